Source: an optimization exercise on an open RTL-to-GDS flow (aim: small area, a short achievable clock period and few clock cycles per item). Production flows keep margins and buffers that such runs may drop.
RTL that was checked went through simulation tests only; none was proved equivalent to the original.
The runs stand in the order in which they began. Some may have run side by side, so a run need not build on the results above it, and the first need not be the original design.
Not every run is shown, and edits may drop behaviour that the tests do not exercise.
Only the layout flow was run in runs 1 to 3, 6 and 7; the RTL was not checked for function there.
Power figures rest on the tool's default switching activity, not on a simulated workload.

==> flow/config.mk <==
export PLATFORM = sky130hd
export DESIGN_NAME = krnl_ro_rtl
export DESIGN_NICKNAME = krnl_ro_rtl
export VERILOG_FILES = /design/flow/design.v
export SDC_FILE = /design/flow/constraint.sdc
export NUM_CORES = 4
export LEC_CHECK = 0
export CAP_MARGIN = 20
export CORE_MARGIN = 2
export CORE_UTILIZATION = 40
export SLEW_MARGIN = 20
==> flow/constraint.sdc <==
create_clock -name core_clock -period 20.0 [get_ports {ap_clk}]
set_input_delay 4.0000 -clock core_clock [delete_from_list [all_inputs] [get_ports {ap_clk}]]
set_output_delay 4.0000 -clock core_clock [all_outputs]
set_load 0.01 [all_outputs]
==> flow/run.sh <==
#!/bin/bash
# synth_recipe.tcl (not shown) runs the flow's synth.tcl, then flattens the netlist and writes it again
# the make line also repeats each setting of config.mk as NAME=value (left out here)
make -C /OpenROAD-flow-scripts/flow DESIGN_CONFIG=/design/flow/config.mk WORK_HOME=/design/flow/orfs CLKGATE_MAP_FILE= SYNTH_SCRIPT=/design/flow/synth_recipe.tcl finish
==> flow/design.v <==
`default_nettype none
`timescale 1ps/1ps
module krnl_ro_rtl_counter  #(
  parameter integer C_WIDTH  = 4,
  parameter [C_WIDTH-1:0] C_INIT = {C_WIDTH{1'b0}}
)
( 
  input  wire               clk,
  input  wire               clken,
  input  wire               rst,
  input  wire               load,
  input  wire               incr,
  input  wire               decr,
  input  wire [C_WIDTH-1:0] load_value,
  output wire [C_WIDTH-1:0] count,
  output wire               is_zero
);
  localparam [C_WIDTH-1:0] LP_ZERO = {C_WIDTH{1'b0}};
  localparam [C_WIDTH-1:0] LP_ONE = {{C_WIDTH-1{1'b0}},1'b1};
  localparam [C_WIDTH-1:0] LP_MAX = {C_WIDTH{1'b1}};
  reg [C_WIDTH-1:0] count_r;
  reg   is_zero_r;
  assign count = count_r;
  always @(posedge clk) begin 
    if (rst) begin 
      count_r <= C_INIT;
    end
    else if (clken) begin 
      if (load) begin
        count_r <= load_value; 
      end
      else if (incr & ~decr) begin
        count_r <= count_r + 1'b1;
      end
      else if (~incr & decr) begin 
        count_r <= count_r - 1'b1;
      end
      else 
        count_r <= count_r;
    end
  end
  assign is_zero = is_zero_r;
  always @(posedge clk) begin 
    if (rst) begin 
      is_zero_r <= (C_INIT == LP_ZERO);
    end
    else if (clken) begin 
      if (load) begin 
        is_zero_r <= (load_value == LP_ZERO);
      end
      else begin
        is_zero_r <= incr ^ decr ? (decr && (count_r == LP_ONE)) || (incr && (count_r == LP_MAX)) : is_zero_r;
      end
    end
    else begin
      is_zero_r <= is_zero_r;
    end
  end
endmodule
`default_nettype wire
`default_nettype none
module krnl_ro_rtl_fifo #(
  parameter integer DEPTH            = 32,
  parameter integer WIDTH            = 32,
  parameter integer PROG_FULL_THRESH = 16
)
(
  input  wire             clk,
  input  wire             rst,
  input  wire             wr_en,
  input  wire [WIDTH-1:0] din,
  output wire             full,
  output wire             prog_full,
  input  wire             rd_en,
  output wire [WIDTH-1:0] dout,
  output wire             empty
);
localparam integer LP_AW = $clog2(DEPTH);
logic [WIDTH-1:0] mem [0:DEPTH-1];
logic [LP_AW-1:0] wptr;
logic [LP_AW-1:0] rptr;
logic [LP_AW:0]   count;
wire do_wr = wr_en & ~full;
wire do_rd = rd_en & ~empty;
assign full      = (count == DEPTH[LP_AW:0]);
assign empty     = (count == '0);
assign prog_full = (count >= PROG_FULL_THRESH[LP_AW:0]);
assign dout      = mem[rptr];
always @(posedge clk) begin
  if (rst) begin
    wptr  <= '0;
    rptr  <= '0;
    count <= '0;
  end
  else begin
    if (do_wr) wptr <= (wptr == DEPTH[LP_AW-1:0] - 1'b1) ? '0 : wptr + 1'b1;
    if (do_rd) rptr <= (rptr == DEPTH[LP_AW-1:0] - 1'b1) ? '0 : rptr + 1'b1;
    count <= count + {{LP_AW{1'b0}}, do_wr} - {{LP_AW{1'b0}}, do_rd};
  end
end
always @(posedge clk) begin
  if (do_wr) mem[wptr] <= din;
end
endmodule
`default_nettype wire
`default_nettype none
module krnl_ro_rtl_multiply #(
  parameter integer C_DATA_WIDTH   = 32,  
  parameter integer C_NUM_CHANNELS_MULT = 3    
)
(
  input wire                                         aclk,
  input wire                                         areset,
  input wire  [C_NUM_CHANNELS_MULT-1:0]                   s_tvalid,
  input wire  [C_NUM_CHANNELS_MULT-1:0][C_DATA_WIDTH-1:0] s_tdata,
  output wire [C_NUM_CHANNELS_MULT-1:0]                   s_tready,
  output wire                                        m_tvalid,
  output wire [C_DATA_WIDTH-1:0]                     m_tdata,
  input  wire                                        m_tready
);
logic [C_DATA_WIDTH-1:0] acc;
always_comb begin 
  acc = s_tdata[0]; 
  for (int i = 1; i < C_NUM_CHANNELS_MULT; i++) begin 
    acc = acc * s_tdata[i]; 
  end
end
assign m_tvalid = &s_tvalid;
assign m_tdata = acc;
assign s_tready = m_tready & m_tvalid ? {C_NUM_CHANNELS_MULT{1'b1}} : {C_NUM_CHANNELS_MULT{1'b0}};
endmodule
`default_nettype wire
`default_nettype none
module krnl_ro_rtl_axi_read_master #( 
  parameter integer C_ID_WIDTH         = 2,    
  parameter integer C_ADDR_WIDTH       = 64,
  parameter integer C_DATA_WIDTH       = 32,
  parameter integer C_NUM_CHANNELS     = 4,    
  parameter integer C_LENGTH_WIDTH     = 32,  
  parameter integer C_BURST_LEN        = 256,  
  parameter integer C_LOG_BURST_LEN    = 8,
  parameter integer C_MAX_OUTSTANDING  = 3 
)
(
  input  wire                                          aclk,
  input  wire                                          areset,
  input  wire                                          ctrl_start, 
  output wire                                          ctrl_done, 
  input  wire [C_NUM_CHANNELS-1:0][C_ADDR_WIDTH-1:0]   ctrl_offset,
  input  wire                     [C_LENGTH_WIDTH-1:0] ctrl_length,
  input  wire [C_NUM_CHANNELS-1:0]                     ctrl_prog_full,
  output wire                                          arvalid,
  input  wire                                          arready,
  output wire [C_ADDR_WIDTH-1:0]                       araddr,
  output wire [C_ID_WIDTH-1:0]                         arid,
  output wire [7:0]                                    arlen,
  output wire [2:0]                                    arsize,
  input  wire                                          rvalid,
  output wire                                          rready,
  input  wire [C_DATA_WIDTH - 1:0]                     rdata,
  input  wire                                          rlast,
  input  wire [C_ID_WIDTH - 1:0]                       rid,
  input  wire [1:0]                                    rresp,
  output wire [C_NUM_CHANNELS-1:0]                     m_tvalid,
  input  wire [C_NUM_CHANNELS-1:0]                     m_tready,
  output wire [C_NUM_CHANNELS-1:0][C_DATA_WIDTH-1:0]   m_tdata
);
localparam integer LP_MAX_OUTSTANDING_CNTR_WIDTH = $clog2(C_MAX_OUTSTANDING+1); 
localparam integer LP_TRANSACTION_CNTR_WIDTH = C_LENGTH_WIDTH-C_LOG_BURST_LEN;
logic [C_NUM_CHANNELS-1:0]            done;
logic [LP_TRANSACTION_CNTR_WIDTH-1:0] num_full_bursts;
logic                                 num_partial_bursts;
logic                                 start;
logic [LP_TRANSACTION_CNTR_WIDTH-1:0] num_transactions;
logic                                 has_partial_burst;
logic [C_LOG_BURST_LEN-1:0]           final_burst_len;
logic                                 single_transaction;
logic                                 ar_idle;
logic                                 ar_done;
logic                                                         fifo_stall;
logic                                                         arxfer;
logic                                                         arvalid_r; 
logic [C_NUM_CHANNELS-1:0][C_ADDR_WIDTH-1:0]                  addr;
logic [C_ID_WIDTH-1:0]                                        id;
logic [LP_TRANSACTION_CNTR_WIDTH-1:0]                         ar_transactions_to_go;
logic                                                         ar_final_transaction;
logic [C_NUM_CHANNELS-1:0]                                    incr_ar_to_r_cnt;
logic [C_NUM_CHANNELS-1:0]                                    decr_ar_to_r_cnt;
logic [C_NUM_CHANNELS-1:0]                                    stall_ar;
logic [C_NUM_CHANNELS-1:0][LP_MAX_OUTSTANDING_CNTR_WIDTH-1:0] outstanding_vacancy_count;
logic [C_NUM_CHANNELS-1:0]                                tvalid;
logic [C_NUM_CHANNELS-1:0][C_DATA_WIDTH-1:0]              tdata;
logic                                                     rxfer;
logic [C_NUM_CHANNELS-1:0]                                decr_r_transaction_cntr;
logic [C_NUM_CHANNELS-1:0][LP_TRANSACTION_CNTR_WIDTH-1:0] r_transactions_to_go;
logic [C_NUM_CHANNELS-1:0]                                r_final_transaction;
always @(posedge aclk) begin
  for (int i = 0; i < C_NUM_CHANNELS; i++) begin 
    done[i] <= rxfer & rlast & (rid == i) & r_final_transaction[i] ? 1'b1 : 
          ctrl_done ? 1'b0 : done[i]; 
  end
end
assign ctrl_done = &done;
assign num_full_bursts = ctrl_length[C_LOG_BURST_LEN+:C_LENGTH_WIDTH-C_LOG_BURST_LEN];
assign num_partial_bursts = ctrl_length[0+:C_LOG_BURST_LEN] ? 1'b1 : 1'b0; 
always @(posedge aclk) begin 
  start <= ctrl_start;
  num_transactions <= (num_partial_bursts == 1'b0) ? num_full_bursts - 1'b1 : num_full_bursts;
  has_partial_burst <= num_partial_bursts;
  final_burst_len <=  ctrl_length[0+:C_LOG_BURST_LEN] - 1'b1;
end
assign single_transaction = (num_transactions == {LP_TRANSACTION_CNTR_WIDTH{1'b0}}) ? 1'b1 : 1'b0;
assign arvalid = arvalid_r;
assign araddr = addr[id];
assign arlen  = ar_final_transaction || (start & single_transaction) ? final_burst_len : C_BURST_LEN - 1;
assign arsize = $clog2((C_DATA_WIDTH/8));
assign arid   = id;
assign arxfer = arvalid & arready;
assign fifo_stall = ctrl_prog_full[id];
always @(posedge aclk) begin 
  if (areset) begin 
    arvalid_r <= 1'b0;
  end
  else begin
    arvalid_r <= ~ar_idle & ~stall_ar[id] & ~arvalid_r & ~fifo_stall ? 1'b1 : 
                 arready ? 1'b0 : arvalid_r;
  end
end
always @(posedge aclk) begin 
  if (areset) begin 
    ar_idle <= 1'b1; 
  end
  else begin 
    ar_idle <= start   ? 1'b0 :
               ar_done ? 1'b1 : 
                         ar_idle;
  end
end
always @(posedge aclk) begin 
  if (start) begin 
    id <= C_NUM_CHANNELS[C_ID_WIDTH-1:0] - 1'b1;
  end
  else begin
    id <= ~arxfer      ? id :
          (id == '0)   ? C_NUM_CHANNELS[C_ID_WIDTH-1:0] - 1'b1 :
                         id - 1'b1; 
  end
end
always @(posedge aclk) begin 
  for (int i = 0; i < C_NUM_CHANNELS; i++) begin
    addr[i] <= ctrl_start          ? ctrl_offset[i] :
               arxfer && (id == i) ? addr[i] + C_BURST_LEN*C_DATA_WIDTH/8 : 
                                     addr[i];
  end
end
krnl_ro_rtl_counter #(
  .C_WIDTH ( LP_TRANSACTION_CNTR_WIDTH         ) ,
  .C_INIT  ( {LP_TRANSACTION_CNTR_WIDTH{1'b0}} ) 
)
inst_ar_transaction_cntr ( 
  .clk        ( aclk                   ) ,
  .clken      ( 1'b1                   ) ,
  .rst        ( areset                 ) ,
  .load       ( start                  ) ,
  .incr       ( 1'b0                   ) ,
  .decr       ( arxfer && id == '0     ) ,
  .load_value ( num_transactions       ) ,
  .count      ( ar_transactions_to_go  ) ,
  .is_zero    ( ar_final_transaction   ) 
);
assign ar_done = ar_final_transaction && arxfer && id == 1'b0;
always_comb begin 
  for (int i = 0; i < C_NUM_CHANNELS; i++) begin 
    incr_ar_to_r_cnt[i] = rxfer & rlast & (rid == i);
    decr_ar_to_r_cnt[i] = arxfer & (arid == i);
  end
end
krnl_ro_rtl_counter #(
  .C_WIDTH ( LP_MAX_OUTSTANDING_CNTR_WIDTH                       ) ,
  .C_INIT  ( C_MAX_OUTSTANDING[0+:LP_MAX_OUTSTANDING_CNTR_WIDTH] ) 
)
inst_ar_to_r_transaction_cntr[C_NUM_CHANNELS-1:0] ( 
  .clk        ( aclk                           ) ,
  .clken      ( 1'b1                           ) ,
  .rst        ( areset                         ) ,
  .load       ( 1'b0                           ) ,
  .incr       ( incr_ar_to_r_cnt               ) ,
  .decr       ( decr_ar_to_r_cnt               ) ,
  .load_value ( {LP_MAX_OUTSTANDING_CNTR_WIDTH{1'b0}} ) ,
  .count      ( outstanding_vacancy_count      ) ,
  .is_zero    ( stall_ar                       ) 
);
assign m_tvalid = tvalid;
assign m_tdata = tdata;
always_comb begin 
  for (int i = 0; i < C_NUM_CHANNELS; i++) begin
    tvalid[i] = rvalid && (rid == i); 
    tdata[i] = rdata;
  end
end
assign rready = 1'b1;
assign rxfer = rready & rvalid;
always_comb begin 
  for (int i = 0; i < C_NUM_CHANNELS; i++) begin 
    decr_r_transaction_cntr[i] = rxfer & rlast & (rid == i);
  end
end
krnl_ro_rtl_counter #(
  .C_WIDTH ( LP_TRANSACTION_CNTR_WIDTH         ) ,
  .C_INIT  ( {LP_TRANSACTION_CNTR_WIDTH{1'b0}} ) 
)
inst_r_transaction_cntr[C_NUM_CHANNELS-1:0] ( 
  .clk        ( aclk                          ) ,
  .clken      ( 1'b1                          ) ,
  .rst        ( areset                        ) ,
  .load       ( start                         ) ,
  .incr       ( 1'b0                          ) ,
  .decr       ( decr_r_transaction_cntr       ) ,
  .load_value ( num_transactions              ) ,
  .count      ( r_transactions_to_go          ) ,
  .is_zero    ( r_final_transaction           ) 
);
endmodule
`default_nettype wire
`default_nettype none
module krnl_ro_rtl_axi_write_master #(
  parameter integer C_ADDR_WIDTH       = 64,
  parameter integer C_DATA_WIDTH       = 32,
  parameter integer C_MAX_LENGTH_WIDTH = 32,
  parameter integer C_BURST_LEN        = 256,
  parameter integer C_LOG_BURST_LEN    = 8
)
(
  input wire                          ctrl_start,
  input wire [C_ADDR_WIDTH-1:0]       ctrl_offset,
  input wire [C_MAX_LENGTH_WIDTH-1:0] ctrl_length,
  output wire                         ctrl_done,
  input wire                          s_tvalid,
  input wire  [C_DATA_WIDTH-1:0]      s_tdata,
  output wire                         s_tready,
  input wire                          aclk,
  input wire                          areset,
  output wire [C_ADDR_WIDTH-1:0]      awaddr,
  output wire [7:0]                   awlen,
  output wire [2:0]                   awsize,
  output wire                         awvalid,
  input wire                          awready,
  output wire [C_DATA_WIDTH-1:0]      wdata,
  output wire [C_DATA_WIDTH/8-1:0]    wstrb,
  output wire                         wlast,
  output wire                         wvalid,
  input wire                          wready,
  input wire [1:0]                    bresp,
  input wire                          bvalid,
  output wire                         bready
);
localparam integer LP_LOG_MAX_W_TO_AW = 8;  
localparam integer LP_TRANSACTION_CNTR_WIDTH = C_MAX_LENGTH_WIDTH-C_LOG_BURST_LEN;
logic [LP_TRANSACTION_CNTR_WIDTH-1:0] num_full_bursts;
logic                                 num_partial_bursts;
logic                                 start;
logic [LP_TRANSACTION_CNTR_WIDTH-1:0] num_transactions;
logic                                 has_partial_burst;
logic [C_LOG_BURST_LEN-1:0]           final_burst_len;
logic                                 single_transaction;
logic                                 wxfer;        
logic                                 wfirst;
logic                                 load_burst_cntr;
logic [C_LOG_BURST_LEN-1:0]           wxfers_to_go;   
logic [LP_TRANSACTION_CNTR_WIDTH-1:0] w_transactions_to_go;
logic                                 w_final_transaction;
logic                                 w_almost_final_transaction;
logic                                 awxfer;
logic                                 awvalid_r; 
logic [C_ADDR_WIDTH-1:0]              addr;
logic                                 wfirst_d1; 
logic                                 wfirst_pulse;
logic [LP_LOG_MAX_W_TO_AW-1:0]        dbg_w_to_aw_outstanding;
logic                                 idle_aw;
logic [LP_TRANSACTION_CNTR_WIDTH-1:0] aw_transactions_to_go;
logic                                 aw_final_transaction;
wire                                  bxfer;
logic [LP_TRANSACTION_CNTR_WIDTH-1:0] b_transactions_to_go;
logic                                 b_final_transaction;
assign num_full_bursts = ctrl_length[C_LOG_BURST_LEN+:C_MAX_LENGTH_WIDTH-C_LOG_BURST_LEN];
assign num_partial_bursts = ctrl_length[0+:C_LOG_BURST_LEN] ? 1'b1 : 1'b0; 
always @(posedge aclk) begin 
  start <= ctrl_start;
  num_transactions <= (num_partial_bursts == 1'b0) ? num_full_bursts - 1'b1 : num_full_bursts;
  has_partial_burst <= num_partial_bursts;
  final_burst_len <=  ctrl_length[0+:C_LOG_BURST_LEN] - 1'b1;
end
assign ctrl_done = bxfer & b_final_transaction;
assign single_transaction = (num_transactions == {LP_TRANSACTION_CNTR_WIDTH{1'b0}}) ? 1'b1 : 1'b0;
assign wvalid        = s_tvalid;
assign wdata         = s_tdata;
assign wstrb         = {(C_DATA_WIDTH/8){1'b1}};
assign s_tready = wready;
assign wxfer = wvalid & wready; 
always @(posedge aclk) begin 
  if (areset) begin 
    wfirst <= 1'b1;
  end
  else begin
    wfirst <= wxfer ? wlast : wfirst;
  end
end
assign load_burst_cntr = (wxfer & wlast & w_almost_final_transaction & ~w_final_transaction) || (start & single_transaction);
krnl_ro_rtl_counter #(
  .C_WIDTH ( C_LOG_BURST_LEN         ) ,
  .C_INIT  ( {C_LOG_BURST_LEN{1'b1}} ) 
)
inst_burst_cntr ( 
  .clk        ( aclk            ) ,
  .clken      ( 1'b1            ) ,
  .rst        ( areset          ) ,
  .load       ( load_burst_cntr ) ,
  .incr       ( 1'b0            ) ,
  .decr       ( wxfer           ) ,
  .load_value ( final_burst_len ) ,
  .count      ( wxfers_to_go    ) ,
  .is_zero    ( wlast           ) 
);
krnl_ro_rtl_counter #(
  .C_WIDTH ( LP_TRANSACTION_CNTR_WIDTH         ) ,
  .C_INIT  ( {LP_TRANSACTION_CNTR_WIDTH{1'b0}} ) 
)
inst_w_transaction_cntr ( 
  .clk        ( aclk                 ) ,
  .clken      ( 1'b1                 ) ,
  .rst        ( areset               ) ,
  .load       ( start                ) ,
  .incr       ( 1'b0                 ) ,
  .decr       ( wxfer & wlast        ) ,
  .load_value ( num_transactions     ) ,
  .count      ( w_transactions_to_go ) ,
  .is_zero    ( w_final_transaction  ) 
);
always @(posedge aclk) begin
  w_almost_final_transaction <= (w_transactions_to_go == 1) ? 1'b1 : 1'b0;
end
assign awvalid = awvalid_r;
assign awxfer = awvalid & awready;
always @(posedge aclk) begin 
  if (areset) begin 
    awvalid_r <= 1'b0;
  end
  else begin
    awvalid_r <= ~idle_aw & ~awvalid_r ? 1'b1 : 
                 awready               ? 1'b0 : 
                                         awvalid_r;
  end
end
assign awaddr = addr;
always @(posedge aclk) begin 
  addr <= ctrl_start ? ctrl_offset :
          awxfer     ? addr + C_BURST_LEN*C_DATA_WIDTH/8 : 
                       addr;
end
assign awlen   = aw_final_transaction || (start & single_transaction) ? final_burst_len : C_BURST_LEN - 1;
assign awsize  = $clog2((C_DATA_WIDTH/8));
krnl_ro_rtl_counter #(
  .C_WIDTH (LP_LOG_MAX_W_TO_AW),
  .C_INIT ({LP_LOG_MAX_W_TO_AW{1'b0}})
)
inst_w_to_aw_cntr ( 
  .clk        ( aclk                    ) ,
  .clken      ( 1'b1                    ) ,
  .rst        ( areset                  ) ,
  .load       ( 1'b0                    ) ,
  .incr       ( wfirst_pulse            ) ,
  .decr       ( awxfer                  ) ,
  .load_value (                         ) ,
  .count      ( dbg_w_to_aw_outstanding ) ,
  .is_zero    ( idle_aw                 ) 
);
always @(posedge aclk) begin 
  wfirst_d1 <= wvalid & wfirst; 
end
always @(posedge aclk) begin 
  wfirst_pulse <= wvalid & wfirst & ~wfirst_d1;
end
krnl_ro_rtl_counter #(
  .C_WIDTH ( LP_TRANSACTION_CNTR_WIDTH         ) ,
  .C_INIT  ( {LP_TRANSACTION_CNTR_WIDTH{1'b0}} ) 
)
inst_aw_transaction_cntr ( 
  .clk        ( aclk                   ) ,
  .clken      ( 1'b1                   ) ,
  .rst        ( areset                 ) ,
  .load       ( start                  ) ,
  .incr       ( 1'b0                   ) ,
  .decr       ( awxfer                 ) ,
  .load_value ( num_transactions       ) ,
  .count      ( aw_transactions_to_go  ) ,
  .is_zero    ( aw_final_transaction   ) 
);
assign bready = 1'b1;
assign bxfer = bready & bvalid;
krnl_ro_rtl_counter #(
  .C_WIDTH ( LP_TRANSACTION_CNTR_WIDTH         ) ,
  .C_INIT  ( {LP_TRANSACTION_CNTR_WIDTH{1'b0}} ) 
)
inst_b_transaction_cntr ( 
  .clk        ( aclk                 ) ,
  .clken      ( 1'b1                 ) ,
  .rst        ( areset               ) ,
  .load       ( start                ) ,
  .incr       ( 1'b0                 ) ,
  .decr       ( bxfer                ) ,
  .load_value ( num_transactions     ) ,
  .count      ( b_transactions_to_go ) ,
  .is_zero    ( b_final_transaction  ) 
);
endmodule
`default_nettype wire
`timescale 1ns/1ps
module krnl_ro_rtl_control_s_axi
#(parameter
    C_S_AXI_ADDR_WIDTH = 7,
    C_S_AXI_DATA_WIDTH = 32
)(
    input  wire                          ACLK,
    input  wire                          ARESET,
    input  wire                          ACLK_EN,
    input  wire [C_S_AXI_ADDR_WIDTH-1:0] AWADDR,
    input  wire                          AWVALID,
    output wire                          AWREADY,
    input  wire [C_S_AXI_DATA_WIDTH-1:0] WDATA,
    input  wire [C_S_AXI_DATA_WIDTH/8-1:0] WSTRB,
    input  wire                          WVALID,
    output wire                          WREADY,
    output wire [1:0]                    BRESP,
    output wire                          BVALID,
    input  wire                          BREADY,
    input  wire [C_S_AXI_ADDR_WIDTH-1:0] ARADDR,
    input  wire                          ARVALID,
    output wire                          ARREADY,
    output wire [C_S_AXI_DATA_WIDTH-1:0] RDATA,
    output wire [1:0]                    RRESP,
    output wire                          RVALID,
    input  wire                          RREADY,
    output wire                          interrupt,
    output wire                          ap_start,
    input  wire                          ap_done,
    input  wire                          ap_ready,
    input  wire                          ap_idle,
    output wire [63:0]                   a,
    output wire [63:0]                   b,
    output wire [63:0]                   c,
    output wire [63:0]                   d,
    output wire [31:0]                   length_r,
    output wire [63:0]                   ro_in,
    output wire [63:0]                   ro_out
);
localparam
    ADDR_AP_CTRL         = 7'h00,
    ADDR_GIE             = 7'h04,
    ADDR_IER             = 7'h08,
    ADDR_ISR             = 7'h0c,
    ADDR_A_DATA_0        = 7'h10,
    ADDR_A_DATA_1        = 7'h14,
    ADDR_A_CTRL          = 7'h18,
    ADDR_B_DATA_0        = 7'h1c,
    ADDR_B_DATA_1        = 7'h20,
    ADDR_B_CTRL          = 7'h24,
    ADDR_D_DATA_0        = 7'h28,
    ADDR_D_DATA_1        = 7'h2c,
    ADDR_D_CTRL          = 7'h30,
    ADDR_C_DATA_0        = 7'h34,
    ADDR_C_DATA_1        = 7'h38,
    ADDR_C_CTRL          = 7'h3c,
    ADDR_LENGTH_R_DATA_0 = 7'h40,
    ADDR_LENGTH_R_CTRL   = 7'h44,
    ADDR_RO_IN_DATA_0    = 7'h48,
    ADDR_RO_IN_DATA_1    = 7'h4c,
    ADDR_RO_IN_DATA_CTRL = 7'h50,
    ADDR_RO_OUT_DATA_0   = 7'h54,
    ADDR_RO_OUT_DATA_1   = 7'h58,
    ADDR_RO_OUT_DATA_CTRL= 7'h5c,
    WRIDLE               = 2'd0,
    WRDATA               = 2'd1,
    WRRESP               = 2'd2,
    RDIDLE               = 2'd0,
    RDDATA               = 2'd1,
    ADDR_BITS         = 7;
    reg  [1:0]                    wstate;
    reg  [1:0]                    wnext;
    reg  [ADDR_BITS-1:0]          waddr;
    wire [31:0]                   wmask;
    wire                          aw_hs;
    wire                          w_hs;
    reg  [1:0]                    rstate;
    reg  [1:0]                    rnext;
    reg  [31:0]                   rdata;
    wire                          ar_hs;
    wire [ADDR_BITS-1:0]          raddr;
    wire                          int_ap_idle;
    wire                          int_ap_ready;
    reg                           int_ap_done;
    reg                           int_ap_start;
    reg                           int_auto_restart;
    reg                           int_gie;
    reg  [1:0]                    int_ier;
    reg  [1:0]                    int_isr;
    reg  [63:0]                   int_a;
    reg  [63:0]                   int_b;
    reg  [63:0]                   int_c;
    reg  [63:0]                   int_d;
    reg  [31:0]                   int_length_r;
    reg  [63:0]                   int_ro_in;
    reg  [63:0]                   int_ro_out;
assign AWREADY = (~ARESET) & (wstate == WRIDLE);
assign WREADY  = (wstate == WRDATA);
assign BRESP   = 2'b00;   
assign BVALID  = (wstate == WRRESP);
assign wmask   = { {8{WSTRB[3]}}, {8{WSTRB[2]}}, {8{WSTRB[1]}}, {8{WSTRB[0]}} };
assign aw_hs   = AWVALID & AWREADY;
assign w_hs    = WVALID & WREADY;
always @(posedge ACLK) begin
    if (ARESET)
        wstate <= WRIDLE;
    else if (ACLK_EN)
        wstate <= wnext;
end
always @(*) begin
    case (wstate)
        WRIDLE:
            if (AWVALID)
                wnext = WRDATA;
            else
                wnext = WRIDLE;
        WRDATA:
            if (WVALID)
                wnext = WRRESP;
            else
                wnext = WRDATA;
        WRRESP:
            if (BREADY)
                wnext = WRIDLE;
            else
                wnext = WRRESP;
        default:
            wnext = WRIDLE;
    endcase
end
always @(posedge ACLK) begin
    if (ACLK_EN) begin
        if (aw_hs)
            waddr <= AWADDR[ADDR_BITS-1:0];
    end
end
assign ARREADY = (~ARESET) && (rstate == RDIDLE);
assign RDATA   = rdata;
assign RRESP   = 2'b00;   
assign RVALID  = (rstate == RDDATA);
assign ar_hs   = ARVALID & ARREADY;
assign raddr   = ARADDR[ADDR_BITS-1:0];
always @(posedge ACLK) begin
    if (ARESET)
        rstate <= RDIDLE;
    else if (ACLK_EN)
        rstate <= rnext;
end
always @(*) begin
    case (rstate)
        RDIDLE:
            if (ARVALID)
                rnext = RDDATA;
            else
                rnext = RDIDLE;
        RDDATA:
            if (RREADY & RVALID)
                rnext = RDIDLE;
            else
                rnext = RDDATA;
        default:
            rnext = RDIDLE;
    endcase
end
always @(posedge ACLK) begin
    if (ACLK_EN) begin
        if (ar_hs) begin
            rdata <= 1'b0;
            case (raddr)
                ADDR_AP_CTRL: begin
                    rdata[0] <= int_ap_start;
                    rdata[1] <= int_ap_done;
                    rdata[2] <= int_ap_idle;
                    rdata[3] <= int_ap_ready;
                    rdata[7] <= int_auto_restart;
                end
                ADDR_GIE: begin
                    rdata <= int_gie;
                end
                ADDR_IER: begin
                    rdata <= int_ier;
                end
                ADDR_ISR: begin
                    rdata <= int_isr;
                end
                ADDR_A_DATA_0: begin
                    rdata <= int_a[31:0];
                end
                ADDR_A_DATA_1: begin
                    rdata <= int_a[63:32];
                end
                ADDR_B_DATA_0: begin
                    rdata <= int_b[31:0];
                end
                ADDR_B_DATA_1: begin
                    rdata <= int_b[63:32];
                end
                ADDR_C_DATA_0: begin
                    rdata <= int_c[31:0];
                end
                ADDR_C_DATA_1: begin
                    rdata <= int_c[63:32];
                end
                ADDR_D_DATA_0: begin
                    rdata <= int_d[31:0];
                end
                ADDR_D_DATA_1: begin
                    rdata <= int_d[63:32];
                end
                ADDR_LENGTH_R_DATA_0: begin
                    rdata <= int_length_r[31:0];
                end
                ADDR_RO_IN_DATA_0: begin
                    rdata <= int_ro_in[31:0];
                end
                ADDR_RO_IN_DATA_1: begin
                    rdata <= int_ro_in[63:32];
                end
                ADDR_RO_OUT_DATA_0: begin
                    rdata <= int_ro_out[31:0];
                end
                ADDR_RO_OUT_DATA_1: begin
                rdata <= int_ro_out[63:32];
                end
            endcase
        end
    end
end
assign interrupt    = int_gie & (|int_isr);
assign ap_start     = int_ap_start;
assign int_ap_idle  = ap_idle;
assign int_ap_ready = ap_ready;
assign a            = int_a;
assign b            = int_b;
assign c            = int_c;
assign d            = int_d;
assign length_r     = int_length_r;
assign ro_in        = int_ro_in;
assign ro_out       = int_ro_out;
always @(posedge ACLK) begin
    if (ARESET)
        int_ap_start <= 1'b0;
    else if (ACLK_EN) begin
        if (w_hs && waddr == ADDR_AP_CTRL && WSTRB[0] && WDATA[0])
            int_ap_start <= 1'b1;
        else if (int_ap_ready)
            int_ap_start <= int_auto_restart;  
    end
end
always @(posedge ACLK) begin
    if (ARESET)
        int_ap_done <= 1'b0;
    else if (ACLK_EN) begin
        if (ap_done)
            int_ap_done <= 1'b1;
        else if (ar_hs && raddr == ADDR_AP_CTRL)
            int_ap_done <= 1'b0;  
    end
end
always @(posedge ACLK) begin
    if (ARESET)
        int_auto_restart <= 1'b0;
    else if (ACLK_EN) begin
        if (w_hs && waddr == ADDR_AP_CTRL && WSTRB[0])
            int_auto_restart <=  WDATA[7];
    end
end
always @(posedge ACLK) begin
    if (ARESET)
        int_gie <= 1'b0;
    else if (ACLK_EN) begin
        if (w_hs && waddr == ADDR_GIE && WSTRB[0])
            int_gie <= WDATA[0];
    end
end
always @(posedge ACLK) begin
    if (ARESET)
        int_ier <= 1'b0;
    else if (ACLK_EN) begin
        if (w_hs && waddr == ADDR_IER && WSTRB[0])
            int_ier <= WDATA[1:0];
    end
end
always @(posedge ACLK) begin
    if (ARESET)
        int_isr[0] <= 1'b0;
    else if (ACLK_EN) begin
        if (int_ier[0] & ap_done)
            int_isr[0] <= 1'b1;
        else if (w_hs && waddr == ADDR_ISR && WSTRB[0])
            int_isr[0] <= int_isr[0] ^ WDATA[0];  
    end
end
always @(posedge ACLK) begin
    if (ARESET)
        int_isr[1] <= 1'b0;
    else if (ACLK_EN) begin
        if (int_ier[1] & ap_ready)
            int_isr[1] <= 1'b1;
        else if (w_hs && waddr == ADDR_ISR && WSTRB[0])
            int_isr[1] <= int_isr[1] ^ WDATA[1];  
    end
end
always @(posedge ACLK) begin
    if (ARESET)
        int_a[31:0] <= 0;
    else if (ACLK_EN) begin
        if (w_hs && waddr == ADDR_A_DATA_0)
            int_a[31:0] <= (WDATA[31:0] & wmask) | (int_a[31:0] & ~wmask);
    end
end
always @(posedge ACLK) begin
    if (ARESET)
        int_a[63:32] <= 0;
    else if (ACLK_EN) begin
        if (w_hs && waddr == ADDR_A_DATA_1)
            int_a[63:32] <= (WDATA[31:0] & wmask) | (int_a[63:32] & ~wmask);
    end
end
always @(posedge ACLK) begin
    if (ARESET)
        int_b[31:0] <= 0;
    else if (ACLK_EN) begin
        if (w_hs && waddr == ADDR_B_DATA_0)
            int_b[31:0] <= (WDATA[31:0] & wmask) | (int_b[31:0] & ~wmask);
    end
end
always @(posedge ACLK) begin
    if (ARESET)
        int_b[63:32] <= 0;
    else if (ACLK_EN) begin
        if (w_hs && waddr == ADDR_B_DATA_1)
            int_b[63:32] <= (WDATA[31:0] & wmask) | (int_b[63:32] & ~wmask);
    end
end
always @(posedge ACLK) begin
    if (ARESET)
        int_c[31:0] <= 0;
    else if (ACLK_EN) begin
        if (w_hs && waddr == ADDR_C_DATA_0)
            int_c[31:0] <= (WDATA[31:0] & wmask) | (int_c[31:0] & ~wmask);
    end
end
always @(posedge ACLK) begin
    if (ARESET)
        int_c[63:32] <= 0;
    else if (ACLK_EN) begin
        if (w_hs && waddr == ADDR_C_DATA_1)
            int_c[63:32] <= (WDATA[31:0] & wmask) | (int_c[63:32] & ~wmask);
    end
end
always @(posedge ACLK) begin
    if (ARESET)
        int_d[31:0] <= 0;
    else if (ACLK_EN) begin
        if (w_hs && waddr == ADDR_D_DATA_0)
            int_d[31:0] <= (WDATA[31:0] & wmask) | (int_d[31:0] & ~wmask);
    end
end
always @(posedge ACLK) begin
    if (ARESET)
        int_d[63:32] <= 0;
    else if (ACLK_EN) begin
        if (w_hs && waddr == ADDR_D_DATA_1)
            int_d[63:32] <= (WDATA[31:0] & wmask) | (int_d[63:32] & ~wmask);
    end
end
always @(posedge ACLK) begin
    if (ARESET)
        int_length_r[31:0] <= 0;
    else if (ACLK_EN) begin
        if (w_hs && waddr == ADDR_LENGTH_R_DATA_0)
            int_length_r[31:0] <= (WDATA[31:0] & wmask) | (int_length_r[31:0] & ~wmask);
    end
end
always @(posedge ACLK) begin
    if (ARESET)
        int_ro_in[31:0] <= 0;
    else if (ACLK_EN) begin
        if (w_hs && waddr == ADDR_RO_IN_DATA_0)
            int_ro_in[31:0] <= (WDATA[31:0] & wmask) | (int_ro_in[31:0] & ~wmask);
    end
end
always @(posedge ACLK) begin
    if (ARESET)
        int_ro_in[63:32] <= 0;
    else if (ACLK_EN) begin
        if (w_hs && waddr == ADDR_RO_IN_DATA_1)
            int_ro_in[63:32] <= (WDATA[31:0] & wmask) | (int_ro_in[63:32] & ~wmask);
    end
end
always @(posedge ACLK) begin
    if (ARESET)
        int_ro_out[31:0] <= 0;
    else if (ACLK_EN) begin
        if (w_hs && waddr == ADDR_RO_OUT_DATA_0)
            int_ro_out[31:0] <= (WDATA[31:0] & wmask) | (int_ro_out[31:0] & ~wmask);
    end
end
always @(posedge ACLK) begin
    if (ARESET)
        int_ro_out[63:32] <= 0;
    else if (ACLK_EN) begin
        if (w_hs && waddr == ADDR_RO_OUT_DATA_1)
            int_ro_out[63:32] <= (WDATA[31:0] & wmask) | (int_ro_out[63:32] & ~wmask);
    end
end
endmodule
`default_nettype none
`timescale 1 ns / 1 ps 
module krnl_ro_rtl_int #( 
  parameter integer  C_S_AXI_CONTROL_DATA_WIDTH = 32,
  parameter integer  C_S_AXI_CONTROL_ADDR_WIDTH = 7,
  parameter integer  C_M_AXI_GMEM_ID_WIDTH = 1,
  parameter integer  C_M_AXI_GMEM_ADDR_WIDTH = 64,
  parameter integer  C_M_AXI_GMEM_DATA_WIDTH = 32
)
(
  input  wire  ap_clk,
  input  wire  ap_rst_n,
  output wire                                 m_axi_gmem_AWVALID,
  input  wire                                 m_axi_gmem_AWREADY,
  output wire [C_M_AXI_GMEM_ADDR_WIDTH-1:0]   m_axi_gmem_AWADDR,
  output wire [C_M_AXI_GMEM_ID_WIDTH - 1:0]   m_axi_gmem_AWID,
  output wire [7:0]                           m_axi_gmem_AWLEN,
  output wire [2:0]                           m_axi_gmem_AWSIZE,
  output wire [1:0]                           m_axi_gmem_AWBURST,
  output wire [1:0]                           m_axi_gmem_AWLOCK,
  output wire [3:0]                           m_axi_gmem_AWCACHE,
  output wire [2:0]                           m_axi_gmem_AWPROT,
  output wire [3:0]                           m_axi_gmem_AWQOS,
  output wire [3:0]                           m_axi_gmem_AWREGION,
  output wire                                 m_axi_gmem_WVALID,
  input  wire                                 m_axi_gmem_WREADY,
  output wire [C_M_AXI_GMEM_DATA_WIDTH-1:0]   m_axi_gmem_WDATA,
  output wire [C_M_AXI_GMEM_DATA_WIDTH/8-1:0] m_axi_gmem_WSTRB,
  output wire                                 m_axi_gmem_WLAST,
  output wire                                 m_axi_gmem_ARVALID,
  input  wire                                 m_axi_gmem_ARREADY,
  output wire [C_M_AXI_GMEM_ADDR_WIDTH-1:0]   m_axi_gmem_ARADDR,
  output wire [C_M_AXI_GMEM_ID_WIDTH-1:0]     m_axi_gmem_ARID,
  output wire [7:0]                           m_axi_gmem_ARLEN,
  output wire [2:0]                           m_axi_gmem_ARSIZE,
  output wire [1:0]                           m_axi_gmem_ARBURST,
  output wire [1:0]                           m_axi_gmem_ARLOCK,
  output wire [3:0]                           m_axi_gmem_ARCACHE,
  output wire [2:0]                           m_axi_gmem_ARPROT,
  output wire [3:0]                           m_axi_gmem_ARQOS,
  output wire [3:0]                           m_axi_gmem_ARREGION,
  input  wire                                 m_axi_gmem_RVALID,
  output wire                                 m_axi_gmem_RREADY,
  input  wire [C_M_AXI_GMEM_DATA_WIDTH - 1:0] m_axi_gmem_RDATA,
  input  wire                                 m_axi_gmem_RLAST,
  input  wire [C_M_AXI_GMEM_ID_WIDTH - 1:0]   m_axi_gmem_RID,
  input  wire [1:0]                           m_axi_gmem_RRESP,
  input  wire                                 m_axi_gmem_BVALID,
  output wire                                 m_axi_gmem_BREADY,
  input  wire [1:0]                           m_axi_gmem_BRESP,
  input  wire [C_M_AXI_GMEM_ID_WIDTH - 1:0]   m_axi_gmem_BID,
  input  wire                                    s_axi_control_AWVALID,
  output wire                                    s_axi_control_AWREADY,
  input  wire [C_S_AXI_CONTROL_ADDR_WIDTH-1:0]   s_axi_control_AWADDR,
  input  wire                                    s_axi_control_WVALID,
  output wire                                    s_axi_control_WREADY,
  input  wire [C_S_AXI_CONTROL_DATA_WIDTH-1:0]   s_axi_control_WDATA,
  input  wire [C_S_AXI_CONTROL_DATA_WIDTH/8-1:0] s_axi_control_WSTRB,
  input  wire                                    s_axi_control_ARVALID,
  output wire                                    s_axi_control_ARREADY,
  input  wire [C_S_AXI_CONTROL_ADDR_WIDTH-1:0]   s_axi_control_ARADDR,
  output wire                                    s_axi_control_RVALID,
  input  wire                                    s_axi_control_RREADY,
  output wire [C_S_AXI_CONTROL_DATA_WIDTH-1:0]   s_axi_control_RDATA,
  output wire [1:0]                              s_axi_control_RRESP,
  output wire                                    s_axi_control_BVALID,
  input  wire                                    s_axi_control_BREADY,
  output wire [1:0]                              s_axi_control_BRESP,
  output wire                                    interrupt 
);
localparam integer LP_NUM_READ_CHANNELS  = 3;
localparam integer LP_NUM_READ_CHANNELS_MULT  = 3;
localparam integer LP_LENGTH_WIDTH       = 32;
localparam integer LP_DW_BYTES           = C_M_AXI_GMEM_DATA_WIDTH/8;
localparam integer LP_AXI_BURST_LEN      = 8;
localparam integer LP_LOG_BURST_LEN      = $clog2(LP_AXI_BURST_LEN);
localparam integer LP_RD_MAX_OUTSTANDING = 3;
localparam integer LP_RD_FIFO_DEPTH      = LP_AXI_BURST_LEN*(LP_RD_MAX_OUTSTANDING + 1);
localparam integer LP_WR_FIFO_DEPTH      = LP_AXI_BURST_LEN;
logic areset;  
logic ap_start;
logic ap_start_pulse;
logic ap_start_r;
logic ap_ready;
logic ap_done;
logic ap_idle;
logic [C_M_AXI_GMEM_ADDR_WIDTH-1:0] a;
logic [C_M_AXI_GMEM_ADDR_WIDTH-1:0] b;
logic [C_M_AXI_GMEM_ADDR_WIDTH-1:0] c;
logic [C_M_AXI_GMEM_ADDR_WIDTH-1:0] d;
logic [C_M_AXI_GMEM_ADDR_WIDTH-1:0] ro_in;
logic [C_M_AXI_GMEM_ADDR_WIDTH-1:0] ro_out;
logic [LP_LENGTH_WIDTH-1:0]         length_r;
logic read_done;
logic [LP_NUM_READ_CHANNELS-1:0] rd_tvalid;
logic [LP_NUM_READ_CHANNELS-1:0] rd_tready_n; 
logic [LP_NUM_READ_CHANNELS-1:0] [C_M_AXI_GMEM_DATA_WIDTH-1:0] rd_tdata;
logic [LP_NUM_READ_CHANNELS-1:0] ctrl_rd_fifo_prog_full;
logic [LP_NUM_READ_CHANNELS-1:0] rd_fifo_tvalid_n;
logic [LP_NUM_READ_CHANNELS-1:0] rd_fifo_tready; 
logic [LP_NUM_READ_CHANNELS-1:0] [C_M_AXI_GMEM_DATA_WIDTH-1:0] rd_fifo_tdata;
logic                               adder_tvalid;
logic                               adder_tready_n; 
logic [C_M_AXI_GMEM_DATA_WIDTH-1:0] adder_tdata;
logic                               wr_fifo_tvalid_n;
logic                               wr_fifo_tready; 
logic [C_M_AXI_GMEM_DATA_WIDTH-1:0] wr_fifo_tdata;
assign m_axi_gmem_AWID     = {C_M_AXI_GMEM_ID_WIDTH{1'b0}};
assign m_axi_gmem_AWBURST  = 2'b01;
assign m_axi_gmem_AWLOCK   = 2'b00;
assign m_axi_gmem_AWCACHE  = 4'b0011;
assign m_axi_gmem_AWPROT   = 3'b000;
assign m_axi_gmem_AWQOS    = 4'b0000;
assign m_axi_gmem_AWREGION = 4'b0000;
assign m_axi_gmem_ARBURST  = 2'b01;
assign m_axi_gmem_ARLOCK   = 2'b00;
assign m_axi_gmem_ARCACHE  = 4'b0011;
assign m_axi_gmem_ARPROT   = 3'b000;
assign m_axi_gmem_ARQOS    = 4'b0000;
assign m_axi_gmem_ARREGION = 4'b0000;
always @(posedge ap_clk) begin 
  areset <= ~ap_rst_n; 
end
always @(posedge ap_clk) begin 
  begin 
    ap_start_r <= ap_start;
  end
end
assign ap_start_pulse = ap_start & ~ap_start_r;
always @(posedge ap_clk) begin 
  if (areset) begin 
    ap_idle <= 1'b1;
  end
  else begin 
    ap_idle <= ap_done        ? 1'b1 : 
               ap_start_pulse ? 1'b0 : 
                                ap_idle;
  end
end
assign ap_ready = ap_done;
krnl_ro_rtl_control_s_axi #(
  .C_S_AXI_ADDR_WIDTH( C_S_AXI_CONTROL_ADDR_WIDTH ),
  .C_S_AXI_DATA_WIDTH( C_S_AXI_CONTROL_DATA_WIDTH )
) 
inst_krnl_ro_control_s_axi (
  .AWVALID   ( s_axi_control_AWVALID         ) ,
  .AWREADY   ( s_axi_control_AWREADY         ) ,
  .AWADDR    ( s_axi_control_AWADDR          ) ,
  .WVALID    ( s_axi_control_WVALID          ) ,
  .WREADY    ( s_axi_control_WREADY          ) ,
  .WDATA     ( s_axi_control_WDATA           ) ,
  .WSTRB     ( s_axi_control_WSTRB           ) ,
  .ARVALID   ( s_axi_control_ARVALID         ) ,
  .ARREADY   ( s_axi_control_ARREADY         ) ,
  .ARADDR    ( s_axi_control_ARADDR          ) ,
  .RVALID    ( s_axi_control_RVALID          ) ,
  .RREADY    ( s_axi_control_RREADY          ) ,
  .RDATA     ( s_axi_control_RDATA           ) ,
  .RRESP     ( s_axi_control_RRESP           ) ,
  .BVALID    ( s_axi_control_BVALID          ) ,
  .BREADY    ( s_axi_control_BREADY          ) ,
  .BRESP     ( s_axi_control_BRESP           ) ,
  .ACLK      ( ap_clk                        ) ,
  .ARESET    ( areset                        ) ,
  .ACLK_EN   ( 1'b1                          ) ,
  .ap_start  ( ap_start                      ) ,
  .interrupt ( interrupt                     ) ,
  .ap_ready  ( ap_ready                      ) ,
  .ap_done   ( ap_done                       ) ,  
  .ap_idle   ( ap_idle                       ) ,
  .a         ( a[0+:C_M_AXI_GMEM_ADDR_WIDTH] ) ,
  .b         ( b[0+:C_M_AXI_GMEM_ADDR_WIDTH] ) ,
  .c         ( c[0+:C_M_AXI_GMEM_ADDR_WIDTH] ) ,
  .d         ( d[0+:C_M_AXI_GMEM_ADDR_WIDTH] ) ,
  .ro_in     ( ro_in[0+:C_M_AXI_GMEM_ADDR_WIDTH] ) ,
  .ro_out    ( ro_out[0+:C_M_AXI_GMEM_ADDR_WIDTH] ) ,
  .length_r  ( length_r[0+:LP_LENGTH_WIDTH]  ) 
);
krnl_ro_rtl_axi_read_master #( 
  .C_ADDR_WIDTH       ( C_M_AXI_GMEM_ADDR_WIDTH ) ,
  .C_DATA_WIDTH       ( C_M_AXI_GMEM_DATA_WIDTH ) ,
  .C_ID_WIDTH         ( C_M_AXI_GMEM_ID_WIDTH   ) ,
  .C_NUM_CHANNELS     ( LP_NUM_READ_CHANNELS    ) ,
  .C_LENGTH_WIDTH     ( LP_LENGTH_WIDTH         ) ,
  .C_BURST_LEN        ( LP_AXI_BURST_LEN        ) ,
  .C_LOG_BURST_LEN    ( LP_LOG_BURST_LEN        ) ,
  .C_MAX_OUTSTANDING  ( LP_RD_MAX_OUTSTANDING   )
)
inst_axi_read_master ( 
  .aclk           ( ap_clk                 ) ,
  .areset         ( areset                 ) ,
  .ctrl_start     ( ap_start_pulse         ) ,
  .ctrl_done      ( read_done              ) ,
  .ctrl_offset    ( {b,a,ro_in}            ) ,
  .ctrl_length    ( length_r               ) ,
  .ctrl_prog_full ( ctrl_rd_fifo_prog_full ) ,
  .arvalid        ( m_axi_gmem_ARVALID     ) ,
  .arready        ( m_axi_gmem_ARREADY     ) ,
  .araddr         ( m_axi_gmem_ARADDR      ) ,
  .arid           ( m_axi_gmem_ARID        ) ,
  .arlen          ( m_axi_gmem_ARLEN       ) ,
  .arsize         ( m_axi_gmem_ARSIZE      ) ,
  .rvalid         ( m_axi_gmem_RVALID      ) ,
  .rready         ( m_axi_gmem_RREADY      ) ,
  .rdata          ( m_axi_gmem_RDATA       ) ,
  .rlast          ( m_axi_gmem_RLAST       ) ,
  .rid            ( m_axi_gmem_RID         ) ,
  .rresp          ( m_axi_gmem_RRESP       ) ,
  .m_tvalid       ( rd_tvalid              ) ,
  .m_tready       ( ~rd_tready_n           ) ,
  .m_tdata        ( rd_tdata               ) 
);
krnl_ro_rtl_fifo #(
  .DEPTH            ( LP_RD_FIFO_DEPTH        ) ,
  .WIDTH            ( C_M_AXI_GMEM_DATA_WIDTH ) ,
  .PROG_FULL_THRESH ( LP_AXI_BURST_LEN-2      )
) inst_rd_fifo[LP_NUM_READ_CHANNELS-1:0] (
  .clk       ( ap_clk                 ) ,
  .rst       ( areset                 ) ,
  .wr_en     ( rd_tvalid              ) ,
  .din       ( rd_tdata               ) ,
  .full      ( rd_tready_n            ) ,
  .prog_full ( ctrl_rd_fifo_prog_full ) ,
  .rd_en     ( rd_fifo_tready         ) ,
  .dout      ( rd_fifo_tdata          ) ,
  .empty     ( rd_fifo_tvalid_n       )
);
krnl_ro_rtl_multiply #( 
  .C_DATA_WIDTH   ( C_M_AXI_GMEM_DATA_WIDTH ) ,
  .C_NUM_CHANNELS_MULT ( LP_NUM_READ_CHANNELS_MULT ) 
)
inst_adder ( 
  .aclk     ( ap_clk                 ) ,
  .areset   ( areset                 ) ,
  .s_tvalid ( ~rd_fifo_tvalid_n[2:0] ) ,
  .s_tready ( rd_fifo_tready[2:0]    ) ,
  .s_tdata  ( rd_fifo_tdata[2:0]     ) ,
  .m_tvalid ( adder_tvalid         ) ,
  .m_tready ( ~adder_tready_n      ) ,
  .m_tdata  ( adder_tdata          ) 
);
krnl_ro_rtl_fifo #(
  .DEPTH            ( LP_WR_FIFO_DEPTH        ) ,
  .WIDTH            ( C_M_AXI_GMEM_DATA_WIDTH ) ,
  .PROG_FULL_THRESH ( LP_WR_FIFO_DEPTH        )
) inst_wr_fifo (
  .clk       ( ap_clk           ) ,
  .rst       ( areset           ) ,
  .wr_en     ( adder_tvalid     ) ,
  .din       ( adder_tdata      ) ,
  .full      ( adder_tready_n   ) ,
  .prog_full (                  ) ,
  .rd_en     ( wr_fifo_tready   ) ,
  .dout      ( wr_fifo_tdata    ) ,
  .empty     ( wr_fifo_tvalid_n )
);
krnl_ro_rtl_axi_write_master #( 
  .C_ADDR_WIDTH       ( C_M_AXI_GMEM_ADDR_WIDTH ) ,
  .C_DATA_WIDTH       ( C_M_AXI_GMEM_DATA_WIDTH ) ,
  .C_MAX_LENGTH_WIDTH ( LP_LENGTH_WIDTH     ) ,
  .C_BURST_LEN        ( LP_AXI_BURST_LEN        ) ,
  .C_LOG_BURST_LEN    ( LP_LOG_BURST_LEN        ) 
)
inst_axi_write_master ( 
  .aclk        ( ap_clk             ) ,
  .areset      ( areset             ) ,
  .ctrl_start  ( ap_start_pulse     ) ,
  .ctrl_offset ( c                  ) ,
  .ctrl_length ( length_r           ) ,
  .ctrl_done   ( ap_done            ) ,
  .awvalid     ( m_axi_gmem_AWVALID ) ,
  .awready     ( m_axi_gmem_AWREADY ) ,
  .awaddr      ( m_axi_gmem_AWADDR  ) ,
  .awlen       ( m_axi_gmem_AWLEN   ) ,
  .awsize      ( m_axi_gmem_AWSIZE  ) ,
  .s_tvalid    ( ~wr_fifo_tvalid_n  ) ,
  .s_tready    ( wr_fifo_tready     ) ,
  .s_tdata     ( wr_fifo_tdata      ) ,
  .wvalid      ( m_axi_gmem_WVALID  ) ,
  .wready      ( m_axi_gmem_WREADY  ) ,
  .wdata       ( m_axi_gmem_WDATA   ) ,
  .wstrb       ( m_axi_gmem_WSTRB   ) ,
  .wlast       ( m_axi_gmem_WLAST   ) ,
  .bvalid      ( m_axi_gmem_BVALID  ) ,
  .bready      ( m_axi_gmem_BREADY  ) ,
  .bresp       ( m_axi_gmem_BRESP   ) 
);
endmodule
`default_nettype wire
`default_nettype none
`timescale 1 ns / 1 ps 
module krnl_ro_rtl #( 
  parameter integer  C_S_AXI_CONTROL_DATA_WIDTH = 32,
  parameter integer  C_S_AXI_CONTROL_ADDR_WIDTH = 7,
  parameter integer  C_M_AXI_GMEM_ID_WIDTH = 2,
  parameter integer  C_M_AXI_GMEM_ADDR_WIDTH = 64,
  parameter integer  C_M_AXI_GMEM_DATA_WIDTH = 32
)
(
  input  wire  ap_clk,
  input  wire  ap_rst_n,
  output wire                                 m_axi_gmem_AWVALID,
  input  wire                                 m_axi_gmem_AWREADY,
  output wire [C_M_AXI_GMEM_ADDR_WIDTH-1:0]   m_axi_gmem_AWADDR,
  output wire [C_M_AXI_GMEM_ID_WIDTH - 1:0]   m_axi_gmem_AWID,
  output wire [7:0]                           m_axi_gmem_AWLEN,
  output wire [2:0]                           m_axi_gmem_AWSIZE,
  output wire [1:0]                           m_axi_gmem_AWBURST,
  output wire [1:0]                           m_axi_gmem_AWLOCK,
  output wire [3:0]                           m_axi_gmem_AWCACHE,
  output wire [2:0]                           m_axi_gmem_AWPROT,
  output wire [3:0]                           m_axi_gmem_AWQOS,
  output wire [3:0]                           m_axi_gmem_AWREGION,
  output wire                                 m_axi_gmem_WVALID,
  input  wire                                 m_axi_gmem_WREADY,
  output wire [C_M_AXI_GMEM_DATA_WIDTH-1:0]   m_axi_gmem_WDATA,
  output wire [C_M_AXI_GMEM_DATA_WIDTH/8-1:0] m_axi_gmem_WSTRB,
  output wire                                 m_axi_gmem_WLAST,
  output wire                                 m_axi_gmem_ARVALID,
  input  wire                                 m_axi_gmem_ARREADY,
  output wire [C_M_AXI_GMEM_ADDR_WIDTH-1:0]   m_axi_gmem_ARADDR,
  output wire [C_M_AXI_GMEM_ID_WIDTH-1:0]     m_axi_gmem_ARID,
  output wire [7:0]                           m_axi_gmem_ARLEN,
  output wire [2:0]                           m_axi_gmem_ARSIZE,
  output wire [1:0]                           m_axi_gmem_ARBURST,
  output wire [1:0]                           m_axi_gmem_ARLOCK,
  output wire [3:0]                           m_axi_gmem_ARCACHE,
  output wire [2:0]                           m_axi_gmem_ARPROT,
  output wire [3:0]                           m_axi_gmem_ARQOS,
  output wire [3:0]                           m_axi_gmem_ARREGION,
  input  wire                                 m_axi_gmem_RVALID,
  output wire                                 m_axi_gmem_RREADY,
  input  wire [C_M_AXI_GMEM_DATA_WIDTH - 1:0] m_axi_gmem_RDATA,
  input  wire                                 m_axi_gmem_RLAST,
  input  wire [C_M_AXI_GMEM_ID_WIDTH - 1:0]   m_axi_gmem_RID,
  input  wire [1:0]                           m_axi_gmem_RRESP,
  input  wire                                 m_axi_gmem_BVALID,
  output wire                                 m_axi_gmem_BREADY,
  input  wire [1:0]                           m_axi_gmem_BRESP,
  input  wire [C_M_AXI_GMEM_ID_WIDTH - 1:0]   m_axi_gmem_BID,
  input  wire                                    s_axi_control_AWVALID,
  output wire                                    s_axi_control_AWREADY,
  input  wire [C_S_AXI_CONTROL_ADDR_WIDTH-1:0]   s_axi_control_AWADDR,
  input  wire                                    s_axi_control_WVALID,
  output wire                                    s_axi_control_WREADY,
  input  wire [C_S_AXI_CONTROL_DATA_WIDTH-1:0]   s_axi_control_WDATA,
  input  wire [C_S_AXI_CONTROL_DATA_WIDTH/8-1:0] s_axi_control_WSTRB,
  input  wire                                    s_axi_control_ARVALID,
  output wire                                    s_axi_control_ARREADY,
  input  wire [C_S_AXI_CONTROL_ADDR_WIDTH-1:0]   s_axi_control_ARADDR,
  output wire                                    s_axi_control_RVALID,
  input  wire                                    s_axi_control_RREADY,
  output wire [C_S_AXI_CONTROL_DATA_WIDTH-1:0]   s_axi_control_RDATA,
  output wire [1:0]                              s_axi_control_RRESP,
  output wire                                    s_axi_control_BVALID,
  input  wire                                    s_axi_control_BREADY,
  output wire [1:0]                              s_axi_control_BRESP,
  output wire                                    interrupt 
);
krnl_ro_rtl_int #(
  .C_S_AXI_CONTROL_DATA_WIDTH  ( C_S_AXI_CONTROL_DATA_WIDTH ),
  .C_S_AXI_CONTROL_ADDR_WIDTH  ( C_S_AXI_CONTROL_ADDR_WIDTH ),
  .C_M_AXI_GMEM_ID_WIDTH       ( C_M_AXI_GMEM_ID_WIDTH ),
  .C_M_AXI_GMEM_ADDR_WIDTH     ( C_M_AXI_GMEM_ADDR_WIDTH ),
  .C_M_AXI_GMEM_DATA_WIDTH     ( C_M_AXI_GMEM_DATA_WIDTH )
)
inst_krnl_ro_rtl_int (
  .ap_clk                 ( ap_clk ),
  .ap_rst_n               ( ap_rst_n ),
  .m_axi_gmem_AWVALID     ( m_axi_gmem_AWVALID ),
  .m_axi_gmem_AWREADY     ( m_axi_gmem_AWREADY ),
  .m_axi_gmem_AWADDR      ( m_axi_gmem_AWADDR ),
  .m_axi_gmem_AWID        ( m_axi_gmem_AWID ),
  .m_axi_gmem_AWLEN       ( m_axi_gmem_AWLEN ),
  .m_axi_gmem_AWSIZE      ( m_axi_gmem_AWSIZE ),
  .m_axi_gmem_AWBURST     ( m_axi_gmem_AWBURST ),
  .m_axi_gmem_AWLOCK      ( m_axi_gmem_AWLOCK ),
  .m_axi_gmem_AWCACHE     ( m_axi_gmem_AWCACHE ),
  .m_axi_gmem_AWPROT      ( m_axi_gmem_AWPROT ),
  .m_axi_gmem_AWQOS       ( m_axi_gmem_AWQOS ),
  .m_axi_gmem_AWREGION    ( m_axi_gmem_AWREGION ),
  .m_axi_gmem_WVALID      ( m_axi_gmem_WVALID ),
  .m_axi_gmem_WREADY      ( m_axi_gmem_WREADY ),
  .m_axi_gmem_WDATA       ( m_axi_gmem_WDATA ),
  .m_axi_gmem_WSTRB       ( m_axi_gmem_WSTRB ),
  .m_axi_gmem_WLAST       ( m_axi_gmem_WLAST ),
  .m_axi_gmem_ARVALID     ( m_axi_gmem_ARVALID ),
  .m_axi_gmem_ARREADY     ( m_axi_gmem_ARREADY ),
  .m_axi_gmem_ARADDR      ( m_axi_gmem_ARADDR ),
  .m_axi_gmem_ARID        ( m_axi_gmem_ARID ),
  .m_axi_gmem_ARLEN       ( m_axi_gmem_ARLEN ),
  .m_axi_gmem_ARSIZE      ( m_axi_gmem_ARSIZE ),
  .m_axi_gmem_ARBURST     ( m_axi_gmem_ARBURST ),
  .m_axi_gmem_ARLOCK      ( m_axi_gmem_ARLOCK ),
  .m_axi_gmem_ARCACHE     ( m_axi_gmem_ARCACHE ),
  .m_axi_gmem_ARPROT      ( m_axi_gmem_ARPROT ),
  .m_axi_gmem_ARQOS       ( m_axi_gmem_ARQOS ),
  .m_axi_gmem_ARREGION    ( m_axi_gmem_ARREGION ),
  .m_axi_gmem_RVALID      ( m_axi_gmem_RVALID ),
  .m_axi_gmem_RREADY      ( m_axi_gmem_RREADY ),
  .m_axi_gmem_RDATA       ( m_axi_gmem_RDATA ),
  .m_axi_gmem_RLAST       ( m_axi_gmem_RLAST ),
  .m_axi_gmem_RID         ( m_axi_gmem_RID ),
  .m_axi_gmem_RRESP       ( m_axi_gmem_RRESP ),
  .m_axi_gmem_BVALID      ( m_axi_gmem_BVALID ),
  .m_axi_gmem_BREADY      ( m_axi_gmem_BREADY ),
  .m_axi_gmem_BRESP       ( m_axi_gmem_BRESP ),
  .m_axi_gmem_BID         ( m_axi_gmem_BID ),
  .s_axi_control_AWVALID  ( s_axi_control_AWVALID ),
  .s_axi_control_AWREADY  ( s_axi_control_AWREADY ),
  .s_axi_control_AWADDR   ( s_axi_control_AWADDR ),
  .s_axi_control_WVALID   ( s_axi_control_WVALID ),
  .s_axi_control_WREADY   ( s_axi_control_WREADY ),
  .s_axi_control_WDATA    ( s_axi_control_WDATA ),
  .s_axi_control_WSTRB    ( s_axi_control_WSTRB ),
  .s_axi_control_ARVALID  ( s_axi_control_ARVALID ),
  .s_axi_control_ARREADY  ( s_axi_control_ARREADY ),
  .s_axi_control_ARADDR   ( s_axi_control_ARADDR ),
  .s_axi_control_RVALID   ( s_axi_control_RVALID ),
  .s_axi_control_RREADY   ( s_axi_control_RREADY ),
  .s_axi_control_RDATA    ( s_axi_control_RDATA ),
  .s_axi_control_RRESP    ( s_axi_control_RRESP ),
  .s_axi_control_BVALID   ( s_axi_control_BVALID ),
  .s_axi_control_BREADY   ( s_axi_control_BREADY ),
  .s_axi_control_BRESP    ( s_axi_control_BRESP ),
  .interrupt              ( interrupt )
);
endmodule
`default_nettype wire
==> results.yml, run 1 <==
worst_hold_path:
  hold_path_class: "reg -> reg"
  hold_depth: 1
  holdCritStartpoint: "inst_krnl_ro_rtl_int.inst_axi_write_master.wfirst_d1"
synth:
  yosysWarningCount: 11
  synthMuxAreaShare_pct: 12.10
  synth_compound_area_share_pct: 3.901
  synth.yosys.seq_area_share_pct: 60.01
  synth-edff-count: 3623
  netlist_area_um2: 204300
  ys_types: 83
  syn_area_per_cell_um2: 14.66
  synthSimpleGateAreaFrac_pct: 7.995
  synthAdderAreaFrac_pct: 10.12
  synthXorXnorAreaFrac_pct: 2.461
  syn-instance-count: 13933
  async_flop_share_pct: 0
  synth_top_family_by_area: "multiplexers"
  ys_ff_latch: 4313
  synthFlopType: "edfxtp_1"
worst_setup_path:
  r2r_slack_ns: 0.96
  critical-path-max-stage-delay_ns: 0.71
  r2r_end: "inst_krnl_ro_rtl_int.inst_wr_fifo.mem[0][31]"
  start_kind: "flop"
  slowest_stage: "dfxtp_4"
  crit_path_end_kind: "flop"
  required_ns: 20.70
  path_class: "reg -> reg"
  cp.arrival_ns: 19.74
  cp_max_fo: 34
  rr_worst_depth: 58
  path_common_cell: "fa_1"
finish:
  layout.nets: 15548
  drive_gt1_share_pct: 15.70
  area_growth_pct: 12.97
  num-fill-cells: 44549
sta:
  layout_min_cycle_time_ns: 19.04
  max_freq_mhz: 52.53
  fin_crit_sh_pct: 95.18
  finalHoldViolCount: 0
  slew_violations: 0
  rsz0062_at_grt: "no"
  max-slew-margin-rel_pct: 17.69
  tns_ns: 0
  final-setup-viol-count: 0
  worst_slew_pin_slew_ns: 1.222
  fin_skew_ns: 0.1169
clocking:
  clk_latency_ns: 1.04
  postCtsHoldBufs: 0
  clockBufferDepth: 4
  post_cts_buffers: 0
  clkSlewWorstSetupHoldPaths_ns: 0.06
  root_buffer: "clkbuf_16"
  cts-htree-levels: 5
  cts.sinks: 4313
  cts.repair.resized: 0
  cts_tree: "built"
  cts_buffers: 438
die:
  die_y_um: 718.7
  die_w_um: 718.7
  design.die.area_um2: 516500
  fp-row-count: 262
  core_um2: 508800
  pin_count: 379
  floorplan.initialDensity_pct: 40.16
detailed_routing:
  drc: 0
  viasPerCell: 5.623
  avgRoutedWirePerCell_um: 26.80
  drtPass1Iterations: 6
  dr_total_vias: 120397
  detail-route-antenna-nets: 0
  wirelength_um: 573700
  drtIter0Drc: 13818
grt:
  grt_pass1_vias: 119491
  grt_pass1_wl_um: 832300
  grt_overflow_total: 0
  antenna_found_initial: 46
  grt_max_degree: 169
  gr-usage-all-layers_pct: 21.76
run:
  maxCapViolCount: 0
placement:
  globalplace.congestion: 0.8609
  port_buffers: 306
  hpwl_um: 359200
outcome:
  status: "no timing/DRC/antenna violations"
metrics by stage:
step	setup WS, ns	hold WS, ns	area (um^2)	utilization, %	instances
after global placement	1.090	0.3744	216300	42.51	20575
after CTS	0.9826	0.3847	230700	45.34	21390
after floorplan	1.810	0.3639	204500	-	13997
after global routing	0.08458	0.3964	230800	45.36	21400
final	0.9634	0.3809	230800	45.36	21410
after detailed placement	0.9769	0.3758	216300	42.51	20575
metal layers:
layer | share of wire (%) | up-vias | GRT usage (%)
met5 | 0.013 | - | 0
met2 | 46 | 4886 | 34.58
met3 | 7.7 | 853 | 3.192
met4 | 3.6 | 12 | 6.796
met1 | 42 | 63080 | 31.03
li1 | - | 51566 | -
worst max-delay path by stage:
stage / startpoint / endpoint / slack (ns)
global route: flop / inst_krnl_ro_rtl_int.inst_wr_fifo.mem[0][31] / 0.08
floorplan: flop / inst_krnl_ro_rtl_int.inst_wr_fifo.mem[0][31] / 1.81
CTS: flop / inst_krnl_ro_rtl_int.inst_wr_fifo.mem[0][31] / 0.98
detailed placement: flop / inst_krnl_ro_rtl_int.inst_wr_fifo.mem[4][31] / 0.98
global placement: flop / inst_krnl_ro_rtl_int.inst_wr_fifo.mem[4][31] / 1.09
finish: flop / inst_krnl_ro_rtl_int.inst_wr_fifo.mem[0][31] / 0.96
cell usage after synthesis (all sizes together), types with 87 or more instances:
| library cell | count | share of area [%] |
|---|---|---|
| edfxtp | 3623 | 53 |
| nand2 | 1634 | 3.0 |
| mux4 | 975 | 11 |
| inv | 904 | 1.7 |
| fa | 820 | 8.0 |
| a21oi | 695 | 1.7 |
| dfxtp | 690 | 6.8 |
| clkbuf | 574 | 1.1 |
| nor2 | 545 | 1.0 |
| nand3 | 535 | 1.3 |
| ha | 340 | 2.1 |
| xnor2 | 337 | 1.4 |
| o21ai | 312 | 0.76 |
| buf | 232 | 0.69 |
| xor2 | 219 | 0.94 |
| and2 | 213 | 0.65 |
| mux2i | 171 | 0.84 |
| a22oi | 113 | 0.42 |
| nand2b | 112 | 0.34 |
| mux2 | 92 | 0.51 |
| nor3 | 87 | 0.21 |
worst max-delay path: cells and delay by family (launching register included):
family | cells | cell delay [ns]
flip-flops | 1 | 0.71
AO/OA/AOI/OAI | 6 | 1.37
multiplexers | 3 | 1.48
AND/OR/NAND/NOR | 7 | 1.53
adder cells (fa/ha/maj) | 17 | 7.68
XOR/XNOR | 17 | 4.74
buffers and inverters | 8 | 1.21
layout by cell type, fill, tap and decap left out, types with 113 or more instances in the layout:
cell             instances
edfxtp_1              3623
nand2_1               1627
mux4_2                 971
inv_1                  900
fa_1                   820
a21oi_1                695
dfxtp_1                669
nand3_1                535
clkbuf_16              442
nor2_1                 420
buf_4                  365
ha_1                   340
xnor2_1                329
o21ai_0                311
clkdlybuf4s50_1        270
xor2_1                 219
and2_1                 212
mux2i_1                167
nor2_4                 115
a22oi_1                113
cell type report:
| type | instances | area (um^2) | area share [%] |
|---|---|---|---|
| sequential | 4313 | 122700 | 53.15 |
| multi-input combinational | 7971 | 76010 | 32.93 |
| clock buffer | 541 | 11590 | 5.023 |
| tap | 6732 | 8423 | 3.650 |
| timing repair buffer | 654 | 5821 | 2.522 |
| inverter | 907 | 3415 | 1.479 |
| clock inverter | 274 | 2821 | 1.223 |
| antenna | 18 | 45.04 | 0.01952 |
cells by family after synthesis:
group	count (synthesis)
DFF	4313
and+or+nand+nor	3567
buffers and inverters	1713
AOI/OAI and AO/OA	1377
muxes	1238
adders and majority gates	1160
xor gates and xnor gates	563
other	2
Power of run 1 is not shown: default switching activity piles up to over one toggle a cycle in this logic, so the estimate is an artifact.
## Run 2: large edit since run 1, in outline
flow/design.v: 1353 -> 2786 lines; modules unchanged: 5
  krnl_ro_rtl_multiply: edited, 25 -> 1609 lines, shown in part
  krnl_ro_rtl_control_s_axi: edited, 407 -> 225 lines
  krnl_ro_rtl_int: edited, 286 -> 316 lines
  code outside the modules changed too, not shown
==> module krnl_ro_rtl_multiply, changes in run 2, first 74 of 1633 lines <==
@@ -1,25 +1,1609 @@
-module krnl_ro_rtl_multiply #(
-  parameter integer C_DATA_WIDTH   = 32,  
-  parameter integer C_NUM_CHANNELS_MULT = 3    
-)
-(
-  input wire                                         aclk,
-  input wire                                         areset,
-  input wire  [C_NUM_CHANNELS_MULT-1:0]                   s_tvalid,
-  input wire  [C_NUM_CHANNELS_MULT-1:0][C_DATA_WIDTH-1:0] s_tdata,
-  output wire [C_NUM_CHANNELS_MULT-1:0]                   s_tready,
-  output wire                                        m_tvalid,
-  output wire [C_DATA_WIDTH-1:0]                     m_tdata,
-  input  wire                                        m_tready
+module krnl_ro_rtl_multiply (
+  input  wire [31:0] a,
+  input  wire [31:0] b,
+  output wire [31:0] p
 );
-logic [C_DATA_WIDTH-1:0] acc;
-always_comb begin 
-  acc = s_tdata[0]; 
-  for (int i = 1; i < C_NUM_CHANNELS_MULT; i++) begin 
-    acc = acc * s_tdata[i]; 
-  end
-end
-assign m_tvalid = &s_tvalid;
-assign m_tdata = acc;
-assign s_tready = m_tready & m_tvalid ? {C_NUM_CHANNELS_MULT{1'b1}} : {C_NUM_CHANNELS_MULT{1'b0}};
+  wire neg0;
+  wire one0;
+  wire two0;
+  wire pp0_0;
+  wire pp0_1;
+  wire pp0_2;
+  wire pp0_3;
+  wire pp0_4;
+  wire pp0_5;
+  wire pp0_6;
+  wire pp0_7;
+  wire pp0_8;
+  wire pp0_9;
+  wire pp0_10;
+  wire pp0_11;
+  wire pp0_12;
+  wire pp0_13;
+  wire pp0_14;
+  wire pp0_15;
+  wire pp0_16;
+  wire pp0_17;
+  wire pp0_18;
+  wire pp0_19;
+  wire pp0_20;
+  wire pp0_21;
+  wire pp0_22;
+  wire pp0_23;
+  wire pp0_24;
+  wire pp0_25;
+  wire pp0_26;
+  wire pp0_27;
+  wire pp0_28;
+  wire pp0_29;
+  wire pp0_30;
+  wire pp0_31;
+  wire neg1;
+  wire one1;
+  wire two1;
+  wire pp1_0;
+  wire pp1_1;
+  wire pp1_2;
+  wire pp1_3;
+  wire pp1_4;
+  wire pp1_5;
+  wire pp1_6;
==> module krnl_ro_rtl_control_s_axi as of run 2 <==
module krnl_ro_rtl_control_s_axi #(
  parameter integer C_S_AXI_ADDR_WIDTH = 7,
  parameter integer C_S_AXI_DATA_WIDTH = 32
)(
  input  wire                            ACLK,
  input  wire                            ARESET,       
  input  wire                            ARESET_NEXT,  
  input  wire [C_S_AXI_ADDR_WIDTH-1:0]   AWADDR,
  input  wire                            AWVALID,
  output wire                            AWREADY,
  input  wire [C_S_AXI_DATA_WIDTH-1:0]   WDATA,
  input  wire [C_S_AXI_DATA_WIDTH/8-1:0] WSTRB,
  input  wire                            WVALID,
  output wire                            WREADY,
  output wire [1:0]                      BRESP,
  output wire                            BVALID,
  input  wire                            BREADY,
  input  wire [C_S_AXI_ADDR_WIDTH-1:0]   ARADDR,
  input  wire                            ARVALID,
  output wire                            ARREADY,
  output wire [C_S_AXI_DATA_WIDTH-1:0]   RDATA,
  output wire [1:0]                      RRESP,
  output wire                            RVALID,
  input  wire                            RREADY,
  output wire                            interrupt,
  output wire                            ap_start_pulse,  
  input  wire                            ap_done,         
  output wire [63:0]                     a,
  output wire [63:0]                     b,
  output wire [63:0]                     c,
  output wire [31:0]                     length_r,
  output wire [63:0]                     ro_in
);
localparam [6:0]
  ADDR_AP_CTRL       = 7'h00,
  ADDR_GIE           = 7'h04,
  ADDR_IER           = 7'h08,
  ADDR_ISR           = 7'h0c,
  ADDR_A_DATA_0      = 7'h10,
  ADDR_A_DATA_1      = 7'h14,
  ADDR_B_DATA_0      = 7'h1c,
  ADDR_B_DATA_1      = 7'h20,
  ADDR_D_DATA_0      = 7'h28,
  ADDR_D_DATA_1      = 7'h2c,
  ADDR_C_DATA_0      = 7'h34,
  ADDR_C_DATA_1      = 7'h38,
  ADDR_LENGTH_R      = 7'h40,
  ADDR_RO_IN_DATA_0  = 7'h48,
  ADDR_RO_IN_DATA_1  = 7'h4c,
  ADDR_RO_OUT_DATA_0 = 7'h54,
  ADDR_RO_OUT_DATA_1 = 7'h58;
reg        w_idle;       
reg        awready_r;    
reg        wready_r;     
reg        bvalid_r;     
reg  [6:0] waddr;
wire aw_hs = AWVALID & awready_r;
wire w_hs  = WVALID & wready_r;
wire w_idle_next = ARESET | (w_idle & ~AWVALID) | (bvalid_r & BREADY);
always @(posedge ACLK) begin
  if (ARESET) begin
    w_idle   <= 1'b1;
    wready_r <= 1'b0;
    bvalid_r <= 1'b0;
  end
  else begin
    w_idle   <= w_idle_next;
    wready_r <= aw_hs | (wready_r & ~WVALID);
    bvalid_r <= w_hs | (bvalid_r & ~BREADY);
  end
  awready_r <= ~ARESET_NEXT & w_idle_next;
  if (aw_hs) waddr <= AWADDR;
end
assign AWREADY = awready_r;
assign WREADY  = wready_r;
assign BVALID  = bvalid_r;
assign BRESP   = 2'b00;
reg         int_ap_start;
reg         int_ap_done;
reg         int_ap_idle;
reg         int_auto_restart;
reg         int_gie;
reg  [1:0]  int_ier;
reg  [1:0]  int_isr;
reg         int_irq;
reg         start_pulse;
reg  [63:0] int_a, int_b, int_c, int_d, int_ro_in, int_ro_out;
reg  [31:0] int_length_r;
wire wr_ctrl = w_hs && waddr == ADDR_AP_CTRL && WSTRB[0];
wire wr_gie  = w_hs && waddr == ADDR_GIE     && WSTRB[0];
wire wr_ier  = w_hs && waddr == ADDR_IER     && WSTRB[0];
wire wr_isr  = w_hs && waddr == ADDR_ISR     && WSTRB[0];
wire set_start = wr_ctrl && WDATA[0] && !int_ap_start;
reg        r_idle;     
reg        arready_r;  
reg        r_sel;      
reg        rvalid_r;
reg  [6:0] raddr;
reg  [31:0] rdata_r;
wire rd_ctrl = r_sel && raddr == ADDR_AP_CTRL;
wire       gie_next = wr_gie ? WDATA[0] : int_gie;
wire [1:0] isr_next;
assign isr_next[0] = (int_ier[0] & ap_done) ? 1'b1 :
                     wr_isr ? int_isr[0] ^ WDATA[0] : int_isr[0];
assign isr_next[1] = (int_ier[1] & ap_done) ? 1'b1 :
                     wr_isr ? int_isr[1] ^ WDATA[1] : int_isr[1];
always @(posedge ACLK) begin
  if (ARESET) begin
    int_ap_start     <= 1'b0;
    int_ap_done      <= 1'b0;
    int_ap_idle      <= 1'b1;
    int_auto_restart <= 1'b0;
    int_gie          <= 1'b0;
    int_ier          <= 2'b0;
    int_isr          <= 2'b0;
    int_irq          <= 1'b0;
    start_pulse      <= 1'b0;
  end
  else begin
    if (wr_ctrl && WDATA[0])
      int_ap_start <= 1'b1;
    else if (ap_done)
      int_ap_start <= int_auto_restart;
    if (ap_done)
      int_ap_done <= 1'b1;
    else if (rd_ctrl)
      int_ap_done <= 1'b0;
    if (ap_done)
      int_ap_idle <= 1'b1;
    else if (set_start)
      int_ap_idle <= 1'b0;
    if (wr_ctrl)
      int_auto_restart <= WDATA[7];
    int_gie     <= gie_next;
    if (wr_ier)
      int_ier <= WDATA[1:0];
    int_isr     <= isr_next;
    int_irq     <= gie_next & (|isr_next);
    start_pulse <= set_start;
  end
end
function automatic [31:0] wmerge(input [31:0] old, input [31:0] d, input [3:0] s);
  wmerge = { s[3] ? d[31:24] : old[31:24], s[2] ? d[23:16] : old[23:16],
             s[1] ? d[15:8]  : old[15:8],  s[0] ? d[7:0]   : old[7:0] };
endfunction
always @(posedge ACLK) begin
  if (ARESET) begin
    int_a        <= 64'b0;
    int_b        <= 64'b0;
    int_c        <= 64'b0;
    int_d        <= 64'b0;
    int_ro_in    <= 64'b0;
    int_ro_out   <= 64'b0;
    int_length_r <= 32'b0;
  end
  else if (w_hs) begin
    case (waddr)
      ADDR_A_DATA_0:      int_a[31:0]       <= wmerge(int_a[31:0],       WDATA, WSTRB);
      ADDR_A_DATA_1:      int_a[63:32]      <= wmerge(int_a[63:32],      WDATA, WSTRB);
      ADDR_B_DATA_0:      int_b[31:0]       <= wmerge(int_b[31:0],       WDATA, WSTRB);
      ADDR_B_DATA_1:      int_b[63:32]      <= wmerge(int_b[63:32],      WDATA, WSTRB);
      ADDR_C_DATA_0:      int_c[31:0]       <= wmerge(int_c[31:0],       WDATA, WSTRB);
      ADDR_C_DATA_1:      int_c[63:32]      <= wmerge(int_c[63:32],      WDATA, WSTRB);
      ADDR_D_DATA_0:      int_d[31:0]       <= wmerge(int_d[31:0],       WDATA, WSTRB);
      ADDR_D_DATA_1:      int_d[63:32]      <= wmerge(int_d[63:32],      WDATA, WSTRB);
      ADDR_LENGTH_R:      int_length_r      <= wmerge(int_length_r,      WDATA, WSTRB);
      ADDR_RO_IN_DATA_0:  int_ro_in[31:0]   <= wmerge(int_ro_in[31:0],   WDATA, WSTRB);
      ADDR_RO_IN_DATA_1:  int_ro_in[63:32]  <= wmerge(int_ro_in[63:32],  WDATA, WSTRB);
      ADDR_RO_OUT_DATA_0: int_ro_out[31:0]  <= wmerge(int_ro_out[31:0],  WDATA, WSTRB);
      ADDR_RO_OUT_DATA_1: int_ro_out[63:32] <= wmerge(int_ro_out[63:32], WDATA, WSTRB);
      default: ;
    endcase
  end
end
assign interrupt      = int_irq;
assign ap_start_pulse = start_pulse;
assign a              = int_a;
assign b              = int_b;
assign c              = int_c;
assign length_r       = int_length_r;
assign ro_in          = int_ro_in;
wire ar_hs = ARVALID & arready_r;
wire r_idle_next = ARESET | (r_idle & ~ARVALID) | (rvalid_r & RREADY);
always @(posedge ACLK) begin
  if (ARESET) begin
    r_idle   <= 1'b1;
    r_sel    <= 1'b0;
    rvalid_r <= 1'b0;
  end
  else begin
    r_idle   <= r_idle_next;
    r_sel    <= ar_hs;
    rvalid_r <= r_sel | (rvalid_r & ~RREADY);
  end
  arready_r <= ~ARESET_NEXT & r_idle_next;
  if (ar_hs) raddr <= ARADDR;
  if (r_sel) begin
    case (raddr)
      ADDR_AP_CTRL:       rdata_r <= {24'b0, int_auto_restart, 3'b0, ap_done,
                                      int_ap_idle, int_ap_done, int_ap_start};
      ADDR_GIE:           rdata_r <= {31'b0, int_gie};
      ADDR_IER:           rdata_r <= {30'b0, int_ier};
      ADDR_ISR:           rdata_r <= {30'b0, int_isr};
      ADDR_A_DATA_0:      rdata_r <= int_a[31:0];
      ADDR_A_DATA_1:      rdata_r <= int_a[63:32];
      ADDR_B_DATA_0:      rdata_r <= int_b[31:0];
      ADDR_B_DATA_1:      rdata_r <= int_b[63:32];
      ADDR_C_DATA_0:      rdata_r <= int_c[31:0];
      ADDR_C_DATA_1:      rdata_r <= int_c[63:32];
      ADDR_D_DATA_0:      rdata_r <= int_d[31:0];
      ADDR_D_DATA_1:      rdata_r <= int_d[63:32];
      ADDR_LENGTH_R:      rdata_r <= int_length_r;
      ADDR_RO_IN_DATA_0:  rdata_r <= int_ro_in[31:0];
      ADDR_RO_IN_DATA_1:  rdata_r <= int_ro_in[63:32];
      ADDR_RO_OUT_DATA_0: rdata_r <= int_ro_out[31:0];
      ADDR_RO_OUT_DATA_1: rdata_r <= int_ro_out[63:32];
      default:            rdata_r <= 32'b0;
    endcase
  end
end
assign ARREADY = arready_r;
assign RVALID  = rvalid_r;
assign RDATA   = rdata_r;
assign RRESP   = 2'b00;
endmodule
==> module krnl_ro_rtl_int as of run 2 <==
module krnl_ro_rtl_int #( 
  parameter integer  C_S_AXI_CONTROL_DATA_WIDTH = 32,
  parameter integer  C_S_AXI_CONTROL_ADDR_WIDTH = 7,
  parameter integer  C_M_AXI_GMEM_ID_WIDTH = 1,
  parameter integer  C_M_AXI_GMEM_ADDR_WIDTH = 64,
  parameter integer  C_M_AXI_GMEM_DATA_WIDTH = 32
)
(
  input  wire  ap_clk,
  input  wire  ap_rst_n,
  output wire                                 m_axi_gmem_AWVALID,
  input  wire                                 m_axi_gmem_AWREADY,
  output wire [C_M_AXI_GMEM_ADDR_WIDTH-1:0]   m_axi_gmem_AWADDR,
  output wire [C_M_AXI_GMEM_ID_WIDTH - 1:0]   m_axi_gmem_AWID,
  output wire [7:0]                           m_axi_gmem_AWLEN,
  output wire [2:0]                           m_axi_gmem_AWSIZE,
  output wire [1:0]                           m_axi_gmem_AWBURST,
  output wire [1:0]                           m_axi_gmem_AWLOCK,
  output wire [3:0]                           m_axi_gmem_AWCACHE,
  output wire [2:0]                           m_axi_gmem_AWPROT,
  output wire [3:0]                           m_axi_gmem_AWQOS,
  output wire [3:0]                           m_axi_gmem_AWREGION,
  output wire                                 m_axi_gmem_WVALID,
  input  wire                                 m_axi_gmem_WREADY,
  output wire [C_M_AXI_GMEM_DATA_WIDTH-1:0]   m_axi_gmem_WDATA,
  output wire [C_M_AXI_GMEM_DATA_WIDTH/8-1:0] m_axi_gmem_WSTRB,
  output wire                                 m_axi_gmem_WLAST,
  output wire                                 m_axi_gmem_ARVALID,
  input  wire                                 m_axi_gmem_ARREADY,
  output wire [C_M_AXI_GMEM_ADDR_WIDTH-1:0]   m_axi_gmem_ARADDR,
  output wire [C_M_AXI_GMEM_ID_WIDTH-1:0]     m_axi_gmem_ARID,
  output wire [7:0]                           m_axi_gmem_ARLEN,
  output wire [2:0]                           m_axi_gmem_ARSIZE,
  output wire [1:0]                           m_axi_gmem_ARBURST,
  output wire [1:0]                           m_axi_gmem_ARLOCK,
  output wire [3:0]                           m_axi_gmem_ARCACHE,
  output wire [2:0]                           m_axi_gmem_ARPROT,
  output wire [3:0]                           m_axi_gmem_ARQOS,
  output wire [3:0]                           m_axi_gmem_ARREGION,
  input  wire                                 m_axi_gmem_RVALID,
  output wire                                 m_axi_gmem_RREADY,
  input  wire [C_M_AXI_GMEM_DATA_WIDTH - 1:0] m_axi_gmem_RDATA,
  input  wire                                 m_axi_gmem_RLAST,
  input  wire [C_M_AXI_GMEM_ID_WIDTH - 1:0]   m_axi_gmem_RID,
  input  wire [1:0]                           m_axi_gmem_RRESP,
  input  wire                                 m_axi_gmem_BVALID,
  output wire                                 m_axi_gmem_BREADY,
  input  wire [1:0]                           m_axi_gmem_BRESP,
  input  wire [C_M_AXI_GMEM_ID_WIDTH - 1:0]   m_axi_gmem_BID,
  input  wire                                    s_axi_control_AWVALID,
  output wire                                    s_axi_control_AWREADY,
  input  wire [C_S_AXI_CONTROL_ADDR_WIDTH-1:0]   s_axi_control_AWADDR,
  input  wire                                    s_axi_control_WVALID,
  output wire                                    s_axi_control_WREADY,
  input  wire [C_S_AXI_CONTROL_DATA_WIDTH-1:0]   s_axi_control_WDATA,
  input  wire [C_S_AXI_CONTROL_DATA_WIDTH/8-1:0] s_axi_control_WSTRB,
  input  wire                                    s_axi_control_ARVALID,
  output wire                                    s_axi_control_ARREADY,
  input  wire [C_S_AXI_CONTROL_ADDR_WIDTH-1:0]   s_axi_control_ARADDR,
  output wire                                    s_axi_control_RVALID,
  input  wire                                    s_axi_control_RREADY,
  output wire [C_S_AXI_CONTROL_DATA_WIDTH-1:0]   s_axi_control_RDATA,
  output wire [1:0]                              s_axi_control_RRESP,
  output wire                                    s_axi_control_BVALID,
  input  wire                                    s_axi_control_BREADY,
  output wire [1:0]                              s_axi_control_BRESP,
  output wire                                    interrupt 
);
localparam integer LP_RD_BURST_LEN = 2;    
localparam integer LP_LOG_RD_BURST = 1;
localparam integer LP_WQ_DEPTH     = 2;    
localparam integer LP_LEN_W        = 13;   
logic        areset;
logic        start;
logic        done;
logic [63:0] a, b, c, ro_in;
logic [31:0] length_r;
wire  [LP_LEN_W-1:0] len = length_r[LP_LEN_W-1:0];
always @(posedge ap_clk) begin
  areset <= ~ap_rst_n;
end
krnl_ro_rtl_control_s_axi #(
  .C_S_AXI_ADDR_WIDTH ( C_S_AXI_CONTROL_ADDR_WIDTH ),
  .C_S_AXI_DATA_WIDTH ( C_S_AXI_CONTROL_DATA_WIDTH )
)
inst_krnl_ro_control_s_axi (
  .ACLK           ( ap_clk                ),
  .ARESET         ( areset                ),
  .ARESET_NEXT    ( ~ap_rst_n             ),
  .AWADDR         ( s_axi_control_AWADDR  ),
  .AWVALID        ( s_axi_control_AWVALID ),
  .AWREADY        ( s_axi_control_AWREADY ),
  .WDATA          ( s_axi_control_WDATA   ),
  .WSTRB          ( s_axi_control_WSTRB   ),
  .WVALID         ( s_axi_control_WVALID  ),
  .WREADY         ( s_axi_control_WREADY  ),
  .BRESP          ( s_axi_control_BRESP   ),
  .BVALID         ( s_axi_control_BVALID  ),
  .BREADY         ( s_axi_control_BREADY  ),
  .ARADDR         ( s_axi_control_ARADDR  ),
  .ARVALID        ( s_axi_control_ARVALID ),
  .ARREADY        ( s_axi_control_ARREADY ),
  .RDATA          ( s_axi_control_RDATA   ),
  .RRESP          ( s_axi_control_RRESP   ),
  .RVALID         ( s_axi_control_RVALID  ),
  .RREADY         ( s_axi_control_RREADY  ),
  .interrupt      ( interrupt             ),
  .ap_start_pulse ( start                 ),
  .ap_done        ( done                  ),
  .a              ( a                     ),
  .b              ( b                     ),
  .c              ( c                     ),
  .length_r       ( length_r              ),
  .ro_in          ( ro_in                 )
);
assign m_axi_gmem_AWID     = {C_M_AXI_GMEM_ID_WIDTH{1'b0}};
assign m_axi_gmem_AWSIZE   = 3'd2;
assign m_axi_gmem_AWBURST  = 2'b01;
assign m_axi_gmem_AWLOCK   = 2'b00;
assign m_axi_gmem_AWCACHE  = 4'b0011;
assign m_axi_gmem_AWPROT   = 3'b000;
assign m_axi_gmem_AWQOS    = 4'b0000;
assign m_axi_gmem_AWREGION = 4'b0000;
assign m_axi_gmem_ARSIZE   = 3'd2;
assign m_axi_gmem_ARBURST  = 2'b01;
assign m_axi_gmem_ARLOCK   = 2'b00;
assign m_axi_gmem_ARCACHE  = 4'b0011;
assign m_axi_gmem_ARPROT   = 3'b000;
assign m_axi_gmem_ARQOS    = 4'b0000;
assign m_axi_gmem_ARREGION = 4'b0000;
assign m_axi_gmem_WSTRB    = {C_M_AXI_GMEM_DATA_WIDTH/8{1'b1}};
assign m_axi_gmem_BREADY   = 1'b1;
logic                       arvalid_r;
logic [63:0]                araddr_r;
logic [LP_LOG_RD_BURST-1:0] arlen_r;
logic [1:0]                 arid_r;
logic                       ar_more;   
logic [1:0]                 ar_sel;    
logic [LP_LEN_W-2:0]        ar_off;    
logic [LP_LEN_W-1:0]        ar_rem;    
wire                  ar_hs   = arvalid_r & m_axi_gmem_ARREADY;
wire                  ar_load = start | (ar_hs & ar_more);
wire [LP_LEN_W-1:0]   ar_rem_c = start ? len : ar_rem;
wire                  ar_last_chunk = (ar_rem_c <= LP_RD_BURST_LEN);
wire [63:0]           ar_base = (ar_sel == 2'd0) ? ro_in : (ar_sel == 2'd1) ? a : b;
always @(posedge ap_clk) begin
  if (areset) begin
    arvalid_r <= 1'b0;
    ar_more   <= 1'b0;
    ar_sel    <= 2'd0;
    ar_off    <= '0;
  end
  else begin
    if (ar_load)
      arvalid_r <= 1'b1;
    else if (ar_hs)
      arvalid_r <= 1'b0;
    if (ar_load) begin
      ar_more <= ~(ar_sel == 2'd2 && ar_last_chunk);
      ar_rem  <= ar_rem_c;
      if (ar_sel == 2'd2) begin
        ar_sel <= 2'd0;
        ar_off <= ar_last_chunk ? '0 : ar_off + LP_RD_BURST_LEN;
        ar_rem <= ar_rem_c - LP_RD_BURST_LEN;
      end
      else begin
        ar_sel <= ar_sel + 1'b1;
      end
    end
  end
  if (ar_load) begin
    araddr_r <= ar_base + {ar_off, 2'b00};
    arlen_r  <= ar_last_chunk ? ar_rem_c[LP_LOG_RD_BURST-1:0] - 1'b1 : {LP_LOG_RD_BURST{1'b1}};
    arid_r   <= ar_sel;
  end
end
assign m_axi_gmem_ARVALID = arvalid_r;
assign m_axi_gmem_ARADDR  = {araddr_r[63:2], 2'b00};
assign m_axi_gmem_ARLEN   = {{(8-LP_LOG_RD_BURST){1'b0}}, arlen_r};
assign m_axi_gmem_ARID    = arid_r;
logic                       rready_r;
logic                       r_v;
logic [31:0]                r_d;
logic [1:0]                 r_id;
logic                       r_last;
logic [LP_LOG_RD_BURST-1:0] r_k;       
logic [31:0]                slot [LP_RD_BURST_LEN];
logic [31:0]                prod;
always @(posedge ap_clk) begin
  r_d    <= m_axi_gmem_RDATA;
  r_id   <= m_axi_gmem_RID;
  r_last <= m_axi_gmem_RLAST;
  if (areset)
    r_v <= 1'b0;
  else
    r_v <= m_axi_gmem_RVALID & rready_r;
  if (areset | start)
    r_k <= '0;
  else if (r_v)
    r_k <= r_last ? '0 : r_k + 1'b1;
end
wire        r_is_x = (r_id == 2'd0);
wire        r_is_z = (r_id == 2'd2);
wire [31:0] mul_a  = r_is_x ? 32'd1 : slot[r_k];
krnl_ro_rtl_multiply inst_mul (
  .a ( mul_a ),
  .b ( r_d   ),
  .p ( prod  )
);
always @(posedge ap_clk) begin
  for (int i = 0; i < LP_RD_BURST_LEN; i++) begin
    if (r_v && !r_is_z && r_k == i) slot[i] <= prod;
  end
end
logic                awvalid_r;
logic                aw_adv;
logic                aw_more;
logic [63:10]        aw_hi;
logic [7:0]          awlen_r;
logic [LP_LEN_W-1:0] aw_rem;      
wire                aw_hs    = awvalid_r & m_axi_gmem_AWREADY;
wire [LP_LEN_W-1:0] aw_rem_n = start ? len : aw_rem - 13'd256;
always @(posedge ap_clk) begin
  if (areset) begin
    awvalid_r <= 1'b0;
    aw_adv    <= 1'b0;
  end
  else begin
    if (start | aw_adv)
      awvalid_r <= 1'b1;
    else if (aw_hs)
      awvalid_r <= 1'b0;
    aw_adv <= aw_hs & aw_more;
  end
  if (start | aw_adv) begin
    aw_rem  <= aw_rem_n;
    aw_more <= (aw_rem_n > 13'd256);
    awlen_r <= (aw_rem_n > 13'd256) ? 8'hFF : aw_rem_n[7:0] - 1'b1;
  end
  if (start)
    aw_hi <= c[63:10];
  else if (aw_adv)
    aw_hi <= aw_hi + 1'b1;
end
assign m_axi_gmem_AWVALID = awvalid_r;
assign m_axi_gmem_AWADDR  = {aw_hi, c[9:0]};
assign m_axi_gmem_AWLEN   = awlen_r;
wire                res_v = r_v & r_is_z;
logic [LP_LEN_W-1:0] w_rem;
logic [7:0]          w_cnt;
wire                 res_l = (w_rem == 1) | (w_cnt == 8'hFF);
always @(posedge ap_clk) begin
  if (start) begin
    w_rem <= len;
    w_cnt <= '0;
  end
  else if (res_v) begin
    w_rem <= w_rem - 1'b1;
    w_cnt <= w_cnt + 1'b1;
  end
end
localparam integer LP_WQ_AW = (LP_WQ_DEPTH > 1) ? $clog2(LP_WQ_DEPTH) : 1;
logic                  wvalid_r;
logic [31:0]           wdata_r;
logic                  wlast_r;
logic [32:0]           wq [LP_WQ_DEPTH];
logic [LP_WQ_AW-1:0]   wq_wp, wq_rp;
logic [LP_WQ_AW:0]     wq_n;
wire w_take    = ~wvalid_r | m_axi_gmem_WREADY;
wire wq_empty  = (wq_n == 0);
wire wq_pop    = w_take & ~wq_empty;
wire res_to_w  = w_take & wq_empty & res_v;
wire wq_push   = res_v & ~res_to_w;
wire [LP_WQ_AW:0] wq_n_next = wq_n + wq_push - wq_pop;
wire wvalid_next = w_take ? (~wq_empty | res_v) : 1'b1;
always @(posedge ap_clk) begin
  if (areset) begin
    wvalid_r <= 1'b0;
    wq_n     <= '0;
    wq_wp    <= '0;
    wq_rp    <= '0;
    rready_r <= 1'b0;
  end
  else begin
    wvalid_r <= wvalid_next;
    wq_n     <= wq_n_next;
    if (wq_push) wq_wp <= (wq_wp == LP_WQ_DEPTH-1) ? '0 : wq_wp + 1'b1;
    if (wq_pop)  wq_rp <= (wq_rp == LP_WQ_DEPTH-1) ? '0 : wq_rp + 1'b1;
    rready_r <= ({1'b0, wq_n_next} + wvalid_next + (m_axi_gmem_RVALID & rready_r)) <= LP_WQ_DEPTH;
  end
  if (res_v) wq[wq_wp] <= {res_l, prod};
  if (wq_pop)
    {wlast_r, wdata_r} <= wq[wq_rp];
  else if (res_to_w)
    {wlast_r, wdata_r} <= {res_l, prod};
end
assign m_axi_gmem_RREADY = rready_r;
assign m_axi_gmem_WVALID = wvalid_r;
assign m_axi_gmem_WDATA  = wdata_r;
assign m_axi_gmem_WLAST  = wlast_r;
logic       busy;
logic [4:0] b_left;
assign done = busy & m_axi_gmem_BVALID & (b_left == 5'd1);
always @(posedge ap_clk) begin
  if (areset)
    busy <= 1'b0;
  else if (start)
    busy <= 1'b1;
  else if (done)
    busy <= 1'b0;
  if (start)
    b_left <= (len + 13'd255) >> 8;
  else if (m_axi_gmem_BVALID)
    b_left <= b_left - 1'b1;
end
endmodule
==> results.yml, run 2 <==
synth:
  synthSimpleGateAreaFrac_pct: 16.86
  ys_types: 91
  synthAdderAreaFrac_pct: 10.97
  synth_commonest_cells: "843 x nand2_1, 616 x a21oi_1, 593 x nor2_1"
  synth_compound_area_share_pct: 18.02
  yosys.area.top_type: "edfxtp_1"
  async_flop_share_pct: 0
  synthTopCellsByArea: "edfxtp_1 20%, dfxtp_1 18%, fa_1 6.7%"
  synth.yosys.seq_area_share_pct: 37.84
  syn_area_per_cell_um2: 8.602
  syn-instance-count: 6627
  synth_top_family_by_area: "compound AO/OA/AOI/OAI gates"
  synthMuxAreaShare_pct: 5.467
  synthXorXnorAreaFrac_pct: 4.168
  synth_top_area_share_pct: 20.07
  ys_ff_latch: 887
  netlist_area_um2: 57010
  synth-edff-count: 381
  synthFlopType: "dfxtp_1"
  yosysWarningCount: 3
  synth_most_common_cell: "nand2_1"
finish:
  layout_common_cells: "843 x nand2_1, 616 x a21oi_1, 555 x nor2_1"
  area_growth_pct: 12.69
  largest-register: "inst_krnl_ro_rtl_int.wq"
  regArea_um2: 21620
  num-fill-cells: 13750
  stdcell_area_um2: 64240
  drive_gt1_share_pct: 6.856
  largest_reg_flops: 66
  multiInputGateArea_um2: 32000
  layout.nets: 6933
  final_common_cell: "nand2_1"
clocking:
  root_buffer: "clkbuf_16"
  clk_latency_ns: 0.78
  clockBufferDepth: 3
  clkSlewWorstSetupHoldPaths_ns: 0.06
  cts_tree: "built"
  cts.repair.resized: 0
  postCtsHoldBufs: 0
  cts.sinks: 887
  cts_buffers: 98
  post_cts_buffers: 0
  cts-htree-levels: 3
sta:
  hold_ws_ns: 0.4558
  layout_min_cycle_time_ns: 8.757
  tns_ns: 0
  slew_violations: 0
  max-slew-margin-rel_pct: 20.69
  fin_crit_sh_pct: 43.78
  final-setup-viol-count: 0
  rsz0062_at_grt: "no"
  max_freq_mhz: 114.2
  finalHoldViolCount: 0
  fin_skew_ns: 0.08006
  worst_slew_pin_slew_ns: 1.190
grt:
  grt_pass1_wl_um: 304700
  antenna_found_initial: 11
  gr-usage-all-layers_pct: 27.46
  grt_pass1_vias: 47006
  grt_overflow_total: 0
  grt_max_degree: 96
worst_setup_path:
  cp.arrival_ns: 9.19
  critical-path-max-stage-delay_ns: 0.81
  critical_path_buf_inv_count: 3
  crit_chain: "buf_4, mux2_2, and2_1, o22ai_1, nor2_1, nor2_1, a221oi_1, fa_1, fa_1, fa_1, inv_1, fa_1, inv_1, fa_1, ha_1, and3_1, nand2_1, or3_1, o21ai_0, a31oi_1, o211a_1, a211oi_1"
  required_ns: 20.43
  start_kind: "flop"
  cp_max_fo: 21
  crit_path_end_kind: "flop"
  path_class: "reg -> reg"
  path_common_cell: "fa_1"
  slowest_stage: "o21ai_0"
  critPathTopFamily: "adder cells"
placement:
  dpl-instance-area_um2: 60950
  port_buffers: 308
  hpwl_um: 141000
  globalplace.congestion: 0.9602
outcome:
  status: "no timing/DRC/antenna violations"
worst_hold_path:
  hold_path_class: "reg -> reg"
detailed_routing:
  avgRoutedWirePerCell_um: 24.33
  viasPerCell: 5.957
  drc: 0
  drtIter0Drc: 6723
  wirelength_um: 207600
  drtPass1Iterations: 8
  detail-route-antenna-nets: 0
  dr_total_vias: 50815
die:
  pin_count: 379
  floorplan.initialDensity_pct: 40.26
  fp-row-count: 138
  die_y_um: 381.5
  core_um2: 141600
  die_w_um: 381.5
  design.die.area_um2: 145600
run:
  maxCapViolCount: 0
## run 2: cell count changes in the layout (fill, tap and decap cells not counted), sizes merged, moves of 256 or more
cell,before,now
edfxtp,3623,381
inv,920,251
mux4,975,0
clkbuf,541,139
fa,820,190
buf,384,128
nand2,1634,843
## run 2: per-layer routing
layer  up-vias  global-route usage [%]  wire (um)
met5         -                 0.09921         70
met4        10                   15.09      12590
met3       509                   5.695      19150
met2      2562                   45.01      97740
met1     24443                   33.70      78040
li1      23291                       -          -
## run 2: layout make-up
class / instances / area share [%]
diodes: 4 / 0.01558
clock buffers: 139 / 4.228
clock inverters: 44 / 0.8239
inverters: 250 / 1.461
multi-input cells: 4881 / 49.81
flip-flops and latches: 887 / 33.66
well taps: 1890 / 3.681
repair buffers: 436 / 6.322
## run 2: worst paths after layout
path | start | to | slack [ns] | cells past startpoint
setup / recovery | inst_krnl_ro_rtl_int.r_k | inst_krnl_ro_rtl_int.wdata_r[30] | 11.24 | 22
hold / removal | flop | flop | 0.46 | 2
setup reg to reg | inst_krnl_ro_rtl_int.r_k | inst_krnl_ro_rtl_int.wdata_r[30] | 11.24 | 22
hold reg to reg | flop | flop | 0.46 | 2
## run 2: tightest hold or removal path: stages (launching register included)
cell and delay (ns):
dfxtp_1 0.31, nand2_1 0.05, a21oi_1 0.05
## run 2: cell families (layout without fill, tap and decap cells)
kind of cell	after synthesis	in the layout
AND/OR/NAND/NOR	2185	2185
XOR/XNOR	265	265
adder cells (fa/ha/maj)	413	413
buffers and inverters	922	869
AO/OA/AOI/OAI	1650	1650
flip-flops	887	887
other	2	69
multiplexers	303	303
## run 2: through the flow
stage          cells  utilization [%]  setup WS (ns)
2_1_floorplan   6690                -          12.50
3_3_place_gp    8342            43.04          11.37
3_5_place_dp    8342            43.05          11.35
4_1_cts         8525            45.34          11.33
5_1_grt         8527            45.37          10.81
6_report        8531            45.37          11.24
Power of run 2 is left out for the same reason.
==> run 3, diff against run 2 <==
--- a/flow/config.mk
+++ b/flow/config.mk
@@ -6,4 +6,5 @@
 export NUM_CORES = 4
 export LEC_CHECK = 0
+export ABC_AREA = 1
 export CAP_MARGIN = 20
 export CORE_MARGIN = 2
==> results.yml, run 3 <==
worst_setup_path:
  r2r_start: "inst_krnl_ro_rtl_int.r_d[1]"
  r2r_end: "inst_krnl_ro_rtl_int.wdata_r[28]"
  slowest_stage: "clkinv_1"
  crit_path_end_kind: "flop"
  critical_path_buf_inv_count: 5
  cp.arrival_ns: 9.23
  required_ns: 20.55
  critPathTopFamily: "adder cells"
  path_class: "reg -> reg"
  start_kind: "flop"
  critical-path-max-stage-delay_ns: 0.82
  rr_worst_depth: 25
  cp_max_fo: 34
  r2r_slack_ns: 11.32
  path_common_cell: "fa_1"
synth:
  synth_top_area_share_pct: 22.01
  ys_ff_latch: 887
  syn-instance-count: 6256
  yosysWarningCount: 3
  synthFlopType: "dfxtp_1"
  synth.yosys.seq_area_share_pct: 41.50
  yosys.area.top_type: "edfxtp_1"
  netlist_area_um2: 51980
  ys_types: 68
  synth_commonest_cells: "913 x nand2_1, 839 x inv_1, 506 x dfxtp_1"
  async_flop_share_pct: 0
  synth_most_common_cell: "nand2_1"
  synth-edff-count: 381
  syn_area_per_cell_um2: 8.309
  synthTopCellsByArea: "edfxtp_1 22%, dfxtp_1 19%, fa_1 7.3%"
detailed_routing:
  drc: 0
  drtIter0Drc: 4992
  wirelength_um: 189200
  drtPass1Iterations: 6
  avgRoutedWirePerCell_um: 22.99
  dr_total_vias: 45468
  viasPerCell: 5.527
  detail-route-antenna-nets: 0
grt:
  grt_max_degree: 147
  gr-usage-all-layers_pct: 27.91
  antenna_found_initial: 13
  grt_overflow_total: 0
  grt_pass1_wl_um: 277800
  grt_pass1_vias: 42774
finish:
  final_core_util_pct: 46.12
  area_growth_pct: 14.74
  stdcell_count: 8226
  largest_reg_flops: 66
  final_common_cell: "nand2_1"
  drive_gt1_share_pct: 5.215
  layout.nets: 6775
  largest-register: "inst_krnl_ro_rtl_int.wq"
  layout_common_cells: "909 x nand2_1, 836 x inv_1, 502 x dfxtp_1"
clocking:
  cts_buffers: 100
  post_cts_buffers: 0
  clk_latency_ns: 0.74
  cts-htree-levels: 3
  clockBufferDepth: 3
  root_buffer: "clkbuf_16"
  cts.repair.resized: 0
  cts.sinks: 887
  postCtsHoldBufs: 0
  clkSlewWorstSetupHoldPaths_ns: 0.06
  cts_tree: "built"
sta:
  finalHoldViolCount: 0
  worst_slew_pin_slew_ns: 1.218
  setup_ws_ns: 11.32
  tns_ns: 0
  fin_crit_sh_pct: 43.38
  layout_min_cycle_time_ns: 8.677
  final-setup-viol-count: 0
  max_freq_mhz: 115.3
  max-slew-margin-rel_pct: 18.52
  rsz0062_at_grt: "no"
  slew_violations: 0
  fin_skew_ns: 0.08790
run:
  maxCapViolCount: 0
placement:
  post-place-ws_ns: 11.48
  globalplace.congestion: 0.9510
  placedCellCount: 8034
  hpwl_um: 135600
  port_buffers: 308
die:
  die_y_um: 364.5
  core_um2: 129300
  fp-row-count: 132
  die_w_um: 364.5
  pin_count: 379
  floorplan.initialDensity_pct: 40.20
  design.die.area_um2: 132900
worst_hold_path:
  hold_path_class: "reg -> reg"
  hold_depth: 2
outcome:
  status: "no timing/DRC/antenna violations"
run 3: cell count changes in the layout (fill, tap and decap cells not counted), moves of 66 or more:
cell / change
nand3_1: -213
inv_1: +590
xnor2_1: -114
mux2i_1: -246
o22ai_1: +223
a222oi_1: -89
o21ai_0: +157
nor2_1: -82
nand2_1: +66
a21oi_1: -122
xor2_1: +270
a22oi_1: -89
maj3_1: -137
run 3: layer usage:
layer | global-route usage [%] | vias up | wire length [um]
li1 | - | 21089 | -
met1 | 34.53 | 21681 | 71710
met2 | 45.90 | 2204 | 88710
met3 | 5.125 | 480 | 16340
met4 | 15.58 | 14 | 12300
met5 | 0 | - | 92
run 3: layout make-up:
cell class / count / area, um^2
diodes: 3 / 7.507
clock buffers: 134 / 2835
clock inverters: 53 / 550.5
fillers: 12619 / 69680
inverters: 887 / 3338
multi-input cells: 4139 / 25490
flip-flops and latches: 887 / 21580
well taps: 1742 / 2180
repair buffers: 381 / 3659
run 3: logic make-up (layout without fill, tap and decap cells):
group,Yosys count,count (layout),synth area share [%]
other,2,68,0.01445
buffers and inverters,1293,1455,10.05
muxes,2,2,0.03851
AOI/OAI and AO/OA,1558,1558,17.14
and+or+nand+nor,1821,1821,14.84
xor gates and xnor gates,417,417,7.026
DFF,887,887,41.50
adders and majority gates,276,276,9.387
run 3: stage by stage:
stage / hold slack, ns / instance area [um^2]
3_3_place_gp: 0.4334 / 56200
3_5_place_dp: 0.4389 / 56210
4_1_cts: 0.4485 / 59600
6_report: 0.4490 / 59640
2_1_floorplan: 0.4241 / 52220
5_1_grt: 0.4653 / 59640
run 3: worst register-to-register path, cell delays in order, from the launching register on:
cell      delay [ns]
dfxtp_2         0.31
buf_4           0.48
clkinv_1        0.58
nor2_1          0.32
clkinv_1        0.82
o22ai_1         0.52
xor2_1          0.24
fa_1            0.47
fa_1            0.52
fa_1            0.54
inv_1           0.07
fa_1            0.55
inv_1           0.07
fa_1            0.54
ha_1            0.40
nand2_1         0.09
nor4_1          0.45
nand3_1         0.13
nand3_1         0.29
nand3_1         0.11
nand2_1         0.11
nand2_1         0.06
nand2_1         0.06
xor2_1          0.55
nor2_1          0.08
a31oi_1         0.15
run 3: worst max-delay path by stage:
stage	from	endpoint	slack, ns	cells past startpoint
after floorplan	m_axi_gmem_ARREADY	inst_krnl_ro_rtl_int.ar_off[11]	12.88	12
final	inst_krnl_ro_rtl_int.r_d[1]	inst_krnl_ro_rtl_int.wdata_r[28]	11.32	25
after global placement	inst_krnl_ro_rtl_int.r_d[1]	inst_krnl_ro_rtl_int.wq[0][31]	11.44	24
after global routing	inst_krnl_ro_rtl_int.r_d[1]	inst_krnl_ro_rtl_int.wdata_r[28]	10.85	25
after CTS	inst_krnl_ro_rtl_int.r_d[1]	inst_krnl_ro_rtl_int.wdata_r[28]	11.43	25
after detailed placement	inst_krnl_ro_rtl_int.r_d[1]	inst_krnl_ro_rtl_int.wdata_r[28]	11.48	25
Power of run 3 is left out for the same reason.
==> run 4, diff against run 3 <==
--- a/flow/design.v
+++ b/flow/design.v
@@ -107,5 +107,7 @@
 module krnl_ro_rtl_multiply (
   input  wire [31:0] a,
-  input  wire [31:0] b,
+  input  wire [15:0] bneg,   
+  input  wire [15:0] bone,   
+  input  wire [15:0] btwo,   
   output wire [31:0] p
 );
@@ -910,7 +912,7 @@
   wire s239;
   wire c239;
-  assign neg0 = b[1];
-  assign one0 = b[0] ^ 1'b0;
-  assign two0 = (b[1] & ~b[0] & ~1'b0) | (~b[1] & b[0] & 1'b0);
+  assign neg0 = bneg[0];
+  assign one0 = bone[0];
+  assign two0 = btwo[0];
   assign pp0_0 = (one0 & a[0]) ^ neg0;
   assign pp0_1 = ((one0 & a[1]) | (two0 & a[0])) ^ neg0;
@@ -945,7 +947,7 @@
   assign pp0_30 = ((one0 & a[30]) | (two0 & a[29])) ^ neg0;
   assign pp0_31 = ((one0 & a[31]) | (two0 & a[30])) ^ neg0;
-  assign neg1 = b[3];
-  assign one1 = b[2] ^ b[1];
-  assign two1 = (b[3] & ~b[2] & ~b[1]) | (~b[3] & b[2] & b[1]);
+  assign neg1 = bneg[1];
+  assign one1 = bone[1];
+  assign two1 = btwo[1];
   assign pp1_0 = (one1 & a[0]) ^ neg1;
   assign pp1_1 = ((one1 & a[1]) | (two1 & a[0])) ^ neg1;
@@ -978,7 +980,7 @@
   assign pp1_28 = ((one1 & a[28]) | (two1 & a[27])) ^ neg1;
   assign pp1_29 = ((one1 & a[29]) | (two1 & a[28])) ^ neg1;
-  assign neg2 = b[5];
-  assign one2 = b[4] ^ b[3];
-  assign two2 = (b[5] & ~b[4] & ~b[3]) | (~b[5] & b[4] & b[3]);
+  assign neg2 = bneg[2];
+  assign one2 = bone[2];
+  assign two2 = btwo[2];
   assign pp2_0 = (one2 & a[0]) ^ neg2;
   assign pp2_1 = ((one2 & a[1]) | (two2 & a[0])) ^ neg2;
@@ -1009,7 +1011,7 @@
   assign pp2_26 = ((one2 & a[26]) | (two2 & a[25])) ^ neg2;
   assign pp2_27 = ((one2 & a[27]) | (two2 & a[26])) ^ neg2;
-  assign neg3 = b[7];
-  assign one3 = b[6] ^ b[5];
-  assign two3 = (b[7] & ~b[6] & ~b[5]) | (~b[7] & b[6] & b[5]);
+  assign neg3 = bneg[3];
+  assign one3 = bone[3];
+  assign two3 = btwo[3];
   assign pp3_0 = (one3 & a[0]) ^ neg3;
   assign pp3_1 = ((one3 & a[1]) | (two3 & a[0])) ^ neg3;
@@ -1038,7 +1040,7 @@
   assign pp3_24 = ((one3 & a[24]) | (two3 & a[23])) ^ neg3;
   assign pp3_25 = ((one3 & a[25]) | (two3 & a[24])) ^ neg3;
-  assign neg4 = b[9];
-  assign one4 = b[8] ^ b[7];
-  assign two4 = (b[9] & ~b[8] & ~b[7]) | (~b[9] & b[8] & b[7]);
+  assign neg4 = bneg[4];
+  assign one4 = bone[4];
+  assign two4 = btwo[4];
   assign pp4_0 = (one4 & a[0]) ^ neg4;
   assign pp4_1 = ((one4 & a[1]) | (two4 & a[0])) ^ neg4;
@@ -1065,7 +1067,7 @@
   assign pp4_22 = ((one4 & a[22]) | (two4 & a[21])) ^ neg4;
   assign pp4_23 = ((one4 & a[23]) | (two4 & a[22])) ^ neg4;
-  assign neg5 = b[11];
-  assign one5 = b[10] ^ b[9];
-  assign two5 = (b[11] & ~b[10] & ~b[9]) | (~b[11] & b[10] & b[9]);
+  assign neg5 = bneg[5];
+  assign one5 = bone[5];
+  assign two5 = btwo[5];
   assign pp5_0 = (one5 & a[0]) ^ neg5;
   assign pp5_1 = ((one5 & a[1]) | (two5 & a[0])) ^ neg5;
@@ -1090,7 +1092,7 @@
   assign pp5_20 = ((one5 & a[20]) | (two5 & a[19])) ^ neg5;
   assign pp5_21 = ((one5 & a[21]) | (two5 & a[20])) ^ neg5;
-  assign neg6 = b[13];
-  assign one6 = b[12] ^ b[11];
-  assign two6 = (b[13] & ~b[12] & ~b[11]) | (~b[13] & b[12] & b[11]);
+  assign neg6 = bneg[6];
+  assign one6 = bone[6];
+  assign two6 = btwo[6];
   assign pp6_0 = (one6 & a[0]) ^ neg6;
   assign pp6_1 = ((one6 & a[1]) | (two6 & a[0])) ^ neg6;
@@ -1113,7 +1115,7 @@
   assign pp6_18 = ((one6 & a[18]) | (two6 & a[17])) ^ neg6;
   assign pp6_19 = ((one6 & a[19]) | (two6 & a[18])) ^ neg6;
-  assign neg7 = b[15];
-  assign one7 = b[14] ^ b[13];
-  assign two7 = (b[15] & ~b[14] & ~b[13]) | (~b[15] & b[14] & b[13]);
+  assign neg7 = bneg[7];
+  assign one7 = bone[7];
+  assign two7 = btwo[7];
   assign pp7_0 = (one7 & a[0]) ^ neg7;
   assign pp7_1 = ((one7 & a[1]) | (two7 & a[0])) ^ neg7;
@@ -1134,7 +1136,7 @@
   assign pp7_16 = ((one7 & a[16]) | (two7 & a[15])) ^ neg7;
   assign pp7_17 = ((one7 & a[17]) | (two7 & a[16])) ^ neg7;
-  assign neg8 = b[17];
-  assign one8 = b[16] ^ b[15];
-  assign two8 = (b[17] & ~b[16] & ~b[15]) | (~b[17] & b[16] & b[15]);
+  assign neg8 = bneg[8];
+  assign one8 = bone[8];
+  assign two8 = btwo[8];
   assign pp8_0 = (one8 & a[0]) ^ neg8;
   assign pp8_1 = ((one8 & a[1]) | (two8 & a[0])) ^ neg8;
@@ -1153,7 +1155,7 @@
   assign pp8_14 = ((one8 & a[14]) | (two8 & a[13])) ^ neg8;
   assign pp8_15 = ((one8 & a[15]) | (two8 & a[14])) ^ neg8;
-  assign neg9 = b[19];
-  assign one9 = b[18] ^ b[17];
-  assign two9 = (b[19] & ~b[18] & ~b[17]) | (~b[19] & b[18] & b[17]);
+  assign neg9 = bneg[9];
+  assign one9 = bone[9];
+  assign two9 = btwo[9];
   assign pp9_0 = (one9 & a[0]) ^ neg9;
   assign pp9_1 = ((one9 & a[1]) | (two9 & a[0])) ^ neg9;
@@ -1170,7 +1172,7 @@
   assign pp9_12 = ((one9 & a[12]) | (two9 & a[11])) ^ neg9;
   assign pp9_13 = ((one9 & a[13]) | (two9 & a[12])) ^ neg9;
-  assign neg10 = b[21];
-  assign one10 = b[20] ^ b[19];
-  assign two10 = (b[21] & ~b[20] & ~b[19]) | (~b[21] & b[20] & b[19]);
+  assign neg10 = bneg[10];
+  assign one10 = bone[10];
+  assign two10 = btwo[10];
   assign pp10_0 = (one10 & a[0]) ^ neg10;
   assign pp10_1 = ((one10 & a[1]) | (two10 & a[0])) ^ neg10;
@@ -1185,7 +1187,7 @@
   assign pp10_10 = ((one10 & a[10]) | (two10 & a[9])) ^ neg10;
   assign pp10_11 = ((one10 & a[11]) | (two10 & a[10])) ^ neg10;
-  assign neg11 = b[23];
-  assign one11 = b[22] ^ b[21];
-  assign two11 = (b[23] & ~b[22] & ~b[21]) | (~b[23] & b[22] & b[21]);
+  assign neg11 = bneg[11];
+  assign one11 = bone[11];
+  assign two11 = btwo[11];
   assign pp11_0 = (one11 & a[0]) ^ neg11;
   assign pp11_1 = ((one11 & a[1]) | (two11 & a[0])) ^ neg11;
@@ -1198,7 +1200,7 @@
   assign pp11_8 = ((one11 & a[8]) | (two11 & a[7])) ^ neg11;
   assign pp11_9 = ((one11 & a[9]) | (two11 & a[8])) ^ neg11;
-  assign neg12 = b[25];
-  assign one12 = b[24] ^ b[23];
-  assign two12 = (b[25] & ~b[24] & ~b[23]) | (~b[25] & b[24] & b[23]);
+  assign neg12 = bneg[12];
+  assign one12 = bone[12];
+  assign two12 = btwo[12];
   assign pp12_0 = (one12 & a[0]) ^ neg12;
   assign pp12_1 = ((one12 & a[1]) | (two12 & a[0])) ^ neg12;
@@ -1209,7 +1211,7 @@
   assign pp12_6 = ((one12 & a[6]) | (two12 & a[5])) ^ neg12;
   assign pp12_7 = ((one12 & a[7]) | (two12 & a[6])) ^ neg12;
-  assign neg13 = b[27];
-  assign one13 = b[26] ^ b[25];
-  assign two13 = (b[27] & ~b[26] & ~b[25]) | (~b[27] & b[26] & b[25]);
+  assign neg13 = bneg[13];
+  assign one13 = bone[13];
+  assign two13 = btwo[13];
   assign pp13_0 = (one13 & a[0]) ^ neg13;
   assign pp13_1 = ((one13 & a[1]) | (two13 & a[0])) ^ neg13;
@@ -1218,14 +1220,14 @@
   assign pp13_4 = ((one13 & a[4]) | (two13 & a[3])) ^ neg13;
   assign pp13_5 = ((one13 & a[5]) | (two13 & a[4])) ^ neg13;
-  assign neg14 = b[29];
-  assign one14 = b[28] ^ b[27];
-  assign two14 = (b[29] & ~b[28] & ~b[27]) | (~b[29] & b[28] & b[27]);
+  assign neg14 = bneg[14];
+  assign one14 = bone[14];
+  assign two14 = btwo[14];
   assign pp14_0 = (one14 & a[0]) ^ neg14;
   assign pp14_1 = ((one14 & a[1]) | (two14 & a[0])) ^ neg14;
   assign pp14_2 = ((one14 & a[2]) | (two14 & a[1])) ^ neg14;
   assign pp14_3 = ((one14 & a[3]) | (two14 & a[2])) ^ neg14;
-  assign neg15 = b[31];
-  assign one15 = b[30] ^ b[29];
-  assign two15 = (b[31] & ~b[30] & ~b[29]) | (~b[31] & b[30] & b[29]);
+  assign neg15 = bneg[15];
+  assign one15 = bone[15];
+  assign two15 = btwo[15];
   assign pp15_0 = (one15 & a[0]) ^ neg15;
   assign pp15_1 = ((one15 & a[1]) | (two15 & a[0])) ^ neg15;
@@ -2460,120 +2462,133 @@
 assign m_axi_gmem_WSTRB    = {C_M_AXI_GMEM_DATA_WIDTH/8{1'b1}};
 assign m_axi_gmem_BREADY   = 1'b1;
-logic                       arvalid_r;
-logic [63:0]                araddr_r;
-logic [LP_LOG_RD_BURST-1:0] arlen_r;
-logic [1:0]                 arid_r;
-logic                       ar_more;   
-logic [1:0]                 ar_sel;    
-logic [LP_LEN_W-2:0]        ar_off;    
-logic [LP_LEN_W-1:0]        ar_rem;    
-wire                  ar_hs   = arvalid_r & m_axi_gmem_ARREADY;
-wire                  ar_load = start | (ar_hs & ar_more);
-wire [LP_LEN_W-1:0]   ar_rem_c = start ? len : ar_rem;
-wire                  ar_last_chunk = (ar_rem_c <= LP_RD_BURST_LEN);
-wire [63:0]           ar_base = (ar_sel == 2'd0) ? ro_in : (ar_sel == 2'd1) ? a : b;
+logic                arvalid_r;
+logic                awvalid_r;
+logic [63:2]         axaddr_r;
+logic [7:0]          axlen_r;
+logic [1:0]          axid_r;
+logic                ax_more;   
+logic [1:0]          ax_sel;    
+logic [LP_LEN_W-2:0] ax_off;    
+logic [LP_LEN_W-1:0] ax_rem;    
+wire                ax_hs    = (arvalid_r & m_axi_gmem_ARREADY) | (awvalid_r & m_axi_gmem_AWREADY);
+wire                ax_load  = start | (ax_hs & ax_more);
+wire [LP_LEN_W-1:0] ax_rem_c = start ? len : ax_rem;
+wire                ax_wr    = (ax_sel == 2'd3);
+wire                rd_last  = (ax_rem_c <= LP_RD_BURST_LEN);
+wire                wr_last  = (ax_rem_c <= 13'd256);
+logic [63:0]        ax_base;
+always_comb begin
+  case (ax_sel)
+    2'd0:    ax_base = ro_in;
+    2'd1:    ax_base = a;
+    2'd2:    ax_base = b;
+    default: ax_base = c;
+  endcase
+end
 always @(posedge ap_clk) begin
   if (areset) begin
     arvalid_r <= 1'b0;
-    ar_more   <= 1'b0;
-    ar_sel    <= 2'd0;
-    ar_off    <= '0;
+    awvalid_r <= 1'b0;
+    ax_more   <= 1'b0;
+    ax_sel    <= 2'd0;
+    ax_off    <= '0;
   end
   else begin
-    if (ar_load)
-      arvalid_r <= 1'b1;
-    else if (ar_hs)
+    if (ax_load) begin
+      arvalid_r <= ~ax_wr;
+      awvalid_r <= ax_wr;
+    end
+    else if (ax_hs) begin
       arvalid_r <= 1'b0;
-    if (ar_load) begin
-      ar_more <= ~(ar_sel == 2'd2 && ar_last_chunk);
-      ar_rem  <= ar_rem_c;
-      if (ar_sel == 2'd2) begin
-        ar_sel <= 2'd0;
-        ar_off <= ar_last_chunk ? '0 : ar_off + LP_RD_BURST_LEN;
-        ar_rem <= ar_rem_c - LP_RD_BURST_LEN;
+      awvalid_r <= 1'b0;
+    end
+    if (ax_load) begin
+      ax_more <= ~(ax_wr & wr_last);
+      ax_rem  <= ax_rem_c;
+      if (ax_wr) begin
+        ax_sel <= wr_last ? 2'd0 : 2'd3;
+        ax_off <= wr_last ? '0 : ax_off + 12'd256;
+        ax_rem <= ax_rem_c - 13'd256;
+      end
+      else if (ax_sel == 2'd2) begin
+        ax_sel <= rd_last ? 2'd3 : 2'd0;
+        ax_off <= rd_last ? '0 : ax_off + LP_RD_BURST_LEN;
+        ax_rem <= rd_last ? len : ax_rem_c - LP_RD_BURST_LEN;
       end
       else begin
-        ar_sel <= ar_sel + 1'b1;
+        ax_sel <= ax_sel + 1'b1;
       end
     end
   end
-  if (ar_load) begin
-    araddr_r <= ar_base + {ar_off, 2'b00};
-    arlen_r  <= ar_last_chunk ? ar_rem_c[LP_LOG_RD_BURST-1:0] - 1'b1 : {LP_LOG_RD_BURST{1'b1}};
-    arid_r   <= ar_sel;
+  if (ax_load) begin
+    axaddr_r <= ax_base[63:2] + {50'b0, ax_off};
+    axlen_r  <= ax_wr ? (wr_last ? ax_rem_c[7:0] - 1'b1 : 8'hFF)
+                      : (rd_last ? {7'b0, ax_rem_c[LP_LOG_RD_BURST-1:0] - 1'b1} : LP_RD_BURST_LEN - 1);
+    axid_r   <= ax_sel;
   end
 end
 assign m_axi_gmem_ARVALID = arvalid_r;
-assign m_axi_gmem_ARADDR  = {araddr_r[63:2], 2'b00};
-assign m_axi_gmem_ARLEN   = {{(8-LP_LOG_RD_BURST){1'b0}}, arlen_r};
-assign m_axi_gmem_ARID    = arid_r;
-logic                       rready_r;
-logic                       r_v;
-logic [31:0]                r_d;
-logic [1:0]                 r_id;
-logic                       r_last;
-logic [LP_LOG_RD_BURST-1:0] r_k;       
-logic [31:0]                slot [LP_RD_BURST_LEN];
-logic [31:0]                prod;
-always @(posedge ap_clk) begin
-  r_d    <= m_axi_gmem_RDATA;
-  r_id   <= m_axi_gmem_RID;
-  r_last <= m_axi_gmem_RLAST;
-  if (areset)
-    r_v <= 1'b0;
-  else
-    r_v <= m_axi_gmem_RVALID & rready_r;
-  if (areset | start)
-    r_k <= '0;
-  else if (r_v)
-    r_k <= r_last ? '0 : r_k + 1'b1;
-end
-wire        r_is_x = (r_id == 2'd0);
-wire        r_is_z = (r_id == 2'd2);
-wire [31:0] mul_a  = r_is_x ? 32'd1 : slot[r_k];
-krnl_ro_rtl_multiply inst_mul (
-  .a ( mul_a ),
-  .b ( r_d   ),
-  .p ( prod  )
-);
+assign m_axi_gmem_ARADDR  = {axaddr_r, 2'b00};
+assign m_axi_gmem_ARLEN   = axlen_r;
+assign m_axi_gmem_ARID    = axid_r;
+assign m_axi_gmem_AWVALID = awvalid_r;
+assign m_axi_gmem_AWADDR  = {axaddr_r, 2'b00};
+assign m_axi_gmem_AWLEN   = axlen_r;
+logic        rready_r;
+logic        r_x, r_y, r_z;    
+logic [15:0] r_neg, r_one, r_two;
+logic [31:0] slot0, slot1;
+logic [1:0]  q_n;
+logic [31:0] prod;
+logic [31:0] r_raw;
+wire  [32:0] rdx = {m_axi_gmem_RDATA, 1'b0};
+wire         r_in = m_axi_gmem_RVALID & rready_r;
 always @(posedge ap_clk) begin
-  for (int i = 0; i < LP_RD_BURST_LEN; i++) begin
-    if (r_v && !r_is_z && r_k == i) slot[i] <= prod;
+  for (int j = 0; j < 16; j++) begin
+    r_neg[j] <= rdx[2*j+2];
+    r_one[j] <= rdx[2*j+1] ^ rdx[2*j];
+    r_two[j] <= (rdx[2*j+2] & ~rdx[2*j+1] & ~rdx[2*j]) | (~rdx[2*j+2] & rdx[2*j+1] & rdx[2*j]);
   end
-end
-logic                awvalid_r;
-logic                aw_adv;
-logic                aw_more;
-logic [63:10]        aw_hi;
-logic [7:0]          awlen_r;
-logic [LP_LEN_W-1:0] aw_rem;      
-wire                aw_hs    = awvalid_r & m_axi_gmem_AWREADY;
-wire [LP_LEN_W-1:0] aw_rem_n = start ? len : aw_rem - 13'd256;
-always @(posedge ap_clk) begin
   if (areset) begin
-    awvalid_r <= 1'b0;
-    aw_adv    <= 1'b0;
+    r_x <= 1'b0;
+    r_y <= 1'b0;
+    r_z <= 1'b0;
   end
   else begin
-    if (start | aw_adv)
-      awvalid_r <= 1'b1;
-    else if (aw_hs)
-      awvalid_r <= 1'b0;
-    aw_adv <= aw_hs & aw_more;
+    r_x <= r_in & (m_axi_gmem_RID == 2'd0);
+    r_y <= r_in & (m_axi_gmem_RID == 2'd1);
+    r_z <= r_in & (m_axi_gmem_RID == 2'd2);
   end
-  if (start | aw_adv) begin
-    aw_rem  <= aw_rem_n;
-    aw_more <= (aw_rem_n > 13'd256);
-    awlen_r <= (aw_rem_n > 13'd256) ? 8'hFF : aw_rem_n[7:0] - 1'b1;
-  end
-  if (start)
-    aw_hi <= c[63:10];
-  else if (aw_adv)
-    aw_hi <= aw_hi + 1'b1;
 end
-assign m_axi_gmem_AWVALID = awvalid_r;
-assign m_axi_gmem_AWADDR  = {aw_hi, c[9:0]};
-assign m_axi_gmem_AWLEN   = awlen_r;
-wire                res_v = r_v & r_is_z;
+always_comb begin
+  for (int j = 0; j < 16; j++) begin
+    r_raw[2*j+1] = r_neg[j];
+    r_raw[2*j]   = r_one[j] ^ ((j > 0) ? r_neg[(j > 0) ? j-1 : 0] : 1'b0);
+  end
+end
+krnl_ro_rtl_multiply inst_mul (
+  .a    ( slot0 ),
+  .bneg ( r_neg ),
+  .bone ( r_one ),
+  .btwo ( r_two ),
+  .p    ( prod  )
+);
+always @(posedge ap_clk) begin
+  if (areset | start)
+    q_n <= 2'd0;
+  else
+    q_n <= q_n + r_x - r_z;
+  if (r_x && q_n == 2'd0)
+    slot0 <= r_raw;
+  else if (r_y && q_n == 2'd1)
+    slot0 <= prod;
+  else if ((r_y || r_z) && q_n == 2'd2)
+    slot0 <= slot1;
+  if (r_x && q_n == 2'd1)
+    slot1 <= r_raw;
+  else if (r_y && q_n == 2'd2)
+    slot1 <= prod;
+end
+wire                 res_v = r_z;
 logic [LP_LEN_W-1:0] w_rem;
 logic [7:0]          w_cnt;
@@ -2603,4 +2618,5 @@
 wire [LP_WQ_AW:0] wq_n_next = wq_n + wq_push - wq_pop;
 wire wvalid_next = w_take ? (~wq_empty | res_v) : 1'b1;
+wire in_z        = m_axi_gmem_RVALID & rready_r & (m_axi_gmem_RID == 2'd2);
 always @(posedge ap_clk) begin
   if (areset) begin
@@ -2616,5 +2632,5 @@
     if (wq_push) wq_wp <= (wq_wp == LP_WQ_DEPTH-1) ? '0 : wq_wp + 1'b1;
     if (wq_pop)  wq_rp <= (wq_rp == LP_WQ_DEPTH-1) ? '0 : wq_rp + 1'b1;
-    rready_r <= ({1'b0, wq_n_next} + wvalid_next + (m_axi_gmem_RVALID & rready_r)) <= LP_WQ_DEPTH;
+    rready_r <= ({1'b0, wq_n_next} + wvalid_next + in_z) <= LP_WQ_DEPTH;
   end
   if (res_v) wq[wq_wp] <= {res_l, prod};
==> flow/flow/run.sh (new file) <==
#!/bin/bash
# The standard layout, with repair_timing asked to leave setup slack
# SETUP_SLACK_MARGIN ns at the design's clock period, so that the layout
# is timed for a shorter period than the one it is checked at. The SDC and
# every other step are the standard flow's own.
set -euo pipefail
bash standard.sh SETUP_SLACK_MARGIN=14 finish > flow_make.log 2>&1
==> flow/standard.sh (new file) <==
#!/bin/bash
# synth_recipe.tcl (not shown) runs the flow's synth.tcl, then flattens the netlist and writes it again
# the make line also repeats each setting of config.mk as NAME=value (left out here)
make -C /OpenROAD-flow-scripts/flow DESIGN_CONFIG=/design/flow/config.mk WORK_HOME=/design/flow/orfs CLKGATE_MAP_FILE= SYNTH_SCRIPT=/design/flow/synth_recipe.tcl "${@:-finish}"
--- a/flow/config.mk
+++ b/flow/config.mk
@@ -7,6 +7,6 @@
 export LEC_CHECK = 0
 export ABC_AREA = 1
-export CAP_MARGIN = 20
+export CAP_MARGIN = 30
 export CORE_MARGIN = 2
-export CORE_UTILIZATION = 40
+export CORE_UTILIZATION = 60
 export SLEW_MARGIN = 20
removed: flow/run.sh
==> results.yml, run 4 <==
outcome:
  status: "no timing/DRC/antenna violations"
die:
  fp-row-count: 106
  design.die.area_um2: 86210
  die_w_um: 293.6
  floorplan.initialDensity_pct: 60.42
  core_um2: 83290
  pin_count: 379
  die_y_um: 293.6
finish:
  layout_common_cells: "852 x nand2_1, 789 x inv_1, 548 x o21ai_0"
  multiInputGateArea_um2: 26620
  layout.nets: 6830
  num-fill-cells: 6471
  stdcell_area_um2: 59820
  drive_gt1_share_pct: 11.43
  final_common_cell: "nand2_1"
  largest-register: "inst_krnl_ro_rtl_int.wq"
  area_growth_pct: 18.87
  regArea_um2: 19850
  largest_reg_flops: 66
detailed_routing:
  viasPerCell: 6.134
  detail-route-antenna-nets: 0
  dr_total_vias: 46654
  wirelength_um: 180700
  drc: 0
  avgRoutedWirePerCell_um: 23.76
  drtIter0Drc: 5884
  drtPass1Iterations: 7
run:
  maxCapViolCount: 0
synth:
  syn-instance-count: 6227
  synth_top_family_by_area: "compound AO/OA/AOI/OAI gates"
  synth-edff-count: 312
  synthFlopType: "dfxtp_1"
  synthAdderAreaFrac_pct: 9.746
  synthTopCellsByArea: "dfxtp_1 21%, edfxtp_1 19%, fa_1 7.6%"
  synthMuxAreaShare_pct: 0.4376
  synth_commonest_cells: "870 x nand2_1, 846 x inv_1, 568 x o21ai_0"
  synth_top_area_share_pct: 20.72
  synthXorXnorAreaFrac_pct: 6.805
  yosysWarningCount: 2
  synth.yosys.seq_area_share_pct: 39.34
  netlist_area_um2: 50330
  synth_compound_area_share_pct: 18.18
  ys_ff_latch: 833
  synthSimpleGateAreaFrac_pct: 14.30
  syn_area_per_cell_um2: 8.082
  ys_types: 58
  async_flop_share_pct: 0
  synth_most_common_cell: "nand2_1"
  yosys.area.top_type: "dfxtp_1"
sta:
  fin_crit_sh_pct: 30.75
  final-setup-viol-count: 0
  max-slew-margin-rel_pct: 20.17
  tns_ns: 0
  max_freq_mhz: 162.6
  fin_skew_ns: 0.06224
  layout_min_cycle_time_ns: 6.150
  worst_slew_pin_slew_ns: 1.191
  finalHoldViolCount: 0
  hold_ws_ns: 0.4493
  slew_violations: 0
  rsz0062_at_grt: "yes"
worst_setup_path:
  rr_worst_depth: 22
  cp_max_fo: 7
  path_class: "reg -> reg"
  start_kind: "flop"
  cp.arrival_ns: 6.53
  required_ns: 20.38
  r2r_slack_ns: 13.85
  r2r_start: "inst_krnl_ro_rtl_int.r_one[0]"
  crit_path_end_kind: "flop"
  r2r_end: "inst_krnl_ro_rtl_int.wdata_r[29]"
clocking:
  cts-htree-levels: 3
  clkSlewWorstSetupHoldPaths_ns: 0.06
  clk_latency_ns: 0.70
  clockBufferDepth: 3
  root_buffer: "clkbuf_16"
  cts_tree: "built"
  cts.sinks: 833
  cts_buffers: 89
placement:
  port_buffers: 312
  globalplace.congestion: 1.024
  hpwl_um: 122200
  dpl-instance-area_um2: 53510
grt:
  grt_pass1_vias: 43512
  grt_max_degree: 140
  gr-usage-all-layers_pct: 40.08
  grt_pass1_wl_um: 263300
  antenna_found_initial: 2
  grt_overflow_total: 0
worst_hold_path:
  hold_path_class: "reg -> reg"
  hold_depth: 2
[run 4: changes by cell type after synthesis, sizes merged, moves of 9 or more]
| cell | delta |
|---|---|
| o21ai | +145 |
| a21oi | -84 |
| edfxtp | -69 |
| buf | +58 |
| o211ai | +45 |
| nand2 | -39 |
| nor3 | -38 |
| o22ai | -26 |
| mux2 | +16 |
| dfxtp | +15 |
| xor2 | -14 |
| xnor2 | -12 |
| a211oi | -9 |
[run 4: per-stage QoR]
stage | setup slack (ns) | utilization (%) | cells
floorplan | 13.83 | - | 6285
global placement | 13.03 | 64.16 | 7284
detailed placement | 13.00 | 64.24 | 7290
CTS | 13.95 | 69.69 | 7537
global route | 13.67 | 71.82 | 7604
finish | 13.85 | 71.82 | 7606
[run 4: cell type report]
cell class,count,share of cell area (%)
clock buffers,120,4.231
clock inverters,46,0.9893
diodes,2,0.008366
repair inverters,6,0.07111
well taps,1080,2.259
multi-input cells,4098,44.50
flip-flops and latches,833,33.18
inverters,891,5.890
repair buffers,530,8.864
[run 4: worst max path at each step]
stage	start	slack (ns)	end
after floorplan	m_axi_gmem_ARREADY	13.83	inst_krnl_ro_rtl_int.ax_rem[0]
after global placement	inst_krnl_ro_rtl_int.r_one[2]	13.03	inst_krnl_ro_rtl_int.wdata_r[29]
after detailed placement	inst_krnl_ro_rtl_int.r_one[2]	13.00	inst_krnl_ro_rtl_int.wdata_r[29]
after CTS	s_axi_control_WVALID	13.95	flop
after global routing	inst_krnl_ro_rtl_int.r_one[0]	13.67	inst_krnl_ro_rtl_int.wdata_r[29]
final	inst_krnl_ro_rtl_int.r_one[0]	13.85	inst_krnl_ro_rtl_int.wdata_r[29]
[run 4: kinds of logic after synthesis]
group                    Yosys count
multiplexers                      20
buffers and inverters           1354
flip-flops                       833
AND/OR/NAND/NOR                 1734
AO/OA/AOI/OAI                   1615
XOR/XNOR                         391
other                              2
adder cells (fa/ha/maj)          278
[run 4: metal layers]
metal | vias to the layer above | GRT usage (%) | part of all wire, %
met1 | 21819 | 49.36 | 36
met3 | 798 | 7.923 | 11
li1 | 20992 | - | -
met2 | 3041 | 64.34 | 45
met4 | 4 | 26.16 | 7.9
met5 | - | 0 | 0.014
[run 4: worst max-delay path, stage by stage (launching register included)]
cell and delay [ns]:
dfxtp_4 0.38, clkinvlp_4 0.14, buf_12 0.17, clkbuf_16 0.17, o22ai_1 0.22, xor2_1 0.22
ha_1 0.28, fa_1 0.54, fa_1 0.52, fa_1 0.55, inv_1 0.07, fa_1 0.54
inv_1 0.06, fa_2 0.50, ha_4 0.40, nand2_4 0.11, nor3_4 0.25, nor3b_2 0.18
o21ai_1 0.14, nand2_1 0.11, nand2_2 0.11, nand3_2 0.08, o21ai_0 0.10
[run 4: what timing repair did]
item                                   CTS  global route
pin swaps                               29            82
resized for setup                      165           265
hold buffers                             0             0
setup endpoints to repair              118           311
buffers inserted                        73            59
cloned                                   8             3
endpoints found under the hold margin    0             0
Testbench counts for the RTL of run 4, summed over its fixed seeds: cycles 18,687, items 5,627.
Power of run 4 is left out for the same reason.
==> run 5, diff against run 4 <==
--- a/flow/config.mk
+++ b/flow/config.mk
@@ -9,4 +9,4 @@
 export CAP_MARGIN = 30
 export CORE_MARGIN = 2
-export CORE_UTILIZATION = 60
+export CORE_UTILIZATION = 40
 export SLEW_MARGIN = 20
==> results.yml, run 5 <==
outcome:
  status: "no timing/DRC/antenna violations"
finish:
  largest_reg_flops: 66
  drive_gt1_share_pct: 10.90
  layout_common_cells: "854 x nand2_1, 803 x inv_1, 553 x o21ai_0"
  stdcell_count: 8210
  largest-register: "inst_krnl_ro_rtl_int.wq"
  layout.nets: 6861
  area_growth_pct: 19.91
  final_common_cell: "nand2_1"
die:
  design.die.area_um2: 128700
  core_um2: 125200
  die_y_um: 358.7
  die_w_um: 358.7
  fp-row-count: 130
  floorplan.initialDensity_pct: 40.18
  pin_count: 379
sta:
  worst_slew_pin_slew_ns: 1.246
  fin_skew_ns: 0.03897
  final-setup-viol-count: 0
  layout_min_cycle_time_ns: 6.097
  rsz0062_at_grt: "yes"
  max_freq_mhz: 164.0
  fin_crit_sh_pct: 30.49
  slew_violations: 0
  finalHoldViolCount: 0
  tns_ns: 0
  max-slew-margin-rel_pct: 16.65
detailed_routing:
  wirelength_um: 187600
  dr_total_vias: 45759
  detail-route-antenna-nets: 0
  drc: 0
  drtIter0Drc: 5253
  viasPerCell: 5.574
  avgRoutedWirePerCell_um: 22.85
  drtPass1Iterations: 6
clocking:
  cts_buffers: 95
  root_buffer: "clkbuf_16"
  clk_latency_ns: 0.73
  clkSlewWorstSetupHoldPaths_ns: 0.07
  cts_tree: "built"
  cts-htree-levels: 3
  clockBufferDepth: 3
  cts.sinks: 833
  postCtsHoldBufs: 0
grt:
  grt_overflow_total: 0
  grt_util_met2_pct: 45.32
  grt_pass1_wl_um: 273300
  grt_max_degree: 117
  grt_pass1_vias: 42739
  grtUsageMet3_pct: 5.447
  antenna_found_initial: 4
  gr-usage-all-layers_pct: 28.29
  grt_use_met1_pct: 36.57
  grt-busiest-layer: "met2"
synth:
  ys_ff_latch: 833
  yosysWarningCount: 2
  async_flop_share_pct: 0
  syn-instance-count: 6227
  synth.yosys.seq_area_share_pct: 39.34
  synth_most_common_cell: "nand2_1"
  synth_commonest_cells: "870 x nand2_1, 846 x inv_1, 568 x o21ai_0"
  syn_area_per_cell_um2: 8.082
  synthFlopType: "dfxtp_1"
  synthTopCellsByArea: "dfxtp_1 21%, edfxtp_1 19%, fa_1 7.6%"
  ys_types: 58
  synth-edff-count: 312
  yosys.area.top_type: "dfxtp_1"
  synth_top_area_share_pct: 20.72
  netlist_area_um2: 50330
worst_setup_path:
  path_common_cell: "fa_1"
  required_ns: 20.44
  cp_max_fo: 5
  crit_path_start: "inst_krnl_ro_rtl_int.slot0[18]"
  critical-path-max-stage-delay_ns: 0.61
  cp.arrival_ns: 6.54
  crit_path_end_kind: "flop"
  start_kind: "flop"
  crit_chain: "clkinvlp_4, buf_4, o22ai_2, xor2_2, fa_1, fa_1, fa_1, fa_1, inv_1, fa_1, inv_1, fa_2, ha_4, a21oi_4, o21ai_0, a221oi_2, nand3_2, nand3_1, o21ai_0"
  r2r_start: "inst_krnl_ro_rtl_int.slot0[18]"
  path_class: "reg -> reg"
  slowest_stage: "fa_2"
placement:
  port_buffers: 312
  hpwl_um: 131500
  globalplace.congestion: 0.9423
  placedCellCount: 7865
worst_hold_path:
  hold_path_class: "reg -> reg"
run:
  maxCapViolCount: 0
run 5: kinds of logic (layout without fill, tap and decap cells):
group	after synthesis	in the layout	share of synthesized area (%)
XOR/XNOR	391	391	6.805
AO/OA/AOI/OAI	1615	1615	18.18
AND/OR/NAND/NOR	1734	1734	14.30
flip-flops	833	833	39.34
adder cells (fa/ha/maj)	278	278	9.746
buffers and inverters	1354	1626	11.17
multiplexers	20	20	0.4376
other	2	63	0.01492
run 5: per-layer routing:
| metal | vias up | wire length [um] | part of all wire, % |
|---|---|---|---|
| met5 | - | 21 | 0.011 |
| met4 | 4 | 10490 | 5.6 |
| met3 | 518 | 16600 | 8.8 |
| met2 | 2404 | 85940 | 46 |
| met1 | 21746 | 74580 | 40 |
| li1 | 21087 | - | - |
run 5: timing repair:
action,CTS,global route
endpoints found under the setup margin,284,260
gates cloned,10,1
pin swaps,48,46
setup buffers,83,68
gates resized for setup,188,153
run 5: worst paths after layout:
path,end,slack [ns],depth (start not counted)
setup / recovery,inst_krnl_ro_rtl_int.wdata_r[29],13.90,19
hold / removal,flop,0.44,2
setup reg to reg,inst_krnl_ro_rtl_int.wdata_r[29],13.90,19
hold reg to reg,flop,0.44,2
run 5: final cells by class:
cell class                 count  area [um^2]
clock inverter                29        331.6
inverter                     891         3518
sequential                   833        19850
clock buffer                 145         2771
multi-input combinational   4098        26250
fill                       12089        64900
timing repair inverter         7        52.55
tap                         1650         2064
antenna                        3        7.507
timing repair buffer         554         5503
run 5: critical path: cells and delay by family (launching register included):
kind | cells | cell delay [ns]
buffers and inverters | 4 | 0.47
adder cells (fa/ha/maj) | 7 | 3.54
flip-flops | 1 | 0.44
XOR/XNOR | 1 | 0.10
AND/OR/NAND/NOR | 2 | 0.35
AO/OA/AOI/OAI | 5 | 0.91
run 5: metrics by stage:
stage                     utilization [%]  setup slack (ns)  hold slack [ns]  cell area (um^2)
final                               48.18             13.90           0.4425             60350
after global routing                48.18             13.74           0.4599             60340
after CTS                           47.12             13.88           0.4461             59010
after detailed placement            43.40             12.70           0.4369             54360
after global placement              43.24             12.67           0.4326             54160
after floorplan                         -             13.83           0.4237             50640
Power of run 5 is left out for the same reason.
==> run 6, diff against run 5 <==
--- a/flow/design.v
+++ b/flow/design.v
@@ -110,5 +110,6 @@
   input  wire [15:0] bone,   
   input  wire [15:0] btwo,   
-  output wire [31:0] p
+  output wire [31:0] s,    
+  output wire [31:0] c
 );
   wire neg0;
@@ -1712,7 +1713,6 @@
   assign s239 = s209 ^ c179 ^ c208;
   assign c239 = (s209 & c179) | (s209 & c208) | (c179 & c208);
-  wire [31:0] r0 = {s239, s238, s237, s236, s235, s234, s233, s232, s231, s230, s229, s228, s227, s226, s225, s224, s223, s222, s221, s220, s219, s218, s217, s216, s215, s214, s213, s212, s211, s210, pp0_1, pp0_0};
-  wire [31:0] r1 = {c238, c237, c236, c235, c234, c233, c232, c231, c230, c229, c228, c227, c226, c225, c224, c223, c222, c221, c220, c219, c218, c217, c216, c215, c214, c213, c212, c211, c210, neg1, 1'b0, neg0};
-  assign p = r0 + r1;
+  assign s = {s239, s238, s237, s236, s235, s234, s233, s232, s231, s230, s229, s228, s227, s226, s225, s224, s223, s222, s221, s220, s219, s218, s217, s216, s215, s214, s213, s212, s211, s210, pp0_1, pp0_0};
+  assign c = {c238, c237, c236, c235, c234, c233, c232, c231, c230, c229, c228, c227, c226, c225, c224, c223, c222, c221, c220, c219, c218, c217, c216, c215, c214, c213, c212, c211, c210, neg1, 1'b0, neg0};
 endmodule
 `default_nettype wire
@@ -2247,4 +2247,15 @@
              s[1] ? d[15:8]  : old[15:8],  s[0] ? d[7:0]   : old[7:0] };
 endfunction
+reg        wr_arg;
+reg [31:0] wr_data;
+reg [3:0]  wr_strb;
+always @(posedge ACLK) begin
+  wr_data <= WDATA;
+  wr_strb <= WSTRB;
+  if (ARESET)
+    wr_arg <= 1'b0;
+  else
+    wr_arg <= w_hs;
+end
 always @(posedge ACLK) begin
   if (ARESET) begin
@@ -2257,19 +2268,19 @@
     int_length_r <= 32'b0;
   end
-  else if (w_hs) begin
+  else if (wr_arg) begin
     case (waddr)
-      ADDR_A_DATA_0:      int_a[31:0]       <= wmerge(int_a[31:0],       WDATA, WSTRB);
-      ADDR_A_DATA_1:      int_a[63:32]      <= wmerge(int_a[63:32],      WDATA, WSTRB);
-      ADDR_B_DATA_0:      int_b[31:0]       <= wmerge(int_b[31:0],       WDATA, WSTRB);
-      ADDR_B_DATA_1:      int_b[63:32]      <= wmerge(int_b[63:32],      WDATA, WSTRB);
-      ADDR_C_DATA_0:      int_c[31:0]       <= wmerge(int_c[31:0],       WDATA, WSTRB);
-      ADDR_C_DATA_1:      int_c[63:32]      <= wmerge(int_c[63:32],      WDATA, WSTRB);
-      ADDR_D_DATA_0:      int_d[31:0]       <= wmerge(int_d[31:0],       WDATA, WSTRB);
-      ADDR_D_DATA_1:      int_d[63:32]      <= wmerge(int_d[63:32],      WDATA, WSTRB);
-      ADDR_LENGTH_R:      int_length_r      <= wmerge(int_length_r,      WDATA, WSTRB);
-      ADDR_RO_IN_DATA_0:  int_ro_in[31:0]   <= wmerge(int_ro_in[31:0],   WDATA, WSTRB);
-      ADDR_RO_IN_DATA_1:  int_ro_in[63:32]  <= wmerge(int_ro_in[63:32],  WDATA, WSTRB);
-      ADDR_RO_OUT_DATA_0: int_ro_out[31:0]  <= wmerge(int_ro_out[31:0],  WDATA, WSTRB);
-      ADDR_RO_OUT_DATA_1: int_ro_out[63:32] <= wmerge(int_ro_out[63:32], WDATA, WSTRB);
+      ADDR_A_DATA_0:      int_a[31:0]       <= wmerge(int_a[31:0],       wr_data, wr_strb);
+      ADDR_A_DATA_1:      int_a[63:32]      <= wmerge(int_a[63:32],      wr_data, wr_strb);
+      ADDR_B_DATA_0:      int_b[31:0]       <= wmerge(int_b[31:0],       wr_data, wr_strb);
+      ADDR_B_DATA_1:      int_b[63:32]      <= wmerge(int_b[63:32],      wr_data, wr_strb);
+      ADDR_C_DATA_0:      int_c[31:0]       <= wmerge(int_c[31:0],       wr_data, wr_strb);
+      ADDR_C_DATA_1:      int_c[63:32]      <= wmerge(int_c[63:32],      wr_data, wr_strb);
+      ADDR_D_DATA_0:      int_d[31:0]       <= wmerge(int_d[31:0],       wr_data, wr_strb);
+      ADDR_D_DATA_1:      int_d[63:32]      <= wmerge(int_d[63:32],      wr_data, wr_strb);
+      ADDR_LENGTH_R:      int_length_r      <= wmerge(int_length_r,      wr_data, wr_strb);
+      ADDR_RO_IN_DATA_0:  int_ro_in[31:0]   <= wmerge(int_ro_in[31:0],   wr_data, wr_strb);
+      ADDR_RO_IN_DATA_1:  int_ro_in[63:32]  <= wmerge(int_ro_in[63:32],  wr_data, wr_strb);
+      ADDR_RO_OUT_DATA_0: int_ro_out[31:0]  <= wmerge(int_ro_out[31:0],  wr_data, wr_strb);
+      ADDR_RO_OUT_DATA_1: int_ro_out[63:32] <= wmerge(int_ro_out[63:32], wr_data, wr_strb);
       default: ;
     endcase
@@ -2538,9 +2549,12 @@
 logic        r_x, r_y, r_z;    
 logic [15:0] r_neg, r_one, r_two;
+logic        m_y, m_z;         
+logic [31:0] m_s, m_c;
+logic        last_x;           
 logic [31:0] slot0, slot1;
 logic [1:0]  q_n;
-logic [31:0] prod;
 logic [31:0] r_raw;
-wire  [32:0] rdx = {m_axi_gmem_RDATA, 1'b0};
+logic [31:0] mul_s, mul_c;
+wire  [32:0] rdx  = {m_axi_gmem_RDATA, 1'b0};
 wire         r_in = m_axi_gmem_RVALID & rready_r;
 always @(posedge ap_clk) begin
@@ -2551,7 +2565,10 @@
   end
   if (areset) begin
-    r_x <= 1'b0;
-    r_y <= 1'b0;
-    r_z <= 1'b0;
+    r_x    <= 1'b0;
+    r_y    <= 1'b0;
+    r_z    <= 1'b0;
+    m_y    <= 1'b0;
+    m_z    <= 1'b0;
+    last_x <= 1'b0;
   end
   else begin
@@ -2559,5 +2576,10 @@
     r_y <= r_in & (m_axi_gmem_RID == 2'd1);
     r_z <= r_in & (m_axi_gmem_RID == 2'd2);
+    m_y <= r_y;
+    m_z <= r_z;
+    if (r_in) last_x <= (m_axi_gmem_RID == 2'd0);
   end
+  m_s <= mul_s;
+  m_c <= mul_c;
 end
 always_comb begin
@@ -2572,23 +2594,27 @@
   .bone ( r_one ),
   .btwo ( r_two ),
-  .p    ( prod  )
+  .s    ( mul_s ),
+  .c    ( mul_c )
 );
+wire [31:0] prod = m_s + m_c;
+wire       q_pop  = r_y | r_z;
+wire [1:0] q_left = q_n - q_pop;
 always @(posedge ap_clk) begin
   if (areset | start)
     q_n <= 2'd0;
   else
-    q_n <= q_n + r_x - r_z;
-  if (r_x && q_n == 2'd0)
+    q_n <= q_left + (r_x | m_y);
+  if (r_x && q_left == 2'd0)
     slot0 <= r_raw;
-  else if (r_y && q_n == 2'd1)
+  else if (m_y && q_left == 2'd0)
     slot0 <= prod;
-  else if ((r_y || r_z) && q_n == 2'd2)
+  else if (q_pop)
     slot0 <= slot1;
-  if (r_x && q_n == 2'd1)
+  if (r_x && q_left == 2'd1)
     slot1 <= r_raw;
-  else if (r_y && q_n == 2'd2)
+  else if (m_y && q_left == 2'd1)
     slot1 <= prod;
 end
-wire                 res_v = r_z;
+wire                 res_v = m_z;
 logic [LP_LEN_W-1:0] w_rem;
 logic [7:0]          w_cnt;
@@ -2618,5 +2644,13 @@
 wire [LP_WQ_AW:0] wq_n_next = wq_n + wq_push - wq_pop;
 wire wvalid_next = w_take ? (~wq_empty | res_v) : 1'b1;
-wire in_z        = m_axi_gmem_RVALID & rready_r & (m_axi_gmem_RID == 2'd2);
+wire in_z        = r_in & (m_axi_gmem_RID == 2'd2);
+wire in_y_single = r_in & (m_axi_gmem_RID == 2'd1) & m_axi_gmem_RLAST & last_x;
+wire [2:0] held   = wvalid_r + wq_n;
+wire [2:0] held_k = held + m_z + r_z;
+wire       w_pop  = wvalid_r & m_axi_gmem_WREADY;
+wire       rready_next = !in_y_single &&
+                         ((held_k <= LP_WQ_DEPTH - 1) ||
+                          (held_k == LP_WQ_DEPTH     && (!in_z || w_pop)) ||
+                          (held_k == LP_WQ_DEPTH + 1 && !in_z && w_pop));
 always @(posedge ap_clk) begin
   if (areset) begin
@@ -2632,5 +2666,5 @@
     if (wq_push) wq_wp <= (wq_wp == LP_WQ_DEPTH-1) ? '0 : wq_wp + 1'b1;
     if (wq_pop)  wq_rp <= (wq_rp == LP_WQ_DEPTH-1) ? '0 : wq_rp + 1'b1;
-    rready_r <= ({1'b0, wq_n_next} + wvalid_next + in_z) <= LP_WQ_DEPTH;
+    rready_r <= rready_next;
   end
   if (res_v) wq[wq_wp] <= {res_l, prod};
==> flow/flow/run.sh (replaced) <==
#!/bin/bash
# The standard layout with two changes to how it is made:
# - repair_timing is asked to leave SETUP_SLACK_MARGIN ns of setup slack at
#   the design's clock period, so the layout is timed for a shorter period
#   than the one it is checked at (the SDC is the standard flow's own, unchanged);
# - every input and output port still gets a buffer, but a plain buf cell
#   that the resizer may size up, not the delay buffer buffer_ports picks.
set -euo pipefail
bash standard.sh SETUP_SLACK_MARGIN=15.5 \
  "BUFFER_PORTS_ARGS=-buffer_cell sky130_fd_sc_hd__buf_1" finish > flow_make.log 2>&1
==> results.yml, run 6 <==
detailed_routing:
  avgRoutedWirePerCell_um: 21.91
  drc: 0
  wirelength_um: 191800
  drtIter0Drc: 5426
  viasPerCell: 5.441
  detail-route-antenna-nets: 0
  drtPass1Iterations: 9
  dr_total_vias: 47637
synth:
  synthTopCellsByArea: "dfxtp_1 23%, edfxtp_1 17%, nand2_1 7.1%"
  yosysWarningCount: 2
  synthSimpleGateAreaFrac_pct: 16.41
  synth_most_common_cell: "nand2_1"
  async_flop_share_pct: 0
  netlist_area_um2: 53680
  yosys.area.top_type: "dfxtp_1"
  syn_area_per_cell_um2: 8.024
  synth_compound_area_share_pct: 16.21
  synth_top_area_share_pct: 23.27
  ys_types: 57
  syn-instance-count: 6690
  synth-edff-count: 312
  synth.yosys.seq_area_share_pct: 40.73
  synthXorXnorAreaFrac_pct: 5.809
  synth_top_family_by_area: "simple AND/OR/NAND/NOR gates"
  synthFlopType: "dfxtp_1"
  synthAdderAreaFrac_pct: 9.184
  ys_ff_latch: 936
  synth_commonest_cells: "1,016 x nand2_1, 907 x inv_1, 680 x o21ai_0"
  synthMuxAreaShare_pct: 0.5501
sta:
  fin_skew_ns: 0.08212
  fin_crit_sh_pct: 27.27
  finalHoldViolCount: 0
  max_freq_mhz: 183.3
  slew_violations: 0
  rsz0062_at_grt: "yes"
  final-setup-viol-count: 0
  max-slew-margin-rel_pct: 31.69
  worst_slew_pin_slew_ns: 1.022
  layout_min_cycle_time_ns: 5.455
  tns_ns: 0
outcome:
  status: "no timing/DRC/antenna violations"
pwr:
  total_power_uw: 7601
  leakagePower_uw: 0.02505
  power_density_nw_per_um2: 123.1
  vdd_drop_max_v: 0.0001139
clocking:
  cts.sinks: 936
  root_buffer: "clkbuf_16"
  clockBufferDepth: 3
  postCtsHoldBufs: 0
  cts-htree-levels: 3
  clk_latency_ns: 0.77
  clkSlewWorstSetupHoldPaths_ns: 0.06
  cts_tree: "built"
  cts_buffers: 102
grt:
  grt_pass1_wl_um: 279500
  grtUsageMet3_pct: 4.784
  antenna_found_initial: 8
  grt_max_degree: 193
  grt_use_met1_pct: 37.35
  grt_pass1_vias: 44627
  grt_util_met2_pct: 41.81
  gr-usage-all-layers_pct: 27.02
  grt-busiest-layer: "met2"
  grt_overflow_total: 0
finish:
  largest_reg_flops: 66
  drive_gt1_share_pct: 12.32
  layout_common_cells: "1,005 x nand2_1, 865 x inv_1, 655 x o21ai_0"
  final_common_cell: "nand2_1"
  largest-register: "inst_krnl_ro_rtl_int.wq"
  stdcell_area_um2: 61750
  layout.nets: 7275
  area_growth_pct: 15.03
worst_setup_path:
  crit_chain: "buf_1"
  rr_worst_depth: 21
  crit_path_end_kind: "output port"
  slowest_stage: "edfxtp_1"
  critical-path-max-stage-delay_ns: 0.53
  critPathTopFamily: "flip-flops"
  critical_path_buf_inv_count: 1
  required_ns: 16.00
  start_kind: "flop"
  r2r_start: "inst_krnl_ro_rtl_int.slot0[21]"
  r2r_slack_ns: 15.48
  r2r_end: "inst_krnl_ro_rtl_int.m_s[31]"
  path_class: "reg -> out"
  cp_max_fo: 1
  cp.arrival_ns: 1.45
placement:
  hpwl_um: 133100
  dpl-instance-area_um2: 55670
  port_buffers: 313
  globalplace.congestion: 0.9466
die:
  floorplan.initialDensity_pct: 40.27
  fp-row-count: 134
  die_w_um: 370.3
  pin_count: 379
  design.die.area_um2: 137100
  core_um2: 133300
  die_y_um: 370.3
worst_hold_path:
  hold_path_class: "reg -> reg"
  hold_depth: 2
run:
  maxCapViolCount: 0
## run 6: cell count changes in the layout (fill, tap and decap cells not counted), moves of 101 or more
cell | previous run | this run
clkdlybuf4s50_1 | 312 | 0
clkbuf_2 | 1 | 189
nand2_1 | 854 | 1005
nand3_1 | 170 | 290
o21ai_0 | 553 | 655
buf_1 | 0 | 101
## run 6: power breakdown
group          switching [uW]  internal (uW)
Clock                     856           1170
Combinational            2100           1120
Sequential               79.0           2270
## run 6: kinds of logic (layout without fill, tap and decap cells)
kind of cell / after synthesis / after routing
simple gates: 2082 / 2083
compound gates: 1589 / 1589
buf+inv: 1418 / 1652
flops: 936 / 936
xor+xnor: 356 / 356
fa+ha+maj: 280 / 280
mux: 27 / 27
other cells: 2 / 64
## run 6: area by class of cell
type	instances	area, um^2
Tap cell	1768	2212
Clock buffer	129	2776
Timing Repair Buffer	500	3613
Antenna cell	5	12.51
Fill cell	13026	71540
Clock inverter	65	815.8
Multi-Input combinational cell	4394	26580
Timing Repair inverter	11	55.05
Sequential cell	936	21940
Inverter	947	3735
## run 6: stage by stage
stage	hold WS, ns	setup slack, ns	util (%)	instances
2_1_floorplan	0.3290	14.06	-	6747
3_3_place_gp	0.4335	14.30	41.71	8421
3_5_place_dp	0.4372	14.23	41.76	8424
4_1_cts	0.4470	14.52	45.56	8704
5_1_grt	0.4669	14.50	46.32	8752
6_report	0.4443	14.55	46.32	8755
## run 6: what timing repair did
action                     4_1_cts  5_1_grt
setup buffers                   62       39
pin swaps                       23       34
gates resized for setup        187      289
setup endpoints to repair      407      352
hold endpoints to repair         0        0
cloned                          24        3
## run 6: worst max-delay path by stage
| stage | cells after the start | slack (ns) | endpoint |
|---|---|---|---|
| finish | 1 | 14.55 | s_axi_control_RDATA[3] |
| CTS | 1 | 14.52 | s_axi_control_RDATA[3] |
| global route | 1 | 14.50 | s_axi_control_RDATA[3] |
| floorplan | 3 | 14.06 | inst_krnl_ro_rtl_int.axaddr_r[10] |
| global placement | 7 | 14.30 | flop |
| detailed placement | 7 | 14.23 | flop |
## run 6: metal layers
layer  wire (um)  part of all wire, %  vias up
met3       18430                  9.6      440
met5          25                0.013        -
met1       80120                   42    22565
met2       84910                   44     2386
li1            -                    -    22242
met4        8334                  4.3        4
==> run 7, diff against run 6 <==
--- a/flow/design.v
+++ b/flow/design.v
@@ -2481,8 +2481,7 @@
 logic [1:0]          ax_sel;    
 logic [LP_LEN_W-2:0] ax_off;    
-logic [LP_LEN_W-1:0] ax_rem;    
 wire                ax_hs    = (arvalid_r & m_axi_gmem_ARREADY) | (awvalid_r & m_axi_gmem_AWREADY);
 wire                ax_load  = start | (ax_hs & ax_more);
-wire [LP_LEN_W-1:0] ax_rem_c = start ? len : ax_rem;
+wire [LP_LEN_W-1:0] ax_rem_c = len - {1'b0, ax_off};    
 wire                ax_wr    = (ax_sel == 2'd3);
 wire                rd_last  = (ax_rem_c <= LP_RD_BURST_LEN);
@@ -2516,14 +2515,11 @@
     if (ax_load) begin
       ax_more <= ~(ax_wr & wr_last);
-      ax_rem  <= ax_rem_c;
       if (ax_wr) begin
         ax_sel <= wr_last ? 2'd0 : 2'd3;
         ax_off <= wr_last ? '0 : ax_off + 12'd256;
-        ax_rem <= ax_rem_c - 13'd256;
       end
       else if (ax_sel == 2'd2) begin
         ax_sel <= rd_last ? 2'd3 : 2'd0;
         ax_off <= rd_last ? '0 : ax_off + LP_RD_BURST_LEN;
-        ax_rem <= rd_last ? len : ax_rem_c - LP_RD_BURST_LEN;
       end
       else begin
@@ -2548,5 +2544,5 @@
 logic        rready_r;
 logic        r_x, r_y, r_z;    
-logic [15:0] r_neg, r_one, r_two;
+logic [31:0] r_d;
 logic        m_y, m_z;         
 logic [31:0] m_s, m_c;
@@ -2554,14 +2550,9 @@
 logic [31:0] slot0, slot1;
 logic [1:0]  q_n;
-logic [31:0] r_raw;
+logic [15:0] b_neg, b_one, b_two;
 logic [31:0] mul_s, mul_c;
-wire  [32:0] rdx  = {m_axi_gmem_RDATA, 1'b0};
 wire         r_in = m_axi_gmem_RVALID & rready_r;
 always @(posedge ap_clk) begin
-  for (int j = 0; j < 16; j++) begin
-    r_neg[j] <= rdx[2*j+2];
-    r_one[j] <= rdx[2*j+1] ^ rdx[2*j];
-    r_two[j] <= (rdx[2*j+2] & ~rdx[2*j+1] & ~rdx[2*j]) | (~rdx[2*j+2] & rdx[2*j+1] & rdx[2*j]);
-  end
+  r_d <= m_axi_gmem_RDATA;
   if (areset) begin
     r_x    <= 1'b0;
@@ -2583,15 +2574,17 @@
   m_c <= mul_c;
 end
+wire [32:0] rdx = {r_d, 1'b0};
 always_comb begin
   for (int j = 0; j < 16; j++) begin
-    r_raw[2*j+1] = r_neg[j];
-    r_raw[2*j]   = r_one[j] ^ ((j > 0) ? r_neg[(j > 0) ? j-1 : 0] : 1'b0);
+    b_neg[j] = rdx[2*j+2];
+    b_one[j] = rdx[2*j+1] ^ rdx[2*j];
+    b_two[j] = (rdx[2*j+2] & ~rdx[2*j+1] & ~rdx[2*j]) | (~rdx[2*j+2] & rdx[2*j+1] & rdx[2*j]);
   end
 end
 krnl_ro_rtl_multiply inst_mul (
   .a    ( slot0 ),
-  .bneg ( r_neg ),
-  .bone ( r_one ),
-  .btwo ( r_two ),
+  .bneg ( b_neg ),
+  .bone ( b_one ),
+  .btwo ( b_two ),
   .s    ( mul_s ),
   .c    ( mul_c )
@@ -2606,5 +2599,5 @@
     q_n <= q_left + (r_x | m_y);
   if (r_x && q_left == 2'd0)
-    slot0 <= r_raw;
+    slot0 <= r_d;
   else if (m_y && q_left == 2'd0)
     slot0 <= prod;
@@ -2612,5 +2605,5 @@
     slot0 <= slot1;
   if (r_x && q_left == 2'd1)
-    slot1 <= r_raw;
+    slot1 <= r_d;
   else if (m_y && q_left == 2'd1)
     slot1 <= prod;
--- a/flow/config.mk
+++ b/flow/config.mk
@@ -11,2 +11,3 @@
 export CORE_UTILIZATION = 40
 export SLEW_MARGIN = 20
+export TNS_END_PERCENT = 0
==> results.yml, run 7 <==
clocking:
  cts-htree-levels: 3
  cts_buffers: 101
  cts_tree: "built"
  clkSlewWorstSetupHoldPaths_ns: 0.06
  clockBufferDepth: 3
  cts.sinks: 907
  clk_latency_ns: 0.76
  root_buffer: "clkbuf_16"
synth:
  synthFlopType: "dfxtp_1"
  synth_top_area_share_pct: 23.41
  synth.yosys.seq_area_share_pct: 40.67
  synth_commonest_cells: "871 x inv_1, 837 x nand2_1, 620 x o21ai_0"
  synth-edff-count: 299
  synth_most_common_cell: "inv_1"
  synthTopCellsByArea: "dfxtp_1 23%, edfxtp_1 17%, fa_1 7.4%"
  syn-instance-count: 6339
  syn_area_per_cell_um2: 8.204
  async_flop_share_pct: 0
  netlist_area_um2: 52000
  yosysWarningCount: 2
  ys_ff_latch: 907
  yosys.area.top_type: "dfxtp_1"
  ys_types: 70
sta:
  tns_ns: 0
  layout_min_cycle_time_ns: 5.446
  hold_ws_ns: 0.4473
  worst_slew_pin_slew_ns: 1.077
  fin_skew_ns: 0.07803
  slew_violations: 0
  finalHoldViolCount: 0
  final-setup-viol-count: 0
  rsz0062_at_grt: "yes"
  max_freq_mhz: 183.6
  fin_crit_sh_pct: 27.23
  max-slew-margin-rel_pct: 27.46
grt:
  grt_max_degree: 170
  gr-usage-all-layers_pct: 27.17
  grt_overflow_total: 0
  grt_pass1_vias: 42490
  grt_pass1_wl_um: 270400
  antenna_found_initial: 13
detailed_routing:
  drtIter0Drc: 4865
  drc: 0
  detail-route-antenna-nets: 0
  avgRoutedWirePerCell_um: 22.45
  wirelength_um: 186900
  dr_total_vias: 45848
  drtPass1Iterations: 6
  viasPerCell: 5.505
pwr:
  leakagePower_uw: 0.02328
  power_density_nw_per_um2: 122.3
  vdd_drop_max_v: 0.0001005
die:
  die_y_um: 364.6
  die_w_um: 364.6
  core_um2: 129300
  design.die.area_um2: 132900
  floorplan.initialDensity_pct: 40.21
  fp-row-count: 132
  pin_count: 379
worst_setup_path:
  critPathTopFamily: "flip-flops"
  r2r_start: "inst_krnl_ro_rtl_int.r_d[7]"
  crit_path_end_kind: "output port"
  crit_chain: "clkbuf_2"
  slowest_stage: "edfxtp_1"
  path_class: "reg -> out"
  cp_max_fo: 1
  critical-path-max-stage-delay_ns: 0.52
  r2r_slack_ns: 14.65
  start_kind: "flop"
  r2r_end: "inst_krnl_ro_rtl_int.m_s[31]"
  critical_path_buf_inv_count: 1
  cp.arrival_ns: 1.45
  rr_worst_depth: 26
  required_ns: 16.00
finish:
  layout.nets: 6889
  area_growth_pct: 13.47
  layout_common_cells: "859 x inv_1, 821 x nand2_1, 614 x o21ai_0"
  stdcell_count: 8329
  final_common_cell: "inv_1"
  num-fill-cells: 12655
  largest-register: "inst_krnl_ro_rtl_int.wq"
  largest_reg_flops: 66
  drive_gt1_share_pct: 7.564
worst_hold_path:
  hold_path_class: "reg -> reg"
  hold_depth: 2
placement:
  port_buffers: 313
  globalplace.congestion: 0.9542
  hpwl_um: 131300
  placedCellCount: 8074
outcome:
  status: "no timing/DRC/antenna violations"
run:
  maxCapViolCount: 0
-- run 7: cell types whose count changed after synthesis, moves of 36 or more --
| cell | change |
|---|---|
| nor2_1 | -91 |
| nand2_1 | -179 |
| inv_1 | -36 |
| o21ai_0 | -60 |
| a221oi_1 | +40 |
| nand3_1 | -79 |
| a21oi_1 | +45 |
-- run 7: metal layers --
metal	part of all wire (%)	vias to the layer above	GRT usage [%]	wire [um]
met1	41	21866	37.05	77470
met2	44	2305	41.31	81670
met4	4.3	12	10.72	8115
met3	10	431	6.690	19610
li1	-	21234	-	-
met5	0.039	-	0	73
-- run 7: repair_timing --
action                     in CTS  in global routing
hold buffers                    0                  0
setup buffers                   9                 39
setup endpoints to repair     411                424
cloned                          7                  5
resized for setup              82                 68
pin swaps                       5                 20
-- run 7: report_power, final --
part / internal [uW] / switching [uW] / leakage, uW
Combinational: 1000 / 1910 / 0.0138
Clock: 1160 / 844 / 0.00176
Sequential: 2210 / 87.9 / 0.00770
Total: 4370 / 2840 / 0.0233
-- run 7: cell families (layout without fill, tap and decap cells) --
group                      count (synthesis)  in the layout  share of synthesized area, %
xor gates and xnor gates                 371            371                         6.263
muxes                                      7              7                        0.1347
other                                      2             64                       0.01444
and+or+nand+nor                         1721           1721                         13.96
AOI/OAI and AO/OA                       1662           1662                         18.13
adders and majority gates                288            288                         9.701
buffers and inverters                   1381           1567                         11.12
DFF                                      907            907                         40.67
-- run 7: area by class of cell --
type	instances	area (um^2)	area share (%)
timing repair buffer	459	2826	4.790
multi-input combinational	4110	25650	43.46
inverter	916	3536	5.992
clock inverter	57	718.2	1.217
antenna	3	7.507	0.01272
sequential	907	21190	35.91
timing repair inverter	3	15.01	0.02544
clock buffer	132	2892	4.900
tap	1742	2180	3.694
-- run 7: worst max-delay path by stage --
stage | to | slack (ns) | cells past startpoint
after floorplan | inst_krnl_ro_rtl_int.ax_sel[1] | 13.95 | 7
after global placement | inst_krnl_ro_rtl_int.m_s[31] | 13.44 | 25
after detailed placement | inst_krnl_ro_rtl_int.m_s[31] | 13.39 | 26
after CTS | s_axi_control_RDATA[4] | 14.48 | 1
after global routing | inst_krnl_ro_rtl_int.m_s[31] | 14.46 | 26
final | s_axi_control_RDATA[4] | 14.55 | 1
-- run 7: stage by stage --
| stage | power (uW) | cell area (um^2) | setup WS [ns] | util, % |
|---|---|---|---|---|
| 6_report | 7215 | 59010 | 14.55 | 45.63 |
| 5_1_grt | 7678 | 59000 | 14.46 | 45.63 |
| 4_1_cts | 7232 | 58270 | 14.48 | 45.06 |
| 3_5_place_dp | 5192 | 54150 | 13.39 | 41.87 |
| 3_3_place_gp | 5123 | 53900 | 13.44 | 41.68 |
| 2_1_floorplan | 4162 | 52260 | 13.95 | - |
==> run 8, diff against run 7 <==
--- a/flow/design.v
+++ b/flow/design.v
@@ -2544,5 +2544,5 @@
 logic        rready_r;
 logic        r_x, r_y, r_z;    
-logic [31:0] r_d;
+logic [15:0] r_neg, r_one, r_two;
 logic        m_y, m_z;         
 logic [31:0] m_s, m_c;
@@ -2550,9 +2550,14 @@
 logic [31:0] slot0, slot1;
 logic [1:0]  q_n;
-logic [15:0] b_neg, b_one, b_two;
+logic [31:0] r_raw;
 logic [31:0] mul_s, mul_c;
+wire  [32:0] rdx  = {m_axi_gmem_RDATA, 1'b0};
 wire         r_in = m_axi_gmem_RVALID & rready_r;
 always @(posedge ap_clk) begin
-  r_d <= m_axi_gmem_RDATA;
+  for (int j = 0; j < 16; j++) begin
+    r_neg[j] <= rdx[2*j+2];
+    r_one[j] <= rdx[2*j+1] ^ rdx[2*j];
+    r_two[j] <= (rdx[2*j+2] & ~rdx[2*j+1] & ~rdx[2*j]) | (~rdx[2*j+2] & rdx[2*j+1] & rdx[2*j]);
+  end
   if (areset) begin
     r_x    <= 1'b0;
@@ -2574,17 +2579,15 @@
   m_c <= mul_c;
 end
-wire [32:0] rdx = {r_d, 1'b0};
 always_comb begin
   for (int j = 0; j < 16; j++) begin
-    b_neg[j] = rdx[2*j+2];
-    b_one[j] = rdx[2*j+1] ^ rdx[2*j];
-    b_two[j] = (rdx[2*j+2] & ~rdx[2*j+1] & ~rdx[2*j]) | (~rdx[2*j+2] & rdx[2*j+1] & rdx[2*j]);
+    r_raw[2*j+1] = r_neg[j];
+    r_raw[2*j]   = r_one[j] ^ ((j > 0) ? r_neg[(j > 0) ? j-1 : 0] : 1'b0);
   end
 end
 krnl_ro_rtl_multiply inst_mul (
   .a    ( slot0 ),
-  .bneg ( b_neg ),
-  .bone ( b_one ),
-  .btwo ( b_two ),
+  .bneg ( r_neg ),
+  .bone ( r_one ),
+  .btwo ( r_two ),
   .s    ( mul_s ),
   .c    ( mul_c )
@@ -2599,5 +2602,5 @@
     q_n <= q_left + (r_x | m_y);
   if (r_x && q_left == 2'd0)
-    slot0 <= r_d;
+    slot0 <= r_raw;
   else if (m_y && q_left == 2'd0)
     slot0 <= prod;
@@ -2605,5 +2608,5 @@
     slot0 <= slot1;
   if (r_x && q_left == 2'd1)
-    slot1 <= r_d;
+    slot1 <= r_raw;
   else if (m_y && q_left == 2'd1)
     slot1 <= prod;
@@ -2671,18 +2674,18 @@
 assign m_axi_gmem_WDATA  = wdata_r;
 assign m_axi_gmem_WLAST  = wlast_r;
-logic       busy;
-logic [4:0] b_left;
-assign done = busy & m_axi_gmem_BVALID & (b_left == 5'd1);
+logic       b_last;    
+logic [4:0] b_left;    
+assign done = b_last & m_axi_gmem_BVALID;
 always @(posedge ap_clk) begin
-  if (areset)
-    busy <= 1'b0;
-  else if (start)
-    busy <= 1'b1;
-  else if (done)
-    busy <= 1'b0;
   if (start)
     b_left <= (len + 13'd255) >> 8;
   else if (m_axi_gmem_BVALID)
     b_left <= b_left - 1'b1;
+  if (areset)
+    b_last <= 1'b0;
+  else if (start)
+    b_last <= (len <= 13'd256);
+  else if (m_axi_gmem_BVALID)
+    b_last <= b_last ? 1'b0 : (b_left == 5'd2);
 end
 endmodule
==> results.yml, run 8 <==
detailed_routing:
  drc: 0
  drtIter0Drc: 5381
  drtPass1Iterations: 8
  viasPerCell: 5.540
  dr_total_vias: 46086
  avgRoutedWirePerCell_um: 22.53
  detail-route-antenna-nets: 0
  wirelength_um: 187400
finish:
  num-fill-cells: 12755
  largest-register: "inst_krnl_ro_rtl_int.wq"
  layout.nets: 6872
  final_common_cell: "inv_1"
  largest_reg_flops: 66
  layout_common_cells: "896 x inv_1, 738 x nand2_1, 625 x o21ai_0"
  area_growth_pct: 11.57
  stdcell_area_um2: 58370
  drive_gt1_share_pct: 6.772
grt:
  grt_max_degree: 204
  grt_pass1_vias: 42410
  grt_pass1_wl_um: 273300
  grt_overflow_total: 0
  antenna_found_initial: 15
  gr-usage-all-layers_pct: 27.31
sta:
  max_freq_mhz: 184.5
  tns_ns: 0
  fin_skew_ns: 0.03841
  setup_ws_ns: 14.58
  slew_violations: 0
  final-setup-viol-count: 0
  finalHoldViolCount: 0
  fin_crit_sh_pct: 27.10
  worst_slew_pin_slew_ns: 1.069
  max-slew-margin-rel_pct: 27.99
  rsz0062_at_grt: "yes"
  layout_min_cycle_time_ns: 5.419
placement:
  globalplace.congestion: 0.9171
  hpwl_um: 129800
  port_buffers: 313
  dpl-instance-area_um2: 54320
  post-place-ws_ns: 13.86
synth:
  ys_types: 62
  yosysWarningCount: 2
  synthTopCellsByArea: "dfxtp_1 24%, edfxtp_1 17%, fa_1 7.3%"
  synth.yosys.seq_area_share_pct: 41.04
  synth_commonest_cells: "915 x inv_1, 744 x nand2_1, 625 x o21ai_0"
  ys_ff_latch: 923
  synthFlopType: "dfxtp_1"
  syn_area_per_cell_um2: 8.244
  async_flop_share_pct: 0
  synth_top_area_share_pct: 23.88
  synth_most_common_cell: "inv_1"
  synth-edff-count: 299
  syn-instance-count: 6346
  yosys.area.top_type: "dfxtp_1"
  netlist_area_um2: 52320
clocking:
  cts.sinks: 923
  cts-htree-levels: 3
  root_buffer: "clkbuf_16"
  clkSlewWorstSetupHoldPaths_ns: 0.07
  cts_tree: "built"
  cts_buffers: 104
  clockBufferDepth: 3
  postCtsHoldBufs: 0
  clk_latency_ns: 0.75
die:
  fp-row-count: 132
  die_y_um: 365.7
  pin_count: 379
  design.die.area_um2: 133700
  die_w_um: 365.7
  floorplan.initialDensity_pct: 40.35
  core_um2: 129600
worst_setup_path:
  critical-path-max-stage-delay_ns: 0.49
  slowest_stage: "edfxtp_1"
  crit_chain: "clkbuf_2"
  required_ns: 16.00
  critPathTopFamily: "flip-flops"
  cp_max_fo: 2
  critical_path_buf_inv_count: 1
  path_class: "reg -> out"
  cp.arrival_ns: 1.42
  crit_path_end_kind: "output port"
  start_kind: "flop"
pwr:
  leakagePower_uw: 0.02306
  total_power_uw: 7288
  power_density_nw_per_um2: 124.9
  vdd_drop_max_v: 0.0001297
run:
  maxCapViolCount: 0
worst_hold_path:
  hold_path_class: "reg -> reg"
outcome:
  status: "no timing/DRC/antenna violations"
run 8: cell types whose count changed after synthesis, sizes merged, moves of 20 or more:
| cell | before | now |
|---|---|---|
| nor2 | 509 | 537 |
| nand3 | 221 | 178 |
| xor2 | 325 | 356 |
| o21ai | 661 | 685 |
| inv | 893 | 932 |
| nand2 | 843 | 754 |
| mux2 | 0 | 20 |
run 8: kinds of logic after synthesis:
| group | after synthesis | share of synthesized area [%] |
|---|---|---|
| buf+inv | 1420 | 11.30 |
| flops | 923 | 41.04 |
| mux | 23 | 0.4879 |
| xor+xnor | 386 | 6.462 |
| other cells | 2 | 0.01435 |
| compound gates | 1699 | 18.25 |
| fa+ha+maj | 287 | 9.605 |
| simple gates | 1606 | 12.84 |
run 8: worst paths after layout:
path	start	to	slack [ns]	depth (start not counted)
worst max-delay path	inst_krnl_ro_rtl_int.axaddr_r[44]	m_axi_gmem_AWADDR[44]	14.58	1
worst max register to register	inst_krnl_ro_rtl_int.r_one[8]	inst_krnl_ro_rtl_int.m_s[31]	14.74	23
worst min-delay path	flop	flop	0.45	2
worst min register to register	flop	flop	0.45	2
run 8: area by class of cell:
| type | count | area, um^2 | area share (%) |
|---|---|---|---|
| clock inverter | 52 | 559.3 | 0.9582 |
| inverter | 955 | 3687 | 6.317 |
| antenna | 6 | 15.01 | 0.02572 |
| clock buffer | 143 | 2944 | 5.044 |
| multi-input combinational | 4061 | 25240 | 43.24 |
| sequential | 923 | 21490 | 36.82 |
| timing repair inverter | 5 | 25.02 | 0.04287 |
| timing repair buffer | 432 | 2223 | 3.809 |
| tap | 1742 | 2180 | 3.734 |
run 8: metal layers:
layer | share of wire (%) | global-route usage (%)
met5 | 0.047 | 0
met4 | 3.5 | 9.796
met3 | 11 | 5.905
met2 | 43 | 41.25
met1 | 42 | 38.36
run 8: report_power, final:
group	internal (uW)	switching (uW)	total, uW
logic	1030	1970	2990
clock network	1130	838	1970
registers	2250	84.7	2330
run 8: worst reg2reg max path, cell delays in order (launching register included):
cell and delay [ns]:
dfxtp_2 0.48, clkinvlp_4 0.28, o22ai_1 0.28, xor2_1 0.21, fa_1 0.51, fa_1 0.51
fa_1 0.57, inv_1 0.06, fa_1 0.53, inv_1 0.06, fa_1 0.44, xor2_1 0.17
or2_2 0.32, nand2_1 0.06, nand2_1 0.06, nand2_1 0.06, nand2_1 0.05, nand2_1 0.12
inv_1 0.05, nand2_1 0.06, nand2_1 0.05, nand3b_1 0.15, nand2_1 0.06, inv_1 0.04
run 8: per-stage QoR:
stage | hold WS, ns | std cells | utilization (%)
2_1_floorplan | 0.3290 | 6404 | -
6_report | 0.4460 | 8319 | 45.02
4_1_cts | 0.4464 | 8277 | 44.70
5_1_grt | 0.4543 | 8314 | 45.01
3_3_place_gp | 0.4326 | 8065 | 41.80
3_5_place_dp | 0.4367 | 8070 | 41.90
run 8: what timing repair did:
| item | 4_1_cts | 5_1_grt |
|---|---|---|
| gates resized for setup | 14 | 39 |
| endpoints found under the setup margin | 413 | 451 |
| pin swaps | 0 | 1 |
| buffers inserted | 9 | 29 |
| gates cloned | 3 | 2 |
Testbench counts for the RTL of run 8, summed over its fixed seeds: cycles 18,719, items 5,627.
==> run 9, diff against run 8 <==
--- a/flow/design.v
+++ b/flow/design.v
@@ -2481,6 +2481,8 @@
 logic [1:0]          ax_sel;    
 logic [LP_LEN_W-2:0] ax_off;    
+logic               ar_go;      
+logic               aw_go;      
 wire                ax_hs    = (arvalid_r & m_axi_gmem_ARREADY) | (awvalid_r & m_axi_gmem_AWREADY);
-wire                ax_load  = start | (ax_hs & ax_more);
+wire                ax_load  = start | (ar_go & m_axi_gmem_ARREADY) | (aw_go & m_axi_gmem_AWREADY);
 wire [LP_LEN_W-1:0] ax_rem_c = len - {1'b0, ax_off};    
 wire                ax_wr    = (ax_sel == 2'd3);
@@ -2496,8 +2498,13 @@
   endcase
 end
+wire arvalid_n = ax_load ? ~ax_wr : (arvalid_r & ~ax_hs);
+wire awvalid_n = ax_load ?  ax_wr : (awvalid_r & ~ax_hs);
+wire ax_more_n = ax_load ? ~(ax_wr & wr_last) : ax_more;
 always @(posedge ap_clk) begin
   if (areset) begin
     arvalid_r <= 1'b0;
     awvalid_r <= 1'b0;
+    ar_go     <= 1'b0;
+    aw_go     <= 1'b0;
     ax_more   <= 1'b0;
     ax_sel    <= 2'd0;
@@ -2505,14 +2512,10 @@
   end
   else begin
+    arvalid_r <= arvalid_n;
+    awvalid_r <= awvalid_n;
+    ar_go     <= arvalid_n & ax_more_n;
+    aw_go     <= awvalid_n & ax_more_n;
+    ax_more   <= ax_more_n;
     if (ax_load) begin
-      arvalid_r <= ~ax_wr;
-      awvalid_r <= ax_wr;
-    end
-    else if (ax_hs) begin
-      arvalid_r <= 1'b0;
-      awvalid_r <= 1'b0;
-    end
-    if (ax_load) begin
-      ax_more <= ~(ax_wr & wr_last);
       if (ax_wr) begin
         ax_sel <= wr_last ? 2'd0 : 2'd3;
@@ -2638,5 +2641,6 @@
 wire res_to_w  = w_take & wq_empty & res_v;
 wire wq_push   = res_v & ~res_to_w;
-wire [LP_WQ_AW:0] wq_n_next = wq_n + wq_push - wq_pop;
+wire [LP_WQ_AW:0] wq_n_next = (wq_push == wq_pop) ? wq_n :
+                              wq_push ? wq_n + 1'b1 : wq_n - 1'b1;
 wire wvalid_next = w_take ? (~wq_empty | res_v) : 1'b1;
 wire in_z        = r_in & (m_axi_gmem_RID == 2'd2);
==> flow/flow/run.sh (replaced) <==
#!/bin/bash
# The standard layout with three changes to how it is made:
# - repair_timing is asked to leave SETUP_SLACK_MARGIN ns of setup slack at
#   the design's clock period, so the layout is timed for a shorter period
#   than the one it is checked at (the SDC is the standard flow's own, unchanged);
# - every input and output port still gets a buffer, but a plain buf cell
#   that the resizer may size up, not the delay buffer buffer_ports picks;
# - clock tree synthesis clusters up to 25 sinks within 60 um per buffer
#   and adds no dummy loads, so the tree has fewer buffers.
set -euo pipefail
bash standard.sh SETUP_SLACK_MARGIN=15.5 \
  "BUFFER_PORTS_ARGS=-buffer_cell sky130_fd_sc_hd__buf_1" \
  "CTS_ARGS=-sink_clustering_enable -repair_clock_nets -dont_use_dummy_load -sink_clustering_size 25 -sink_clustering_max_diameter 60" \
  finish > flow_make.log 2>&1
==> results.yml, run 9 <==
synth:
  synth_commonest_cells: "902 x inv_1, 805 x nand2_1, 626 x dfxtp_1"
  synth_top_area_share_pct: 23.99
  synth_most_common_cell: "inv_1"
  synthFlopType: "dfxtp_1"
  syn_area_per_cell_um2: 8.228
  syn-instance-count: 6348
  ys_ff_latch: 925
  yosysWarningCount: 2
  ys_types: 60
  yosys.area.top_type: "dfxtp_1"
  synth-edff-count: 299
  async_flop_share_pct: 0
  synthTopCellsByArea: "dfxtp_1 24%, edfxtp_1 17%, fa_1 7.3%"
  synth.yosys.seq_area_share_pct: 41.18
  netlist_area_um2: 52230
detailed_routing:
  avgRoutedWirePerCell_um: 22.43
  wl_met1_um: 78130
  dr_total_vias: 45493
  drtPass1Iterations: 6
  top_layer: "met5"
  detail-route-antenna-nets: 0
  wl_met3_um: 19140
  wl_met2_um: 77440
  viasPerCell: 5.550
  drc: 0
  drtIter0Drc: 4990
  wirelength_um: 183900
sta:
  tns_ns: 0
  fin_skew_ns: 0.1140
  finalHoldViolCount: 0
  fin_crit_sh_pct: 27.18
  worst_slew_pin_slew_ns: 1.052
  slew_violations: 0
  rsz0062_at_grt: "yes"
  layout_min_cycle_time_ns: 5.437
  final-setup-viol-count: 0
  max_freq_mhz: 183.9
  max-slew-margin-rel_pct: 29.13
worst_setup_path:
  crit_chain: "clkbuf_2"
  critPathTopFamily: "flip-flops"
  critical_path_buf_inv_count: 1
  path_class: "reg -> out"
  crit_path_end_kind: "output port"
  start_kind: "flop"
  slowest_stage: "edfxtp_1"
  critical-path-max-stage-delay_ns: 0.53
  cp_max_fo: 2
  cp.arrival_ns: 1.44
  required_ns: 16.00
pwr:
  vdd_drop_max_v: 0.00008847
  power_density_nw_per_um2: 111.6
  leakagePower_uw: 0.02259
  total_power_uw: 6357
clocking:
  cts-htree-levels: 3
  cts.sinks: 925
  clk_latency_ns: 0.75
  cts_tree: "built"
  root_buffer: "clkbuf_16"
  clockBufferDepth: 3
  postCtsHoldBufs: 0
  cts_buffers: 97
  clkSlewWorstSetupHoldPaths_ns: 0.07
finish:
  final_common_cell: "inv_1"
  layout_common_cells: "895 x inv_1, 800 x nand2_1, 625 x o21ai_0"
  largest-register: "inst_krnl_ro_rtl_int.wq"
  layout.nets: 6842
  area_growth_pct: 9.023
  largest_reg_flops: 66
  drive_gt1_share_pct: 5.053
die:
  floorplan.initialDensity_pct: 40.34
  fp-row-count: 132
  die_w_um: 365.4
  die_y_um: 365.4
  design.die.area_um2: 133500
  pin_count: 379
  core_um2: 129500
placement:
  globalplace.congestion: 0.9282
  hpwl_um: 130400
  port_buffers: 313
grt:
  gr-usage-all-layers_pct: 26.99
  grt_max_degree: 159
  grt_pass1_vias: 42198
  grt_pass1_wl_um: 270000
  grt_overflow_total: 0
  antenna_found_initial: 6
worst_hold_path:
  hold_path_class: "reg -> reg"
run:
  maxCapViolCount: 0
outcome:
  status: "no timing/DRC/antenna violations"
==> run 9: kinds of logic (layout without fill, tap and decap cells) <==
| kind of cell | Yosys count | in the layout | synth area share, % |
|---|---|---|---|
| xor+xnor | 385 | 385 | 6.456 |
| compound gates | 1629 | 1629 | 17.54 |
| buf+inv | 1411 | 1457 | 11.21 |
| other cells | 2 | 63 | 0.01438 |
| flops | 925 | 925 | 41.18 |
| simple gates | 1686 | 1686 | 13.50 |
| mux | 25 | 25 | 0.5270 |
| fa+ha+maj | 285 | 285 | 9.572 |
==> run 9: path summary, 6_finish.rpt <==
kind	startpoint	to	slack, ns	cells after the start
max reg2reg	inst_krnl_ro_rtl_int.ax_sel[0]	inst_krnl_ro_rtl_int.axaddr_r[39]	14.67	19
min	flop	flop	0.41	2
max	inst_krnl_ro_rtl_int.axaddr_r[56]	m_axi_gmem_ARADDR[56]	14.56	1
min reg2reg	flop	flop	0.41	2
==> run 9: area by class of cell <==
cell class,count,area (um^2)
Fill cell,12937,72540
Timing Repair inverter,1,5.005
Multi-Input combinational cell,4070,25210
Sequential cell,925,21520
Clock buffer,97,2427
Antenna cell,3,7.507
Tap cell,1742,2180
Timing Repair Buffer,414,2003
Inverter,945,3601
==> run 9: where the power goes <==
group          leakage [uW]  switching [uW]  internal (uW)  total (uW)
registers           0.00786            67.1           2220        2280
clock network       0.00120             716            843        1560
logic                0.0135            1660            860        2520
==> run 9: tightest hold or removal path, cell delays in order, from the launching register on <==
cell and delay [ns]:
dfxtp_1 0.31, nand2_1 0.08, nor2_1 0.04
==> run 9: what timing repair did <==
item	in CTS	in global routing
resized for setup	3	14
endpoints found under the hold margin	0	0
buffers inserted	4	14
endpoints found under the setup margin	407	448
gates cloned	0	1
==> run 9: stage by stage <==
stage	instances	worst slack, ns	util [%]	hold slack (ns)	instance area, um^2
after floorplan	6406	14.49	-	0.3290	52520
after global placement	8068	14.12	41.85	0.4331	54190
after detailed placement	8076	14.07	41.94	0.4379	54310
after CTS	8177	14.55	43.85	0.3999	56770
after global routing	8194	14.54	43.97	0.4461	56940
final	8197	14.56	43.98	0.4054	56950
==> run 9: metal layers <==
layer	vias up	GRT usage [%]
met4	4	11.92
li1	20997	-
met2	2358	39.87
met1	21686	37.50
met3	448	6.293
met5	-	0
Testbench counts for the RTL of run 9, summed over its fixed seeds: cycles 18,719, items 5,627.
==> run 10, diff against run 9 <==
--- a/flow/flow/run.sh
+++ b/flow/flow/run.sh
@@ -6,9 +6,9 @@
 # - every input and output port still gets a buffer, but a plain buf cell
 #   that the resizer may size up, not the delay buffer buffer_ports picks;
-# - clock tree synthesis clusters up to 25 sinks within 60 um per buffer
+# - clock tree synthesis clusters up to 30 sinks within 40 um per buffer
 #   and adds no dummy loads, so the tree has fewer buffers.
 set -euo pipefail
 bash standard.sh SETUP_SLACK_MARGIN=15.5 \
   "BUFFER_PORTS_ARGS=-buffer_cell sky130_fd_sc_hd__buf_1" \
-  "CTS_ARGS=-sink_clustering_enable -repair_clock_nets -dont_use_dummy_load -sink_clustering_size 25 -sink_clustering_max_diameter 60" \
+  "CTS_ARGS=-sink_clustering_enable -repair_clock_nets -dont_use_dummy_load -sink_clustering_size 30 -sink_clustering_max_diameter 40" \
   finish > flow_make.log 2>&1
==> results.yml, run 10 <==
synth:
  synth-edff-count: 299
  synthFlopType: "dfxtp_1"
  synthTopCellsByArea: "dfxtp_1 24%, edfxtp_1 17%, fa_1 7.3%"
  async_flop_share_pct: 0
  netlist_area_um2: 52230
  synth.yosys.seq_area_share_pct: 41.18
  syn_area_per_cell_um2: 8.228
  synth_top_area_share_pct: 23.99
  yosys.area.top_type: "dfxtp_1"
  ys_types: 60
  synth_most_common_cell: "inv_1"
  ys_ff_latch: 925
  syn-instance-count: 6348
  yosysWarningCount: 2
  synth_commonest_cells: "902 x inv_1, 805 x nand2_1, 626 x dfxtp_1"
pwr:
  power_density_nw_per_um2: 118.6
  total_power_uw: 6907
  vdd_drop_max_v: 0.00007549
  leakagePower_uw: 0.02324
worst_hold_path:
  holdCritStartpoint: "inst_krnl_ro_rtl_int.r_y"
  hold_path_class: "reg -> reg"
sta:
  rsz0062_at_grt: "yes"
  tns_ns: 0
  final-setup-viol-count: 0
  fin_crit_sh_pct: 27.29
  finalHoldViolCount: 0
  worst_slew_pin_slew_ns: 1.125
  layout_min_cycle_time_ns: 5.458
  max_freq_mhz: 183.2
  slew_violations: 0
  setup_ws_ns: 14.54
  fin_skew_ns: 0.1150
  max-slew-margin-rel_pct: 24.24
detailed_routing:
  drtIter0Drc: 4783
  avgRoutedWirePerCell_um: 22.43
  viasPerCell: 5.531
  drtPass1Iterations: 7
  dr_total_vias: 45603
  drc: 0
  detail-route-antenna-nets: 0
  wirelength_um: 184900
clocking:
  clkSlewWorstSetupHoldPaths_ns: 0.05
  clockBufferDepth: 3
  cts_buffers: 150
  cts.sinks: 925
  root_buffer: "clkbuf_16"
  cts-htree-levels: 4
  cts_tree: "built"
  clk_latency_ns: 0.80
worst_setup_path:
  r2r_start: "inst_krnl_ro_rtl_int.r_one[7]"
  critical-path-max-stage-delay_ns: 0.52
  cp_max_fo: 2
  required_ns: 16.00
  start_kind: "flop"
  cp.arrival_ns: 1.46
  path_class: "reg -> out"
  crit_path_start: "inst_krnl_ro_rtl_int.axaddr_r[56]"
  crit_path_end_kind: "output port"
  crit_chain: "buf_1"
  critical_path_buf_inv_count: 1
  critPathTopFamily: "flip-flops"
  slowest_stage: "edfxtp_1"
grt:
  antenna_found_initial: 7
  gr-usage-all-layers_pct: 27.19
  grt_max_degree: 159
  grt_pass1_vias: 42710
  grt_pass1_wl_um: 271500
  grt_overflow_total: 0
finish:
  stdcell_area_um2: 58250
  largest_reg_flops: 66
  layout_common_cells: "897 x inv_1, 800 x nand2_1, 625 x o21ai_0"
  area_growth_pct: 11.52
  drive_gt1_share_pct: 5.723
  largest-register: "inst_krnl_ro_rtl_int.wq"
  final_common_cell: "inv_1"
  layout.nets: 6890
die:
  floorplan.initialDensity_pct: 40.34
  core_um2: 129500
  pin_count: 379
  die_y_um: 365.4
  die_w_um: 365.4
  design.die.area_um2: 133500
  fp-row-count: 132
placement:
  post-place-ws_ns: 14.07
  dpl-instance-area_um2: 54310
  hpwl_um: 130400
  globalplace.congestion: 0.9282
  port_buffers: 313
run:
  maxCapViolCount: 0
outcome:
  status: "no timing/DRC/antenna violations"
## run 10: timing repair
action,4_1_cts,5_1_grt
gates resized for setup,2,17
endpoints found under the setup margin,402,437
hold buffers,0,0
buffers inserted,2,11
## run 10: final timing paths
check | depth (start not counted) | end | slack (ns)
max | 1 | m_axi_gmem_ARADDR[56] | 14.54
min | 2 | inst_krnl_ro_rtl_int.m_y | 0.44
max reg2reg | 19 | inst_krnl_ro_rtl_int.m_s[31] | 14.72
min reg2reg | 2 | inst_krnl_ro_rtl_int.m_y | 0.44
## run 10: metal layers
metal	global-route usage, %	wire length (um)
met1	37.36	78130
met5	0	25
met3	6.615	19860
met4	12.95	8780
met2	40.04	78110
## run 10: logic make-up after synthesis
| family | after synthesis | share of synthesized area, % |
|---|---|---|
| and+or+nand+nor | 1686 | 13.50 |
| other | 2 | 0.01438 |
| DFF | 925 | 41.18 |
| muxes | 25 | 0.5270 |
| xor gates and xnor gates | 385 | 6.456 |
| adders and majority gates | 285 | 9.572 |
| buffers and inverters | 1411 | 11.21 |
| AOI/OAI and AO/OA | 1629 | 17.54 |
## run 10: stage by stage
step	std cells	hold WS, ns	utilization [%]
2_1_floorplan	6406	0.3290	-
3_3_place_gp	8068	0.4331	41.85
3_5_place_dp	8076	0.4379	41.94
4_1_cts	8228	0.4442	44.86
5_1_grt	8242	0.4613	44.98
6_report	8245	0.4408	44.99
## run 10: layout make-up
type	count	area, um^2
fillers	12829	71230
repair buffers	410	1998
clock buffers	150	3754
diodes	3	7.507
inverters	945	3591
multi-input cells	4070	25210
well taps	1742	2180
flip-flops and latches	925	21520
## run 10: power breakdown
group          internal [uW]  switching [uW]  leakage (uW)  total [uW]
combinational            861            1660        0.0135        2520
clock                   1290             807       0.00185        2100
sequential              2220            66.9       0.00786        2290
==> run 11, diff against run 10 <==
--- a/flow/flow/run.sh
+++ b/flow/flow/run.sh
@@ -6,9 +6,9 @@
 # - every input and output port still gets a buffer, but a plain buf cell
 #   that the resizer may size up, not the delay buffer buffer_ports picks;
-# - clock tree synthesis clusters up to 30 sinks within 40 um per buffer
+# - clock tree synthesis clusters up to 25 sinks within 60 um per buffer
 #   and adds no dummy loads, so the tree has fewer buffers.
 set -euo pipefail
 bash standard.sh SETUP_SLACK_MARGIN=15.5 \
   "BUFFER_PORTS_ARGS=-buffer_cell sky130_fd_sc_hd__buf_1" \
-  "CTS_ARGS=-sink_clustering_enable -repair_clock_nets -dont_use_dummy_load -sink_clustering_size 30 -sink_clustering_max_diameter 40" \
+  "CTS_ARGS=-sink_clustering_enable -repair_clock_nets -dont_use_dummy_load -sink_clustering_size 25 -sink_clustering_max_diameter 60" \
   finish > flow_make.log 2>&1
--- a/flow/config.mk
+++ b/flow/config.mk
@@ -6,5 +6,4 @@
 export NUM_CORES = 4
 export LEC_CHECK = 0
-export ABC_AREA = 1
 export CAP_MARGIN = 30
 export CORE_MARGIN = 2
==> results.yml, run 11 <==
synth:
  synth_top_area_share_pct: 24.42
  yosysWarningCount: 2
  synthTopCellsByArea: "dfxtp_1 24%, edfxtp_1 17%, fa_1 7.5%"
  async_flop_share_pct: 0
  synth_commonest_cells: "626 x dfxtp_1, 549 x nand2_1, 409 x a21oi_1"
  ys_types: 83
  synthFlopType: "dfxtp_1"
  synth.yosys.seq_area_share_pct: 41.91
  ys_ff_latch: 925
  netlist_area_um2: 51320
  syn_area_per_cell_um2: 9.709
  yosys.area.top_type: "dfxtp_1"
  synth-edff-count: 299
  syn-instance-count: 5286
  synth_most_common_cell: "dfxtp_1"
clocking:
  cts-htree-levels: 3
  cts.sinks: 925
  postCtsHoldBufs: 0
  clockBufferDepth: 3
  cts_tree: "built"
  cts_buffers: 89
  clk_latency_ns: 0.74
  root_buffer: "clkbuf_16"
  clkSlewWorstSetupHoldPaths_ns: 0.07
die:
  floorplan.initialDensity_pct: 40.25
  fp-row-count: 131
  die_y_um: 362.2
  design.die.area_um2: 131200
  core_um2: 127500
  pin_count: 379
  die_w_um: 362.2
pwr:
  leakagePower_uw: 0.01980
  power_density_nw_per_um2: 114.6
  vdd_drop_max_v: 0.0001364
detailed_routing:
  wirelength_um: 176700
  drc: 0
  viasPerCell: 5.938
  drtPass1Iterations: 8
  dr_total_vias: 41634
  detail-route-antenna-nets: 0
  drtIter0Drc: 4886
  avgRoutedWirePerCell_um: 25.20
outcome:
  status: "no timing/DRC/antenna violations"
worst_setup_path:
  crit_path_end_kind: "output port"
  cp_max_fo: 2
  cp.arrival_ns: 1.45
  start_kind: "flop"
  required_ns: 16.00
  path_class: "reg -> out"
finish:
  layout_common_cells: "616 x dfxtp_1, 548 x nand2_1, 408 x a21oi_1"
  area_growth_pct: 8.828
  final_common_cell: "dfxtp_1"
  largest_reg_flops: 66
  num-fill-cells: 12179
  drive_gt1_share_pct: 6.640
  layout.nets: 5736
  largest-register: "inst_krnl_ro_rtl_int.wq"
sta:
  fin_skew_ns: 0.09462
  setup_ws_ns: 14.55
  worst_slew_pin_slew_ns: 0.9828
  tns_ns: 0
  finalHoldViolCount: 0
  fin_crit_sh_pct: 27.27
  rsz0062_at_grt: "yes"
  slew_violations: 0
  final-setup-viol-count: 0
  max_freq_mhz: 183.4
  max-slew-margin-rel_pct: 33.97
  layout_min_cycle_time_ns: 5.453
placement:
  port_buffers: 313
  globalplace.congestion: 0.8951
  hpwl_um: 113700
  post-place-ws_ns: 13.93
grt:
  gr-usage-all-layers_pct: 26.15
  antenna_found_initial: 10
  grt_overflow_total: 0
  grt_pass1_vias: 39493
  grt_max_degree: 89
  grt_pass1_wl_um: 258000
run:
  maxCapViolCount: 0
worst_hold_path:
  hold_path_class: "reg -> reg"
run 11: cell count changes after synthesis, sizes merged, moves of 146 or more:
cell / change
o22ai: -341
a22oi: +338
xor2: -146
nand2: -261
nor2: -249
inv: -636
nand3: +154
xnor2: +216
o21ai: -540
mux2i: +160
run 11: cells by family after synthesis:
logic type / synth area share (%)
AND/OR/NAND/NOR: 12.62
AO/OA/AOI/OAI: 14.52
flip-flops: 41.91
buffers and inverters: 7.029
XOR/XNOR: 7.765
adder cells (fa/ha/maj): 9.762
multiplexers: 6.378
other: 0.01463
run 11: per-layer routing:
layer  part of all wire [%]  wire length (um)  vias to the layer above  global-route usage, %
met4                    4.7              8387                        8                  12.06
met5                  0.026                46                        -                      0
met1                     39             69600                    20411                  33.87
met2                     46             80430                     2240                  41.49
met3                     10             18260                      509                  5.987
li1                       -                 -                    18466                      -
run 11: power by group:
part	leakage, uW	switching [uW]	internal (uW)
clock network	0.00110	707	776
registers	0.00799	73.3	2220
logic	0.0107	1610	1010
run 11: area by class of cell:
type / count / area, um^2 / area share [%]
Sequential cell: 925 / 21530 / 38.55
Clock buffer: 89 / 2227 / 3.988
Tap cell: 1662 / 2079 / 3.723
Multi-Input combinational cell: 3608 / 26610 / 47.64
Timing Repair Buffer: 442 / 2327 / 4.167
Antenna cell: 4 / 10.01 / 0.01792
Inverter: 282 / 1071 / 1.918
run 11: critical path: stages (launching register included):
cell      delay, ns
edfxtp_1       0.42
buf_12         0.17
buf_1          0.12
run 11: repair_timing:
action	CTS	global route
setup endpoints to repair	442	456
resized for setup	7	10
pin swaps	0	0
buffers inserted	4	5
run 11: worst paths after layout:
| check | startpoint | end | slack [ns] | cells past startpoint |
|---|---|---|---|---|
| max | inst_krnl_ro_rtl_int.axaddr_r[16] | m_axi_gmem_ARADDR[16] | 14.55 | 2 |
| min | flop | flop | 0.45 | 2 |
| max reg2reg | inst_krnl_ro_rtl_int.ax_sel[1] | inst_krnl_ro_rtl_int.axaddr_r[55] | 14.72 | 12 |
| min reg2reg | flop | flop | 0.45 | 2 |
run 11: through the flow:
stage          area, um^2  total power, uW  std cells  util (%)  hold WS (ns)
6_report            55850             6401       7012     43.80        0.4542
5_1_grt             55840             6848       7008     43.79        0.4735
4_1_cts             55750             6457       7003     43.72        0.4541
3_5_place_dp        53420             4968       6910     41.89        0.4461
3_3_place_gp        53320             4910       6905     41.81        0.4418
2_1_floorplan       51600             4104       5344         -        0.3290
==> run 12, diff against run 11 <==
--- a/flow/flow/run.sh
+++ b/flow/flow/run.sh
@@ -6,9 +6,9 @@
 # - every input and output port still gets a buffer, but a plain buf cell
 #   that the resizer may size up, not the delay buffer buffer_ports picks;
-# - clock tree synthesis clusters up to 25 sinks within 60 um per buffer
+# - clock tree synthesis clusters up to 30 sinks within 75 um per buffer
 #   and adds no dummy loads, so the tree has fewer buffers.
 set -euo pipefail
 bash standard.sh SETUP_SLACK_MARGIN=15.5 \
   "BUFFER_PORTS_ARGS=-buffer_cell sky130_fd_sc_hd__buf_1" \
-  "CTS_ARGS=-sink_clustering_enable -repair_clock_nets -dont_use_dummy_load -sink_clustering_size 25 -sink_clustering_max_diameter 60" \
+  "CTS_ARGS=-sink_clustering_enable -repair_clock_nets -dont_use_dummy_load -sink_clustering_size 30 -sink_clustering_max_diameter 75" \
   finish > flow_make.log 2>&1
==> results.yml, run 12 <==
synth:
  synth_top_area_share_pct: 24.42
  synth_most_common_cell: "dfxtp_1"
  synthFlopType: "dfxtp_1"
  synth-edff-count: 299
  synth_commonest_cells: "626 x dfxtp_1, 549 x nand2_1, 409 x a21oi_1"
  synth.yosys.seq_area_share_pct: 41.91
  async_flop_share_pct: 0
  synthTopCellsByArea: "dfxtp_1 24%, edfxtp_1 17%, fa_1 7.5%"
  ys_types: 83
  ys_ff_latch: 925
  netlist_area_um2: 51320
  yosysWarningCount: 2
  syn-instance-count: 5286
  syn_area_per_cell_um2: 9.709
  yosys.area.top_type: "dfxtp_1"
finish:
  largest-register: "inst_krnl_ro_rtl_int.wq"
  final_common_cell: "dfxtp_1"
  layout.nets: 5697
  area_growth_pct: 7.024
  drive_gt1_share_pct: 5.917
  layout_common_cells: "616 x dfxtp_1, 548 x nand2_1, 408 x a21oi_1"
  num-fill-cells: 12264
  largest_reg_flops: 66
clocking:
  clk_latency_ns: 0.75
  cts-htree-levels: 2
  cts_buffers: 56
  cts.sinks: 925
  cts_tree: "built"
  root_buffer: "clkbuf_16"
  postCtsHoldBufs: 0
  clockBufferDepth: 3
  clkSlewWorstSetupHoldPaths_ns: 0.11
pwr:
  power_density_nw_per_um2: 110.1
  pwr-share-clk_pct: 18.8
  leakagePower_uw: 0.01934
  pwr-share-comb_pct: 43.2
  p_switching_uw: 2325
  p_int_uw: 3723
  switching_share_pct: 38.45
  seqPwrFrac_pct: 38.0
  vdd_drop_max_v: 0.0001317
worst_setup_path:
  critical-path-max-stage-delay_ns: 0.56
  slowest_stage: "edfxtp_1"
  crit_chain: "clkbuf_2"
  path_class: "reg -> out"
  crit_path_end_kind: "output port"
  required_ns: 16.00
  cp_max_fo: 2
  critical_path_buf_inv_count: 1
  critPathTopFamily: "flip-flops"
  cp.arrival_ns: 1.50
  start_kind: "flop"
detailed_routing:
  drtPass1Iterations: 9
  wirelength_um: 175700
  detail-route-antenna-nets: 0
  dr_total_vias: 41401
  drtIter0Drc: 4860
  viasPerCell: 5.938
  drc: 0
  avgRoutedWirePerCell_um: 25.19
worst_hold_path:
  hold_path_class: "reg -> reg"
sta:
  final-setup-viol-count: 0
  fin_skew_ns: 0.1181
  tns_ns: 0
  max-slew-margin-rel_pct: 33.64
  max_freq_mhz: 181.7
  finalHoldViolCount: 0
  fin_crit_sh_pct: 27.51
  worst_slew_pin_slew_ns: 0.9954
  slew_violations: 0
  rsz0062_at_grt: "yes"
  hold_ws_ns: 0.4577
  layout_min_cycle_time_ns: 5.503
placement:
  globalplace.congestion: 0.8951
  port_buffers: 313
  hpwl_um: 113700
outcome:
  status: "no timing/DRC/antenna violations"
die:
  die_w_um: 362.2
  floorplan.initialDensity_pct: 40.25
  die_y_um: 362.2
  pin_count: 379
  fp-row-count: 131
  design.die.area_um2: 131200
  core_um2: 127500
grt:
  gr-usage-all-layers_pct: 25.88
  grt_max_degree: 89
  grt_pass1_wl_um: 256300
  antenna_found_initial: 12
  grt_overflow_total: 0
  grt_pass1_vias: 39256
run:
  maxCapViolCount: 0
==> run 12: cell counts after synthesis <==
Identical to the previous run, type by type.
==> run 12: what timing repair did <==
item / CTS / global route
gates resized for setup: 7 / 4
pin swaps: 0 / 0
endpoints found under the setup margin: 441 / 458
buffers inserted: 3 / 0
==> run 12: cell families (layout without fill, tap and decap cells) <==
family          after synthesis  after routing  share of synthesized area, %
other cells                   2             63                       0.01463
buf+inv                     811            774                         7.029
flops                       925            925                         41.91
compound gates             1136           1136                         14.52
xor+xnor                    455            455                         7.765
simple gates               1429           1429                         12.62
fa+ha+maj                   286            286                         9.762
mux                         242            242                         6.378
==> run 12: area by class of cell <==
class                           instances  area [um^2]  area share (%)
Tap cell                             1662         2079           3.786
Clock buffer                           56         1401           2.551
Multi-Input combinational cell       3608        26610           48.44
Sequential cell                       925        21530           39.20
Timing Repair Buffer                  436         2230           4.059
Antenna cell                            3        7.507         0.01367
Inverter                              282         1071           1.950
==> run 12: worst paths after layout <==
| kind | startpoint | slack (ns) | end | cells past startpoint |
|---|---|---|---|---|
| worst max-delay path | inst_krnl_ro_rtl_int.axaddr_r[39] | 14.50 | m_axi_gmem_AWADDR[39] | 1 |
| worst min-delay path | flop | 0.46 | flop | 2 |
| worst max register to register | inst_krnl_ro_rtl_int.slot0[13] | 14.75 | inst_krnl_ro_rtl_int.m_s[31] | 15 |
| worst min register to register | flop | 0.46 | flop | 2 |
==> run 12: routing by layer <==
metal | GRT usage, % | wire length, um
met5 | 0 | 94
met4 | 10.59 | 7430
met3 | 5.854 | 18080
met2 | 41.53 | 80620
met1 | 33.68 | 69430
==> run 12: power groups by stage <==
| stage | combinational [uW] | clock [uW] | sequential, uW |
|---|---|---|---|
| after CTS | 2650 | 1160 | 2300 |
| final | 2620 | 1140 | 2300 |
| after detailed placement | 2630 | 0 | 2340 |
| after floorplan | 1810 | 0 | 2300 |
| after global routing | 2970 | 1220 | 2310 |
| after global placement | 2570 | 0 | 2340 |
==> run 12: through the flow <==
stage               utilization (%)  std cells  total power, uW  cell area (um^2)  worst slack [ns]
floorplan                         -       5344             4104             51600             14.46
CTS                           43.06       6969             6102             54910             14.49
global placement              41.81       6905             4910             53320             14.00
global route                  43.07       6969             6494             54920             14.47
finish                        43.07       6972             6048             54930             14.50
detailed placement            41.89       6910             4968             53420             13.93
==> run 12: worst register-to-register path: stages, from the launching register on <==
cell and delay [ns]:
edfxtp_1 1.01, a22oi_1 0.19, xor2_1 0.20, fa_1 0.58, fa_1 0.49, fa_1 0.55, inv_1 0.05, fa_1 0.56
inv_1 0.07, fa_1 0.43, xor2_1 0.17, xnor2_1 0.20, xnor2_1 0.15, xnor2_1 0.15, xnor2_1 0.15, xnor2_1 0.16
==> run 13, diff against run 12 <==
==> flow/flow/run.sh (replaced) <==
#!/bin/bash
# The standard layout with three changes to how it is made:
# - repair_timing is asked to leave SETUP_SLACK_MARGIN ns of setup slack at
#   the design's clock period, so the layout is timed for a shorter period
#   than the one it is checked at (the SDC is the standard flow's own, unchanged);
# - every input and output port still gets a buffer, but a plain buf cell
#   that the resizer may size up, not the delay buffer buffer_ports picks;
# - clock tree synthesis clusters up to 25 sinks within 60 um per buffer
#   and adds no dummy loads, so the tree has fewer buffers.
set -euo pipefail
bash standard.sh SETUP_SLACK_MARGIN=15 \
  "BUFFER_PORTS_ARGS=-buffer_cell sky130_fd_sc_hd__buf_1" \
  "CTS_ARGS=-sink_clustering_enable -repair_clock_nets -dont_use_dummy_load -sink_clustering_size 25 -sink_clustering_max_diameter 60" \
  finish > flow_make.log 2>&1
==> results.yml, run 13 <==
outcome:
  status: "no timing/DRC/antenna violations"
synth:
  netlist_area_um2: 51320
  synth.yosys.seq_area_share_pct: 41.91
  synth_most_common_cell: "dfxtp_1"
  synthTopCellsByArea: "dfxtp_1 24%, edfxtp_1 17%, fa_1 7.5%"
  synth_top_family_by_area: "compound AO/OA/AOI/OAI gates"
  synth_compound_area_share_pct: 14.52
  synth_top_area_share_pct: 24.42
  syn-instance-count: 5286
  ys_ff_latch: 925
  synthFlopType: "dfxtp_1"
  synthMuxAreaShare_pct: 6.378
  ys_types: 83
  syn_area_per_cell_um2: 9.709
  yosys.area.top_type: "dfxtp_1"
  synthAdderAreaFrac_pct: 9.762
  synth-edff-count: 299
  yosysWarningCount: 2
  async_flop_share_pct: 0
  synth_commonest_cells: "626 x dfxtp_1, 549 x nand2_1, 409 x a21oi_1"
  synthXorXnorAreaFrac_pct: 7.765
  synthSimpleGateAreaFrac_pct: 12.62
pwr:
  vdd_drop_max_v: 0.0001364
  power_density_nw_per_um2: 114.6
  leakagePower_uw: 0.01980
detailed_routing:
  drtPass1Iterations: 8
  dr_total_vias: 41634
  avgRoutedWirePerCell_um: 25.20
  viasPerCell: 5.938
  drtIter0Drc: 4886
  wirelength_um: 176700
  detail-route-antenna-nets: 0
  drc: 0
grt:
  gr-usage-all-layers_pct: 26.15
  grt_overflow_total: 0
  grt_pass1_vias: 39493
  antenna_found_initial: 10
  grt_max_degree: 89
  grt_pass1_wl_um: 258000
clocking:
  cts_buffers: 89
  cts-htree-levels: 3
  clockBufferDepth: 3
  cts_tree: "built"
  root_buffer: "clkbuf_16"
  clkSlewWorstSetupHoldPaths_ns: 0.07
  clk_latency_ns: 0.74
  cts.sinks: 925
worst_setup_path:
  r2r_start: "inst_krnl_ro_rtl_int.ax_sel[1]"
  r2r_end: "inst_krnl_ro_rtl_int.axaddr_r[55]"
  crit_path_end_kind: "output port"
  crit_chain: "buf_12, buf_1"
  critical_path_buf_inv_count: 2
  required_ns: 16.00
  critPathTopFamily: "flip-flops"
  cp.arrival_ns: 1.45
  slowest_stage: "edfxtp_1"
  cp_max_fo: 2
  rr_worst_depth: 12
  path_class: "reg -> out"
  start_kind: "flop"
  r2r_slack_ns: 14.72
  critical-path-max-stage-delay_ns: 0.42
die:
  core_um2: 127500
  floorplan.initialDensity_pct: 40.25
  pin_count: 379
  fp-row-count: 131
  die_w_um: 362.2
  die_y_um: 362.2
  design.die.area_um2: 131200
sta:
  slew_violations: 0
  fin_skew_ns: 0.09462
  max_freq_mhz: 183.4
  finalHoldViolCount: 0
  setup_ws_ns: 14.55
  max-slew-margin-rel_pct: 33.97
  worst_slew_pin_slew_ns: 0.9828
  rsz0062_at_grt: "yes"
  tns_ns: 0
  final-setup-viol-count: 0
  layout_min_cycle_time_ns: 5.453
  fin_crit_sh_pct: 27.27
  hold_ws_ns: 0.4542
finish:
  area_growth_pct: 8.828
  stdcell_area_um2: 55850
  layout_common_cells: "616 x dfxtp_1, 548 x nand2_1, 408 x a21oi_1"
  largest_reg_flops: 66
  drive_gt1_share_pct: 6.640
  final_common_cell: "dfxtp_1"
  layout.nets: 5736
  final_core_util_pct: 43.80
  largest-register: "inst_krnl_ro_rtl_int.wq"
worst_hold_path:
  hold_depth: 2
  hold_path_class: "reg -> reg"
placement:
  port_buffers: 313
  globalplace.congestion: 0.8951
  hpwl_um: 113700
  post-place-ws_ns: 13.93
  dpl-instance-area_um2: 53420
run:
  maxCapViolCount: 0
[run 13: area by class of cell]
cell class	instances	area, um^2
inverter	282	1071
sequential	925	21530
antenna	4	10.01
clock buffer	89	2227
fill	12179	71670
multi-input combinational	3608	26610
timing repair buffer	442	2327
tap	1662	2079
[run 13: report_power, final]
| part | total [uW] | switching (uW) | internal (uW) |
|---|---|---|---|
| logic | 2620 | 1610 | 1010 |
| registers | 2300 | 73.3 | 2220 |
| clock network | 1480 | 707 | 776 |
| total | 6400 | 2390 | 4010 |
[run 13: worst max-delay path by stage]
stage                                                 start                               to  cells after the start
after floorplan                          m_axi_gmem_ARREADY  inst_krnl_ro_rtl_int.ax_off[11]                      7
after global placement                   m_axi_gmem_ARREADY   inst_krnl_ro_rtl_int.ax_off[3]                      6
after detailed placement                 m_axi_gmem_ARREADY   inst_krnl_ro_rtl_int.ax_off[3]                      6
after CTS                 inst_krnl_ro_rtl_int.axaddr_r[42]            m_axi_gmem_AWADDR[42]                      1
after global routing      inst_krnl_ro_rtl_int.axaddr_r[21]            m_axi_gmem_ARADDR[21]                      2
final                     inst_krnl_ro_rtl_int.axaddr_r[16]            m_axi_gmem_ARADDR[16]                      2
[run 13: layer usage]
metal | GRT usage (%) | wire (um)
met5 | 0 | 46
met4 | 12.06 | 8387
met3 | 5.987 | 18260
met2 | 41.49 | 80430
met1 | 33.87 | 69600
[run 13: tightest hold or removal path, cell delays in order (launching register included)]
cell and delay [ns]:
dfxtp_1 0.31, nand2_1 0.05, a21oi_1 0.05
[run 13: per-stage QoR]
stage / std cells / power (uW)
after floorplan: 5344 / 4104
after global placement: 6905 / 4910
after detailed placement: 6910 / 4968
after CTS: 7003 / 6457
after global routing: 7008 / 6848
final: 7012 / 6401
[run 13: timing repair]
action                                  in CTS  in global routing
hold buffers                                 0                  0
buffers inserted                             4                  5
endpoints found under the setup margin     269                332
resized for setup                            7                 10
[run 13: kinds of logic after synthesis]
group	count (synthesis)
buffers and inverters	811
AO/OA/AOI/OAI	1136
XOR/XNOR	455
other	2
multiplexers	242
adder cells (fa/ha/maj)	286
flip-flops	925
AND/OR/NAND/NOR	1429
==> run 14, diff against run 13 <==
--- a/flow/flow/run.sh
+++ b/flow/flow/run.sh
@@ -9,5 +9,5 @@
 #   and adds no dummy loads, so the tree has fewer buffers.
 set -euo pipefail
-bash standard.sh SETUP_SLACK_MARGIN=15 \
+bash standard.sh SETUP_SLACK_MARGIN=15.5 \
   "BUFFER_PORTS_ARGS=-buffer_cell sky130_fd_sc_hd__buf_1" \
   "CTS_ARGS=-sink_clustering_enable -repair_clock_nets -dont_use_dummy_load -sink_clustering_size 25 -sink_clustering_max_diameter 60" \
--- a/flow/config.mk
+++ b/flow/config.mk
@@ -8,5 +8,5 @@
 export CAP_MARGIN = 30
 export CORE_MARGIN = 2
-export CORE_UTILIZATION = 40
+export CORE_UTILIZATION = 50
 export SLEW_MARGIN = 20
 export TNS_END_PERCENT = 0
==> results.yml, run 14 <==
outcome:
  status: "no timing/DRC/antenna violations"
worst_setup_path:
  path_class: "reg -> out"
  slowest_stage: "edfxtp_1"
  cp_max_fo: 2
  r2r_end: "inst_krnl_ro_rtl_int.axaddr_r[63]"
  critPathTopFamily: "flip-flops"
  start_kind: "flop"
  critical_path_depth: 1
  cp.arrival_ns: 1.47
  r2r_start: "inst_krnl_ro_rtl_int.ax_sel[1]"
  critical_path_buf_inv_count: 1
  crit_path_end_kind: "output port"
  rr_worst_depth: 12
  required_ns: 16.00
  r2r_slack_ns: 14.87
  crit_chain: "buf_1"
  critical-path-max-stage-delay_ns: 0.58
pwr:
  switching_share_pct: 37.42
  leakagePower_uw: 0.01976
  vdd_drop_max_v: 0.0001024
  power_density_nw_per_um2: 115.6
  pwr-share-clk_pct: 23.0
  pwr-share-comb_pct: 41.2
  p_int_uw: 4017
  p_switching_uw: 2402
  seqPwrFrac_pct: 35.8
detailed_routing:
  wl_met3_um: 16090
  dr_total_vias: 41074
  wirelength_um: 169400
  detail-route-antenna-nets: 0
  drc: 0
  wl_met2_um: 78880
  drtPass1Iterations: 9
  avgRoutedWirePerCell_um: 25.23
  drtIter0Drc: 4706
  viasPerCell: 6.118
  top_layer: "met5"
  wl_met1_um: 66800
synth:
  async_flop_share_pct: 0
  ys_types: 83
  netlist_area_um2: 51320
  synth_commonest_cells: "626 x dfxtp_1, 549 x nand2_1, 409 x a21oi_1"
  syn-instance-count: 5286
  synthTopCellsByArea: "dfxtp_1 24%, edfxtp_1 17%, fa_1 7.5%"
  synth_top_area_share_pct: 24.42
  synth_most_common_cell: "dfxtp_1"
  syn_area_per_cell_um2: 9.709
  ys_ff_latch: 925
  yosys.area.top_type: "dfxtp_1"
  synthFlopType: "dfxtp_1"
  synth-edff-count: 299
  yosysWarningCount: 2
  synth.yosys.seq_area_share_pct: 41.91
sta:
  slew_violations: 0
  worst_slew_pin_slew_ns: 1.038
  layout_min_cycle_time_ns: 5.466
  fin_skew_ns: 0.08535
  final-setup-viol-count: 0
  max-slew-margin-rel_pct: 30.82
  max_freq_mhz: 183.0
  fin_crit_sh_pct: 27.33
  rsz0062_at_grt: "yes"
  tns_ns: 0
  finalHoldViolCount: 0
die:
  die_w_um: 324.4
  die_y_um: 324.4
  design.die.area_um2: 105200
  core_um2: 101700
  pin_count: 379
  fp-row-count: 117
  floorplan.initialDensity_pct: 50.44
placement:
  port_buffers: 313
  globalplace.congestion: 0.9025
  hpwl_um: 107300
grt:
  grt_pass1_wl_um: 252700
  grt_max_degree: 91
  antenna_found_initial: 7
  grt_pass1_vias: 39224
  grt_overflow_total: 0
  gr-usage-all-layers_pct: 31.36
finish:
  layout_common_cells: "616 x dfxtp_1, 548 x nand2_1, 408 x a21oi_1"
  drive_gt1_share_pct: 6.568
  final_core_util_pct: 54.57
  layout.nets: 5734
  largest-register: "inst_krnl_ro_rtl_int.wq"
  largest_reg_flops: 66
  final_common_cell: "dfxtp_1"
  area_growth_pct: 8.182
clocking:
  root_buffer: "clkbuf_16"
  clk_latency_ns: 0.70
  cts.sinks: 925
  clkSlewWorstSetupHoldPaths_ns: 0.07
  postCtsHoldBufs: 0
  cts_tree: "built"
  cts_buffers: 89
  clockBufferDepth: 3
  cts-htree-levels: 3
run:
  maxCapViolCount: 0
worst_hold_path:
  hold_path_class: "reg -> reg"
  hold_depth: 2
==> run 14: power groups by stage <==
stage	Sequential [uW]	Combinational, uW	Clock, uW
after floorplan	2300	1810	0
after global placement	2330	2610	0
after detailed placement	2330	2650	0
after CTS	2300	2680	1500
after global routing	2300	2980	1570
final	2300	2650	1480
==> run 14: layer usage <==
layer / vias up / track usage, %
li1: 18458 / -
met1: 20100 / 41.37
met2: 2083 / 50.36
met3: 421 / 6.363
met4: 12 / 12.87
met5: - / 0
==> run 14: worst max-delay path by stage <==
stage / startpoint / end
floorplan: m_axi_gmem_ARREADY / inst_krnl_ro_rtl_int.ax_off[11]
global placement: s_axi_control_WVALID / flop
detailed placement: m_axi_gmem_ARREADY / inst_krnl_ro_rtl_int.ax_off[3]
CTS: inst_krnl_ro_rtl_int.axaddr_r[36] / m_axi_gmem_ARADDR[36]
global route: inst_krnl_ro_rtl_int.axaddr_r[36] / m_axi_gmem_ARADDR[36]
finish: inst_krnl_ro_rtl_int.axaddr_r[36] / m_axi_gmem_ARADDR[36]
==> run 14: tightest hold or removal path: stages, from the launching register on <==
cell,delay (ns)
dfxtp_1,0.31
nand2_1,0.05
a21oi_1,0.05
==> run 14: cell type report <==
cell class,count,area (um^2)
Fill cell,9203,46220
Multi-Input combinational cell,3608,26650
Sequential cell,925,21530
Timing Repair Buffer,440,2315
Clock buffer,89,2227
Tap cell,1368,1712
Inverter,282,1085
Antenna cell,2,5.005
==> run 14: timing repair <==
action / CTS / global route
gates resized for setup: 2 / 3
hold endpoints to repair: 0 / 0
buffers inserted: 7 / 0
endpoints found under the setup margin: 449 / 454
==> run 14: cells by family (layout without fill, tap and decap cells) <==
family	Yosys count	count (layout)	synth area share [%]
mux	242	242	6.378
buf+inv	811	811	7.029
fa+ha+maj	286	286	9.762
xor+xnor	455	455	7.765
compound gates	1136	1136	14.52
other cells	2	62	0.01463
flops	925	925	41.91
simple gates	1429	1429	12.62
==> run 14: metrics by stage <==
| step | hold slack [ns] | cells | cell area (um^2) | setup WS [ns] | power (uW) |
|---|---|---|---|---|---|
| after floorplan | 0.3290 | 5344 | 51600 | 14.46 | 4104 |
| after detailed placement | 0.4463 | 6614 | 53080 | 13.96 | 4987 |
| after global routing | 0.4711 | 6712 | 55520 | 14.48 | 6850 |
| final | 0.4535 | 6714 | 55520 | 14.53 | 6419 |
| after global placement | 0.4413 | 6609 | 52970 | 13.98 | 4940 |
| after CTS | 0.4541 | 6710 | 55450 | 14.55 | 6470 |

what the ideal ports hide:
In the flow no input, the clock included, has a driving cell. The finished layouts below were timed again as built, in two steps.
Step 1 assumes that a clkbuf_16 drives the clock port and a buf_2 every other input.
Step 2, shift: input delay + t, output delay - t, t = (earliest + latest rising clock arrival at the registers) / 2. This alone moves slack from input paths to output paths.
Slacks: ideal / step 1 / step 2; pairs: ideal / step 1.
run | t, ns | setup WS [ns] | hold slack, ns | worst register clock-pin slew, ns | cell pins on the clock port's net
run 1 | 1.107 | 0.963 / 0.963 / 0.963 | 0.381 / 0.381 / 0.381 | 0.07 / 0.07 | 1
run 2 | 0.812 | 11.243 / 11.243 / 11.243 | 0.456 / 0.456 / 0.456 | 0.08 / 0.08 | 1
run 3 | 0.785 | 11.323 / 11.323 / 11.323 | 0.449 / 0.449 / 0.449 | 0.07 / 0.07 | 1
run 4 | 0.746 | 13.850 / 13.850 / 13.369 | 0.449 / 0.449 / 0.449 | 0.07 / 0.07 | 1
run 5 | 0.795 | 13.903 / 13.903 / 13.315 | 0.442 / 0.442 / 0.442 | 0.07 / 0.07 | 1
run 6 | 0.816 | 14.545 / 14.460 / 14.457 | 0.444 / 0.444 / 0.444 | 0.07 / 0.07 | 1
run 7 | 0.806 | 14.554 / 14.470 / 14.107 | 0.447 / 0.447 / 0.447 | 0.07 / 0.07 | 1
run 8 | 0.806 | 14.581 / 14.507 / 13.955 | 0.446 / 0.446 / 0.446 | 0.07 / 0.07 | 1
run 9 | 0.774 | 14.563 / 14.485 / 14.039 | 0.405 / 0.405 / 0.405 | 0.08 / 0.08 | 1
run 10 | 0.816 | 14.542 / 14.465 / 14.047 | 0.441 / 0.441 / 0.441 | 0.07 / 0.07 | 1
run 11 | 0.766 | 14.547 / 14.476 / 13.939 | 0.454 / 0.454 / 0.454 | 0.09 / 0.09 | 1
run 12 | 0.758 | 14.497 / 14.427 / 13.943 | 0.458 / 0.458 / 0.458 | 0.12 / 0.12 | 1
run 13 | 0.766 | 14.547 / 14.476 / 13.939 | 0.454 / 0.454 / 0.454 | 0.09 / 0.09 | 1
run 14 | 0.733 | 14.534 / 14.461 / 14.073 | 0.454 / 0.454 / 0.454 | 0.10 / 0.10 | 1
After both steps every run listed still meets setup and hold. The setup slack of run 8, which loses most, moves by -0.074 ns with the drivers and by -0.626 ns with both steps.
